Source: an optimization exercise on an open RTL-to-GDS flow (aim: small area). Production flows keep margins and buffers that such runs may drop. The RTL was checked by simulation tests, not by an equivalence proof against the original design. The runs stand in the order in which they began. Some may have run side by side, so a run need not build on the results above it, and the first need not be the original design. Not every run is shown, and edits may drop behaviour that the tests do not exercise. Power figures rest on the tool's default switching activity, not on a simulated workload.

[run.sh]
#!/bin/bash
# synth_recipe.tcl (not shown) runs the flow's synth.tcl, then flattens the netlist and writes it again
# the make line also repeats each setting of config.mk as NAME=value (left out here)
make -C /OpenROAD-flow-scripts/flow DESIGN_CONFIG=/design/flow/config.mk WORK_HOME=/design/flow/orfs CLKGATE_MAP_FILE= SYNTH_SCRIPT=/design/flow/synth_recipe.tcl finish
[config.mk]
export PLATFORM = sky130hd
export DESIGN_NAME = vga_game
export DESIGN_NICKNAME = vga_game
export VERILOG_FILES = /design/flow/design.v
export SDC_FILE = /design/flow/constraint.sdc
export NUM_CORES = 4
export LEC_CHECK = 0
export CAP_MARGIN = 20
export CORE_MARGIN = 2
export CORE_UTILIZATION = 40
export PLACE_DENSITY = 0.6
export SLEW_MARGIN = 20
[constraint.sdc]
create_clock -name core_clock -period 10.0 [get_ports {clk}]
set_input_delay 2.0000 -clock core_clock [delete_from_list [all_inputs] [get_ports {clk}]]
set_output_delay 2.0000 -clock core_clock [all_outputs]
set_load 0.01 [all_outputs]
[design.v]
`timescale 1ns / 1ps
module button_pulse(
		    input clk,
		    input raw_button,
		    output button_pulse
		    );
    localparam N = 3;
    reg [N - 1:0] Q_reg;
    always @(posedge clk)
    begin
        Q_reg <= {Q_reg[N - 2:0], raw_button};
    end
    assign button_pulse = (&Q_reg[N - 2:0]) & ~Q_reg[N-1];
endmodule
`timescale 1ns/1ps
module rand_num_gen 
    #(parameter N = 8)(
    input clk, reset, enable,
    output [N-1:0] o_rand
    );
    reg [N-1 : 0] i_rand, i_rand_next;
    wire shift_in;
    always @ (posedge clk or posedge reset)
    begin
        if(reset)
        begin
            i_rand <= 'd1;
        end
        else if (enable)
        begin
            i_rand <= i_rand_next;
        end
        else  
        begin
            i_rand <= o_rand;
        end
    end
    always @(*)
    begin
        i_rand_next = {shift_in, o_rand[N-1:1]};
    end
    assign o_rand = i_rand;
    assign shift_in = o_rand[0] ^ o_rand[2] ^ o_rand[3] ^ o_rand[4];
endmodule
`timescale 1ns/1ps
module higher_or_lower_fsm (
    input clk, reset, higher_btn, lower_btn, confirm_btn,
    output reg [2:0] rgb_led,
    output reg [2:0] state,
    output reg [7:0] rand_num, counter, temp_rand_num
);
    localparam Idle = 0;
    localparam Guess = 1;
    localparam Get_Next = 2;
    localparam Check_Next = 3;
    localparam Results = 4;
    wire [7:0] i_rand;
    reg [2:0] next_rgb_led;
    reg [2:0] next_state;
    reg [7:0] next_rand_num, next_temp_rand_num;
    reg [7:0] next_counter;
    reg rng_enb;
    reg [1:0] guess;
    reg [1:0] next_guess; 
    rand_num_gen rng1 (
        .clk(clk),
        .reset(reset),
        .enable(rng_enb),
        .o_rand(i_rand)
    );
    always @(posedge clk or posedge reset)
    begin
        if(reset)
        begin
            state <= Idle;
            rgb_led <= 3'b000;
            rand_num <= 0;
            counter <= 0;
            temp_rand_num <= 0;
            guess <= 0;
        end
        else 
        begin
            state <= next_state;
            rgb_led <= next_rgb_led;
            rand_num <= next_rand_num;
            temp_rand_num <= next_temp_rand_num;
            counter <= next_counter;
            guess <= next_guess;
        end
    end
    always @(*)
    begin
        next_state = state;
        next_rgb_led = rgb_led;
        next_rand_num = rand_num;
        next_counter = counter;
        next_temp_rand_num = temp_rand_num;
        next_guess = guess;
        case(state)
            Idle:
            begin
                next_counter = 0;
                next_rand_num = 0;
                next_temp_rand_num = 0;
                next_guess = 2'b00;
                next_rgb_led = 3'b001;  
                rng_enb = 1;
                next_guess = 2'b00;
                if(confirm_btn)
                    next_state = Guess;
            end
            Guess:
            begin
                next_rand_num = i_rand;
                rng_enb = 0;
                next_rgb_led = 3'b111;  
                if (higher_btn)
                begin
                    next_state = Get_Next;
                    next_guess = 2'b10;
                    rng_enb = 1;
                end else if (lower_btn)
                begin
                    next_state = Get_Next;
                    next_guess = 2'b01;
                    rng_enb = 1;
                end
            end
            Get_Next:
            begin
                next_temp_rand_num = i_rand;
                next_state = Check_Next;
                rng_enb = 0;
            end
            Check_Next:
            begin
                rng_enb = 0;
                if (((rand_num <= temp_rand_num) && guess[1]) || ((rand_num >= temp_rand_num) && guess[0]))
                begin
                    next_counter = counter + 1;
                    next_state = Guess;
                end 
                else
                begin
                    next_state = Results;
                end
            end
            Results:
            begin
                next_rgb_led = 3'b100;  
                rng_enb = 1;  
                if(confirm_btn)
                begin
                    next_state = Guess;
                end
            end 
            default:
            begin
                next_state = Idle;
                rng_enb = 0;
            end
        endcase
    end
endmodule
`timescale 1ns / 1ps
module double_dabble (
    input [7:0] num_in,
    output reg [11:0] bcd_out
);
    integer i; 
    always @(num_in)
    begin
        bcd_out = 0;
        for(i = 0; i < 8; i = i + 1)
        begin
            bcd_out = {bcd_out[10:0], num_in[7-i]};
            if (i < 7 && bcd_out[3:0] > 4)
                bcd_out[3:0] = bcd_out[3:0] + 3;
             if (i < 7 && bcd_out[7:4] > 4)
                bcd_out[7:4] = bcd_out[7:4] + 3;   
             if (i < 7 && bcd_out[11:8] > 4)
                bcd_out[11:8] = bcd_out[11:8] + 3;
        end
    end
endmodule
`timescale 1ns / 1ps
module clk_25MHz_divider(
    input clk, reset,
    output clk_25MHz_o
    );
    reg [1:0] clk_counter;
    always@(posedge clk or posedge reset)
    begin
        if(reset)
        begin
            clk_counter <= 0;
        end
        else
        begin
            clk_counter <= clk_counter + 1;
        end
    end
    assign clk_25MHz_o = (clk_counter == 0);
endmodule
`timescale 1ns / 1ps
module vga_num_gen(
    input enable, clk,
    input [9:0] h_size, v_size, h_start, v_start, h_counter, v_counter,
    input [3:0] bcd,
    output reg [3:0] o_red, o_green, o_blue
    );
    reg [3:0] i_red, i_green, i_blue;
    always @(posedge clk)
    begin
        o_red <= i_red;
        o_green <= i_green;
        o_blue <= i_blue;
    end
    always @(*) 
    begin
        if (enable)
        begin
        i_red = o_red;
        i_green = o_green;
        i_blue = o_blue;
        case(bcd)
                0:
                begin
                    if(((h_counter == h_size + h_start) || h_counter == h_start) && v_counter >= v_start && v_counter <= (v_start + v_size))
                    begin
                        i_red = 0;
                        i_green = 0;
                        i_blue = 0;
                    end 
                    else if ((v_counter == v_start || (v_counter == v_start + v_size)) && (h_counter >= h_start && h_counter <= (h_start + h_size)))
                    begin
                        i_red = 0;
                        i_green = 0;
                        i_blue = 0;
                    end
                    else 
                    begin
                        i_red = 4'hF;
                        i_green = 4'hF;
                        i_blue = 4'hF;
                    end
                end
                1:
                begin
                    if(h_counter == h_size + h_start && v_counter >= v_start && v_counter <= (v_start + v_size))
                    begin
                        i_red = 0;
                        i_green = 0;
                        i_blue = 0;
                    end
                    else 
                    begin
                        i_red = 4'hF;
                        i_green = 4'hF;
                        i_blue = 4'hF;
                    end
                end
                2:
                begin
                    if (h_counter >= h_start && v_counter == v_start && h_counter <= h_start + h_size)
                    begin
                        i_red = 0;
                        i_green = 0;
                        i_blue = 0;
                    end 
                    else if (v_counter > v_start && (v_counter < (v_start + (v_size / 2))) && h_counter == h_start + h_size)
                    begin
                        i_red = 0;
                        i_green = 0;
                        i_blue = 0;
                    end else if (v_counter == (v_start + (v_size / 2)) && h_counter >= h_start && h_counter <= (h_start + h_size))
                    begin
                        i_red = 0;
                        i_green = 0;
                        i_blue = 0;
                    end
                    else if (h_counter == h_start && (v_counter >= v_start + (v_size/2)) && v_counter <= v_start + v_size)
                    begin
                        i_red = 0;
                        i_green = 0;
                        i_blue = 0;
                    end
                    else if(v_counter == v_start + v_size && h_counter >= h_start && h_counter <= (h_start + h_size))
                    begin
                        i_red = 0;
                        i_green = 0;
                        i_blue = 0;
                    end
                    else
                    begin
                        i_red = 4'hF;
                        i_green = 4'hF;
                        i_blue = 4'hF; 
                    end
                end
                3:
                begin
                    if(v_counter == v_start && h_counter >= h_start && h_counter <= (h_start + h_size))
                    begin
                        i_red = 0;
                        i_green = 0;
                        i_blue = 0;
                    end 
                    else if (h_counter == (h_start + h_size) && v_counter >= v_start && v_counter <= (v_start + v_size))
                    begin
                        i_red = 0;
                        i_green = 0;
                        i_blue = 0;
                    end
                    else if (h_counter >= h_start && h_counter <= (h_start + h_size) && v_counter == (v_start + (v_size/2)))
                    begin
                        i_red = 0;
                        i_green = 0;
                        i_blue = 0;
                    end
                    else if (h_counter >= h_start && h_counter <= (h_start + h_size) && v_counter == (v_start + v_size))
                    begin
                        i_red = 0;
                        i_green = 0;
                        i_blue = 0;
                    end
                    else 
                    begin
                        i_red = 4'hF;
                        i_green = 4'hF;
                        i_blue = 4'hF; 
                    end
                end
                4:
                begin
                    if (h_counter == h_start && v_counter >= v_start && v_counter <= (v_start + v_size/2))
                    begin
                        i_red = 0;
                        i_green = 0;
                        i_blue = 0;
                    end 
                    else if (h_counter >= h_start && h_counter <= (h_start + h_size) && v_counter == (v_start + (v_size/2)))
                    begin
                        i_red = 0;
                        i_green = 0;
                        i_blue = 0;
                    end 
                    else if(h_counter == h_size + h_start && v_counter >= v_start && v_counter <= (v_start + v_size))
                    begin
                        i_red = 0;
                        i_green = 0;
                        i_blue = 0;
                    end
                    else 
                    begin
                        i_red = 4'hF;
                        i_green = 4'hF;
                        i_blue = 4'hF;
                    end
                end
                5:
                begin
                    if ((h_counter >= h_start) && (h_counter <= (h_start + h_size)) && v_counter == v_start)
                    begin
                        i_red = 0;
                        i_green = 0;
                        i_blue = 0;
                    end
                    else if(h_counter == h_start && (v_counter >= v_start && v_counter <= (v_start + v_size/2)))
                    begin
                        i_red = 0;
                        i_green = 0;
                        i_blue = 0;
                    end
                    else if((h_counter >= h_start) && (h_counter <= (h_start + h_size)) && v_counter == (v_start + v_size/2))
                    begin
                        i_red = 0;
                        i_green = 0;
                        i_blue = 0;
                    end
                    else if (h_counter == (h_start + h_size) && v_counter >= (v_start + v_size/2) && v_counter <= (v_start + v_size))
                    begin
                        i_red = 0;
                        i_green = 0;
                        i_blue = 0;
                    end
                    else if((h_counter >= h_start) && (h_counter <= (h_start + h_size)) && v_counter == (v_size + v_start))
                    begin
                        i_red = 0;
                        i_green = 0;
                        i_blue = 0;
                    end
                    else begin
                        i_red = 4'hF;
                        i_green = 4'hF;
                        i_blue = 4'hF; 
                    end
                end
                6:
                begin
                    if ((h_counter >= h_start) && (h_counter <= (h_start + h_size)) && v_counter == v_start)
                    begin
                        i_red = 0;
                        i_green = 0;
                        i_blue = 0;
                    end 
                    else if (h_counter == h_start && v_counter >= v_start && v_counter <= v_start + v_size)
                    begin
                        i_red = 0;
                        i_green = 0;
                        i_blue = 0;
                    end
                    else if((h_counter >= h_start) && (h_counter <= (h_start + h_size)) && v_counter == (v_start + v_size/2))
                    begin
                        i_red = 0;
                        i_green = 0;
                        i_blue = 0;
                    end
                    else if (h_counter == (h_start + h_size) && v_counter >= (v_start + v_size/2) && v_counter <= (v_start + v_size))
                    begin
                        i_red = 0;
                        i_green = 0;
                        i_blue = 0;
                    end
                    else if((h_counter >= h_start) && (h_counter <= (h_start + h_size)) && v_counter == (v_size + v_start))
                    begin
                        i_red = 0;
                        i_green = 0;
                        i_blue = 0;
                    end
                    else begin
                        i_red = 4'hF;
                        i_green = 4'hF;
                        i_blue = 4'hF; 
                    end
                end
                7:
                begin
                    if (h_counter >= h_start && v_counter == v_start && h_counter <= h_start + h_size)
                    begin
                        i_red = 0;
                        i_green = 0;
                        i_blue = 0;
                    end 
                    else if(h_counter == h_size + h_start && v_counter >= v_start && v_counter <= (v_start + v_size))
                    begin
                        i_red = 0;
                        i_green = 0;
                        i_blue = 0;
                    end
                    else 
                    begin
                        i_red = 4'hF;
                        i_green = 4'hF;
                        i_blue = 4'hF;
                    end
                end
                8:
                begin
                    if(((h_counter == h_size + h_start) || h_counter == h_start) && v_counter >= v_start && v_counter <= (v_start + v_size))
                    begin
                        i_red = 0;
                        i_green = 0;
                        i_blue = 0;
                    end 
                    else if ((v_counter == v_start || (v_counter == v_start + v_size)) && (h_counter >= h_start && h_counter <= (h_start + h_size)))
                    begin
                        i_red = 0;
                        i_green = 0;
                        i_blue = 0;
                    end
                    else if((h_counter >= h_start) && (h_counter <= (h_start + h_size)) && v_counter == (v_start + v_size/2))
                    begin
                        i_red = 0; 
                        i_green = 0;
                        i_blue = 0;
                    end
                    else 
                    begin
                        i_red = 4'hF;
                        i_green = 4'hF;
                        i_blue = 4'hF;
                    end
                end
                9:
                begin
                    if (h_counter == h_start && v_counter >= v_start && v_counter <= (v_start + v_size/2))
                    begin
                        i_red = 0;
                        i_green = 0;
                        i_blue = 0;
                    end 
                    else if (h_counter >= h_start && h_counter <= (h_start + h_size) && v_counter == (v_start + (v_size/2)))
                    begin
                        i_red = 0;
                        i_green = 0;
                        i_blue = 0;
                    end 
                    else if(h_counter == h_size + h_start && v_counter >= v_start && v_counter <= (v_start + v_size))
                    begin
                        i_red = 0;
                        i_green = 0;
                        i_blue = 0;
                    end
                    else if(h_counter >= h_start && h_counter <= h_start + h_size && v_counter == v_start)
                    begin
                        i_red = 0;
                        i_green = 0;
                        i_blue = 0;
                    end
                    else 
                    begin
                        i_red = 4'hF;
                        i_green = 4'hF;
                        i_blue = 4'hF;
                    end
                end
                default;
            endcase
        end
        else
        begin
            i_red = 4'hF;
            i_green = 4'hF;
            i_blue = 4'hF;
        end
    end
endmodule
`timescale 1ns/1ps
module vga_driver
    #(parameter HORZ_RES = 640, 
    parameter VERT_RES = 480, 
    parameter H_FRONT_PORCH = 16, 
    parameter H_SYNC_PULSE = 96, 
    parameter H_BACK_PORCH = 48, 
    parameter H_TOTAL = 800, 
    parameter V_FRONT_PORCH = 10, 
    parameter V_SYNC_PULSE = 2, 
    parameter V_BACK_PORCH = 33, 
    parameter V_TOTAL = 525) 
    (
        input clk_100MHz, 
        input reset,
        input [2:0] fsm_state,
        input [11:0] bcd_rand_num, bcd_temp_rand_num, bcd_counter,
        output o_hsync, o_vsync,
        output [3:0] o_red, o_green, o_blue
    );
    reg [9:0] h_counter;
    reg [9:0] v_counter;
    wire clk_25MHz;
    clk_25MHz_divider clk_25 (
        .clk(clk_100MHz),
        .reset(reset),
        .clk_25MHz_o(clk_25MHz)
    );
    always@(posedge clk_100MHz or posedge reset)
    begin
        if (reset)
        begin
            h_counter <= 0;
            v_counter <= 0;
        end
        else if (!clk_25MHz)
        begin
        end
        else if (h_counter < H_TOTAL - 1)
        begin
            h_counter <= h_counter + 1;
        end 
        else 
        begin
            h_counter <= 0;
            if(v_counter < V_TOTAL - 1)
            begin
                v_counter <= v_counter + 1;
            end else
            begin
                v_counter <= 0;
            end
        end
    end
    assign o_hsync = ((h_counter > (HORZ_RES + H_FRONT_PORCH)) && (h_counter < (H_TOTAL - H_BACK_PORCH))) ? 0 : 1; 
    assign o_vsync = ((v_counter > (VERT_RES + V_FRONT_PORCH)) && (v_counter < (V_TOTAL - V_BACK_PORCH))) ? 0 : 1; 
    localparam Idle = 0;
    localparam Game_Start = 1;
    localparam Game_Over = 2;
    reg [3:0] i_red, i_green, i_blue;
    reg [3:0] next_red, next_green, next_blue;
    reg [2:0] state;
    reg num_enb;
    reg [9:0] h_size, h_start, v_size, v_start; 
    reg [3:0] bcd;
    wire [3:0] num_red, num_green, num_blue;
    vga_num_gen vga_num1 (
            .enable(num_enb),
            .clk(clk_100MHz),
            .h_size(h_size),
            .h_start(h_start),
            .v_size(v_size),
            .v_start(v_start),
            .bcd(bcd),
            .o_red(num_red),
            .o_green(num_green),
            .o_blue(num_blue),
            .h_counter(h_counter),
            .v_counter(v_counter)
        );
    always@(posedge clk_100MHz)
    begin
        if (fsm_state == 0)
            state <= Idle;
        else if (fsm_state >= 1 && fsm_state <= 3)
            state <= Game_Start;
        else 
        state <= Game_Over;
        i_red <= next_red;
        i_green <= next_green;
        i_blue <= next_blue;
    end
    always @(*)
    begin
        next_red = i_red;
        next_green = i_green;
        next_blue = i_blue;
        num_enb = 0;
        h_size = 0;
        v_size = 0;
        h_start = 0;
        v_start = 0;
        bcd = 0;
        case(state)
            Idle:
            begin
                if(h_counter < HORZ_RES && v_counter < VERT_RES)
                begin
                    if (h_counter >= 100 && h_counter <= 200 && v_counter >= 50 && v_counter <= 150)
                    begin
                        if(h_counter == 100 || h_counter == 200)
                        begin
                            if(v_counter >= 50 && v_counter <= 150)
                            begin
                                next_red = 0;
                                next_green = 0;
                                next_blue = 0;
                            end
                        end 
                        else if(v_counter == 50 || v_counter == 150)
                        begin
                            next_red = 0;
                            next_green = 0;
                            next_blue = 0;
                        end
                        else if(h_counter >= 110-1 && h_counter <= 130+1 && v_counter >= 60 && v_counter <= 140)
                        begin
                            num_enb = 1;
                            h_size = 20;
                            h_start = 110;
                            v_start = 60;
                            v_size = 80;
                            bcd = bcd_counter[11:8];
                            next_red = num_red;
                            next_green = num_green;
                            next_blue = num_blue;
                        end
                        else if(h_counter >= 140-1 && h_counter <= 160+1 && v_counter >= 60 && v_counter <= 140)
                        begin
                            num_enb = 1;
                            h_size = 20;
                            h_start = 140;
                            v_start = 60;
                            v_size = 80;
                            bcd = bcd_counter[7:4];
                            next_red = num_red;
                            next_green = num_green;
                            next_blue = num_blue;
                        end
                        else if(h_counter >= 170-1 && h_counter <= 190+1 && v_counter >= 60 && v_counter <= 140)
                        begin
                            num_enb = 1;
                            h_size = 20;
                            h_start = 170;
                            v_start = 60;
                            v_size = 80;
                            bcd = bcd_counter[3:0];
                            next_red = num_red;
                            next_green = num_green;
                            next_blue = num_blue;
                        end
                        else 
                        begin
                            next_red = 4'hF;
                            next_blue = 4'hF;
                            next_green = 4'hF;
                        end
                    end
                    else if ((h_counter >= 220 && h_counter <= 420) && (v_counter >= 175 && v_counter <= 275))
                    begin
                        if (h_counter == 220 || h_counter == 420)
                        begin
                            next_red = 0;
                            next_green = 0;
                            next_blue = 0;
                        end 
                        else if (v_counter == 175 || v_counter == 275)
                        begin
                            next_red = 0;
                            next_green = 0;
                            next_blue = 0;
                        end 
                        else if(h_counter >= 250-1 && h_counter <= 290+1 && v_counter >= 185 && v_counter <= 265)
                        begin
                            num_enb = 1;
                            h_size = 40;
                            h_start = 250;
                            v_start = 185;
                            v_size = 80;
                            bcd = bcd_rand_num[11:8];
                            next_red = num_red;
                            next_green = num_green;
                            next_blue = num_blue;
                        end
                        else if(h_counter >= 300-1 && h_counter <= 340+1 && v_counter >= 185 && v_counter <= 265)
                        begin
                            num_enb = 1;
                            h_size = 40;
                            h_start = 300;
                            v_start = 185;
                            v_size = 80;
                            bcd = bcd_rand_num[7:4];
                            next_red = num_red;
                            next_green = num_green;
                            next_blue = num_blue;
                        end
                        else if(h_counter >= 350-1 && h_counter <= 390+1 && v_counter >= 185 && v_counter <= 265)
                        begin
                            num_enb = 1;
                            h_size = 40;
                            h_start = 350;
                            v_start = 185;
                            v_size = 80;
                            bcd = bcd_rand_num[3:0];
                            next_red = num_red;
                            next_green = num_green;
                            next_blue = num_blue;
                        end
                        else
                        begin
                            next_red = 4'hF;
                            next_blue = 4'hF;
                            next_green = 4'hF;
                        end
                    end
                    else if (h_counter >= 270 && h_counter <= 370 && v_counter >= 300 && v_counter <= 400)
                    begin
                        if(h_counter == 270 || h_counter == 370)
                        begin
                            next_red = 0;
                            next_green = 0;
                            next_blue = 0;
                        end 
                        else if (v_counter == 300 || v_counter == 400)
                        begin
                            next_red = 0;
                            next_green = 0;
                            next_blue = 0;
                        end 
                        else if (h_counter >= 290 && h_counter <= 350 && v_counter >= 320 && v_counter <= 380)
                        begin
                            if (v_counter == 320)
                            begin
                                next_green = 4'hF;
                                next_red = 0;
                                next_blue = 0;
                            end 
                            else if (v_counter == 380)
                            begin
                                next_green = 4'hF;
                                next_red = 0;
                                next_blue = 0;
                            end 
                            else if (h_counter == 290)
                            begin
                                next_green = 4'hF;
                                next_red = 0;
                                next_blue = 0;
                            end 
                            else
                            begin
                                next_red = 4'hF;
                                next_green = 4'hF;
                                next_blue = 4'hF;
                            end
                        end
                        else 
                        begin
                            next_red = 4'hF;
                            next_green = 4'hF;
                            next_blue = 4'hF;
                        end
                    end
                    else 
                    begin
                        next_red = 4'hF;
                        next_green = 4'hF;
                        next_blue = 4'hF;
                    end
                end
                else 
                begin
                    next_red = 0;
                    next_green = 0;
                    next_blue = 0;
                end
            end
            Game_Start:
            begin
                if(h_counter < HORZ_RES && v_counter < VERT_RES)
                begin
                    if (h_counter >= 100 && h_counter <= 200 && v_counter >= 50 && v_counter <= 150)
                    begin
                        if(h_counter == 100 || h_counter == 200)
                        begin
                            if(v_counter >= 50 && v_counter <= 150)
                            begin
                                next_red = 0;
                                next_green = 0;
                                next_blue = 0;
                            end
                        end 
                        else if(v_counter == 50 || v_counter == 150)
                        begin
                            next_red = 0;
                            next_green = 0;
                            next_blue = 0;
                        end
                        else if(h_counter >= 110-1 && h_counter <= 130+1 && v_counter >= 60 && v_counter <= 140)
                        begin
                            num_enb = 1;
                            h_size = 20;
                            h_start = 110;
                            v_start = 60;
                            v_size = 80;
                            bcd = bcd_counter[11:8];
                            next_red = num_red;
                            next_green = num_green;
                            next_blue = num_blue;
                        end
                        else if(h_counter >= 140-1 && h_counter <= 160+1 && v_counter >= 60 && v_counter <= 140)
                        begin
                            num_enb = 1;
                            h_size = 20;
                            h_start = 140;
                            v_start = 60;
                            v_size = 80;
                            bcd = bcd_counter[7:4];
                            next_red = num_red;
                            next_green = num_green;
                            next_blue = num_blue;
                        end
                        else if(h_counter >= 170-1 && h_counter <= 190+1 && v_counter >= 60 && v_counter <= 140)
                        begin
                            num_enb = 1;
                            h_size = 20;
                            h_start = 170;
                            v_start = 60;
                            v_size = 80;
                            bcd = bcd_counter[3:0];
                            next_red = num_red;
                            next_green = num_green;
                            next_blue = num_blue;
                        end
                        else 
                        begin
                            next_red = 4'hF;
                            next_blue = 4'hF;
                            next_green = 4'hF;
                        end
                    end
                    else if ((h_counter >= 220 && h_counter <= 420) && (v_counter >= 175 && v_counter <= 275))
                    begin
                        if (h_counter == 220 || h_counter == 420)
                        begin
                            next_red = 0;
                            next_green = 0;
                            next_blue = 0;
                        end 
                        else if (v_counter == 175 || v_counter == 275)
                        begin
                            next_red = 0;
                            next_green = 0;
                            next_blue = 0;
                        end 
                        else if(h_counter >= 250-1 && h_counter <= 290+1 && v_counter >= 185 && v_counter <= 265)
                        begin
                            num_enb = 1;
                            h_size = 40;
                            h_start = 250;
                            v_start = 185;
                            v_size = 80;
                            bcd = bcd_rand_num[11:8];
                            next_red = num_red;
                            next_green = num_green;
                            next_blue = num_blue;
                        end
                        else if(h_counter >= 300-1 && h_counter <= 340+1 && v_counter >= 185 && v_counter <= 265)
                        begin
                            num_enb = 1;
                            h_size = 40;
                            h_start = 300;
                            v_start = 185;
                            v_size = 80;
                            bcd = bcd_rand_num[7:4];
                            next_red = num_red;
                            next_green = num_green;
                            next_blue = num_blue;
                        end
                        else if(h_counter >= 350-1 && h_counter <= 390+1 && v_counter >= 185 && v_counter <= 265)
                        begin
                            num_enb = 1;
                            h_size = 40;
                            h_start = 350;
                            v_start = 185;
                            v_size = 80;
                            bcd = bcd_rand_num[3:0];
                            next_red = num_red;
                            next_green = num_green;
                            next_blue = num_blue;
                        end
                        else
                        begin
                            next_red = 4'hF;
                            next_blue = 4'hF;
                            next_green = 4'hF;
                        end
                    end
                    else if (h_counter >= 120 && h_counter <= 220 && v_counter >= 300 && v_counter <= 400)
                    begin
                        if(h_counter == 120 || h_counter == 220)
                        begin
                            next_red = 0;
                            next_green = 0;
                            next_blue = 0;
                        end 
                        else if (v_counter == 300 || v_counter == 400)
                        begin
                            next_red = 0;
                            next_green = 0;
                            next_blue = 0;
                        end 
                        else if (h_counter >= 140 && h_counter <= 200 && v_counter >= 320 && v_counter <= 380)
                        begin
                            if (v_counter == 350)
                            begin
                                next_green = 0;
                                next_red = 0;
                                next_blue = 4'hF;
                            end 
                            else if (h_counter == 140 || h_counter == 200)
                            begin
                                next_green = 0;
                                next_red = 0;
                                next_blue = 4'hF;
                            end 
                            else
                            begin
                                next_red = 4'hF;
                                next_green = 4'hF;
                                next_blue = 4'hF;
                            end
                        end
                        else 
                        begin
                            next_red = 4'hF;
                            next_green = 4'hF;
                            next_blue = 4'hF;
                        end
                    end
                    else if (h_counter >= 420 && h_counter <= 520 && v_counter >= 300 && v_counter <= 400)
                        begin
                            if(h_counter == 420 || h_counter == 520)
                            begin
                                next_red = 0;
                                next_green = 0;
                                next_blue = 0;
                            end 
                            else if (v_counter == 300 || v_counter == 400)
                            begin
                                next_red = 0;
                                next_green = 0;
                                next_blue = 0;
                            end 
                            else if (h_counter >= 440 && h_counter <= 500 && v_counter >= 320 && v_counter <= 380)
                            begin
                                if (v_counter == 380 && h_counter <= 470)
                                begin
                                    next_green = 0;
                                    next_red = 0;
                                    next_blue = 4'hF;
                                end 
                                else if (h_counter == 440)
                                begin
                                    next_green = 0;
                                    next_red = 0;
                                    next_blue = 4'hF;
                                end 
                                else
                                begin
                                    next_red = 4'hF;
                                    next_green = 4'hF;
                                    next_blue = 4'hF;
                                end
                            end
                            else 
                            begin
                                next_red = 4'hF;
                                next_green = 4'hF;
                                next_blue = 4'hF;
                            end
                        end
                    else 
                    begin
                        next_red = 4'hA;
                        next_green = 4'h2;
                        next_blue = 4'hE;
                    end
                end
                else 
                begin
                    next_red = 0;
                    next_green = 0;
                    next_blue = 0;
                end
            end
            Game_Over:
            begin
             if(h_counter < HORZ_RES && v_counter < VERT_RES)
                begin
                    if (h_counter >= 100 && h_counter <= 200 && v_counter >= 50 && v_counter <= 150)
                    begin
                        if(h_counter == 100 || h_counter == 200)
                        begin
                            if(v_counter >= 50 && v_counter <= 150)
                            begin
                                next_red = 0;
                                next_green = 0;
                                next_blue = 0;
                            end
                        end 
                        else if(v_counter == 50 || v_counter == 150)
                        begin
                            next_red = 0;
                            next_green = 0;
                            next_blue = 0;
                        end
                        else if(h_counter >= 110-1 && h_counter <= 130+1 && v_counter >= 60 && v_counter <= 140)
                        begin
                            num_enb = 1;
                            h_size = 20;
                            h_start = 110;
                            v_start = 60;
                            v_size = 80;
                            bcd = bcd_counter[11:8];
                            next_red = num_red;
                            next_green = num_green;
                            next_blue = num_blue;
                        end
                        else if(h_counter >= 140-1 && h_counter <= 160+1 && v_counter >= 60 && v_counter <= 140)
                        begin
                            num_enb = 1;
                            h_size = 20;
                            h_start = 140;
                            v_start = 60;
                            v_size = 80;
                            bcd = bcd_counter[7:4];
                            next_red = num_red;
                            next_green = num_green;
                            next_blue = num_blue;
                        end
                        else if(h_counter >= 170-1 && h_counter <= 190+1 && v_counter >= 60 && v_counter <= 140)
                        begin
                            num_enb = 1;
                            h_size = 20;
                            h_start = 170;
                            v_start = 60;
                            v_size = 80;
                            bcd = bcd_counter[3:0];
                            next_red = num_red;
                            next_green = num_green;
                            next_blue = num_blue;
                        end
                        else 
                        begin
                            next_red = 4'hF;
                            next_blue = 4'hF;
                            next_green = 4'hF;
                        end
                    end
                    else if ((h_counter >= 220 && h_counter <= 420) && (v_counter >= 175 && v_counter <= 275))
                    begin
                        if (h_counter == 220 || h_counter == 420)
                        begin
                            next_red = 0;
                            next_green = 0;
                            next_blue = 0;
                        end 
                        else if (v_counter == 175 || v_counter == 275)
                        begin
                            next_red = 0;
                            next_green = 0;
                            next_blue = 0;
                        end 
                        else if(h_counter >= 250-1 && h_counter <= 290+1 && v_counter >= 185 && v_counter <= 265)
                        begin
                            num_enb = 1;
                            h_size = 40;
                            h_start = 250;
                            v_start = 185;
                            v_size = 80;
                            bcd = bcd_temp_rand_num[11:8];
                            next_red = num_red;
                            next_green = num_green;
                            next_blue = num_blue;
                        end
                        else if(h_counter >= 300-1 && h_counter <= 340+1 && v_counter >= 185 && v_counter <= 265)
                        begin
                            num_enb = 1;
                            h_size = 40;
                            h_start = 300;
                            v_start = 185;
                            v_size = 80;
                            bcd = bcd_temp_rand_num[7:4];
                            next_red = num_red;
                            next_green = num_green;
                            next_blue = num_blue;
                        end
                        else if(h_counter >= 350-1 && h_counter <= 390+1 && v_counter >= 185 && v_counter <= 265)
                        begin
                            num_enb = 1;
                            h_size = 40;
                            h_start = 350;
                            v_start = 185;
                            v_size = 80;
                            bcd = bcd_temp_rand_num[3:0];
                            next_red = num_red;
                            next_green = num_green;
                            next_blue = num_blue;
                        end
                        else
                        begin
                            next_red = 4'hF;
                            next_blue = 4'hF;
                            next_green = 4'hF;
                        end
                    end
                    else if (h_counter >= 270 && h_counter <= 370 && v_counter >= 300 && v_counter <= 400)
                    begin
                        if(h_counter == 270 || h_counter == 370)
                        begin
                            next_red = 0;
                            next_green = 0;
                            next_blue = 0;
                        end 
                        else if (v_counter == 300 || v_counter == 400)
                        begin
                            next_red = 0;
                            next_green = 0;
                            next_blue = 0;
                        end 
                        else if (h_counter >= 290 && h_counter <= 350 && v_counter >= 320 && v_counter <= 380)
                        begin
                            if (v_counter == 320)
                            begin
                                next_green = 4'hF;
                                next_red = 0;
                                next_blue = 0;
                            end 
                            else if (v_counter == 380)
                            begin
                                next_green = 4'hF;
                                next_red = 0;
                                next_blue = 0;
                            end 
                            else if (h_counter == 290)
                            begin
                                next_green = 4'hF;
                                next_red = 0;
                                next_blue = 0;
                            end 
                            else
                            begin
                                next_red = 4'hF;
                                next_green = 4'hF;
                                next_blue = 4'hF;
                            end
                        end
                        else 
                        begin
                            next_red = 4'hF;
                            next_green = 4'hF;
                            next_blue = 4'hF;
                        end
                    end
                    else 
                    begin
                        next_red = 4'hF;
                        next_green = 0;
                        next_blue = 0;
                    end
                end
                else 
                begin
                    next_red = 0;
                    next_green = 0;
                    next_blue = 0;
                end
            end
            default ;
        endcase
    end
    assign o_red = i_red;
    assign o_blue = i_blue;
    assign o_green = i_green;
endmodule
`timescale 1ns / 1ps
module vga_game(
    input clk, reset, higher_btn, lower_btn, confirm_btn,
    output [2:0] rgb_led, state, 
    output o_hsync, o_vsync,
    output [3:0] o_red, o_green, o_blue,
    output [7:0] counter
    );
    wire [2:0] fsm_state;
    wire higher_btn_debounce, lower_btn_debounce;
    wire [7:0] i_counter, i_rand_num, i_temp_rand_num;
    wire [11:0] bcd_rand_num, bcd_temp_num, bcd_counter;
    assign counter = i_counter;
    assign state = fsm_state;
    button_pulse bp_0 (
        .clk(clk),
        .raw_button(higher_btn),
        .button_pulse(higher_btn_debounce)
    );
    button_pulse bp_1 (
        .clk(clk),
        .raw_button(lower_btn),
        .button_pulse(lower_btn_debounce)
    );
    double_dabble dd1 (
        .num_in(i_rand_num),
        .bcd_out(bcd_rand_num)
    );
    double_dabble dd2 (
        .num_in(i_temp_rand_num),
        .bcd_out(bcd_temp_num)
    );
    double_dabble dd3 (
        .num_in(i_counter),
        .bcd_out(bcd_counter)
    );
    higher_or_lower_fsm hol_fsm1 (
        .clk(clk),
        .reset(reset),
        .higher_btn(higher_btn_debounce),
        .lower_btn(lower_btn_debounce),
        .confirm_btn(confirm_btn),
        .rgb_led(rgb_led),
        .state(fsm_state),
        .rand_num(i_rand_num),
        .counter(i_counter),
        .temp_rand_num(i_temp_rand_num)
    );
    vga_driver vga_driver1 (
        .clk_100MHz(clk),
        .reset(reset),
        .fsm_state(fsm_state),
        .bcd_rand_num(bcd_rand_num),
        .bcd_temp_rand_num(bcd_temp_num),
        .bcd_counter(bcd_counter),
        .o_hsync(o_hsync),
        .o_vsync(o_vsync),
        .o_red(o_red),
        .o_green(o_green),
        .o_blue(o_blue)
    );
endmodule
==> metrics.md, run 1 <==
| Metric | Value |
|---|---|
| Status | `complete, no violations` |
| GR Util All Layers | `0.216` |
| Critical path arrival | `7.74 ns` |
| Vias in the first global route | `8480` |
| Drt pass-1 iters | `6` |
| R2R Setup Slk | `2.51 ns` |
| I/O Buffers | `32` |
| Crit. Startpoint | `vga_driver1.h_counter[2]` |
| Post-synth EDFFs | `12` |
| Gr ovfl total | `0` |
| DRT iter0 DRCs | `612` |
| Die Span Y | `157 µm` |
| Layout cells sized above 1 | `0.0686` |
| Synth cell types | `98` |
| Fraction of registers with async set/reset | `0.747` |
| CP peak stage delay | `0.85 ns` |
| Final Cycle Share | `0.749` |
| Antenna violations before repair | `0` |
| Average size of a mapped cell | `7.79 µm²` |
| Hold WC Path Type | `flip-flop to flip-flop` |
| Vias/cell | `5.80` |
| Critical path peak fanout | `26` |
| Clk sinks | `83` |
| Switching Fraction | `0.360` |
| Hold buffer count at cts | `0` |
| Nature of the critical path endpoint | `flip-flop` |
| H-tree levels | `3` |
| Number of antenna diodes | `0` |
| Minimum clock period | `7.49 ns` |
| HPWL Detailed | `19.7 mm` |
| Largest regs | `vga_driver1.h_counter (10), vga_driver1.v_counter (10)` |
| Final hold slack | `0.352 ns` |
| Mapped Area | `9350 µm²` |
| Detailed Route WL | `25.8 mm` |
| Crit path capture | `vga_driver1.vga_num1.o_blue[2]` |
| CP startpoint kind | `flip-flop` |
| IO Count | `33` |
| Die ar. | `24600 µm²` |
| Post-route ant nets | `0` |
| CP top delay family | `simple AND/OR/NAND/NOR gates` |
| Critical path depth | `25` |
| Clock buffer depth | `2` |
| Reg2Reg Capture Point | `vga_driver1.vga_num1.o_blue[2]` |
| Seq cells post-synth | `83` |
| Starting Density | `0.411` |
| First-pass GRT wire length | `43.3 mm` |
| Yosys warns | `7` |
| Max-cap violations | `0` |
| Pins Over Slew Limit | `0` |
| PwrDens | `109 nW/µm²` |
| Core area | `22800 µm²` |
| Largest net degree at the start of global routing | `63` |
| RSZ-0062 raised after global routing | `false` |
| Post-CTS setup repair buffer count | `0` |
| Fin nets | `1312` |
| Peak VDD IR | `0.0000705 V` |
| Reg-to-Reg Start | `vga_driver1.h_counter[2]` |
| CTS tree | `built` |
| Leakage | `4.09 nW` |
| CP bufs+invs | `1` |
| Max Clock Skew | `0.0140 ns` |
| CTS buffer count | `9` |
| Worst skew pair latency | `0.37 ns` |
| Cells after Synth | `1200` |
| Reg power frac | `0.378` |
| Chip width | `157 µm` |
| Final GP Congestion | `0.910` |
| Area Overhead vs Synth | `9.61%` |
| Switch Pwr | `0.000402 W` |
| Top_reg_cell synth | `dfrtp_1` |
| Final setup fails | `0` |
| Max Freq | `0.133 GHz` |
| Internal cell power | `0.000715 W` |
| Setup tns final | `0 ns` |
| Critical path's slowest cell | `dfrtp_1` |
| Post_cts resized | `0` |
| Clk pin slew, worst setup/hold paths | `0.08 ns` |
| Number of cells on the worst hold path | `0` |
| Slew @ Worst Pin | `1.15 ns` |
| Clock tree root buffer cell | `clkbuf_16` |
| Headroom to the max-slew limit | `0.225` |
| Sequential area share after synthesis | `0.224` |
| Clock power frac | `0.321` |
| Worst r2r path cells | `25` |
| Critical Path RT | `10.25 ns` |
| Worst setup path class | `flip-flop to flip-flop` |
| Hold Violations, Final | `0` |
| Drt drc | `0` |
| Vias post-DR | `8837` |
| Drt wl/cell | `17.0 µm` |
| Syn nets | `1307` |
| Combinational power share | `0.300` |
| Filler cells | `2292` |
| FP Rows | `55` |
## cell type report
class / instances / area, µm² / area share
clock inverter: 6 / 62.6 / 0.00610
inverter: 79 / 299 / 0.0292
timing repair buffer: 39 / 373 / 0.0364
sequential: 83 / 2090 / 0.204
tap: 313 / 392 / 0.0382
clock buffer: 10 / 250 / 0.0244
multi-input combinational: 993 / 6780 / 0.662
## per-layer routing
layer | vias up | part of all wire | global-route usage
met5 | - | 0 | 0
met3 | 36 | 0.036 | 0.0267
li1 | 4415 | - | -
met1 | 4190 | 0.50 | 0.302
met4 | 0 | 0.017 | 0.0590
met2 | 196 | 0.45 | 0.351
## per-stage QoR
| stage | setup WS [ns] | instance area [µm²] | total power (W) | util | instances |
|---|---|---|---|---|---|
| 2_1_floorplan | 4.11 | 9350 | 0.000628 | - | 1200 |
| 3_3_place_gp | 2.85 | 9940 | 0.000766 | 0.436 | 1507 |
| 3_5_place_dp | 2.77 | 9940 | 0.000768 | 0.436 | 1507 |
| 4_1_cts | 2.70 | 10300 | 0.00113 | 0.450 | 1523 |
| 5_1_grt | 1.82 | 10300 | 0.00118 | 0.450 | 1523 |
| 6_report | 2.51 | 10300 | 0.00112 | 0.450 | 1523 |
## cells in the final DEF, fill, tap and decap left out, types with 26 or more instances in the layout
master           count
clkdlybuf4s50_1     32
ha_1               101
xnor2_1             29
nor2b_1             26
inv_1               77
nand2_1            125
nor3_1              31
nand3_1             42
o21ai_0             86
a21oi_1             65
dfrtp_1             61
nor2_1             109
nand2b_1            29
## cell usage after synthesis, types with 26 or more instances
cell | number | area (µm²)
a21oi_1 | 65 | 325
nand2_1 | 125 | 469
nand2b_1 | 29 | 181
nor2b_1 | 26 | 163
nor2_1 | 109 | 409
nor3_1 | 31 | 155
nand3_1 | 42 | 210
ha_1 | 101 | 1260
xnor2_1 | 29 | 254
o21ai_0 | 86 | 430
inv_1 | 78 | 293
dfrtp_1 | 61 | 1530
clkbuf_1 | 42 | 158
## worst min path at each step
stage                        from            end  slack [ns]
floorplan           bp_1.Q_reg[1]  bp_1.Q_reg[2]        0.33
detailed placement  bp_1.Q_reg[1]  bp_1.Q_reg[2]        0.34
CTS                 bp_1.Q_reg[1]  bp_1.Q_reg[2]        0.36
global route        bp_1.Q_reg[1]  bp_1.Q_reg[2]        0.36
global placement    bp_1.Q_reg[1]  bp_1.Q_reg[2]        0.33
finish              bp_1.Q_reg[1]  bp_1.Q_reg[2]        0.35
## cell families after synthesis
| family | Yosys count | synth area share |
|---|---|---|
| AOI/OAI and AO/OA | 337 | 0.249 |
| xor gates and xnor gates | 37 | 0.0346 |
| adders and majority gates | 102 | 0.137 |
| buffers and inverters | 124 | 0.0511 |
| DFF | 83 | 0.224 |
| muxes | 37 | 0.0440 |
| other | 1 | 0.000401 |
| and+or+nand+nor | 479 | 0.260 |
## power groups by stage
stage               registers, W  logic [W]  clock network, W
floorplan               0.000438   0.000190                 0
global placement        0.000430   0.000335                 0
detailed placement      0.000431   0.000337                 0
CTS                     0.000424   0.000339          0.000365
global route            0.000429   0.000374          0.000380
finish                  0.000423   0.000335          0.000359
## worst reg2reg max path, stage by stage, from the launching register on
cell and delay [ns]:
dfrtp_1 0.85, nand2_1 0.22, nor3b_1 0.66, a41oi_1 0.24, nor4_2 0.70, nand2b_1 0.21, nor2_1 0.07, nor3_1 0.58
nor2_1 0.37, inv_1 0.17, ha_1 0.26, a21o_1 0.19, a21oi_1 0.22, nor2b_1 0.08, o21ai_0 0.19, xnor2_1 0.09
ha_1 0.30, nand3_1 0.09, nor4_1 0.59, a2bb2oi_1 0.46, nand2_1 0.20, o21ai_0 0.12, o22ai_1 0.10, o2111a_1 0.24
o21ai_1 0.12, a21oi_1 0.08
==> run 2: changes to the inputs <==
==> design.v (replaced) <==
`timescale 1ns / 1ps
module vga_game(
    input clk, reset, higher_btn, lower_btn, confirm_btn,
    output [2:0] rgb_led, state,
    output o_hsync, o_vsync,
    output [3:0] o_red, o_green, o_blue,
    output [7:0] counter
    );
    reg [2:0] qh, ql;
    always @(posedge clk) begin
        qh <= {qh[1:0], higher_btn};
        ql <= {ql[1:0], lower_btn};
    end
    wire hp = qh[1] & qh[0] & ~qh[2];
    wire lp = ql[1] & ql[0] & ~ql[2];
    reg [2:0] s;
    reg [7:0] lfsr, rnum, cnt;
    wire [7:0] tnum = {lfsr_fb(rnum), rnum[7:1]};    
    function lfsr_fb(input [7:0] v);
        lfsr_fb = v[0] ^ v[2] ^ v[3] ^ v[4];
    endfunction
    wire st_idle  = (s == 3'b000);
    wire st_guess = (s == 3'b001);
    wire st_get   = (s[1:0] == 2'b10);
    wire st_check = (s[1:0] == 2'b11);
    wire st_res   = (s == 3'b100);
    wire right = s[2] ^ tnum[7];
    wire rng_en = st_idle | st_res | (st_guess & (hp | lp));
    always @(posedge clk) begin
        if (reset) s <= 3'b000;
        else if (st_idle | st_res) s <= confirm_btn ? 3'b001 : s;
        else if (st_guess) s <= hp ? 3'b010 : lp ? 3'b110 : 3'b001;
        else if (st_get) s <= {s[2], 2'b11};
        else if (st_check) s <= right ? 3'b001 : 3'b100;
        else s <= 3'b000;
        if (reset) lfsr <= 8'd1;
        else if (rng_en) lfsr <= {lfsr_fb(lfsr), lfsr[7:1]};
        if (st_idle) rnum <= 8'd0;
        else if (st_guess) rnum <= lfsr;
        if (st_idle) cnt <= 8'd0;
        else if (st_check & right) cnt <= cnt + 8'd1;
    end
    assign state = {s[2] & ~s[1], s[1:0]};
    assign counter = cnt;
    reg [1:0] ds;
    always @(posedge clk) begin
        if (reset) ds <= 2'b00;
        else ds <= st_idle ? 2'b01 : (st_res | s == 3'b101) ? 2'b11 : 2'b10;
    end
    assign rgb_led = {ds[1], ds[1] & ~ds[0], ds[1] ^ ds[0]};
    reg [11:0] hc;
    reg [9:0] v;
    wire [9:0] h = hc[11:2];
    wire hwrap = (hc == 12'd3199);
    always @(posedge clk) begin
        if (reset) hc <= 12'd3;
        else if (hwrap) hc <= 12'd0;
        else hc <= hc + 12'd1;
        if (reset) v <= 10'd0;
        else if (hwrap) v <= (v == 10'd524) ? 10'd0 : v + 10'd1;
    end
    assign o_hsync = ~(h >= 10'd657 && h <= 10'd751);
    assign o_vsync = ~(v == 10'd491);
    wire idle_d = ~ds[1];
    wire play_d = ds[1] & ~ds[0];
    wire over_d = ds[1] & ds[0];
    wire vtop = (v >= 10'd60 && v <= 10'd140);
    wire vctr = (v >= 10'd185 && v <= 10'd265);
    wire t0 = (h >= 10'd109 && h <= 10'd131);
    wire t1 = (h >= 10'd139 && h <= 10'd161);
    wire t2 = (h >= 10'd169 && h <= 10'd191);
    wire c0 = (h >= 10'd249 && h <= 10'd291);
    wire c1 = (h >= 10'd299 && h <= 10'd341);
    wire c2 = (h >= 10'd349 && h <= 10'd391);
    wire dig_top = vtop & (t0 | t1 | t2);
    wire dig_ctr = vctr & (c0 | c1 | c2);
    wire num_en = dig_top | dig_ctr;
    wire [7:0] num = vtop ? cnt : (over_d ? tnum : rnum);
    function [3:0] add3(input [3:0] x);    
        add3 = {x[3] | (x[2] & x[1]) | (x[2] & x[0]),
                (x[3] & x[0]) | (x[2] & ~x[1] & ~x[0]),
                (x[3] & ~x[0]) | (~x[2] & x[1]) | (x[1] & x[0]),
                (x[3] & ~x[0]) | (~x[3] & ~x[2] & x[0]) | (x[2] & x[1] & ~x[0])};
    endfunction
    wire [3:0] a1 = add3({1'b0, num[7:5]});
    wire [3:0] a2 = add3({a1[2:0], num[4]});
    wire [3:0] a3 = add3({a2[2:0], num[3]});
    wire [3:0] a4 = add3({a3[2:0], num[2]});
    wire [3:0] a5 = add3({a4[2:0], num[1]});
    wire [3:0] b1 = add3({1'b0, a1[3], a2[3], a3[3]});
    wire [3:0] b2 = add3({b1[2:0], a4[3]});
    wire [11:0] bcd = {2'b00, b1[3], b2[3], b2[2:0], a5[3], a5[2:0], num[0]};
    wire [3:0] dig = (t0 | c0) ? bcd[11:8] : (t1 | c1) ? bcd[7:4] : bcd[3:0];
    wire hs = vtop ? (h == 10'd110 || h == 10'd140 || h == 10'd170)
                   : (h == 10'd250 || h == 10'd300 || h == 10'd350);
    wire he = vtop ? (h == 10'd130 || h == 10'd160 || h == 10'd190)
                   : (h == 10'd290 || h == 10'd340 || h == 10'd390);
    wire hin = vtop ? ((h >= 10'd110 && h <= 10'd130) || (h >= 10'd140 && h <= 10'd160) || (h >= 10'd170 && h <= 10'd190))
                    : ((h >= 10'd250 && h <= 10'd290) || (h >= 10'd300 && h <= 10'd340) || (h >= 10'd350 && h <= 10'd390));
    wire vs = (v == 10'd60) || (v == 10'd185);
    wire vm = (v == 10'd100) || (v == 10'd225);
    wire ve = (v == 10'd140) || (v == 10'd265);
    wire vu = vtop ? (v <= 10'd100) : (v <= 10'd225);
    wire vl = vtop ? (v >= 10'd100) : (v >= 10'd225);
    reg sg_t, sg_m, sg_b, sg_lu, sg_ll, sg_ru, sg_rl;
    always @(*) begin
        case (dig)
            4'd0: {sg_t, sg_m, sg_b, sg_lu, sg_ll, sg_ru, sg_rl} = 7'b1011111;
            4'd1: {sg_t, sg_m, sg_b, sg_lu, sg_ll, sg_ru, sg_rl} = 7'b0000011;
            4'd2: {sg_t, sg_m, sg_b, sg_lu, sg_ll, sg_ru, sg_rl} = 7'b1110110;
            4'd3: {sg_t, sg_m, sg_b, sg_lu, sg_ll, sg_ru, sg_rl} = 7'b1110011;
            4'd4: {sg_t, sg_m, sg_b, sg_lu, sg_ll, sg_ru, sg_rl} = 7'b0101011;
            4'd5: {sg_t, sg_m, sg_b, sg_lu, sg_ll, sg_ru, sg_rl} = 7'b1111001;
            4'd6: {sg_t, sg_m, sg_b, sg_lu, sg_ll, sg_ru, sg_rl} = 7'b1111101;
            4'd7: {sg_t, sg_m, sg_b, sg_lu, sg_ll, sg_ru, sg_rl} = 7'b1000011;
            4'd8: {sg_t, sg_m, sg_b, sg_lu, sg_ll, sg_ru, sg_rl} = 7'b1111111;
            4'd9: {sg_t, sg_m, sg_b, sg_lu, sg_ll, sg_ru, sg_rl} = 7'b1101011;
            default: {sg_t, sg_m, sg_b, sg_lu, sg_ll, sg_ru, sg_rl} = 7'b0000000;
        endcase
    end
    wire black = (sg_t & vs & hin) | (sg_m & vm & hin) | (sg_b & ve & hin) |
                 (sg_lu & hs & vu) | (sg_ll & hs & vl) | (sg_ru & he & vu) | (sg_rl & he & vl);
    reg gl;
    always @(posedge clk) gl <= ~(num_en & black);
    localparam [3:0] C_BLACK = 4'b0000, C_WHITE = 4'b1110, C_PURPLE = 4'b0001,
                     C_RED = 4'b1000, C_GREEN = 4'b0100, C_BLUE = 4'b0010;
    reg [3:0] col, ncol;
    always @(posedge clk) col <= ncol;
    wire box1 = (h >= 10'd100 && h <= 10'd200 && v >= 10'd50 && v <= 10'd150);
    wire box2 = (h >= 10'd220 && h <= 10'd420 && v >= 10'd175 && v <= 10'd275);
    wire vbtn = (v >= 10'd300 && v <= 10'd400);
    wire boxc = (h >= 10'd270 && h <= 10'd370) && vbtn;
    wire boxh = (h >= 10'd120 && h <= 10'd220) && vbtn;
    wire boxl = (h >= 10'd420 && h <= 10'd520) && vbtn;
    always @(*) begin
        if (!(h < 10'd640 && v < 10'd480))
            ncol = C_BLACK;
        else if (box1) begin
            if (h == 10'd100 || h == 10'd200 || v == 10'd50 || v == 10'd150) ncol = C_BLACK;
            else if (num_en) ncol = gl ? C_WHITE : C_BLACK;
            else ncol = C_WHITE;
        end else if (box2) begin
            if (h == 10'd220 || h == 10'd420 || v == 10'd175 || v == 10'd275) ncol = C_BLACK;
            else if (num_en) ncol = gl ? C_WHITE : C_BLACK;
            else ncol = C_WHITE;
        end else if (!play_d) begin
            if (boxc) begin
                if (h == 10'd270 || h == 10'd370 || v == 10'd300 || v == 10'd400) ncol = C_BLACK;
                else if (h >= 10'd290 && h <= 10'd350 && v >= 10'd320 && v <= 10'd380 &&
                         (v == 10'd320 || v == 10'd380 || h == 10'd290)) ncol = C_GREEN;
                else ncol = C_WHITE;
            end else
                ncol = over_d ? C_RED : C_WHITE;
        end else begin
            if (boxh) begin
                if (h == 10'd120 || h == 10'd220 || v == 10'd300 || v == 10'd400) ncol = C_BLACK;
                else if (h >= 10'd140 && h <= 10'd200 && v >= 10'd320 && v <= 10'd380 &&
                         (v == 10'd350 || h == 10'd140 || h == 10'd200)) ncol = C_BLUE;
                else ncol = C_WHITE;
            end else if (boxl) begin
                if (h == 10'd420 || h == 10'd520 || v == 10'd300 || v == 10'd400) ncol = C_BLACK;
                else if (h >= 10'd440 && h <= 10'd500 && v >= 10'd320 && v <= 10'd380 &&
                         ((v == 10'd380 && h <= 10'd470) || h == 10'd440)) ncol = C_BLUE;
                else ncol = C_WHITE;
            end else
                ncol = C_PURPLE;
        end
    end
    wire rf = col[3], gf = col[2], bf = col[1], pu = col[0];
    assign o_red   = {rf | pu, rf, rf | pu, rf};
    assign o_green = {gf, gf, gf | pu, gf};
    assign o_blue  = {bf | pu, bf | pu, bf | pu, bf};
endmodule
--- a/config.mk
+++ b/config.mk
@@ -5,8 +5,9 @@
 export SDC_FILE = /design/flow/constraint.sdc
 export NUM_CORES = 4
 export LEC_CHECK = 0
+export ABC_AREA = 1
 export CAP_MARGIN = 20
 export CORE_MARGIN = 2
-export CORE_UTILIZATION = 40
-export PLACE_DENSITY = 0.6
+export CORE_UTILIZATION = 70
+export PLACE_DENSITY = 0.8
 export SLEW_MARGIN = 20
==> metrics.md, run 2 <==
| Metric | Value |
|---|---|
| Status | `complete, no violations` |
| Max reg flops | `12` |
| Drt pass-1 iters | `10` |
| Max Freq | `0.243 GHz` |
| Vias/cell | `6.18` |
| Max Clock Skew | `0.0107 ns` |
| Cells after Synth | `906` |
| Number of antenna diodes | `0` |
| CP peak stage delay | `0.42 ns` |
| Hold Violations, Final | `0` |
| Final hold slack | `0.358 ns` |
| Gr ovfl total | `0` |
| Starting Density | `0.716` |
| Average size of a mapped cell | `6.07 µm²` |
| Number of cells on the worst hold path | `0` |
| Worst r2r path cells | `37` |
| Critical path's slowest cell | `dfxtp_1` |
| Die ar. | `8580 µm²` |
| Peak VDD IR | `0.000161 V` |
| Nature of the critical path endpoint | `flip-flop` |
| Worst setup path class | `flip-flop to flip-flop` |
| Hold WC Path Type | `flip-flop to flip-flop` |
| Detailed Route WL | `16.8 mm` |
| Core area | `7690 µm²` |
| Fin nets | `936` |
| Yosys top cell by area | `dfxtp_1` |
| GR Util All Layers | `0.390` |
| Post-route ant nets | `0` |
| Critical path arrival | `4.37 ns` |
| Leading post-synthesis cells by cell area | `dfxtp_1 (23%), nand2_1 (12%), inv_1 (9.8%)` |
| Clock tree root buffer cell | `clkbuf_8` |
| Clk pin slew, worst setup/hold paths | `0.08 ns` |
| Worst skew pair latency | `0.35 ns` |
| Largest net degree at the start of global routing | `22` |
| Share of the synthesized area in the top cell type | `0.226` |
| Final GP Congestion | `1.19` |
| Die Span Y | `92.7 µm` |
| Fraction of registers with async set/reset | `0` |
| FP Rows | `32` |
| RSZ-0062 raised after global routing | `false` |
| Chip width | `92.7 µm` |
| Most flops, register | `hc` |
| Leakage | `2.66 nW` |
| H-tree levels | `3` |
| Minimum clock period | `4.12 ns` |
| DRT iter0 DRCs | `742` |
| Headroom to the max-slew limit | `0.447` |
| Yosys warns | `1` |
| Most frequent CP cell | `nand2_1` |
| Commonest cells in the netlist | `nand2_1 (169), inv_1 (143), nor2_1 (115)` |
| Syn nets | `924` |
| Final instance area | `5950 µm²` |
| Antenna violations before repair | `0` |
| Area Overhead vs Synth | `8.21%` |
| Drt drc | `0` |
| Critical Path RT | `10.25 ns` |
| Mapped Area | `5500 µm²` |
| Synth cell types | `54` |
| CTS buffer count | `9` |
| Slew @ Worst Pin | `0.820 ns` |
| Pins Over Slew Limit | `0` |
| Clock buffer depth | `2` |
| Commonest non-fill, non-tap cell in the layout | `nand2_1` |
| Seq cells post-synth | `62` |
| Post-CTS setup repair buffer count | `0` |
| First-pass GRT wire length | `26.9 mm` |
| Top_reg_cell synth | `dfxtp_1` |
| Dpl cell area | `5750 µm²` |
| Critical path peak fanout | `21` |
| HPWL Detailed | `13.2 mm` |
| Final setup fails | `0` |
| Hold buffer count at cts | `0` |
| Layout cells sized above 1 | `0.0953` |
| Max-cap violations | `0` |
| Sequential area share after synthesis | `0.226` |
| Final Cycle Share | `0.412` |
| Post_cts resized | `0` |
| Clk sinks | `62` |
| Most frequent cells in the layout | `nand2_1 (169), inv_1 (143), nor2_1 (115)` |
| I/O Buffers | `32` |
| Most frequent cell after synthesis | `nand2_1` |
| Post-synth EDFFs | `0` |
| Largest regs | `hc (12), v (10)` |
| CP startpoint kind | `flip-flop` |
| IO Count | `33` |
| Drt wl/cell | `16.4 µm` |
| Vias post-DR | `6339` |
| PwrDens | `112 nW/µm²` |
| Setup tns final | `0 ns` |
| Vias in the first global route | `5892` |
| CTS tree | `built` |
run 2: changes by cell type after synthesis, sizes merged, moves of 29 or more:
cell and change:
dfrtp -61, nand2b -29, dfxtp +53, ha -88
nand2 +82, inv +73
run 2: worst max-delay path, delay by kind of cell (launching register included):
kind	cells	cell delay, ns
buf+inv	5	0.50
fa+ha+maj	2	0.47
simple gates	30	2.62
flops	1	0.42
run 2: metal layers:
layer	GRT usage	wire, µm	part of all wire
met1	0.472	6460	0.38
met2	0.620	7410	0.44
met3	0.133	2150	0.13
met4	0.189	764	0.046
met5	0	0	0
run 2: area by class of cell:
| type | instances | area (µm²) |
|---|---|---|
| multi-input cells | 659 | 3480 |
| fillers | 578 | 1730 |
| flip-flops and latches | 62 | 1240 |
| inverters | 153 | 577 |
| repair buffers | 33 | 328 |
| well taps | 102 | 128 |
| clock buffers | 9 | 124 |
| clock inverters | 7 | 80.1 |
run 2: kinds of logic (layout without fill, tap and decap cells):
| kind of cell | after synthesis | count (layout) | synth area share |
|---|---|---|---|
| buffers and inverters | 185 | 202 | 0.143 |
| flip-flops | 62 | 62 | 0.226 |
| XOR/XNOR | 8 | 8 | 0.0127 |
| adder cells (fa/ha/maj) | 13 | 13 | 0.0296 |
| AO/OA/AOI/OAI | 164 | 164 | 0.177 |
| AND/OR/NAND/NOR | 474 | 474 | 0.413 |
run 2: path summary, 6_finish.rpt:
| path | from | slack (ns) | to |
|---|---|---|---|
| worst max-delay path | v[1] | 5.88 | gl |
| worst min register to register | ql[1] | 0.36 | ql[2] |
| worst max register to register | v[1] | 5.88 | gl |
| worst min-delay path | ql[1] | 0.36 | ql[2] |
run 2: report_power, final:
group	switching (W)	internal (W)	total (W)
Sequential	0.0000131	0.000260	0.000273
Clock	0.000114	0.000118	0.000232
Combinational	0.000102	0.0000583	0.000161
run 2: metrics by stage:
step,util,setup WS [ns],power (W),cells
finish,0.774,5.88,0.000666,1025
global route,0.774,5.49,0.000692,1025
detailed placement,0.748,5.95,0.000434,1009
CTS,0.774,5.92,0.000662,1025
global placement,0.748,6.15,0.000426,1009
floorplan,-,6.52,0.000395,906
==> run 3: changes to the inputs <==
--- a/config.mk
+++ b/config.mk
@@ -8,6 +8,6 @@
 export ABC_AREA = 1
 export CAP_MARGIN = 20
 export CORE_MARGIN = 2
-export CORE_UTILIZATION = 70
-export PLACE_DENSITY = 0.8
+export CORE_UTILIZATION = 40
+export PLACE_DENSITY = 0.6
 export SLEW_MARGIN = 20
==> metrics.md, run 3 <==
| Metric | Value |
|---|---|
| Mapped Area | `5500 µm²` |
| Leading post-synthesis cells by cell area | `dfxtp_1 (23%), nand2_1 (12%), inv_1 (9.8%)` |
| Slew @ Worst Pin | `0.771 ns` |
| Layout cells sized above 1 | `0.0933` |
| Die ar. | `14700 µm²` |
| Clk sinks | `62` |
| Layout Cells excl Fill | `1098` |
| Vias/cell | `5.46` |
| Gr ovfl total | `0` |
| Fin nets | `935` |
| Pre-CTS setup slack | `5.93 ns` |
| Final Cycle Share | `0.416` |
| Final setup margin | `5.84 ns` |
| I/O Buffers | `32` |
| Fraction of registers with async set/reset | `0` |
| Final hold slack | `0.348 ns` |
| Largest regs | `hc (12), v (10)` |
| Post-CTS setup repair buffer count | `0` |
| Critical Path RT | `8.00 ns` |
| Core area | `13300 µm²` |
| Detailed Route WL | `17.2 mm` |
| Nature of the critical path endpoint | `output pin` |
| Max Clock Skew | `0.00641 ns` |
| Chip width | `121 µm` |
| Hold WC Path Type | `flip-flop to flip-flop` |
| Most frequent cells in the layout | `nand2_1 (169), inv_1 (143), nor2_1 (115)` |
| Max Freq | `0.240 GHz` |
| Minimum clock period | `4.16 ns` |
| Drt wl/cell | `15.7 µm` |
| Post-route ant nets | `0` |
| H-tree levels | `3` |
| Die Span Y | `121 µm` |
| Hold Violations, Final | `0` |
| Final GP Congestion | `1.04` |
| Critical path arrival | `2.16 ns` |
| Status | `complete, no violations` |
| Sequential area share after synthesis | `0.226` |
| Drt pass-1 iters | `7` |
| Clock tree root buffer cell | `clkbuf_16` |
| Final total power | `0.000748 W` |
| Max-cap violations | `0` |
| Headroom to the max-slew limit | `0.482` |
| GR Util All Layers | `0.241` |
| Placed insts | `1082` |
| CP top delay family | `simple AND/OR/NAND/NOR gates` |
| IO Count | `33` |
| Starting Density | `0.412` |
| Pins Over Slew Limit | `0` |
| Average size of a mapped cell | `6.07 µm²` |
| Hold buffer count at cts | `0` |
| Seq cells post-synth | `62` |
| Clock buffer depth | `2` |
| Critical path depth | `4` |
| Yosys warns | `1` |
| Share of the synthesized area in the top cell type | `0.226` |
| First-pass GRT wire length | `27.6 mm` |
| Antenna violations before repair | `0` |
| Drt drc | `0` |
| Vias post-DR | `5999` |
| Leakage | `2.69 nW` |
| Syn nets | `924` |
| PwrDens | `122 nW/µm²` |
| CP startpoint kind | `flip-flop` |
| Final setup fails | `0` |
| Max reg flops | `12` |
| Cells after Synth | `906` |
| Yosys top cell by area | `dfxtp_1` |
| RSZ-0062 raised after global routing | `false` |
| Worst r2r path cells | `23` |
| Post-synth EDFFs | `0` |
| Commonest cells in the netlist | `nand2_1 (169), inv_1 (143), nor2_1 (115)` |
| Clk pin slew, worst setup/hold paths | `0.06 ns` |
| Critical path peak fanout | `11` |
| Most flops, register | `hc` |
| HPWL Detailed | `13.9 mm` |
| CTS buffer count | `9` |
| FP Rows | `42` |
| Number of cells on the worst hold path | `0` |
| DRT iter0 DRCs | `602` |
| Top_reg_cell synth | `dfxtp_1` |
| CP peak stage delay | `0.65 ns` |
| CTS tree | `built` |
| Peak VDD IR | `0.0000858 V` |
| Commonest non-fill, non-tap cell in the layout | `nand2_1` |
| Synth cell types | `54` |
| Vias in the first global route | `5301` |
| Critical path's slowest cell | `nor2_1` |
| CP bufs+invs | `1` |
| Worst skew pair latency | `0.34 ns` |
| Largest net degree at the start of global routing | `22` |
| CP cell instances | `nor2_1, o211ai_1, nand2_1, clkdlybuf4s50_1` |
| Most frequent cell after synthesis | `nand2_1` |
| Worst setup path class | `flip-flop to output pin` |
| Setup tns final | `0 ns` |
| Post_cts resized | `0` |
| Area Overhead vs Synth | `11.5%` |
| Number of antenna diodes | `0` |
-- run 3: cell families after synthesis --
logic type	after synthesis	share of synthesized area
AO/OA/AOI/OAI	164	0.177
AND/OR/NAND/NOR	474	0.413
flip-flops	62	0.226
buffers and inverters	185	0.143
adder cells (fa/ha/maj)	13	0.0296
XOR/XNOR	8	0.0127
-- run 3: cell type report --
cell class / count / area, µm²
multi-input cells: 659 / 3480
repair buffers: 32 / 320
flip-flops and latches: 62 / 1240
inverters: 153 / 577
fillers: 1446 / 7220
clock inverters: 6 / 68.8
clock buffers: 10 / 229
well taps: 176 / 220
-- run 3: final timing paths --
| path | from | end | slack, ns |
|---|---|---|---|
| setup / recovery | hc[3] | o_hsync | 5.84 |
| hold / removal | qh[1] | qh[2] | 0.35 |
| setup reg to reg | v[0] | gl | 6.00 |
| hold reg to reg | qh[1] | qh[2] | 0.35 |
-- run 3: stage by stage --
stage / cell area (µm²) / utilization
after floorplan: 5500 / -
after global placement: 5830 / 0.437
after detailed placement: 5830 / 0.437
after CTS: 6130 / 0.459
after global routing: 6130 / 0.459
final: 6130 / 0.459
-- run 3: worst register-to-register path: stages (launching register included) --
cell	delay [ns]
dfxtp_1	0.33
inv_1	0.15
ha_1	0.25
inv_1	0.13
nor2_4	0.17
nand3_2	0.11
nand2_4	0.12
nand2_4	0.17
o21ai_0	0.52
inv_1	0.22
a21oi_2	0.18
nand2_1	0.08
nand2_1	0.11
nor2_1	0.08
o31ai_1	0.25
o21a_1	0.22
inv_1	0.09
ha_1	0.29
nor2_1	0.14
nor2_2	0.05
nor2_1	0.08
a21oi_1	0.05
nand3_1	0.08
nand2_1	0.04
-- run 3: power breakdown --
part	switching (W)	internal (W)	leakage, nW
Combinational	0.0000996	0.0000568	2.04
Clock	0.000125	0.000195	0.143
Sequential	0.0000124	0.000260	0.506
-- run 3: layer usage --
layer | wire length [µm] | vias to the layer above | global-route usage
li1 | - | 2995 | -
met3 | 1430 | 43 | 0.0512
met5 | 0 | - | 0
met1 | 8230 | 2679 | 0.351
met4 | 582 | 0 | 0.108
met2 | 6990 | 282 | 0.339
==> run 4: changes to the inputs <==
==> flow/run.sh (new file) <==
#!/bin/bash
# Layout: the standard flow, with an area-oriented ABC script, unit-size port buffers and a
# clock tree of small buffers without dummy loads.
set -euo pipefail
W=$PWD
F=$W/flow
export BUFFER_PORTS_ARGS="-buffer_cell sky130_fd_sc_hd__buf_1"
export CTS_ARGS="-sink_clustering_enable -repair_clock_nets -dont_use_dummy_load -buf_list {sky130_fd_sc_hd__clkbuf_4 sky130_fd_sc_hd__clkbuf_8}"
bash standard.sh SYNTH_SCRIPT=$F/synth.tcl finish > $W/standard.log 2>&1
==> flow/abc_area.script (new file) <==
strash
&get -n
&fraig -x
&put
scorr
dc2
strash
&get -n
&deepsyn -T 20
&put
dch
amap
topo
==> flow/synth.tcl (new file) <==
# Standard synthesis (synth_recipe.tcl), with an area-oriented ABC script in place of ORFS's.
set flow_dir [file dirname [file normalize [info script]]]
proc abc {args} {
  global flow_dir
  set i [lsearch $args -script]
  if {$i >= 0} { lset args [expr {$i + 1}] [file join $flow_dir abc_area.script] }
  yosys abc {*}$args
}
source [file join [file dirname $flow_dir] synth_recipe.tcl]
==> standard.sh (new file) <==
#!/bin/bash
# synth_recipe.tcl (not shown) runs the flow's synth.tcl, then flattens the netlist and writes it again
# the make line also repeats each setting of config.mk as NAME=value (left out here)
make -C /OpenROAD-flow-scripts/flow DESIGN_CONFIG=/design/flow/config.mk WORK_HOME=/design/flow/orfs CLKGATE_MAP_FILE= SYNTH_SCRIPT=/design/flow/synth_recipe.tcl "${@:-finish}"
removed: run.sh
==> metrics.md, run 4 <==
| Metric | Value |
|---|---|
| Post-route ant nets | `0` |
| Largest net degree at the start of global routing | `16` |
| Most frequent cells in the layout | `nor2_1 (105), clkinv_1 (92), dfxtp_1 (62)` |
| RSZ-0062 raised after global routing | `false` |
| Detailed Route WL | `12.4 mm` |
| Final setup margin | `2.98 ns` |
| Chip width | `105 µm` |
| Synth cell types | `48` |
| Critical path arrival | `7.25 ns` |
| Sequential area share after synthesis | `0.303` |
| FP Rows | `36` |
| Worst skew pair latency | `0.35 ns` |
| Layout cells sized above 1 | `0.0161` |
| Fin nets | `641` |
| Number of antenna diodes | `0` |
| Largest regs | `hc (12), v (10)` |
| Max-cap violations | `0` |
| CP top delay family | `compound AO/OA/AOI/OAI gates` |
| IO Count | `33` |
| Starting Density | `0.415` |
| I/O Buffers | `32` |
| Final total power | `0.000574 W` |
| Max reg flops | `12` |
| Leakage | `1.43 nW` |
| Cells after Synth | `592` |
| Die Span Y | `105 µm` |
| Critical Path RT | `10.23 ns` |
| Share of the synthesized area in the top cell type | `0.303` |
| Headroom to the max-slew limit | `0.384` |
| Clk sinks | `62` |
| Gr ovfl total | `0` |
| Post-synth EDFFs | `0` |
| Clk pin slew, worst setup/hold paths | `0.06 ns` |
| H-tree levels | `3` |
| Commonest cells in the netlist | `nor2_1 (105), clkinv_1 (92), dfxtp_1 (62)` |
| Layout Cells excl Fill | `754` |
| Most flops, register | `hc` |
| Final GP Congestion | `0.987` |
| Peak VDD IR | `0.0000955 V` |
| Vias/cell | `5.92` |
| Filler cells | `1003` |
| Hold Violations, Final | `0` |
| Commonest non-fill, non-tap cell in the layout | `nor2_1` |
| Final Cycle Share | `0.702` |
| Drt pass-1 iters | `5` |
| Max Clock Skew | `0.0197 ns` |
| Pre-CTS setup slack | `3.15 ns` |
| Antenna violations before repair | `0` |
| Critical path peak fanout | `15` |
| Core area | `9860 µm²` |
| Clock buffer depth | `2` |
| Max Freq | `0.142 GHz` |
| Vias post-DR | `4460` |
| Placed insts | `745` |
| Pins Over Slew Limit | `0` |
| Critical path's slowest cell | `a222oi_1` |
| Average size of a mapped cell | `6.91 µm²` |
| Hold buffer count at cts | `0` |
| Most frequent cell after synthesis | `nor2_1` |
| Vias in the first global route | `3973` |
| Clock tree root buffer cell | `clkbuf_8` |
| Post_cts resized | `0` |
| CTS buffer count | `9` |
| Most frequent CP cell | `nor2_1` |
| CP startpoint kind | `flip-flop` |
| Leading post-synthesis cells by cell area | `dfxtp_1 (30%), nor2_1 (9.6%), clkinv_1 (8.4%)` |
| GR Util All Layers | `0.229` |
| Hold WC Path Type | `flip-flop to flip-flop` |
| DRT iter0 DRCs | `412` |
| PwrDens | `130 nW/µm²` |
| Fraction of registers with async set/reset | `0` |
| Slew @ Worst Pin | `0.924 ns` |
| Drt wl/cell | `16.5 µm` |
| Worst setup path class | `flip-flop to flip-flop` |
| Final hold slack | `0.353 ns` |
| Top_reg_cell synth | `dfxtp_1` |
| Yosys top cell by area | `dfxtp_1` |
| Status | `complete, no violations` |
| Die ar. | `11100 µm²` |
| Post-CTS setup repair buffer count | `0` |
| Setup tns final | `0 ns` |
| Syn nets | `610` |
| CTS tree | `built` |
| Yosys warns | `1` |
| CP bufs+invs | `4` |
| CP peak stage delay | `0.82 ns` |
| HPWL Detailed | `9.65 mm` |
| Final setup fails | `0` |
| First-pass GRT wire length | `20.3 mm` |
| Area Overhead vs Synth | `7.83%` |
| Nature of the critical path endpoint | `flip-flop` |
| Seq cells post-synth | `62` |
| Mapped Area | `4090 µm²` |
| Minimum clock period | `7.02 ns` |
| Drt drc | `0` |
## run 4: through the flow
step | instance area, µm² | util
floorplan | 4090 | -
global placement | 4290 | 0.435
detailed placement | 4290 | 0.435
CTS | 4410 | 0.447
global route | 4410 | 0.447
finish | 4410 | 0.447
## run 4: layout make-up
class | count | area, µm² | area share
inverter | 92 | 345 | 0.0783
multi-input combinational | 425 | 2410 | 0.546
timing repair buffer | 33 | 128 | 0.0289
clock buffer | 9 | 124 | 0.0281
tap | 133 | 166 | 0.0377
sequential | 62 | 1240 | 0.281
## run 4: kinds of logic (layout without fill, tap and decap cells)
| logic type | after synthesis | after routing | share of synthesized area |
|---|---|---|---|
| simple gates | 227 | 227 | 0.241 |
| fa+ha+maj | 13 | 13 | 0.0398 |
| buf+inv | 105 | 134 | 0.108 |
| compound gates | 185 | 185 | 0.308 |
| flops | 62 | 62 | 0.303 |
## run 4: metal layers
metal / up-vias / share of wire / global-route usage
li1: 2181 / - / -
met1: 1997 / 0.45 / 0.312
met2: 247 / 0.43 / 0.337
met3: 35 / 0.095 / 0.0661
met4: 0 / 0.029 / 0.0933
met5: - / 0 / 0
## run 4: worst paths after layout
kind / start / end / slack [ns] / cells past startpoint
max: v[3] / gl / 2.98 / 28
min: qh[0] / qh[1] / 0.35 / 0
max reg2reg: v[3] / gl / 2.98 / 28
min reg2reg: qh[0] / qh[1] / 0.35 / 0
## run 4: where the power goes
part | total [W] | switching (W) | internal [W] | leakage, nW
registers | 0.000273 | 0.0000116 | 0.000261 | 0.506
clock network | 0.000168 | 0.0000877 | 0.0000800 | 0.0647
logic | 0.000134 | 0.0000888 | 0.0000453 | 0.858
total | 0.000574 | 0.000188 | 0.000386 | 1.43
==> run 5: changes to the inputs <==
==> design.v (replaced) <==
`timescale 1ns / 1ps
module vga_game(
    input clk, reset, higher_btn, lower_btn, confirm_btn,
    output [2:0] rgb_led, state,
    output o_hsync, o_vsync,
    output [3:0] o_red, o_green, o_blue,
    output [7:0] counter
    );
    function lfsr_fb(input [7:0] v);
        lfsr_fb = v[0] ^ v[2] ^ v[3] ^ v[4];
    endfunction
    reg [2:0] qh, ql;
    always @(posedge clk) begin
        qh <= {qh[1:0], higher_btn};
        ql <= {ql[1:0], lower_btn};
    end
    wire hp = qh[1] & qh[0] & ~qh[2];
    wire lp = ql[1] & ql[0] & ~ql[2];
    reg [2:0] s;
    reg [7:0] lfsr, rnum, cnt;
    reg [1:0] ds;
    wire over_d = ds[1] & ds[0];
    wire play_d = ds[1] & ~ds[0];
    wire st_idle  = (s == 3'b000);
    wire st_guess = (s == 3'b001);
    wire st_get   = (s[1:0] == 2'b10);
    wire st_check = (s[1:0] == 2'b11);
    wire st_res   = (s == 3'b100);
    wire right = s[2] ^ lfsr_fb(rnum);
    wire rng_en = st_idle | st_res | (st_guess & (hp | lp));
    always @(posedge clk) begin
        if (reset) s <= 3'b000;
        else if (st_idle | st_res) s <= confirm_btn ? 3'b001 : s;
        else if (st_guess) s <= hp ? 3'b010 : lp ? 3'b110 : 3'b001;
        else if (st_get) s <= {s[2], 2'b11};
        else if (st_check) s <= right ? 3'b001 : 3'b100;
        else s <= 3'b000;
        if (reset) lfsr <= 8'd1;
        else if (rng_en) lfsr <= {lfsr_fb(lfsr), lfsr[7:1]};
        if (st_idle) rnum <= 8'd0;
        else if (st_guess) rnum <= lfsr;
        else if (st_res & ~over_d) rnum <= {lfsr_fb(rnum), rnum[7:1]};
        if (st_idle) cnt <= 8'd0;
        else if (st_check & right) cnt <= cnt + 8'd1;
        if (reset) ds <= 2'b00;
        else ds <= st_idle ? 2'b01 : (st_res | s == 3'b101) ? 2'b11 : 2'b10;
    end
    assign state = {s[2] & ~s[1], s[1:0]};
    assign counter = cnt;
    assign rgb_led = {ds[1], play_d, ds[1] ^ ds[0]};
    reg [11:0] hc;
    wire [9:0] h = hc[11:2];
    reg [2:0] vr;
    reg [6:0] vq;
    wire hwrap = (hc == 12'd3199);
    wire vr_wrap = (vr == 3'd4);
    always @(posedge clk) begin
        if (reset) hc <= 12'd3;
        else if (hwrap) hc <= 12'd0;
        else hc <= hc + 12'd1;
        if (reset) vr <= 3'd0;
        else if (hwrap) vr <= vr_wrap ? 3'd0 : vr + 3'd1;
        if (reset) vq <= 7'd0;
        else if (hwrap & vr_wrap) vq <= (vq == 7'd104) ? 7'd0 : vq + 7'd1;
    end
    assign o_hsync = ~((h >= (657)) && (h <= (751)));
    assign o_vsync = ~(vq == (491) / 5 && vr == (491) % 5);
    wire vtop = (((vq > (60) / 5) || (vq == (60) / 5 && vr >= (60) % 5)) && ((vq < (140) / 5) || (vq == (140) / 5 && vr <= (140) % 5)));
    wire vctr = (((vq > (185) / 5) || (vq == (185) / 5 && vr >= (185) % 5)) && ((vq < (265) / 5) || (vq == (265) / 5 && vr <= (265) % 5)));
    wire t0 = ((h >= (109)) && (h <= (131)));
    wire t1 = ((h >= (139)) && (h <= (161)));
    wire t2 = ((h >= (169)) && (h <= (191)));
    wire c0 = ((h >= (249)) && (h <= (291)));
    wire c1 = ((h >= (299)) && (h <= (341)));
    wire c2 = ((h >= (349)) && (h <= (391)));
    wire num_en = (vtop & (t0 | t1 | t2)) | (vctr & (c0 | c1 | c2));
    wire [7:0] num = vtop ? cnt : rnum;
    function [3:0] add3(input [3:0] x);    
        add3 = {x[3] | (x[2] & x[1]) | (x[2] & x[0]),
                (x[3] & x[0]) | (x[2] & ~x[1] & ~x[0]),
                (x[3] & ~x[0]) | (~x[2] & x[1]) | (x[1] & x[0]),
                (x[3] & ~x[0]) | (~x[3] & ~x[2] & x[0]) | (x[2] & x[1] & ~x[0])};
    endfunction
    wire [3:0] a1 = add3({1'b0, num[7:5]});
    wire [3:0] a2 = add3({a1[2:0], num[4]});
    wire [3:0] a3 = add3({a2[2:0], num[3]});
    wire [3:0] a4 = add3({a3[2:0], num[2]});
    wire [3:0] a5 = add3({a4[2:0], num[1]});
    wire [3:0] b1 = add3({1'b0, a1[3], a2[3], a3[3]});
    wire [3:0] b2 = add3({b1[2:0], a4[3]});
    wire [3:0] d_hun = {2'b00, b1[3], b2[3]};
    wire [3:0] d_ten = {b2[2:0], a5[3]};
    wire [3:0] d_one = {a5[2:0], num[0]};
    wire [3:0] dig = (t0 | c0) ? d_hun : (t1 | c1) ? d_ten : d_one;
    wire hs = vtop ? ((h == (110)) || (h == (140)) || (h == (170)))
                   : ((h == (250)) || (h == (300)) || (h == (350)));
    wire he = vtop ? ((h == (130)) || (h == (160)) || (h == (190)))
                   : ((h == (290)) || (h == (340)) || (h == (390)));
    wire hin = vtop ? (((h >= (110)) && (h <= (130))) || ((h >= (140)) && (h <= (160))) || ((h >= (170)) && (h <= (190))))
                    : (((h >= (250)) && (h <= (290))) || ((h >= (300)) && (h <= (340))) || ((h >= (350)) && (h <= (390))));
    wire vs = ((vq == (60) / 5 && vr == (60) % 5)) || ((vq == (185) / 5 && vr == (185) % 5));
    wire vm = ((vq == (100) / 5 && vr == (100) % 5)) || ((vq == (225) / 5 && vr == (225) % 5));
    wire ve = ((vq == (140) / 5 && vr == (140) % 5)) || ((vq == (265) / 5 && vr == (265) % 5));
    wire vu = vtop ? (((vq < (100) / 5) || (vq == (100) / 5 && vr <= (100) % 5))) : (((vq < (225) / 5) || (vq == (225) / 5 && vr <= (225) % 5)));
    wire vl = vtop ? (((vq > (100) / 5) || (vq == (100) / 5 && vr >= (100) % 5))) : (((vq > (225) / 5) || (vq == (225) / 5 && vr >= (225) % 5)));
    reg sg_t, sg_m, sg_b, sg_lu, sg_ll, sg_ru, sg_rl;
    always @(*) begin
        case (dig)
            4'd0: {sg_t, sg_m, sg_b, sg_lu, sg_ll, sg_ru, sg_rl} = 7'b1011111;
            4'd1: {sg_t, sg_m, sg_b, sg_lu, sg_ll, sg_ru, sg_rl} = 7'b0000011;
            4'd2: {sg_t, sg_m, sg_b, sg_lu, sg_ll, sg_ru, sg_rl} = 7'b1110110;
            4'd3: {sg_t, sg_m, sg_b, sg_lu, sg_ll, sg_ru, sg_rl} = 7'b1110011;
            4'd4: {sg_t, sg_m, sg_b, sg_lu, sg_ll, sg_ru, sg_rl} = 7'b0101011;
            4'd5: {sg_t, sg_m, sg_b, sg_lu, sg_ll, sg_ru, sg_rl} = 7'b1111001;
            4'd6: {sg_t, sg_m, sg_b, sg_lu, sg_ll, sg_ru, sg_rl} = 7'b1111101;
            4'd7: {sg_t, sg_m, sg_b, sg_lu, sg_ll, sg_ru, sg_rl} = 7'b1000011;
            4'd8: {sg_t, sg_m, sg_b, sg_lu, sg_ll, sg_ru, sg_rl} = 7'b1111111;
            4'd9: {sg_t, sg_m, sg_b, sg_lu, sg_ll, sg_ru, sg_rl} = 7'b1101011;
            default: {sg_t, sg_m, sg_b, sg_lu, sg_ll, sg_ru, sg_rl} = 7'b0000000;
        endcase
    end
    wire black = (sg_t & vs & hin) | (sg_m & vm & hin) | (sg_b & ve & hin) |
                 (sg_lu & hs & vu) | (sg_ll & hs & vl) | (sg_ru & he & vu) | (sg_rl & he & vl);
    reg gl;
    always @(posedge clk) gl <= ~(num_en & black);
    localparam [2:0] C_BLACK = 3'b000, C_WHITE = 3'b111, C_RED = 3'b100,
                     C_GREEN = 3'b010, C_BLUE = 3'b001, C_PURPLE = 3'b011;
    reg [2:0] col, ncol;
    always @(posedge clk) col <= ncol;
    wire box1 = ((h >= (100)) && (h <= (200)) && ((vq > (50) / 5) || (vq == (50) / 5 && vr >= (50) % 5)) && ((vq < (150) / 5) || (vq == (150) / 5 && vr <= (150) % 5)));
    wire box2 = ((h >= (220)) && (h <= (420)) && ((vq > (175) / 5) || (vq == (175) / 5 && vr >= (175) % 5)) && ((vq < (275) / 5) || (vq == (275) / 5 && vr <= (275) % 5)));
    wire vbtn = (((vq > (300) / 5) || (vq == (300) / 5 && vr >= (300) % 5)) && ((vq < (400) / 5) || (vq == (400) / 5 && vr <= (400) % 5)));
    wire boxc = ((h >= (270)) && (h <= (370))) && vbtn;
    wire boxh = ((h >= (120)) && (h <= (220))) && vbtn;
    wire boxl = ((h >= (420)) && (h <= (520))) && vbtn;
    always @(*) begin
        if (!(h < 10'd640 && vq < 7'd96))
            ncol = C_BLACK;
        else if (box1) begin
            if ((h == (100)) || (h == (200)) || (vq == (50) / 5 && vr == (50) % 5) || (vq == (150) / 5 && vr == (150) % 5)) ncol = C_BLACK;
            else if (num_en) ncol = gl ? C_WHITE : C_BLACK;
            else ncol = C_WHITE;
        end else if (box2) begin
            if ((h == (220)) || (h == (420)) || (vq == (175) / 5 && vr == (175) % 5) || (vq == (275) / 5 && vr == (275) % 5)) ncol = C_BLACK;
            else if (num_en) ncol = gl ? C_WHITE : C_BLACK;
            else ncol = C_WHITE;
        end else if (!play_d) begin
            if (boxc) begin
                if ((h == (270)) || (h == (370)) || (vq == (300) / 5 && vr == (300) % 5) || (vq == (400) / 5 && vr == (400) % 5)) ncol = C_BLACK;
                else if ((h >= (290)) && (h <= (350)) && ((vq > (320) / 5) || (vq == (320) / 5 && vr >= (320) % 5)) && ((vq < (380) / 5) || (vq == (380) / 5 && vr <= (380) % 5)) &&
                         ((vq == (320) / 5 && vr == (320) % 5) || (vq == (380) / 5 && vr == (380) % 5) || (h == (290)))) ncol = C_GREEN;
                else ncol = C_WHITE;
            end else
                ncol = over_d ? C_RED : C_WHITE;
        end else begin
            if (boxh) begin
                if ((h == (120)) || (h == (220)) || (vq == (300) / 5 && vr == (300) % 5) || (vq == (400) / 5 && vr == (400) % 5)) ncol = C_BLACK;
                else if ((h >= (140)) && (h <= (200)) && ((vq > (320) / 5) || (vq == (320) / 5 && vr >= (320) % 5)) && ((vq < (380) / 5) || (vq == (380) / 5 && vr <= (380) % 5)) &&
                         ((vq == (350) / 5 && vr == (350) % 5) || (h == (140)) || (h == (200)))) ncol = C_BLUE;
                else ncol = C_WHITE;
            end else if (boxl) begin
                if ((h == (420)) || (h == (520)) || (vq == (300) / 5 && vr == (300) % 5) || (vq == (400) / 5 && vr == (400) % 5)) ncol = C_BLACK;
                else if ((h >= (440)) && (h <= (500)) && ((vq > (320) / 5) || (vq == (320) / 5 && vr >= (320) % 5)) && ((vq < (380) / 5) || (vq == (380) / 5 && vr <= (380) % 5)) &&
                         (((vq == (380) / 5 && vr == (380) % 5) && (h <= (470))) || (h == (440)))) ncol = C_BLUE;
                else ncol = C_WHITE;
            end else
                ncol = C_PURPLE;
        end
    end
    wire x = col[2], y = col[1], z = col[0];
    wire r_full = x, r_any = x | (y & z);
    wire g_full = y & (x | ~z), g_any = y;
    wire b_full = z & (x | ~y), b_any = z;
    assign o_red   = {r_any, r_full, r_any, r_full};         
    assign o_green = {g_full, g_full, g_any, g_full};        
    assign o_blue  = {b_any, b_any, b_any, b_full};          
endmodule
==> flow/abc_area.script (replaced) <==
strash
&get -n
&fraig -x
&put
scorr
dc2
strash
&get -n
&deepsyn -I 4 -T 100 -S 7
&put
dch
amap
topo
--- a/config.mk
+++ b/config.mk
@@ -8,6 +8,6 @@
 export ABC_AREA = 1
 export CAP_MARGIN = 20
 export CORE_MARGIN = 2
-export CORE_UTILIZATION = 40
-export PLACE_DENSITY = 0.6
+export CORE_UTILIZATION = 70
+export PLACE_DENSITY = 0.8
 export SLEW_MARGIN = 20
==> metrics.md, run 5 <==
| Metric | Value |
|---|---|
| Most frequent CP cell | `nor2_1` |
| Switching Fraction | `0.307` |
| Detailed Route WL | `12.2 mm` |
| Status | `complete, no violations` |
| Post-CTS setup repair buffer count | `0` |
| Drt pass-1 iters | `9` |
| CP startpoint kind | `flip-flop` |
| FP Rows | `27` |
| Slew @ Worst Pin | `0.869 ns` |
| Clk pin slew, worst setup/hold paths | `0.07 ns` |
| Commonest non-fill, non-tap cell in the layout | `nor2_1` |
| Yosys top cell by area | `dfxtp_1` |
| Final setup fails | `0` |
| Sequential area share after synthesis | `0.301` |
| Highest Signal Layer | `met4` |
| Final hold slack | `0.356 ns` |
| Chip width | `80.1 µm` |
| Critical Path RT | `10.26 ns` |
| Hold WC Path Type | `flip-flop to flip-flop` |
| Average size of a mapped cell | `6.78 µm²` |
| Nature of the critical path endpoint | `flip-flop` |
| Met3 wire len | `1.36 mm` |
| Seq cells post-synth | `61` |
| I/O Buffers | `32` |
| Die ar. | `6410 µm²` |
| CTS tree | `built` |
| Fin nets | `648` |
| Vias/cell | `6.78` |
| Setup tns final | `0 ns` |
| Syn nets | `619` |
| Clock power frac | `0.317` |
| Vias post-DR | `4723` |
| Final GP Congestion | `1.06` |
| Area Overhead vs Synth | `5.65%` |
| Crit. Startpoint | `vr[0]` |
| Max-cap violations | `0` |
| Gr ovfl total | `0` |
| Most flops, register | `hc` |
| Mapped Area | `4050 µm²` |
| Leading post-synthesis cells by cell area | `dfxtp_1 (30%), nor2_1 (12%), clkinv_1 (8.6%)` |
| Pins Over Slew Limit | `0` |
| Worst setup path class | `flip-flop to flip-flop` |
| Share of the synthesized area in the top cell type | `0.301` |
| Final Cycle Share | `0.681` |
| DRT iter0 DRCs | `888` |
| Reg power frac | `0.499` |
| Leakage | `1.46 nW` |
| Cells after Synth | `598` |
| Core area | `5540 µm²` |
| RSZ-0062 raised after global routing | `false` |
| Largest net degree at the start of global routing | `18` |
| First-pass GRT wire length | `19.6 mm` |
| Switch Pwr | `0.000162 W` |
| Hold Violations, Final | `0` |
| Most frequent cells in the layout | `nor2_1 (129), clkinv_1 (93), dfxtp_1 (61)` |
| Synth cell types | `41` |
| GR Util All Layers | `0.392` |
| Post_cts resized | `0` |
| Die Span Y | `80.1 µm` |
| Layout cells sized above 1 | `0.0176` |
| Minimum clock period | `6.81 ns` |
| Starting Density | `0.731` |
| Clk sinks | `61` |
| Min-delay src | `ql[1]` |
| Max Clock Skew | `0.0180 ns` |
| IO Count | `33` |
| Post-synth EDFFs | `0` |
| HPWL Detailed | `8.97 mm` |
| Clock tree root buffer cell | `clkbuf_8` |
| Critical path's slowest cell | `o21ai_0` |
| Combinational power share | `0.184` |
| Critical path arrival | `7.08 ns` |
| Max reg flops | `12` |
| CP peak stage delay | `0.71 ns` |
| CTS buffer count | `9` |
| Peak VDD IR | `0.000156 V` |
| Worst skew pair latency | `0.34 ns` |
| Hold buffer count at cts | `0` |
| Number of antenna diodes | `0` |
| PwrDens | `123 nW/µm²` |
| Filler cells | `402` |
| Wl on met1 | `4.55 mm` |
| Max Freq | `0.147 GHz` |
| Fraction of registers with async set/reset | `0` |
| Drt drc | `0` |
| Headroom to the max-slew limit | `0.415` |
| Met2 WL | `5.69 mm` |
| Drt wl/cell | `17.6 µm` |
| Commonest cells in the netlist | `nor2_1 (129), clkinv_1 (93), dfxtp_1 (61)` |
| Yosys warns | `1` |
| Vias in the first global route | `4218` |
| Top_reg_cell synth | `dfxtp_1` |
| Internal cell power | `0.000365 W` |
| Post-route ant nets | `0` |
| Critical path peak fanout | `14` |
| Reg-to-Reg Start | `vr[0]` |
| Most frequent cell after synthesis | `nor2_1` |
| Antenna violations before repair | `0` |
| H-tree levels | `3` |
| Clock buffer depth | `2` |
## run 5: cell count changes after synthesis, moves of 4 or more
cell      delta
a211oi_1     +9
a21oi_1      +7
a221oi_1     -6
a222oi_1    -10
nand2_1     -15
nand4_1      +5
nor2_1      +24
nor3_1       -5
o211ai_1     -6
o221ai_1     +4
## run 5: cell type report
cell class / count / area, µm² / area share
inverter: 93 / 349 / 0.0815
timing repair buffer: 34 / 135 / 0.0316
multi-input combinational: 428 / 2360 / 0.552
clock buffer: 9 / 124 / 0.0289
sequential: 61 / 1220 / 0.285
tap: 72 / 90.1 / 0.0210
## run 5: worst paths after layout
check	cells after the start	to	slack, ns
max	28	gl	3.19
min	0	ql[2]	0.36
max reg2reg	28	gl	3.19
min reg2reg	0	ql[2]	0.36
## run 5: cell families (layout without fill, tap and decap cells)
group | count (synthesis) | count (layout) | synth area share
AO/OA/AOI/OAI | 181 | 181 | 0.290
adder cells (fa/ha/maj) | 16 | 16 | 0.0494
buffers and inverters | 109 | 136 | 0.116
flip-flops | 61 | 61 | 0.301
AND/OR/NAND/NOR | 231 | 231 | 0.244
## run 5: worst max-delay path: cells and delay by family (launching register included)
kind | cells | cell delay, ns
simple gates | 12 | 1.66
buf+inv | 6 | 1.25
compound gates | 8 | 2.93
fa+ha+maj | 2 | 0.50
flops | 1 | 0.38
## run 5: layer usage
| layer | vias to the layer above | track usage |
|---|---|---|
| li1 | 2145 | - |
| met1 | 2044 | 0.461 |
| met2 | 423 | 0.682 |
| met3 | 111 | 0.0674 |
| met4 | 0 | 0.197 |
| met5 | - | 0 |
## run 5: through the flow
| stage | util | instance area [µm²] | total power, W | setup WS [ns] | cells |
|---|---|---|---|---|---|
| floorplan | - | 4050 | 0.000342 | 4.71 | 598 |
| global route | 0.773 | 4280 | 0.000544 | 2.73 | 697 |
| finish | 0.773 | 4280 | 0.000527 | 3.19 | 697 |
| global placement | 0.750 | 4160 | 0.000355 | 4.16 | 688 |
| CTS | 0.773 | 4280 | 0.000520 | 3.49 | 697 |
| detailed placement | 0.750 | 4160 | 0.000360 | 3.54 | 688 |
## run 5: power by group through the flow
stage	sequential (W)	clock (W)	combinational, W
after floorplan	0.000266	0	0.0000769
after global routing	0.000264	0.000174	0.000106
after global placement	0.000268	0	0.0000871
final	0.000263	0.000167	0.0000970
after CTS	0.000263	0.000164	0.0000935
after detailed placement	0.000268	0	0.0000919
==> run 6: changes to the inputs <==
==> flow/run.sh (replaced) <==
#!/bin/bash
# Layout: the standard flow, with an area-oriented ABC script, unit-size port buffers and a
# clock tree of small buffers without dummy loads.
set -euo pipefail
W=$PWD
F=$W/flow
export BUFFER_PORTS_ARGS="-buffer_cell sky130_fd_sc_hd__buf_1"
export CTS_ARGS="-sink_clustering_enable -repair_clock_nets -dont_use_dummy_load -buf_list {sky130_fd_sc_hd__clkbuf_4}"
bash standard.sh SYNTH_SCRIPT=$F/synth.tcl finish > $W/standard.log 2>&1
==> metrics.md, run 6 <==
| Metric | Value |
|---|---|
| Vias post-DR | `4630` |
| Die ar. | `6410 µm²` |
| Vias/cell | `6.64` |
| Yosys warns | `1` |
| Leakage | `1.44 nW` |
| IO Count | `33` |
| Cells after Synth | `598` |
| Drt pass-1 iters | `6` |
| Min-delay src | `ql[1]` |
| Pins Over Slew Limit | `0` |
| Filler cells | `421` |
| Sequential area share after synthesis | `0.301` |
| Worst r2r path cells | `28` |
| HPWL Detailed | `8.97 mm` |
| R2R Setup Slk | `3.18 ns` |
| Clock tree root buffer cell | `clkbuf_4` |
| Clk sinks | `61` |
| Synth cell types | `41` |
| H-tree levels | `3` |
| Clock buffer depth | `2` |
| WHS Endpoint | `ql[2]` |
| Yosys top cell by area | `dfxtp_1` |
| FP Rows | `27` |
| Most frequent CP cell | `nor2_1` |
| CTS buffer count | `9` |
| Critical path's slowest cell | `o21ai_0` |
| Area Overhead vs Synth | `4.26%` |
| Largest net degree at the start of global routing | `18` |
| Headroom to the max-slew limit | `0.383` |
| Die Span Y | `80.1 µm` |
| CP startpoint kind | `flip-flop` |
| Number of antenna diodes | `0` |
| Nature of the critical path endpoint | `flip-flop` |
| Worst setup path class | `flip-flop to flip-flop` |
| Fraction of registers with async set/reset | `0` |
| Post-CTS setup repair buffer count | `0` |
| Final setup fails | `0` |
| Reg-to-Reg Start | `vr[0]` |
| Clk pin slew, worst setup/hold paths | `0.11 ns` |
| Layout cells sized above 1 | `0.0176` |
| Max reg flops | `12` |
| Worst skew pair latency | `0.42 ns` |
| Chip width | `80.1 µm` |
| Antenna violations before repair | `0` |
| Fraction of the mapped netlist area in adder cells | `0.0494` |
| Max Freq | `0.147 GHz` |
| Final Cycle Share | `0.682` |
| Syn nets | `619` |
| Crit. Startpoint | `vr[0]` |
| Largest family of logic cells by synthesized area | `compound AO/OA/AOI/OAI gates` |
| Mapped Area | `4050 µm²` |
| Post-synth EDFFs | `0` |
| Synth Area in Compound Gates | `0.290` |
| RSZ-0062 raised after global routing | `false` |
| Most frequent cell after synthesis | `nor2_1` |
| Max-cap violations | `0` |
| Critical path arrival | `7.17 ns` |
| Slew @ Worst Pin | `0.916 ns` |
| Setup tns final | `0 ns` |
| Average size of a mapped cell | `6.78 µm²` |
| Most flops, register | `hc` |
| Hold Violations, Final | `0` |
| Final GP Congestion | `1.06` |
| Commonest cells in the netlist | `nor2_1 (129), clkinv_1 (93), dfxtp_1 (61)` |
| Commonest non-fill, non-tap cell in the layout | `nor2_1` |
| Seq cells post-synth | `61` |
| Drt wl/cell | `16.9 µm` |
| Peak VDD IR | `0.000125 V` |
| Reg2Reg Capture Point | `gl` |
| CTS tree | `built` |
| Simple logic cell fraction of the synthesized area | `0.244` |
| Drt drc | `0` |
| Core area | `5540 µm²` |
| Fin nets | `648` |
| Detailed Route WL | `11.8 mm` |
| Final total power | `0.000480 W` |
| Starting Density | `0.731` |
| I/O Buffers | `32` |
| DRT iter0 DRCs | `759` |
| CP peak stage delay | `0.74 ns` |
| XOR/XNOR Fraction of Synth Area | `0` |
| Minimum clock period | `6.82 ns` |
| Gr ovfl total | `0` |
| Share of the synthesized area in the top cell type | `0.301` |
| PwrDens | `114 nW/µm²` |
| Leading post-synthesis cells by cell area | `dfxtp_1 (30%), nor2_1 (12%), clkinv_1 (8.6%)` |
| Critical path peak fanout | `14` |
| Hold WC Path Type | `flip-flop to flip-flop` |
| First-pass GRT wire length | `19.0 mm` |
| Footprint of the multi-input gates | `2360 µm²` |
| Post-route ant nets | `0` |
| Top_reg_cell synth | `dfxtp_1` |
| Number of cells on the worst hold path | `0` |
| Vias in the first global route | `4145` |
| Register area | `1220 µm²` |
| Status | `complete, no violations` |
| Post-synthesis mux area share | `0` |
| Hold buffer count at cts | `0` |
| Max Clock Skew | `0.0345 ns` |
| Most frequent cells in the layout | `nor2_1 (129), clkinv_1 (93), dfxtp_1 (61)` |
| Post_cts resized | `0` |
| GR Util All Layers | `0.382` |
| Critical Path RT | `10.35 ns` |
[run 6: cell counts after synthesis]
No cell type changed its count.
[run 6: routing by layer]
layer  vias to the layer above  global-route usage  part of all wire
li1                       2160                   -                 -
met4                         0               0.232             0.066
met5                         -                   0                 0
met1                      2013               0.461              0.38
met3                       103              0.0652              0.10
met2                       354               0.633              0.46
[run 6: cell families after synthesis]
logic type	count (synthesis)
AOI/OAI and AO/OA	181
and+or+nand+nor	231
adders and majority gates	16
DFF	61
buffers and inverters	109
[run 6: how the worst max path moves through the flow]
| stage | cells after the start | slack (ns) | endpoint |
|---|---|---|---|
| floorplan | 27 | 4.71 | gl |
| global placement | 27 | 4.16 | gl |
| detailed placement | 28 | 3.54 | gl |
| CTS | 28 | 3.51 | gl |
| global route | 28 | 2.61 | gl |
| finish | 28 | 3.18 | gl |
[run 6: layout make-up]
cell class,count,share of cell area
multi-input combinational,428,0.559
sequential,61,0.289
inverter,93,0.0826
timing repair buffer,34,0.0320
tap,72,0.0213
clock buffer,9,0.0160
[run 6: power by group]
group | internal (W) | switching, W | leakage (nW)
Sequential | 0.000253 | 0.00000949 | 0.498
Combinational | 0.0000317 | 0.0000642 | 0.898
Clock | 0.0000417 | 0.0000797 | 0.0414
[run 6: critical path, delay by kind of cell (launching register included)]
kind	cells	cell delay [ns]
compound gates	8	2.98
fa+ha+maj	2	0.50
buf+inv	6	1.24
flops	1	0.39
simple gates	12	1.64
[run 6: through the flow]
step / hold WS, ns / area, µm² / utilization / setup WS [ns] / instances
final: 0.361 / 4230 / 0.763 / 3.18 / 697
after CTS: 0.361 / 4230 / 0.763 / 3.51 / 697
after detailed placement: 0.342 / 4160 / 0.750 / 3.54 / 688
after floorplan: 0.331 / 4050 / - / 4.71 / 598
after global placement: 0.333 / 4160 / 0.750 / 4.16 / 688
after global routing: 0.365 / 4230 / 0.763 / 2.61 / 697
==> run 7: changes to the inputs <==
--- a/design.v
+++ b/design.v
@@ -16,38 +16,41 @@
     end
     wire hp = qh[1] & qh[0] & ~qh[2];
     wire lp = ql[1] & ql[0] & ~ql[2];
-    reg [2:0] s;
+    reg s2;
+    reg [1:0] s10;
+    wire [2:0] s = {s2, s10};
+    reg f;
     reg [7:0] lfsr, rnum, cnt;
-    reg [1:0] ds;
-    wire over_d = ds[1] & ds[0];
-    wire play_d = ds[1] & ~ds[0];
     wire st_idle  = (s == 3'b000);
-    wire st_guess = (s == 3'b001);
+    wire st_guess = (s[1:0] == 2'b01);
     wire st_get   = (s[1:0] == 2'b10);
     wire st_check = (s[1:0] == 2'b11);
     wire st_res   = (s == 3'b100);
+    wire idle_d = (s[2:1] == 2'b00) & ~(s[0] & f);     
+    wire over_d = (s == 3'b101) | (st_res & f);         
+    wire play_d = ~idle_d & ~over_d;
+    wire rst_d  = st_idle & ~f;                         
     wire right = s[2] ^ lfsr_fb(rnum);
     wire rng_en = st_idle | st_res | (st_guess & (hp | lp));
     always @(posedge clk) begin
-        if (reset) s <= 3'b000;
-        else if (st_idle | st_res) s <= confirm_btn ? 3'b001 : s;
-        else if (st_guess) s <= hp ? 3'b010 : lp ? 3'b110 : 3'b001;
-        else if (st_get) s <= {s[2], 2'b11};
-        else if (st_check) s <= right ? 3'b001 : 3'b100;
-        else s <= 3'b000;
+        if (reset) s10 <= 2'b00;
+        else if (st_idle | st_res) s10 <= {1'b0, confirm_btn};
+        else if (st_guess) s10 <= (hp | lp) ? 2'b10 : 2'b01;
+        else if (st_get) s10 <= 2'b11;
+        else s10 <= right ? 2'b01 : 2'b00;
+        s2 <= ~reset & (st_res | (st_guess & lp & ~hp) | (st_get & s2) | (st_check & ~right));
+        f <= ~reset & ~(st_idle & confirm_btn) & ~(st_check & ~right);
         if (reset) lfsr <= 8'd1;
         else if (rng_en) lfsr <= {lfsr_fb(lfsr), lfsr[7:1]};
         if (st_idle) rnum <= 8'd0;
         else if (st_guess) rnum <= lfsr;
-        else if (st_res & ~over_d) rnum <= {lfsr_fb(rnum), rnum[7:1]};
+        else if (st_res & ~f) rnum <= {lfsr_fb(rnum), rnum[7:1]};
         if (st_idle) cnt <= 8'd0;
         else if (st_check & right) cnt <= cnt + 8'd1;
-        if (reset) ds <= 2'b00;
-        else ds <= st_idle ? 2'b01 : (st_res | s == 3'b101) ? 2'b11 : 2'b10;
     end
-    assign state = {s[2] & ~s[1], s[1:0]};
+    assign state = {s[2] & ~s[1] & ~s[0], s[1:0]};
     assign counter = cnt;
-    assign rgb_led = {ds[1], play_d, ds[1] ^ ds[0]};
+    assign rgb_led = {~idle_d, play_d, play_d | (idle_d & ~rst_d)};
     reg [11:0] hc;
     wire [9:0] h = hc[11:2];
     reg [2:0] vr;
@@ -103,28 +106,19 @@
     wire ve = ((vq == (140) / 5 && vr == (140) % 5)) || ((vq == (265) / 5 && vr == (265) % 5));
     wire vu = vtop ? (((vq < (100) / 5) || (vq == (100) / 5 && vr <= (100) % 5))) : (((vq < (225) / 5) || (vq == (225) / 5 && vr <= (225) % 5)));
     wire vl = vtop ? (((vq > (100) / 5) || (vq == (100) / 5 && vr >= (100) % 5))) : (((vq > (225) / 5) || (vq == (225) / 5 && vr >= (225) % 5)));
-    reg sg_t, sg_m, sg_b, sg_lu, sg_ll, sg_ru, sg_rl;
-    always @(*) begin
-        case (dig)
-            4'd0: {sg_t, sg_m, sg_b, sg_lu, sg_ll, sg_ru, sg_rl} = 7'b1011111;
-            4'd1: {sg_t, sg_m, sg_b, sg_lu, sg_ll, sg_ru, sg_rl} = 7'b0000011;
-            4'd2: {sg_t, sg_m, sg_b, sg_lu, sg_ll, sg_ru, sg_rl} = 7'b1110110;
-            4'd3: {sg_t, sg_m, sg_b, sg_lu, sg_ll, sg_ru, sg_rl} = 7'b1110011;
-            4'd4: {sg_t, sg_m, sg_b, sg_lu, sg_ll, sg_ru, sg_rl} = 7'b0101011;
-            4'd5: {sg_t, sg_m, sg_b, sg_lu, sg_ll, sg_ru, sg_rl} = 7'b1111001;
-            4'd6: {sg_t, sg_m, sg_b, sg_lu, sg_ll, sg_ru, sg_rl} = 7'b1111101;
-            4'd7: {sg_t, sg_m, sg_b, sg_lu, sg_ll, sg_ru, sg_rl} = 7'b1000011;
-            4'd8: {sg_t, sg_m, sg_b, sg_lu, sg_ll, sg_ru, sg_rl} = 7'b1111111;
-            4'd9: {sg_t, sg_m, sg_b, sg_lu, sg_ll, sg_ru, sg_rl} = 7'b1101011;
-            default: {sg_t, sg_m, sg_b, sg_lu, sg_ll, sg_ru, sg_rl} = 7'b0000000;
-        endcase
-    end
+    wire d3 = dig[3], d2 = dig[2], d1 = dig[1], d0 = dig[0];
+    wire sg_t  = d3 | d1 | ~(d2 ^ d0);
+    wire sg_m  = d3 | (d2 & ~(d1 & d0)) | (~d2 & d1);
+    wire sg_b  = (~d2 & ~d0) | (d1 & ~d0) | (~d2 & d1) | (d2 & ~d1 & d0);
+    wire sg_lu = d3 | (~d1 & ~d0) | (d2 & ~d1) | (d2 & ~d0);
+    wire sg_ll = ~d0 & (~d2 | d1);
+    wire sg_ru = ~d2 | ~(d1 ^ d0);
+    wire sg_rl = d2 | ~d1 | d0;
     wire black = (sg_t & vs & hin) | (sg_m & vm & hin) | (sg_b & ve & hin) |
                  (sg_lu & hs & vu) | (sg_ll & hs & vl) | (sg_ru & he & vu) | (sg_rl & he & vl);
     reg gl;
     always @(posedge clk) gl <= ~(num_en & black);
-    localparam [2:0] C_BLACK = 3'b000, C_WHITE = 3'b111, C_RED = 3'b100,
-                     C_GREEN = 3'b010, C_BLUE = 3'b001, C_PURPLE = 3'b011;
+    localparam [2:0] C_BLACK = 3'd0, C_WHITE = 3'd4, C_RED = 3'd3, C_GREEN = 3'd7, C_BLUE = 3'd2, C_PURPLE = 3'd6;
     reg [2:0] col, ncol;
     always @(posedge clk) col <= ncol;
     wire box1 = ((h >= (100)) && (h <= (200)) && ((vq > (50) / 5) || (vq == (50) / 5 && vr >= (50) % 5)) && ((vq < (150) / 5) || (vq == (150) / 5 && vr <= (150) % 5)));
@@ -167,11 +161,17 @@
                 ncol = C_PURPLE;
         end
     end
-    wire x = col[2], y = col[1], z = col[0];
-    wire r_full = x, r_any = x | (y & z);
-    wire g_full = y & (x | ~z), g_any = y;
-    wire b_full = z & (x | ~y), b_any = z;
-    assign o_red   = {r_any, r_full, r_any, r_full};         
-    assign o_green = {g_full, g_full, g_any, g_full};        
-    assign o_blue  = {b_any, b_any, b_any, b_full};          
+    reg [11:0] orgb;
+    always @(*) begin
+        case (col)
+            3'd0: orgb = {4'd0, 4'd0, 4'd0};
+            3'd4: orgb = {4'd15, 4'd15, 4'd15};
+            3'd3: orgb = {4'd15, 4'd0, 4'd0};
+            3'd7: orgb = {4'd0, 4'd15, 4'd0};
+            3'd2: orgb = {4'd0, 4'd0, 4'd15};
+            3'd6: orgb = {4'd10, 4'd2, 4'd14};
+            default: orgb = 12'd0;
+        endcase
+    end
+    assign {o_red, o_green, o_blue} = orgb;
 endmodule
==> flow/run.sh (replaced) <==
#!/bin/bash
# Layout: the standard flow, with an area-oriented ABC script, unit-size port buffers and a
# clock tree of small buffers without dummy loads. Adders are left to ABC (no ORFS adder map).
set -euo pipefail
W=$PWD
F=$W/flow
export BUFFER_PORTS_ARGS="-buffer_cell sky130_fd_sc_hd__buf_1"
export CTS_ARGS="-sink_clustering_enable -repair_clock_nets -dont_use_dummy_load -buf_list {sky130_fd_sc_hd__clkbuf_4}"
bash standard.sh SYNTH_SCRIPT=$F/synth.tcl ADDER_MAP_FILE= finish > $W/standard.log 2>&1
==> flow/abc_area.script (replaced) <==
strash
&get -n
&fraig -x
&put
scorr
dc2
strash
&get -n
&deepsyn -I 4 -T 100 -S 1
&put
dch -f
amap
topo
==> metrics.md, run 7 <==
| Metric | Value |
|---|---|
| Post-route ant nets | `0` |
| Drt pass-1 iters | `6` |
| Vias post-DR | `4030` |
| CTS buffer count | `9` |
| Hold WC Path Type | `flip-flop to flip-flop` |
| Peak VDD IR | `0.000136 V` |
| Gr ovfl total | `0` |
| Core area | `4820 µm²` |
| GR Util All Layers | `0.367` |
| Detailed Route WL | `9.74 mm` |
| R2R Setup Slk | `3.47 ns` |
| Yosys top cell by area | `dfxtp_1` |
| H-tree levels | `3` |
| Hold buffer count at cts | `0` |
| Clk sinks | `60` |
| Clk pin slew, worst setup/hold paths | `0.10 ns` |
| Synth cell types | `37` |
| Post_cts resized | `0` |
| Headroom to the max-slew limit | `0.373` |
| Critical path's slowest cell | `o22ai_1` |
| Pins Over Slew Limit | `0` |
| Fin nets | `567` |
| Chip width | `75.4 µm` |
| Most frequent CP cell | `nor2_1` |
| Clock buffer depth | `2` |
| Commonest non-fill, non-tap cell in the layout | `nor2_1` |
| Leading post-synthesis cells by cell area | `dfxtp_1 (34%), nor2_1 (11%), clkinv_1 (8.3%)` |
| Vias/cell | `6.43` |
| Share of the synthesized area in the top cell type | `0.337` |
| Slew @ Worst Pin | `0.940 ns` |
| Fraction of registers with async set/reset | `0` |
| Dpl cell area | `3720 µm²` |
| Sequential area share after synthesis | `0.337` |
| Average size of a mapped cell | `6.79 µm²` |
| Most frequent cells in the layout | `nor2_1 (104), clkinv_1 (79), dfxtp_1 (60)` |
| Drt drc | `0` |
| Final Cycle Share | `0.653` |
| Minimum clock period | `6.53 ns` |
| Max Clock Skew | `0.0332 ns` |
| First-pass GRT wire length | `15.8 mm` |
| HPWL Detailed | `7.39 mm` |
| Commonest cells in the netlist | `nor2_1 (104), clkinv_1 (79), dfxtp_1 (60)` |
| Final GP Congestion | `0.987` |
| CTS tree | `built` |
| Leakage | `1.20 nW` |
| RSZ-0062 raised after global routing | `false` |
| Final setup fails | `0` |
| Drt wl/cell | `15.5 µm` |
| DRT iter0 DRCs | `622` |
| Die Span Y | `75.4 µm` |
| Syn nets | `530` |
| Worst skew pair latency | `0.42 ns` |
| Clock tree root buffer cell | `clkbuf_4` |
| Most frequent cell after synthesis | `nor2_1` |
| Max reg flops | `12` |
| CP peak stage delay | `0.76 ns` |
| Nature of the critical path endpoint | `flip-flop` |
| Number of antenna diodes | `0` |
| Mapped Area | `3560 µm²` |
| Critical path arrival | `6.79 ns` |
| Critical Path RT | `10.25 ns` |
| Post-CTS setup repair buffer count | `0` |
| Antenna violations before repair | `0` |
| FP Rows | `25` |
| Top_reg_cell synth | `dfxtp_1` |
| Starting Density | `0.740` |
| Final setup margin | `3.47 ns` |
| Most flops, register | `hc` |
| Setup tns final | `0 ns` |
| Die ar. | `5680 µm²` |
| Critical path peak fanout | `12` |
| Final instance area | `3790 µm²` |
| Layout cells sized above 1 | `0.0179` |
| Hold Violations, Final | `0` |
| CP startpoint kind | `flip-flop` |
| Cells after Synth | `525` |
| Max Freq | `0.153 GHz` |
| Max-cap violations | `0` |
| IO Count | `33` |
| Largest net degree at the start of global routing | `15` |
| Seq cells post-synth | `60` |
| Final Util | `0.787` |
| PwrDens | `160 nW/µm²` |
| Area Overhead vs Synth | `6.35%` |
| Post-synth EDFFs | `0` |
| Status | `complete, no violations` |
| Vias in the first global route | `3478` |
| Worst setup path class | `flip-flop to flip-flop` |
| Yosys warns | `1` |
| I/O Buffers | `32` |
| Pre-CTS setup slack | `3.67 ns` |
==> run 7: cells by family (layout without fill, tap and decap cells) <==
kind of cell           count (synthesis)  count (layout)  share of synthesized area
AO/OA/AOI/OAI                        173             173                      0.318
flip-flops                            60              60                      0.337
buffers and inverters                 86             121                     0.0979
AND/OR/NAND/NOR                      206             206                      0.247
==> run 7: area by class of cell <==
cell class                      count  area, µm²
Multi-Input combinational cell    379       2010
Tap cell                           67       83.8
Sequential cell                    60       1200
Clock buffer                        9       67.6
Inverter                           79        297
Fill cell                         378       1030
Timing Repair Buffer               33        128
==> run 7: worst paths after layout <==
| kind | from | to | cells past startpoint |
|---|---|---|---|
| worst max-delay path | vq[3] | gl | 28 |
| worst min-delay path | qh[1] | qh[2] | 0 |
| worst max register to register | vq[3] | gl | 28 |
| worst min register to register | qh[1] | qh[2] | 0 |
==> run 7: layer usage <==
layer / part of all wire / wire, µm / GRT usage
met1: 0.41 / 4040 / 0.480
met2: 0.43 / 4200 / 0.568
met3: 0.12 / 1170 / 0.126
met4: 0.034 / 332 / 0.129
met5: 0 / 0 / 0
==> run 7: stage by stage <==
step / std cells / hold slack (ns) / power (W)
3_5_place_dp: 618 / 0.349 / 0.000489
5_1_grt: 627 / 0.373 / 0.000649
3_3_place_gp: 618 / 0.333 / 0.000479
6_report: 627 / 0.362 / 0.000608
4_1_cts: 627 / 0.365 / 0.000603
2_1_floorplan: 525 / 0.331 / 0.000451
==> run 7: report_power, final <==
| part | total [W] | internal [W] | switching, W |
|---|---|---|---|
| sequential | 0.000281 | 0.000261 | 0.0000200 |
| combinational | 0.000207 | 0.0000705 | 0.000137 |
| clock | 0.000120 | 0.0000417 | 0.0000780 |
| total | 0.000608 | 0.000373 | 0.000235 |
==> run 7: critical path: cells and delay by family (launching register included) <==
family / cells / cell delay, ns
DFF: 1 / 0.47
and+or+nand+nor: 13 / 2.00
AOI/OAI and AO/OA: 9 / 2.61
buffers and inverters: 6 / 1.32
==> run 8: changes to the inputs <==
--- a/design.v
+++ b/design.v
@@ -55,8 +55,8 @@
     wire [9:0] h = hc[11:2];
     reg [2:0] vr;
     reg [6:0] vq;
-    wire hwrap = (hc == 12'd3199);
-    wire vr_wrap = (vr == 3'd4);
+    wire hwrap = hc[11] & hc[10] & (&hc[6:0]);       
+    wire vr_wrap = vr[2];                             
     always @(posedge clk) begin
         if (reset) hc <= 12'd3;
         else if (hwrap) hc <= 12'd0;
@@ -64,7 +64,7 @@
         if (reset) vr <= 3'd0;
         else if (hwrap) vr <= vr_wrap ? 3'd0 : vr + 3'd1;
         if (reset) vq <= 7'd0;
-        else if (hwrap & vr_wrap) vq <= (vq == 7'd104) ? 7'd0 : vq + 7'd1;
+        else if (hwrap & vr_wrap) vq <= (vq[6] & vq[5] & vq[3]) ? 7'd0 : vq + 7'd1;    
     end
     assign o_hsync = ~((h >= (657)) && (h <= (751)));
     assign o_vsync = ~(vq == (491) / 5 && vr == (491) % 5);
@@ -94,13 +94,15 @@
     wire [3:0] d_hun = {2'b00, b1[3], b2[3]};
     wire [3:0] d_ten = {b2[2:0], a5[3]};
     wire [3:0] d_one = {a5[2:0], num[0]};
-    wire [3:0] dig = (t0 | c0) ? d_hun : (t1 | c1) ? d_ten : d_one;
-    wire hs = vtop ? ((h == (110)) || (h == (140)) || (h == (170)))
-                   : ((h == (250)) || (h == (300)) || (h == (350)));
-    wire he = vtop ? ((h == (130)) || (h == (160)) || (h == (190)))
-                   : ((h == (290)) || (h == (340)) || (h == (390)));
-    wire hin = vtop ? (((h >= (110)) && (h <= (130))) || ((h >= (140)) && (h <= (160))) || ((h >= (170)) && (h <= (190))))
-                    : (((h >= (250)) && (h <= (290))) || ((h >= (300)) && (h <= (340))) || ((h >= (350)) && (h <= (390))));
+    wire hx1 = (h >= 10'd136), hx2 = (h >= 10'd168), hx3 = (h >= 10'd192),
+         hx4 = (h >= 10'd296), hx5 = (h >= 10'd344);
+    wire sel_hun = ~hx1 | (hx3 & ~hx4);
+    wire sel_ten = (hx1 & ~hx2) | (hx4 & ~hx5);
+    wire [3:0] dig = sel_hun ? d_hun : sel_ten ? d_ten : d_one;
+    wire hs = (h == (110)) || (h == (140)) || (h == (170)) || (h == (250)) || (h == (300)) || (h == (350));
+    wire he = (h == (130)) || (h == (160)) || (h == (190)) || (h == (290)) || (h == (340)) || (h == (390));
+    wire hin = ((h >= (110)) && (h <= (130))) || ((h >= (140)) && (h <= (160))) || ((h >= (170)) && (h <= (190))) ||
+               ((h >= (250)) && (h <= (290))) || ((h >= (300)) && (h <= (340))) || ((h >= (350)) && (h <= (390)));
     wire vs = ((vq == (60) / 5 && vr == (60) % 5)) || ((vq == (185) / 5 && vr == (185) % 5));
     wire vm = ((vq == (100) / 5 && vr == (100) % 5)) || ((vq == (225) / 5 && vr == (225) % 5));
     wire ve = ((vq == (140) / 5 && vr == (140) % 5)) || ((vq == (265) / 5 && vr == (265) % 5));
==> metrics.md, run 8 <==
| Metric | Value |
|---|---|
| CP top delay family | `compound AO/OA/AOI/OAI gates` |
| CTS buffer count | `9` |
| CP peak stage delay | `0.50 ns` |
| Drt drc | `0` |
| Setup tns final | `0 ns` |
| Crit. Startpoint | `vq[3]` |
| Antenna violations before repair | `0` |
| Minimum clock period | `5.98 ns` |
| Status | `complete, no violations` |
| I/O Buffers | `32` |
| Final setup fails | `0` |
| Max-cap violations | `0` |
| Clock buffer depth | `2` |
| Hold Violations, Final | `0` |
| Footprint of the multi-input gates | `2020 µm²` |
| Most flops, register | `hc` |
| Share of the synthesized area in the top cell type | `0.338` |
| First-pass GRT wire length | `15.7 mm` |
| Largest net degree at the start of global routing | `17` |
| Area Overhead vs Synth | `6.16%` |
| IO Count | `33` |
| Fin nets | `570` |
| Clk sinks | `60` |
| Commonest non-fill, non-tap cell in the layout | `nor2_1` |
| Syn nets | `534` |
| Yosys warns | `1` |
| Critical Path RT | `10.31 ns` |
| Seq cells post-synth | `60` |
| Drt pass-1 iters | `6` |
| Critical path peak fanout | `11` |
| Post-synth EDFFs | `0` |
| Clock tree root buffer cell | `clkbuf_4` |
| Synth cell types | `42` |
| Critical path's slowest cell | `dfxtp_1` |
| Min-delay src | `ql[1]` |
| Reg-to-Reg Start | `vq[3]` |
| Max Freq | `0.167 GHz` |
| GR Util All Layers | `0.369` |
| Die ar. | `5670 µm²` |
| CTS tree | `built` |
| Hold WC Path Type | `flip-flop to flip-flop` |
| Nature of the critical path endpoint | `flip-flop` |
| Post_cts resized | `0` |
| DRT iter0 DRCs | `520` |
| Die Span Y | `75.3 µm` |
| Vias post-DR | `4028` |
| Peak VDD IR | `0.000171 V` |
| Post-route ant nets | `0` |
| Core area | `4820 µm²` |
| Chip width | `75.3 µm` |
| Yosys top cell by area | `dfxtp_1` |
| Most frequent cell after synthesis | `nor2_1` |
| Sequential area share after synthesis | `0.338` |
| Max reg flops | `12` |
| Drt wl/cell | `15.7 µm` |
| CP startpoint kind | `flip-flop` |
| Gr ovfl total | `0` |
| Top_reg_cell synth | `dfxtp_1` |
| Leading post-synthesis cells by cell area | `dfxtp_1 (34%), nor2_1 (12%), clkinv_1 (8.0%)` |
| Worst skew pair latency | `0.43 ns` |
| Average size of a mapped cell | `6.72 µm²` |
| Final GP Congestion | `0.976` |
| Starting Density | `0.738` |
| Leakage | `1.21 nW` |
| CP bufs+invs | `6` |
| Slew @ Worst Pin | `0.725 ns` |
| Number of antenna diodes | `0` |
| Final hold slack | `0.316 ns` |
| Layout cells sized above 1 | `0.0160` |
| Worst setup path class | `flip-flop to flip-flop` |
| Final Cycle Share | `0.598` |
| Critical path arrival | `6.29 ns` |
| Vias/cell | `6.39` |
| RSZ-0062 raised after global routing | `false` |
| Headroom to the max-slew limit | `0.512` |
| Vias in the first global route | `3458` |
| Hold buffer count at cts | `0` |
| Post-CTS setup repair buffer count | `0` |
| Register area | `1200 µm²` |
| PwrDens | `170 nW/µm²` |
| Most frequent cells in the layout | `nor2_1 (118), clkinv_1 (76), dfxtp_1 (60)` |
| FP Rows | `25` |
| Cells after Synth | `529` |
| Pins Over Slew Limit | `0` |
| Mapped Area | `3560 µm²` |
| H-tree levels | `3` |
| Filler cells | `394` |
| Max Clock Skew | `0.0388 ns` |
| Clk pin slew, worst setup/hold paths | `0.11 ns` |
| Fraction of registers with async set/reset | `0` |
| HPWL Detailed | `7.56 mm` |
| Commonest cells in the netlist | `nor2_1 (118), clkinv_1 (76), dfxtp_1 (60)` |
| Detailed Route WL | `9.87 mm` |
## run 8: kinds of logic after synthesis
logic type | Yosys count | share of synthesized area
xor gates and xnor gates | 1 | 0.00246
DFF | 60 | 0.338
and+or+nand+nor | 221 | 0.262
buffers and inverters | 83 | 0.0950
AOI/OAI and AO/OA | 164 | 0.303
## run 8: layout make-up
cell class / count / share of cell area
Clock buffer: 9 / 0.0179
Timing Repair Buffer: 32 / 0.0318
Sequential cell: 60 / 0.318
Tap cell: 67 / 0.0222
Multi-Input combinational cell: 386 / 0.534
Inverter: 76 / 0.0756
## run 8: final timing paths
check               end  slack [ns]  cells past startpoint
hold reg to reg   ql[2]        0.32                      0
hold / removal    ql[2]        0.32                      0
setup / recovery     gl        4.02                     31
setup reg to reg     gl        4.02                     31
## run 8: layer usage
layer	up-vias	track usage	wire [µm]	share of wire
met5	-	0	0	0
met4	0	0.142	242	0.025
met3	36	0.100	1060	0.11
met2	263	0.591	4500	0.46
met1	1783	0.478	4070	0.41
li1	1946	-	-	-
## run 8: through the flow
| step | setup WS [ns] | total power (W) | util | cells | area [µm²] |
|---|---|---|---|---|---|
| 4_1_cts | 4.21 | 0.000635 | 0.784 | 630 | 3770 |
| 2_1_floorplan | 5.20 | 0.000470 | - | 529 | 3560 |
| 5_1_grt | 3.40 | 0.000678 | 0.784 | 630 | 3770 |
| 6_report | 4.02 | 0.000640 | 0.784 | 630 | 3770 |
| 3_3_place_gp | 4.82 | 0.000507 | 0.770 | 621 | 3710 |
| 3_5_place_dp | 4.27 | 0.000519 | 0.770 | 621 | 3710 |
## run 8: power breakdown
group	leakage [nW]	internal [W]	switching, W
Sequential	0.489	0.000263	0.0000208
Combinational	0.683	0.0000724	0.000163
Clock	0.0414	0.0000416	0.0000790
## run 8: worst register-to-register path, delay by kind of cell, from the launching register on
kind / cells / cell delay [ns]
buffers and inverters: 6 / 1.09
AND/OR/NAND/NOR: 12 / 2.10
AO/OA/AOI/OAI: 13 / 2.18
flip-flops: 1 / 0.50
==> run 9: changes to the inputs <==
==> flow/abc_area.script (replaced) <==
strash
&get -n
&fraig -x
&put
scorr
dc2
strash
&get -n
&deepsyn -I 4 -T 100 -S 1
&put
dch -f
amap
strash
&get -n
&deepsyn -I 2 -T 60 -S 3
&put
dch -f
amap
topo
==> metrics.md, run 9 <==
| Metric | Value |
|---|---|
| PwrDens | `173 nW/µm²` |
| Peak VDD IR | `0.000202 V` |
| Drt pass-1 iters | `8` |
| Core area | `4790 µm²` |
| Critical Path RT | `10.29 ns` |
| HPWL Detailed | `7.42 mm` |
| Sequential area share after synthesis | `0.341` |
| Post-synth EDFFs | `0` |
| Hold Violations, Final | `0` |
| Clock tree root buffer cell | `clkbuf_4` |
| Top_reg_cell synth | `dfxtp_1` |
| Cells after Synth | `519` |
| Die ar. | `5610 µm²` |
| Critical path arrival | `6.12 ns` |
| Max-cap violations | `0` |
| Max Clock Skew | `0.0301 ns` |
| Syn nets | `524` |
| Clock buffer depth | `2` |
| Yosys top cell by area | `dfxtp_1` |
| Post_cts resized | `0` |
| Setup tns final | `0 ns` |
| Final Util | `0.783` |
| GR Util All Layers | `0.374` |
| Number of cells on the worst hold path | `0` |
| Final total power | `0.000647 W` |
| Average size of a mapped cell | `6.78 µm²` |
| Fin nets | `561` |
| Worst skew pair latency | `0.42 ns` |
| RSZ-0062 raised after global routing | `false` |
| FP Rows | `25` |
| Detailed Route WL | `9.88 mm` |
| Critical path peak fanout | `10` |
| Filler cells | `387` |
| Final GP Congestion | `1.05` |
| Pins Over Slew Limit | `0` |
| CTS buffer count | `9` |
| Seq cells post-synth | `60` |
| Vias post-DR | `4001` |
| Area Overhead vs Synth | `6.43%` |
| Starting Density | `0.736` |
| Gr ovfl total | `0` |
| Post-CTS setup repair buffer count | `0` |
| CTS tree | `built` |
| Synth cell types | `41` |
| Headroom to the max-slew limit | `0.528` |
| Worst setup path class | `flip-flop to flip-flop` |
| Status | `complete, no violations` |
| H-tree levels | `3` |
| Most frequent cells in the layout | `nor2_1 (102), clkinv_1 (74), dfxtp_1 (60)` |
| Largest net degree at the start of global routing | `15` |
| CP startpoint kind | `flip-flop` |
| Nature of the critical path endpoint | `flip-flop` |
| Most frequent cell after synthesis | `nor2_1` |
| Commonest non-fill, non-tap cell in the layout | `nor2_1` |
| Clk sinks | `60` |
| Die Span Y | `74.9 µm` |
| IO Count | `33` |
| First-pass GRT wire length | `15.9 mm` |
| Chip width | `74.9 µm` |
| Max reg flops | `12` |
| Drt drc | `0` |
| Clk pin slew, worst setup/hold paths | `0.09 ns` |
| Vias in the first global route | `3497` |
| Fraction of registers with async set/reset | `0` |
| Layout cells sized above 1 | `0.0181` |
| Minimum clock period | `5.84 ns` |
| Mapped Area | `3520 µm²` |
| Hold WC Path Type | `flip-flop to flip-flop` |
| Share of the synthesized area in the top cell type | `0.341` |
| Vias/cell | `6.44` |
| Leading post-synthesis cells by cell area | `dfxtp_1 (34%), nor2_1 (11%), clkinv_1 (7.9%)` |
| Most flops, register | `hc` |
| Slew @ Worst Pin | `0.705 ns` |
| Final hold slack | `0.353 ns` |
| Leakage | `1.19 nW` |
| Placed insts | `612` |
| Hold buffer count at cts | `0` |
| Number of antenna diodes | `0` |
| Final setup fails | `0` |
| Post-route ant nets | `0` |
| Worst r2r path cells | `26` |
| Footprint of the multi-input gates | `1990 µm²` |
| Yosys warns | `1` |
| Register area | `1200 µm²` |
| Commonest cells in the netlist | `nor2_1 (102), clkinv_1 (74), dfxtp_1 (60)` |
| I/O Buffers | `32` |
| Drt wl/cell | `15.9 µm` |
| DRT iter0 DRCs | `557` |
| Antenna violations before repair | `0` |
| Max Freq | `0.171 GHz` |
| Final Cycle Share | `0.584` |
| Layout Cells excl Fill | `621` |
[run 9: path summary, 6_finish.rpt]
path | start | endpoint | slack (ns)
setup / recovery | vq[3] | gl | 4.16
hold / removal | ql[1] | ql[2] | 0.35
setup reg to reg | vq[3] | gl | 4.16
hold reg to reg | ql[1] | ql[2] | 0.35
[run 9: layout make-up]
type,count,share of cell area
inverters,74,0.0741
well taps,67,0.0224
flip-flops and latches,60,0.321
multi-input cells,378,0.531
clock buffers,9,0.0180
repair buffers,33,0.0341
[run 9: per-stage QoR]
stage / instance area, µm² / worst slack [ns]
global placement: 3680 / 4.76
floorplan: 3520 / 4.73
finish: 3750 / 4.16
CTS: 3750 / 4.34
global route: 3750 / 3.78
detailed placement: 3680 / 4.42
[run 9: power by group]
group / switching [W] / internal, W / total [W]
Combinational: 0.000166 / 0.0000771 / 0.000243
Sequential: 0.0000219 / 0.000263 / 0.000285
Clock: 0.0000774 / 0.0000417 / 0.000119
[run 9: kinds of logic (layout without fill, tap and decap cells)]
logic type | Yosys count | after routing | share of synthesized area
xor+xnor | 1 | 1 | 0.00249
flops | 60 | 60 | 0.341
simple gates | 215 | 215 | 0.269
compound gates | 162 | 162 | 0.294
buf+inv | 81 | 116 | 0.0938
[run 9: critical path, stage by stage (launching register included)]
cell	delay, ns
dfxtp_1	0.50
clkinv_1	0.14
nor2_1	0.23
clkinv_1	0.20
a221oi_1	0.34
buf_4	0.23
clkinv_1	0.24
o22ai_1	0.32
clkinv_1	0.22
nor2_1	0.25
a21oi_1	0.09
o21ai_0	0.09
o21ai_0	0.13
o21ai_0	0.38
clkinv_1	0.20
o22ai_1	0.24
o21ai_0	0.15
nand2_1	0.10
nand2_1	0.05
a222oi_1	0.35
nor2b_1	0.21
o21ai_0	0.16
a31oi_1	0.20
a31oi_1	0.06
or3_1	0.34
o31a_1	0.11
or2_0	0.19
[run 9: per-layer routing]
layer,track usage,part of all wire,vias up
met5,0,0,-
met4,0.153,0.029,0
met3,0.0910,0.12,43
met2,0.575,0.44,284
met1,0.505,0.41,1758
li1,-,-,1916
==> run 10: changes to the inputs <==
==> flow/abc_area.script (replaced) <==
strash
&get -n
&fraig -x
&put
scorr
dc2
strash
&get -n
&deepsyn -I 6 -T 150 -S 1
&put
dch -f
amap
strash
&get -n
&deepsyn -I 3 -T 90 -S 3
&put
dch -f
amap
strash
dch -f
amap
topo
==> metrics.md, run 10 <==
| Metric | Value |
|---|---|
| Largest family of logic cells by synthesized area | `compound AO/OA/AOI/OAI gates` |
| I/O Buffers | `32` |
| Post_cts resized | `0` |
| Top_reg_cell synth | `dfxtp_1` |
| Worst skew pair latency | `0.42 ns` |
| IO Count | `33` |
| Setup tns final | `0 ns` |
| Average size of a mapped cell | `6.77 µm²` |
| Max-cap violations | `0` |
| HPWL Detailed | `7.43 mm` |
| Yosys top cell by area | `dfxtp_1` |
| Commonest cells in the netlist | `nor2_1 (113), clkinv_1 (75), dfxtp_1 (60)` |
| Detailed Route WL | `10.1 mm` |
| Post-route ant nets | `0` |
| Most frequent cells in the layout | `nor2_1 (113), clkinv_1 (75), dfxtp_1 (60)` |
| R2R Setup Slk | `3.89 ns` |
| Synth Area in Compound Gates | `0.308` |
| Clock tree root buffer cell | `clkbuf_4` |
| CTS buffer count | `9` |
| Drt wl/cell | `16.2 µm` |
| Vias in the first global route | `3531` |
| Peak VDD IR | `0.000176 V` |
| Critical path's slowest cell | `o22ai_1` |
| Nature of the critical path endpoint | `flip-flop` |
| Final setup fails | `0` |
| Critical path arrival | `6.41 ns` |
| Critical path peak fanout | `11` |
| Clk pin slew, worst setup/hold paths | `0.11 ns` |
| Hold Violations, Final | `0` |
| Area Overhead vs Synth | `6.40%` |
| Antenna violations before repair | `0` |
| Drt drc | `0` |
| Post-synth EDFFs | `0` |
| Number of antenna diodes | `0` |
| Max Freq | `0.164 GHz` |
| Vias/cell | `6.45` |
| Dpl cell area | `3700 µm²` |
| DRT iter0 DRCs | `694` |
| CP peak stage delay | `0.48 ns` |
| CTS tree | `built` |
| Minimum clock period | `6.11 ns` |
| Synth cell types | `41` |
| Gr ovfl total | `0` |
| Core area | `4790 µm²` |
| Hold buffer count at cts | `0` |
| Fraction of the mapped netlist area in adder cells | `0` |
| Yosys warns | `1` |
| RSZ-0062 raised after global routing | `false` |
| Worst setup path class | `flip-flop to flip-flop` |
| Layout cells sized above 1 | `0.0179` |
| Final instance area | `3770 µm²` |
| Die ar. | `5640 µm²` |
| H-tree levels | `3` |
| CP startpoint kind | `flip-flop` |
| Die Span Y | `75.1 µm` |
| Fin nets | `565` |
| CP top delay family | `compound AO/OA/AOI/OAI gates` |
| Final Cycle Share | `0.611` |
| Seq cells post-synth | `60` |
| Clock buffer depth | `2` |
| Headroom to the max-slew limit | `0.488` |
| Slew @ Worst Pin | `0.763 ns` |
| Commonest non-fill, non-tap cell in the layout | `nor2_1` |
| Share of the synthesized area in the top cell type | `0.339` |
| Most frequent cell after synthesis | `nor2_1` |
| Max reg flops | `12` |
| PwrDens | `176 nW/µm²` |
| Most flops, register | `hc` |
| Drt pass-1 iters | `6` |
| Mapped Area | `3540 µm²` |
| XOR/XNOR Fraction of Synth Area | `0` |
| Clk sinks | `60` |
| Largest net degree at the start of global routing | `17` |
| First-pass GRT wire length | `16.0 mm` |
| Critical Path RT | `10.29 ns` |
| Vias post-DR | `4032` |
| Pins Over Slew Limit | `0` |
| Max Clock Skew | `0.0290 ns` |
| Post-CTS setup repair buffer count | `0` |
| Post-synthesis mux area share | `0` |
| GR Util All Layers | `0.372` |
| Fraction of registers with async set/reset | `0` |
| Simple logic cell fraction of the synthesized area | `0.258` |
| Hold WC Path Type | `flip-flop to flip-flop` |
| Syn nets | `528` |
| Final GP Congestion | `0.992` |
| CP bufs+invs | `8` |
| Leading post-synthesis cells by cell area | `dfxtp_1 (34%), nor2_1 (12%), clkinv_1 (8.0%)` |
| Starting Density | `0.740` |
| Sequential area share after synthesis | `0.339` |
| Most frequent CP cell | `clkinv_1` |
| Chip width | `75.1 µm` |
| FP Rows | `25` |
| Leakage | `1.22 nW` |
| Status | `complete, no violations` |
| Cells after Synth | `523` |
-- run 10: cell type report --
type                       instances  area (µm²)
sequential                        60        1200
clock buffer                       9        67.6
inverter                          75         282
multi-input combinational        381        2010
fill                             348        1020
timing repair buffer              33         128
tap                               67        83.8
-- run 10: kinds of logic (layout without fill, tap and decap cells) --
logic type	count (synthesis)	count (layout)
flops	60	60
compound gates	166	166
buf+inv	82	117
simple gates	215	215
-- run 10: per-stage QoR --
| stage | utilization | worst slack, ns | instances | total power (W) | hold WS, ns |
|---|---|---|---|---|---|
| floorplan | - | 4.35 | 523 | 0.000486 | 0.331 |
| global placement | 0.773 | 4.56 | 616 | 0.000524 | 0.333 |
| detailed placement | 0.773 | 4.17 | 616 | 0.000536 | 0.342 |
| CTS | 0.787 | 4.11 | 625 | 0.000656 | 0.359 |
| global route | 0.787 | 3.49 | 625 | 0.000702 | 0.363 |
| finish | 0.787 | 3.89 | 625 | 0.000664 | 0.363 |
-- run 10: worst paths after layout --
path | start | to | depth (start not counted)
min | ql[1] | ql[2] | 0
max | vq[2] | gl | 27
max reg2reg | vq[2] | gl | 27
min reg2reg | ql[1] | ql[2] | 0
-- run 10: where the power goes --
part           internal (W)  total [W]  switching [W]
combinational     0.0000815   0.000256       0.000175
clock             0.0000417   0.000121      0.0000793
sequential         0.000264   0.000287      0.0000228
-- run 10: per-layer routing --
| metal | vias to the layer above | routed length (µm) | GRT usage |
|---|---|---|---|
| li1 | 1942 | - | - |
| met3 | 48 | 956 | 0.0857 |
| met1 | 1783 | 4110 | 0.470 |
| met5 | - | 0 | 0 |
| met4 | 0 | 339 | 0.173 |
| met2 | 259 | 4710 | 0.604 |
==> run 11: changes to the inputs <==
--- a/design.v
+++ b/design.v
@@ -32,21 +32,28 @@
     wire rst_d  = st_idle & ~f;                         
     wire right = s[2] ^ lfsr_fb(rnum);
     wire rng_en = st_idle | st_res | (st_guess & (hp | lp));
-    always @(posedge clk) begin
-        if (reset) s10 <= 2'b00;
-        else if (st_idle | st_res) s10 <= {1'b0, confirm_btn};
-        else if (st_guess) s10 <= (hp | lp) ? 2'b10 : 2'b01;
-        else if (st_get) s10 <= 2'b11;
-        else s10 <= right ? 2'b01 : 2'b00;
-        s2 <= ~reset & (st_res | (st_guess & lp & ~hp) | (st_get & s2) | (st_check & ~right));
-        f <= ~reset & ~(st_idle & confirm_btn) & ~(st_check & ~right);
-        if (reset) lfsr <= 8'd1;
-        else if (rng_en) lfsr <= {lfsr_fb(lfsr), lfsr[7:1]};
-        if (st_idle) rnum <= 8'd0;
-        else if (st_guess) rnum <= lfsr;
-        else if (st_res & ~f) rnum <= {lfsr_fb(rnum), rnum[7:1]};
-        if (st_idle) cnt <= 8'd0;
-        else if (st_check & right) cnt <= cnt + 8'd1;
+    always @(posedge clk or posedge reset) begin
+        if (reset) begin
+            s10 <= 2'b00;
+            s2 <= 1'b0;
+            f <= 1'b0;
+            lfsr <= 8'd1;
+            rnum <= 8'd0;
+            cnt <= 8'd0;
+        end else begin
+            if (st_idle | st_res) s10 <= {1'b0, confirm_btn};
+            else if (st_guess) s10 <= (hp | lp) ? 2'b10 : 2'b01;
+            else if (st_get) s10 <= 2'b11;
+            else s10 <= right ? 2'b01 : 2'b00;
+            s2 <= st_res | (st_guess & lp & ~hp) | (st_get & s2) | (st_check & ~right);
+            f <= ~(st_idle & confirm_btn) & ~(st_check & ~right);
+            if (rng_en) lfsr <= {lfsr_fb(lfsr), lfsr[7:1]};
+            if (st_idle) rnum <= 8'd0;
+            else if (st_guess) rnum <= lfsr;
+            else if (st_res & ~f) rnum <= {lfsr_fb(rnum), rnum[7:1]};
+            if (st_idle) cnt <= 8'd0;
+            else if (st_check & right) cnt <= cnt + 8'd1;
+        end
     end
     assign state = {s[2] & ~s[1] & ~s[0], s[1:0]};
     assign counter = cnt;
@@ -57,14 +64,17 @@
     reg [6:0] vq;
     wire hwrap = hc[11] & hc[10] & (&hc[6:0]);       
     wire vr_wrap = vr[2];                             
-    always @(posedge clk) begin
-        if (reset) hc <= 12'd3;
-        else if (hwrap) hc <= 12'd0;
-        else hc <= hc + 12'd1;
-        if (reset) vr <= 3'd0;
-        else if (hwrap) vr <= vr_wrap ? 3'd0 : vr + 3'd1;
-        if (reset) vq <= 7'd0;
-        else if (hwrap & vr_wrap) vq <= (vq[6] & vq[5] & vq[3]) ? 7'd0 : vq + 7'd1;    
+    always @(posedge clk or posedge reset) begin
+        if (reset) begin
+            hc <= 12'd3;
+            vr <= 3'd0;
+            vq <= 7'd0;
+        end else begin
+            if (hwrap) hc <= 12'd0;
+            else hc <= hc + 12'd1;
+            if (hwrap) vr <= vr_wrap ? 3'd0 : vr + 3'd1;
+            if (hwrap & vr_wrap) vq <= (vq[6] & vq[5] & vq[3]) ? 7'd0 : vq + 7'd1;    
+        end
     end
     assign o_hsync = ~((h >= (657)) && (h <= (751)));
     assign o_vsync = ~(vq == (491) / 5 && vr == (491) % 5);
==> flow/abc_area.script (replaced) <==
strash
&get -n
&fraig -x
&put
scorr
dc2
strash
&get -n
&deepsyn -I 4 -T 100 -S 1
&put
dch -f
amap
strash
&get -n
&deepsyn -I 2 -T 60 -S 3
&put
dch -f
amap
topo
==> metrics.md, run 11 <==
| Metric | Value |
|---|---|
| Switching Fraction | `0.422` |
| Commonest cells in the netlist | `nor2_1 (117), clkinv_1 (86), dfrtp_1 (47)` |
| Peak VDD IR | `0.000210 V` |
| Reg-to-Reg Start | `vq[5]` |
| RSZ-0062 raised after global routing | `false` |
| Final Cycle Share | `0.480` |
| Share of the synthesized area in the top cell type | `0.314` |
| Post-route ant nets | `0` |
| Top_reg_cell synth | `dfrtp_1` |
| GR Util All Layers | `0.378` |
| Core area | `5140 µm²` |
| H-tree levels | `3` |
| I/O Buffers | `32` |
| DRT iter0 DRCs | `632` |
| Drt drc | `0` |
| Drt pass-1 iters | `7` |
| Post_cts resized | `0` |
| Hold buffer count at cts | `0` |
| Chip width | `77.1 µm` |
| Hold Violations, Final | `0` |
| Synth cell types | `42` |
| Register area | `1460 µm²` |
| Leakage | `1.49 nW` |
| Critical path arrival | `5.09 ns` |
| Most frequent cells in the layout | `nor2_1 (117), clkinv_1 (85), dfrtp_1 (47)` |
| Internal cell power | `0.000425 W` |
| Setup tns final | `0 ns` |
| Pre-CTS setup slack | `5.42 ns` |
| Yosys top cell by area | `dfrtp_1` |
| Commonest non-fill, non-tap cell in the layout | `nor2_1` |
| Starting Density | `0.728` |
| Filler cells | `411` |
| Post-CTS setup repair buffer count | `0` |
| Combinational power share | `0.375` |
| Most flops, register | `hc` |
| Worst skew pair latency | `0.42 ns` |
| CTS buffer count | `9` |
| Vias post-DR | `4113` |
| Reg2Reg Capture Point | `gl` |
| Worst setup path class | `flip-flop to flip-flop` |
| Critical path peak fanout | `12` |
| Max Clock Skew | `0.0308 ns` |
| R2R Setup Slk | `5.20 ns` |
| Cells after Synth | `521` |
| Post-synth EDFFs | `0` |
| Average size of a mapped cell | `7.18 µm²` |
| Max reg flops | `12` |
| Final instance area | `3970 µm²` |
| Clock tree root buffer cell | `clkbuf_4` |
| Drt wl/cell | `17.0 µm` |
| Detailed Route WL | `10.6 mm` |
| Antenna violations before repair | `0` |
| Crit path capture | `gl` |
| PwrDens | `185 nW/µm²` |
| Leading post-synthesis cells by cell area | `dfrtp_1 (31%), nor2_1 (12%), clkinv_1 (8.6%)` |
| Fin nets | `562` |
| Worst r2r path cells | `21` |
| Dpl cell area | `3900 µm²` |
| Layout Cells excl Fill | `625` |
| Switch Pwr | `0.000311 W` |
| Mapped Area | `3740 µm²` |
| Placed insts | `616` |
| HPWL Detailed | `7.99 mm` |
| Headroom to the max-slew limit | `0.422` |
| Clock power frac | `0.162` |
| IO Count | `33` |
| FP Rows | `26` |
| Syn nets | `526` |
| Gr ovfl total | `0` |
| Vias in the first global route | `3921` |
| Largest net degree at the start of global routing | `51` |
| Clock buffer depth | `2` |
| Final hold slack | `0.361 ns` |
| Seq cells post-synth | `60` |
| CTS tree | `built` |
| Footprint of the multi-input gates | `1920 µm²` |
| First-pass GRT wire length | `17.9 mm` |
| Yosys warns | `1` |
| Pins Over Slew Limit | `0` |
| Number of antenna diodes | `0` |
| Critical Path RT | `10.28 ns` |
| Status | `complete, no violations` |
| CP startpoint kind | `flip-flop` |
| Nature of the critical path endpoint | `flip-flop` |
| Number of cells on the worst hold path | `0` |
| Reg power frac | `0.464` |
| Sequential area share after synthesis | `0.389` |
| Layout cells sized above 1 | `0.0252` |
| Vias/cell | `6.58` |
| Max Freq | `0.208 GHz` |
| Fraction of registers with async set/reset | `0.833` |
| Final GP Congestion | `1.11` |
| Clk pin slew, worst setup/hold paths | `0.09 ns` |
| Clk sinks | `60` |
| Final setup fails | `0` |
| Minimum clock period | `4.80 ns` |
| Hold WC Path Type | `flip-flop to flip-flop` |
| Crit. Startpoint | `vq[5]` |
| Die Span Y | `77.1 µm` |
| Max-cap violations | `0` |
| Die ar. | `5950 µm²` |
| Area Overhead vs Synth | `6.12%` |
| Slew @ Worst Pin | `0.858 ns` |
| Most frequent cell after synthesis | `nor2_1` |
| Final setup margin | `5.20 ns` |
[run 11: cell types whose count changed after synthesis, sizes merged, moves of 4 or more]
| cell | before | now |
|---|---|---|
| dfxtp | 60 | 10 |
| dfrtp | 0 | 47 |
| nand2 | 47 | 32 |
| a21oi | 23 | 35 |
| clkinv | 75 | 86 |
| o22a | 10 | 2 |
| a22oi | 2 | 9 |
| o21ai | 44 | 39 |
| nor2 | 113 | 117 |
| nor3 | 23 | 27 |
[run 11: final cells by class]
cell class / instances / share of cell area
well taps: 70 / 0.0221
flip-flops and latches: 60 / 0.367
clock buffers: 9 / 0.0170
repair buffers: 32 / 0.0303
inverters: 86 / 0.0816
multi-input cells: 368 / 0.483
[run 11: worst max-delay path, stage by stage, from the launching register on]
cell	delay [ns]
dfrtp_1	0.57
clkinv_1	0.36
o22ai_1	0.36
clkinv_1	0.23
nor2_1	0.21
clkinv_1	0.13
o21ai_0	0.24
o21ai_0	0.15
nor2_1	0.17
clkinv_1	0.10
o22ai_1	0.21
nor2_1	0.11
xnor2_1	0.14
o21ai_0	0.38
clkinv_1	0.22
nor2_1	0.21
a311oi_1	0.09
a31o_1	0.21
o311a_1	0.10
nor3b_1	0.25
nor2_1	0.07
nand2b_1	0.13
[run 11: cell families after synthesis]
| group | share of synthesized area |
|---|---|
| AO/OA/AOI/OAI | 0.280 |
| XOR/XNOR | 0.00234 |
| buffers and inverters | 0.100 |
| flip-flops | 0.389 |
| AND/OR/NAND/NOR | 0.229 |
[run 11: worst min-delay path by stage]
stage / startpoint / to
final: ql[0] / ql[1]
after global routing: ql[0] / ql[1]
after CTS: qh[1] / qh[2]
after detailed placement: qh[0] / qh[1]
after global placement: ql[1] / ql[2]
after floorplan: ql[0] / ql[1]
[run 11: routing by layer]
layer | track usage | wire length [µm] | up-vias
li1 | - | - | 1899
met1 | 0.463 | 4170 | 1854
met2 | 0.604 | 4820 | 291
met3 | 0.146 | 1230 | 69
met4 | 0.148 | 432 | 0
met5 | 0 | 0 | -
[run 11: power groups by stage]
stage | clock, W | combinational (W) | sequential (W)
3_3_place_gp | 0 | 0.000255 | 0.000337
6_report | 0.000119 | 0.000275 | 0.000341
2_1_floorplan | 0 | 0.000214 | 0.000329
5_1_grt | 0.000127 | 0.000309 | 0.000346
4_1_cts | 0.000117 | 0.000271 | 0.000337
3_5_place_dp | 0 | 0.000268 | 0.000341
[run 11: per-stage QoR]
stage               power, W  utilization
floorplan           0.000543            -
global placement    0.000592        0.758
detailed placement  0.000609        0.758
CTS                 0.000726        0.771
global route        0.000782        0.772
finish              0.000735        0.772

-- afterwards: timing with drivers on the ports --
In the flow no input, the clock included, has a driving cell. The finished layouts below were timed again as built, in two steps.
Step 1 sets driving cells, clkbuf_16 on the clock port and buf_2 on the other inputs (assumed; they add their load-dependent delay and slew).
Step 2 moves the port delays by t, midway between the first and last clock arrival at a register: inputs arrive t later, outputs are due t later. That takes back most of the time a late clock gives input paths.
a / b / c = ideal / step 1 / step 2; a / b = the first two.
run	t, ns	slack for setup (ns)	worst hold slack (ns)	clock arrival spread, ns	cell pins on the clock port's net
run 1	0.405	2.506 / 2.506 / 2.506	0.352 / 0.352 / 0.352	0.018 / 0.018	1
run 2	0.376	5.879 / 5.849 / 5.879	0.358 / 0.358 / 0.358	0.011 / 0.010	1
run 3	0.379	5.837 / 5.796 / 5.885	0.348 / 0.348 / 0.348	0.007 / 0.007	1
run 4	0.370	2.975 / 2.975 / 2.975	0.353 / 0.353 / 0.353	0.024 / 0.024	1
run 5	0.357	3.186 / 3.186 / 3.186	0.356 / 0.356 / 0.356	0.019 / 0.019	1
run 6	0.435	3.178 / 3.178 / 3.178	0.361 / 0.361 / 0.361	0.035 / 0.036	1
run 7	0.428	3.467 / 3.467 / 3.467	0.362 / 0.362 / 0.362	0.033 / 0.033	1
run 8	0.444	4.019 / 4.019 / 4.019	0.316 / 0.316 / 0.316	0.039 / 0.039	1
run 9	0.434	4.164 / 4.164 / 4.164	0.353 / 0.353 / 0.353	0.030 / 0.030	1
run 10	0.440	3.885 / 3.885 / 3.885	0.363 / 0.363 / 0.363	0.029 / 0.029	1
run 11	0.429	5.197 / 5.197 / 5.197	0.361 / 0.361 / 0.361	0.030 / 0.031	1
After both steps every run listed still meets setup and hold.
